Context: an optimization exercise on an open-source flow, tuned for small area, a short achievable clock period and few clock cycles. The choices shown serve that exercise and are no tape-out recipe. RTL that was checked went through simulation tests only; none was proved equivalent to the original. Order is by start time. A run may have started before the one above it ended, and the first run may already hold edits. Not every run is shown, and edits may drop behaviour that the tests do not exercise. The RTL of runs 1 to 4 and 23 was laid out without a check of its function. No driver is modelled on the clock port, so clocking that relies on it looks cheaper here than on a real chip. Power figures rest on the tool's default switching activity, not on a simulated workload.

==> flow/config.mk <==
export PLATFORM = sky130hd
export DESIGN_NAME = interpolation
export DESIGN_NICKNAME = interpolation
export VERILOG_FILES = /design/flow/design.v
export SDC_FILE = /design/flow/constraint.sdc
export NUM_CORES = 4
export LEC_CHECK = 0
export CAP_MARGIN = 20
export CORE_MARGIN = 2
export CORE_UTILIZATION = 25
export SLEW_MARGIN = 20
==> flow/constraint.sdc <==
create_clock -name core_clock -period 30.0 [get_ports {clk}]
set_input_delay 6.0000 -clock core_clock [delete_from_list [all_inputs] [get_ports {clk}]]
set_output_delay 6.0000 -clock core_clock [all_outputs]
set_load 0.01 [all_outputs]
==> flow/design.v <==
module interpolation (
    input           clk,
    input           RST,
    input           START,
    input   [5:0]   H0,
    input   [5:0]   V0,
    input   [3:0]   SW,
    input   [3:0]   SH,
    output          REN,
    input   [7:0]   R_DATA,
    output  [11:0]  ADDR,
    output  [7:0]   O_DATA,
    output          O_VALID
);
function [7:0] lerp;
    input [7:0] a;
    input [7:0] b;
    input [3:0] w;
    reg [11:0] s;
    begin
        s = {4'b0, a}
          + {4'b0, w[0] ? b : a}
          + {3'b0, w[1] ? b : a, 1'b0}
          + {2'b0, w[2] ? b : a, 2'b0}
          + {1'b0, w[3] ? b : a, 3'b0};
        lerp = s[11:4];
    end
endfunction
reg [5:0] h0r;
reg [3:0] swm1, shm1;
reg        r_act;            
reg        r_low;            
reg [3:0]  r_c;              
reg [4:0]  r_j;              
reg [3:0]  r_y;              
reg [11:0] addr_q;
reg        ren_q;
reg        v1, u1, v2, u2;
reg [3:0]  y1, y2;
reg [7:0]  rd, hold;
reg [7:0]  q0, q1, q2, q3;
reg [2:0]  cnt;              
reg [2:0]  alloc;            
reg [4:0]  c_i;
reg [3:0]  c_x;              
reg [7:0]  o_data;
reg        o_valid;
assign REN = ren_q;
assign ADDR = addr_q;
assign O_DATA = o_data;
assign O_VALID = o_valid;
wire       c_last_i = c_i[4];
wire       c_go = (cnt != 3'd0) && (c_x == 4'd0 || cnt[2:1] != 2'b00);
wire [4:0] cx_sum = {1'b0, c_x} + {1'b0, swm1};
wire       pop = c_go && (c_last_i || cx_sum[4]);
reg        n_low, n_more;
reg [3:0]  n_c;
reg [4:0]  n_j;
reg [3:0]  n_y;
reg [5:0]  n_col;
reg [5:0]  n_dr;             
reg [4:0]  ysum;
always @(*) begin
    n_c = r_c;
    n_j = r_j;
    n_y = r_y;
    n_col = addr_q[5:0];
    n_low = 1'b0;
    n_more = 1'b1;
    n_dr = 6'd0;
    ysum = {1'b0, r_y} + {1'b0, shm1};
    if (r_low) begin
        n_dr = 6'h3f;
    end else if (r_c != swm1) begin
        n_c = r_c + 4'd1;
        n_col = addr_q[5:0] + 6'd1;
        n_low = (r_y != 4'd0);
        n_dr = {5'd0, n_low};
    end else begin
        n_c = 4'd0;
        n_j = r_j + 5'd1;
        n_y = ysum[3:0];
        n_col = h0r;
        n_low = (ysum[3:0] != 4'd0);
        n_dr = {4'd0, ysum[4] & n_low, ysum[4] ^ n_low};
        n_more = !r_j[4];
    end
end
wire credit = (alloc != 3'd4) || pop;
wire issue = r_act && n_more && (n_low || credit);
wire       push = v2 && u2;
wire [7:0] kv = lerp(rd, hold, y2);
reg [7:0] s0, s1, s2, s3;
reg [2:0] wi;
always @(*) begin
    s0 = pop ? q1 : q0;
    s1 = pop ? q2 : q1;
    s2 = pop ? q3 : q2;
    s3 = q3;
    wi = cnt - {2'b0, pop};
    if (push) begin
        case (wi[1:0])
            2'd0: s0 = kv;
            2'd1: s1 = kv;
            2'd2: s2 = kv;
            2'd3: s3 = kv;
        endcase
    end
end
always @(posedge clk) begin
    rd <= R_DATA;
    if (v2 && !u2)
        hold <= rd;
    y1 <= r_y;
    u1 <= !r_low;
    y2 <= y1;
    u2 <= u1;
    q0 <= s0;
    q1 <= s1;
    q2 <= s2;
    q3 <= s3;
    o_data <= lerp(q0, q1, c_x);
    if (START) begin
        h0r <= H0;
        swm1 <= SW - 4'd1;
        shm1 <= SH - 4'd1;
        addr_q <= {V0, H0};
        r_low <= 1'b0;
        r_c <= 4'd0;
        r_j <= 5'd0;
        r_y <= 4'd0;
        c_i <= 5'd0;
        c_x <= 4'd0;
    end else begin
        if (issue) begin
            addr_q <= {addr_q[11:6] + n_dr, n_col};
            r_low <= n_low;
            r_c <= n_c;
            r_j <= n_j;
            r_y <= n_y;
        end
        if (c_go) begin
            if (c_last_i) begin
                c_i <= 5'd0;
                c_x <= 4'd0;
            end else begin
                c_i <= c_i + 5'd1;
                c_x <= cx_sum[3:0];
            end
        end
    end
end
always @(posedge clk or posedge RST) begin
    if (RST) begin
        ren_q <= 1'b1;
        r_act <= 1'b0;
        v1 <= 1'b0;
        v2 <= 1'b0;
        cnt <= 3'd0;
        alloc <= 3'd0;
        o_valid <= 1'b0;
    end else begin
        v1 <= !ren_q;
        v2 <= v1;
        o_valid <= c_go;
        if (START) begin
            ren_q <= 1'b0;
            r_act <= 1'b1;
            cnt <= 3'd0;
            alloc <= 3'd1;
        end else begin
            ren_q <= !issue;
            if (!n_more)
                r_act <= 1'b0;
            cnt <= cnt + {2'b0, push} - {2'b0, pop};
            alloc <= alloc + {2'b0, issue && !n_low} - {2'b0, pop};
        end
    end
end
endmodule
==> flow/run.sh <==
#!/bin/bash
# synth_recipe.tcl (not shown) runs the flow's synth.tcl, then flattens the netlist and writes it again
# the make line also repeats each setting of config.mk as NAME=value (left out here)
make -C /OpenROAD-flow-scripts/flow DESIGN_CONFIG=/design/flow/config.mk WORK_HOME=/design/flow/orfs CLKGATE_MAP_FILE= SYNTH_SCRIPT=/design/flow/synth_recipe.tcl finish
==> results of run 1 <==
cells in the mapped netlist (all sizes together) (14+ instances only):
master,number
xor2,19
inv,95
fa,47
clkbuf,15
mux2,14
and2,15
dfxtp,73
xnor2,22
nand2,47
a211oi,17
mux2i,56
edfxtp,42
nor2,26
a21oi,45
ha,50
o21ai,39
cells by family (layout without fill, tap and decap cells):
| family | Yosys count | in the layout | share of synthesized area (%) |
|---|---|---|---|
| adders and majority gates | 97 | 97 | 20.19 |
| buffers and inverters | 122 | 183 | 6.355 |
| AOI/OAI and AO/OA | 132 | 132 | 11.00 |
| DFF | 126 | 126 | 38.66 |
| xor gates and xnor gates | 41 | 41 | 4.629 |
| and+or+nand+nor | 151 | 151 | 9.903 |
| muxes | 70 | 70 | 9.258 |
stage by stage:
step,worst slack (ps),utilization (%)
2_1_floorplan,22970,-
3_3_place_gp,22680,28.32
3_5_place_dp,22670,28.32
4_1_cts,22440,30.22
5_1_grt,22430,30.24
6_report,22500,30.24
state kept, by name, indices dropped and copies added, names as in the netlist, 3 cells and up:
signal,cells
r_y,4
q2,8
shm1,4
cnt,3
swm1,4
q3,8
c_x,4
c_i,5
alloc,3
rd,8
q0,8
y2,4
h0r,6
o_data,8
addr_q,12
y1,4
r_c,4
q1,8
r_j,5
hold,8
cell type report:
class,count,area [um2]
flip-flops and latches,126,2999
repair buffers,56,545.5
multi-input cells,491,4270
inverters,95,356.6
clock inverters,11,101.3
well taps,396,495.5
clock buffers,21,481.7
fillers,3168,21340
layer usage:
layer / part of all wire [%] / track usage, %
met5: 0 / 0
met4: 0.88 / 2.613
met1: 50 / 12.03
met3: 3.6 / 2.749
met2: 45 / 15.08
path summary, 6_finish.rpt:
check / startpoint / slack [ps] / endpoint / depth (start not counted)
hold / removal: y1[1]$_DFF_P_ / 330 / y2[1]$_DFF_P_ / 0
max in group asynchronous: RST / 23740 / ren_q$_DFF_PP1_ / 2
hold reg to reg: y1[1]$_DFF_P_ / 330 / y2[1]$_DFF_P_ / 0
min in group asynchronous: RST / 5900 / o_valid$_DFF_PP0_ / 2
setup / recovery: ren_q$_DFF_PP1_ / 22500 / REN / 1
setup reg to reg: y2[0]$_DFF_P_ / 25410 / q3[5]$_DFFE_PP_ / 15
==> notes.md, run 1 <==
Non-Filler Instances=1196; CTS resizes=0; post-route cell area=0.009250 mm2; Area contributors post-synth=dfxtp_1 (19%), edfxtp_1 (16%), fa_1 (12%); Placer Congestion=0.7414; commonest non-fill, non-tap cells in the layout=inv_1 (94), dfxtp_1 (73), mux2i_1 (56); Tot GR Track Use=9.295%; Final nets=915; Worst path top cell family by delay=buffers and inverters; crit end category=output pin; largest net degree at the start of global routing=73; WL final=14200 um; number of I/O pins=53; Crit-path slowest cell=clkdlybuf4s50_1; gr ovfl total=0; die height=180.2 um; Die Area=0.03245 mm2; Placement Cell Area=0.008662 mm2; Syn Inst Count=739; final worst-path cycle share=25.01%; clock sink total=126; measured slew at the worst slew-check pin=952.6 ps; initial antenna violation count=0; cell area after synthesis=0.007757 mm2; Synth Flop Type=dfxtp_1; area of the core=0.03059 mm2; distinct cell type count after synthesis=60; n_diodes=0; ys async rst share=8.730%; WP data arrival=1500 ps; fraction of layout cells with a size suffix above 1=8.125%; Clk pin slew, worst setup/hold paths=60 ps; Max-cap violations=0; CTS max path bufs=2; DP HPWL=10250 um; Worst setup SP type=flop; htree depth=4; Routed wire per std cell=11.87 um; #FFs+latches synth=126; mean post-synth cell area=10.50 um2; remaining antenna violation count=0; critical path type=reg -> out; first-pass GRT wire length=24920 um; vias in the first global route=5274; die width=180.2 um; Starting DRT DRC Count=235; Max stage delay on crit path=560 ps; Initial Util=25.36%; Port Buffers=52; Worst Clk Skew=10.41 ps; Fin. Hold Viols=0; Critical Path Fanout Max=2; RSZ-0062 raised after global routing=no; TritonCTS clock tree=built; Post-synth EDFFs=42; Core Rows=64; placed cells=1164; setup bufs post-CTS=0; Synth area leader=dfxtp_1; worst min-delay path category=reg -> reg; Inserted Clock Buffers=17; post-DR vias/cell=4.324; Seq/Total Area, Yosys=38.66%; drt pass-1 iters=4; clock latency on the worst-skew pair=420 ps; worst relative slew slack=36.26%; CTS root buf=clkbuf_16; area grow syn2layout=19.24%; commonest non-fill, non-tap cell in the layout=inv_1; Syn. warnings=1; syn nets=867; Buffers & Inverters on Critical Path=1; Hold WS=325.0 ps; status=timing/DRC/antenna clean; Vias=5172; final setup TNS=0 ps; CTS Hold Bufs=0; DRC Markers=0; Setup violations, final=0; Peak Freq=0.1333 GHz; Max Slew Vio Count=0; required time of the worst setup path=24000 ps; Tmin final=7502 ps; worst path cell trace=clkdlybuf4s50_1; Synth top area share=18.84%
Power of run 1 is not shown: default switching activity piles up to over one toggle a cycle in this logic, so the estimate is an artifact.
==> inputs of run 2 (changes only) <==
--- a/flow/design.v
+++ b/flow/design.v
@@ -13,4 +13,17 @@
     output          O_VALID
 );
+function [11:0] add12;
+    input [11:0] x;
+    input [11:0] y;
+    reg c;
+    integer k;
+    begin
+        c = 1'b0;
+        for (k = 0; k < 12; k = k + 1) begin
+            add12[k] = x[k] ^ y[k] ^ c;
+            c = (x[k] & y[k]) | (x[k] & c) | (y[k] & c);
+        end
+    end
+endfunction
 function [7:0] lerp;
     input [7:0] a;
@@ -19,9 +32,8 @@
     reg [11:0] s;
     begin
-        s = {4'b0, a}
-          + {4'b0, w[0] ? b : a}
-          + {3'b0, w[1] ? b : a, 1'b0}
-          + {2'b0, w[2] ? b : a, 2'b0}
-          + {1'b0, w[3] ? b : a, 3'b0};
+        s = add12({4'b0, a}, {4'b0, w[0] ? b : a});
+        s = add12(s, {3'b0, w[1] ? b : a, 1'b0});
+        s = add12(s, {2'b0, w[2] ? b : a, 2'b0});
+        s = add12(s, {1'b0, w[3] ? b : a, 3'b0});
         lerp = s[11:4];
     end
--- a/flow/config.mk
+++ b/flow/config.mk
@@ -8,4 +8,5 @@
 export CAP_MARGIN = 20
 export CORE_MARGIN = 2
-export CORE_UTILIZATION = 25
+export CORE_UTILIZATION = 60
+export CTS_BUF_LIST = sky130_fd_sc_hd__clkbuf_4
 export SLEW_MARGIN = 20
==> run 2 against run 1 <==
Clock-buffer cell count fell by 2. Sequential share of layout area grew 3.6 points. First-iteration DRC count fell by 2.1%. Register-to-register slack lost 2200 ps. Critical path depth unchanged. Flip-flop and latch count unchanged. Critical endpoint unchanged. Worst hold slack better by 18 ps.
==> notes.md, run 2 <==
status=timing/DRC/antenna clean; Max Slew Vio Count=0 (unchanged); Max stage delay on crit path=590 ps (+30 ps); WL final=12380 um (-13%); fraction of layout cells with a size suffix above 1=11.34% (+3.2 points); RR Endpoint=q0[6]$_DFF_P_; distinct cell type count after synthesis=50 (-17%); TritonCTS clock tree=built; final setup TNS=0 ps (unchanged); Worst Hold Launch=u1$_DFF_P_; commonest non-fill, non-tap cells in the layout=dfxtp_1 (73), inv_1 (71), fa_1 (61); measured slew at the worst slew-check pin=1035 ps (+82.05 ps); count leader, synth=dfxtp_1; remaining antenna violation count=0 (unchanged); number of flip-flops in the largest register=12 (unchanged); syn nets=778 (-10%); Synth Flop Type=dfxtp_1; Synth top area share=19.88% (+1.0 points); first-pass GRT wire length=21420 um (-14%); Final nets=828 (-9.5%); area of the core=0.01196 mm2 (-61%); Tot GR Track Use=20.64% (+11 points); Worst path top cell family by delay=flip-flops; Hold WS=343.5 ps (+18.44 ps); Fin. Hold Viols=0 (unchanged); Buffers & Inverters on Critical Path=1 (unchanged); Biggest register=addr_q; cell area after synthesis=0.007350 mm2 (-5.3%); area grow syn2layout=13.26%; Area contributors post-synth=dfxtp_1 (20%), edfxtp_1 (17%), fa_1 (17%); busiest grt layer=met2; Core Rows=40 (-38%); Port Buffers=52 (unchanged); die height=114.7 um (-36%); largest net degree at the start of global routing=62 (-15%); Initial Util=61.44% (+36 points); Post-synth EDFFs=42 (unchanged); DP HPWL=9168 um (-11%); Routed wire per std cell=14.22 um (+20%); post-DR vias/cell=5.390 (+25%); Worst Clk Skew=15.57 ps (+5.157 ps); ys async rst share=8.730% (unchanged); CTS root buf=clkbuf_4; vias in the first global route=4514 (-14%); DRC Markers=0 (unchanged); setup bufs post-CTS=0 (unchanged); Crit-path slowest cell=dfstp_2; Vias=4689 (-9.3%); reg2reg start=y2[0]$_DFF_P_; worst relative slew slack=30.29% (-6.0 points); Seq/Total Area, Yosys=40.81% (+2.1 points); die width=114.7 um (-36%); worst path cell trace=clkdlybuf4s50_1; Max-cap violations=0 (unchanged); clock latency on the worst-skew pair=520 ps (+100 ps); Syn. warnings=1 (unchanged); M3 GR Usage=5.717% (+3.0 points); final worst-path cycle share=25.52% (+0.51 points); RSZ-0062 raised after global routing=no; Syn Inst Count=660 (-11%); Synth area leader=dfxtp_1; CTS Hold Bufs=0 (unchanged); mean post-synth cell area=11.14 um2 (+6.1%); WHS Endpoint=u2$_DFF_P_; Placer Congestion=0.8384 (+13%); critical path type=reg -> out; required time of the worst setup path=24000 ps (about the same); FF-to-FF path depth=21 (+6); Peak Freq=0.1306 GHz (-2.0%); commonest non-fill, non-tap cell in the layout=dfxtp_1; crit end category=output pin; Commonest cells post-synth=dfxtp_1 (73), inv_1 (71), fa_1 (61); WP data arrival=1660 ps (+160 ps); CTS max path bufs=2 (unchanged); htree depth=4 (unchanged); Die Area=0.01315 mm2 (-59%); Critical Path Fanout Max=2 (unchanged); initial antenna violation count=0 (unchanged); clock sink total=126 (unchanged); worst min-delay path category=reg -> reg; gr ovfl total=0 (unchanged); Starting DRT DRC Count=230 (-2.1%); register-to-register setup slack=23220 ps (-2190 ps); met2 Usage GRT=32.39% (+17 points); #FFs+latches synth=126 (unchanged); Inserted Clock Buffers=17 (unchanged); drt pass-1 iters=4 (unchanged); CTS resizes=0 (unchanged); Worst setup SP type=flop; Clk pin slew, worst setup/hold paths=110 ps (+50 ps); n_diodes=0 (unchanged); number of I/O pins=53 (unchanged); Setup violations, final=0 (unchanged); GR Layer Usage met1=28.57% (+17 points); WHS Path Cells=0 (unchanged); Tmin final=7655 ps (+153.6 ps)
[run 2: cells by family after synthesis]
logic type	count (synthesis)	synth area share, %
adders and majority gates	87	21.04
AOI/OAI and AO/OA	99	8.427
xor gates and xnor gates	27	3.218
buffers and inverters	95	5.277
and+or+nand+nor	138	8.682
DFF	126	40.81
muxes	88	12.55
[run 2: per-layer routing]
metal	part of all wire [%]	vias to the layer above
met5	0	-
met4	0.77	0
met3	4.2	10
met2	47	91
met1	48	2253
li1	-	2335
[run 2: final cells by class]
cell class	instances	area [um2]
multi-input combinational	439	3974
fill	913	3637
sequential	126	2999
timing repair buffer	55	538.0
inverter	71	266.5
clock inverter	13	220.2
tap	147	183.9
clock buffer	19	142.6
[run 2: worst max path at each step]
| stage | from | end | slack [ps] | depth (start not counted) |
|---|---|---|---|---|
| after floorplan | START | addr_q[10]$_DFFE_PN_ | 22900 | 3 |
| after global placement | START | addr_q[8]$_DFFE_PN_ | 22280 | 4 |
| after detailed placement | START | addr_q[8]$_DFFE_PN_ | 22230 | 4 |
| after CTS | ren_q$_DFF_PP1_ | REN | 22280 | 1 |
| after global routing | ren_q$_DFF_PP1_ | REN | 22250 | 1 |
| final | ren_q$_DFF_PP1_ | REN | 22340 | 1 |
[run 2: metrics by stage]
step | area [um2] | instances | setup slack [ps] | utilization, %
finish | 8324 | 870 | 22340 | 69.59
global route | 8324 | 870 | 22250 | 69.59
CTS | 8319 | 870 | 22280 | 69.55
detailed placement | 7956 | 838 | 22230 | 66.52
global placement | 7956 | 838 | 22280 | 66.52
floorplan | 7350 | 660 | 22900 | -
Power of run 2 is left out for the same reason.
==> inputs of run 3 (changes only) <==
--- a/flow/design.v
+++ b/flow/design.v
@@ -100,5 +100,5 @@
 end
 wire credit = (alloc != 3'd4) || pop;
-wire issue = r_act && n_more && (n_low || credit);
+wire issue = r_act && n_more && (r_low || credit);
 wire       push = v2 && u2;
 wire [7:0] kv = lerp(rd, hold, y2);
@@ -122,6 +122,5 @@
 always @(posedge clk) begin
     rd <= R_DATA;
-    if (v2 && !u2)
-        hold <= rd;
+    hold <= rd;
     y1 <= r_y;
     u1 <= !r_low;
@@ -133,4 +132,5 @@
     q3 <= s3;
     o_data <= lerp(q0, q1, c_x);
+    ren_q <= !(START || issue);
     if (START) begin
         h0r <= H0;
@@ -165,5 +165,4 @@
 always @(posedge clk or posedge RST) begin
     if (RST) begin
-        ren_q <= 1'b1;
         r_act <= 1'b0;
         v1 <= 1'b0;
@@ -177,14 +176,12 @@
         o_valid <= c_go;
         if (START) begin
-            ren_q <= 1'b0;
             r_act <= 1'b1;
             cnt <= 3'd0;
             alloc <= 3'd1;
         end else begin
-            ren_q <= !issue;
             if (!n_more)
                 r_act <= 1'b0;
             cnt <= cnt + {2'b0, push} - {2'b0, pop};
-            alloc <= alloc + {2'b0, issue && !n_low} - {2'b0, pop};
+            alloc <= alloc + {2'b0, issue && !r_low} - {2'b0, pop};
         end
     end
--- a/flow/config.mk
+++ b/flow/config.mk
@@ -9,4 +9,4 @@
 export CORE_MARGIN = 2
 export CORE_UTILIZATION = 60
-export CTS_BUF_LIST = sky130_fd_sc_hd__clkbuf_4
+export CTS_BUF_LIST = sky130_fd_sc_hd__clkbuf_8
 export SLEW_MARGIN = 20
==> run 3 against run 2 <==
Wire length down 0.27%. Register-to-register slack got worse by 30 ps. Via count is 2.7% lower. Non-clock buffer count is the same. Critical path type unchanged. Clock-buffer cell count decreased by 1. Maximum frequency increased by 3.0%. Critical endpoint is now ADDR[7]. Flip-flop and latch count unchanged. Synthesized cell count down 4.1%.
==> notes.md, run 3 <==
Synth Flop Type=dfxtp_1; reg2reg start=y2[0]$_DFF_P_; DRC Markers=0 (unchanged); Max Slew Vio Count=0 (unchanged); Max-cap violations=0 (unchanged); Area contributors post-synth=dfxtp_1 (23%), fa_1 (17%), edfxtp_1 (14%); Biggest register=addr_q; critical path type=reg -> out; Setup violations, final=0 (unchanged); die height=113.6 um (-0.94%); WHS Path Cells=0 (unchanged); first-pass GRT wire length=21600 um (+0.84%); Fin. Hold Viols=0 (unchanged); RSZ-0062 raised after global routing=no; WP data arrival=1430 ps (-230 ps); TritonCTS clock tree=built; Final nets=802 (-3.1%); Clk pin slew, worst setup/hold paths=70 ps (-40 ps); register-to-register setup slack=23190 ps (-30 ps); commonest non-fill, non-tap cell in the layout=mux2i_1; Tot GR Track Use=21.23% (+0.58 points); Routed wire per std cell=14.62 um (+2.8%); largest net degree at the start of global routing=67 (+8.1%); Synth top area share=22.78% (+2.9 points); fraction of layout cells with a size suffix above 1=9.182% (-2.2 points); drt pass-1 iters=4 (unchanged); count leader, synth=mux2i_1; setup bufs post-CTS=0 (unchanged); area grow syn2layout=13.66%; worst min-delay path category=reg -> reg; RR Endpoint=q2[6]$_DFF_P_; die width=113.6 um (-0.94%); CTS resizes=0 (unchanged); Starting DRT DRC Count=216 (-6.1%); CTS Hold Bufs=0 (unchanged); Tmin final=7433 ps (-222.7 ps); final setup TNS=0 ps (unchanged); n_diodes=0 (unchanged); DP HPWL=9337 um (+1.9%); gr ovfl total=0 (unchanged); syn nets=751 (-3.5%); Worst path top cell family by delay=buffers and inverters; worst path cell trace=clkdlybuf4s50_1; #FFs+latches synth=126 (unchanged); status=timing/DRC/antenna clean; Inserted Clock Buffers=17 (unchanged); Syn Inst Count=633 (-4.1%); post-DR vias/cell=5.408 (+0.33%); htree depth=4 (unchanged); CTS max path bufs=2 (unchanged); CTS root buf=clkbuf_8; remaining antenna violation count=0 (unchanged); commonest non-fill, non-tap cells in the layout=mux2i_1 (88), dfxtp_1 (82), inv_1 (69); Commonest cells post-synth=mux2i_1 (88), dfxtp_1 (82), inv_1 (67); Syn. warnings=1 (unchanged); initial antenna violation count=0 (unchanged); distinct cell type count after synthesis=55 (+10%); Worst Hold Launch=y1[2]$_DFF_P_; worst relative slew slack=33.39% (+3.1 points); number of flip-flops in the largest register=12 (unchanged); number of I/O pins=53 (unchanged); Placer Congestion=0.7646 (-8.8%); Seq/Total Area, Yosys=40.42% (-0.39 points); WL final=12340 um (-0.27%); ys async rst share=7.937% (-0.79 points); Buffers & Inverters on Critical Path=1 (unchanged); WHS Endpoint=y2[2]$_DFF_P_; clock sink total=126 (unchanged); measured slew at the worst slew-check pin=999.2 ps (-35.46 ps); vias in the first global route=4691 (+3.9%); Port Buffers=52 (unchanged); Core Rows=40 (unchanged); Peak Freq=0.1345 GHz (+3.0%); crit end category=output pin; Die Area=0.01290 mm2 (-1.9%); area of the core=0.01186 mm2 (-0.84%); required time of the worst setup path=24000 ps (about the same); filler cell count=953 (+4.4%); Synth area leader=dfxtp_1; cell area after synthesis=0.007207 mm2 (-1.9%); Critical Path Fanout Max=3 (+1); Worst setup SP type=flop; Worst Clk Skew=9.110 ps (-6.461 ps); Initial Util=60.76% (-0.68 points); FF-to-FF path depth=21 (unchanged); clock latency on the worst-skew pair=450 ps (-70 ps); Vias=4564 (-2.7%); Max stage delay on crit path=570 ps (-20 ps); final worst-path cycle share=24.78% (-0.74 points); mean post-synth cell area=11.39 um2 (+2.2%); Post-synth EDFFs=34 (-19%); Crit-path slowest cell=clkdlybuf4s50_1
run 3: cell types whose count changed in the layout (fill, tap and decap cells not counted), sizes merged, moves of 8 or more:
cell	delta
a21oi	-17
dfxtp	+9
edfxtp	-8
mux2	-18
mux2i	+33
nor2	-28
run 3: worst max-delay path by stage:
| stage | start | endpoint | slack (ps) | cells past startpoint |
|---|---|---|---|---|
| after floorplan | START | addr_q[10]$_DFFE_PN_ | 23050 | 3 |
| after CTS | addr_q[7]$_DFFE_PN_ | ADDR[7] | 22530 | 1 |
| after global placement | START | addr_q[10]$_DFFE_PN_ | 22240 | 4 |
| final | addr_q[7]$_DFFE_PN_ | ADDR[7] | 22570 | 1 |
| after global routing | START | addr_q[7]$_DFFE_PN_ | 22480 | 4 |
| after detailed placement | START | addr_q[10]$_DFFE_PN_ | 22170 | 4 |
run 3: cell families (layout without fill, tap and decap cells):
family | after synthesis | after routing | synth area share [%]
DFF | 126 | 126 | 40.42
and+or+nand+nor | 118 | 118 | 8.368
muxes | 103 | 103 | 14.62
buffers and inverters | 90 | 154 | 5.174
adders and majority gates | 87 | 87 | 21.46
AOI/OAI and AO/OA | 84 | 84 | 6.927
xor gates and xnor gates | 25 | 25 | 3.038
run 3: layout make-up:
cell class	count	area [um2]	area share [%]
inverter	67	251.5	3.070
clock buffer	18	247.7	3.024
multi-input combinational	417	3933	48.01
sequential	126	2913	35.56
tap	147	183.9	2.245
clock inverter	14	125.1	1.527
timing repair buffer	55	538.0	6.568
run 3: per-stage QoR:
stage / hold WS [ps] / cells / setup WS, ps / utilization [%] / cell area, um2
global route: 335.5 / 844 / 22480 / 69.06 / 8192
global placement: 314.4 / 812 / 22240 / 65.88 / 7814
floorplan: 309.6 / 633 / 23050 / - / 7207
CTS: 324.1 / 844 / 22530 / 69.02 / 8187
detailed placement: 314.3 / 812 / 22170 / 65.88 / 7814
finish: 320.2 / 844 / 22570 / 69.06 / 8192
run 3: routing by layer:
metal / wire length, um / vias to the layer above / global-route usage (%)
met5: 0 / - / 0
met3: 423 / 22 / 5.739
met1: 5879 / 2201 / 28.69
met2: 5815 / 72 / 32.81
li1: - / 2269 / -
met4: 223 / 0 / 8.537
Power of run 3 is left out for the same reason.
==> inputs of run 4 (changes only) <==
==> flow/flow/run.sh (new file) <==
#!/bin/bash
# The standard ORFS layout (standard.sh) with two changes:
#  - the port buffers are sky130_fd_sc_hd__buf_2 cells instead of the
#    cell buffer_ports picks by itself (a slow clkdlybuf4s50);
#  - clock tree synthesis adds no dummy loads.
# make's full output goes to standard.log; ORFS keeps each step's log under
# orfs/logs.
set -euo pipefail
export BUFFER_PORTS_ARGS="-buffer_cell sky130_fd_sc_hd__buf_2"
export CTS_ARGS="-sink_clustering_enable -repair_clock_nets -dont_use_dummy_load"
bash standard.sh finish > standard.log 2>&1
==> flow/standard.sh (new file) <==
#!/bin/bash
# synth_recipe.tcl (not shown) runs the flow's synth.tcl, then flattens the netlist and writes it again
# the make line also repeats each setting of config.mk as NAME=value (left out here)
make -C /OpenROAD-flow-scripts/flow DESIGN_CONFIG=/design/flow/config.mk WORK_HOME=/design/flow/orfs CLKGATE_MAP_FILE= SYNTH_SCRIPT=/design/flow/synth_recipe.tcl "${@:-finish}"
--- a/flow/config.mk
+++ b/flow/config.mk
@@ -9,4 +9,3 @@
 export CORE_MARGIN = 2
 export CORE_UTILIZATION = 60
-export CTS_BUF_LIST = sky130_fd_sc_hd__clkbuf_8
 export SLEW_MARGIN = 20
removed: flow/run.sh
==> run 4 against run 3 <==
Maximum frequency is essentially flat. Register-to-register slack gained 60 ps. Die area is the same. Clock skew grew 5.7 ps. Synthesized cell count is the same. Wire length shrank 2.8%. Critical path depth grew 3. Worst hold slack gained 5.4 ps. Cell count shrank 1.8%. Design area shrank 2.5%. Critical path type is now in -> reg. Highest routed layer unchanged.
==> notes.md, run 4 <==
Starting DRT DRC Count=239 (+11%); Inserted Clock Buffers=17 (unchanged); Seq/Total Area, Yosys=40.42% (unchanged); Port Buffers=52 (unchanged); Commonest cells post-synth=mux2i_1 (88), dfxtp_1 (82), inv_1 (67); DRC Markers=0 (unchanged); Worst setup SP type=primary input; remaining antenna violation count=0 (unchanged); commonest non-fill, non-tap cells in the layout=mux2i_1 (88), dfxtp_1 (82), inv_1 (67); initial antenna violation count=0 (unchanged); measured slew at the worst slew-check pin=1031 ps (+31.89 ps); critical path type=in -> reg; #FFs+latches synth=126 (unchanged); Synth Flop Type=dfxtp_1; TritonCTS clock tree=built; Max stage delay on crit path=540 ps (-30 ps); DP HPWL=8929 um (-4.4%); RR Endpoint=q2[6]$_DFF_P_; CTS Hold Bufs=0 (unchanged); setup bufs post-CTS=0 (unchanged); commonest non-fill, non-tap cell in the layout=mux2i_1; register-to-register setup slack=23250 ps (+60 ps); number of I/O pins=53 (unchanged); die width=113.6 um (unchanged); ys async rst share=7.937% (unchanged); multi-input combinational cell area=0.003933 mm2 (unchanged); htree depth=4 (unchanged); largest net degree at the start of global routing=67 (unchanged); Final nets=802 (unchanged); CTS resizes=0 (unchanged); area of the core=0.01186 mm2 (unchanged); Tmin final=7435 ps (+2.900 ps); RSZ-0062 raised after global routing=no; mean post-synth cell area=11.39 um2 (unchanged); Routed wire per std cell=14.47 um (-1.1%); count leader, synth=mux2i_1; fraction of layout cells with a size suffix above 1=14.96% (+5.8 points); FF/Latch Area=0.002913 mm2 (unchanged); WHS Endpoint=y2[3]$_DFF_P_; Area contributors post-synth=dfxtp_1 (23%), fa_1 (17%), edfxtp_1 (14%); syn nets=751 (unchanged); Buffers & Inverters on Critical Path=3 (+2); Die Area=0.01290 mm2 (unchanged); Core Rows=40 (unchanged); WL final=11990 um (-2.8%); drt pass-1 iters=4 (unchanged); n_diodes=0 (unchanged); crit end category=flop; Max Slew Vio Count=0 (unchanged); Synth top area share=22.78% (unchanged); required time of the worst setup path=30020 ps (+6020 ps); worst min-delay path category=reg -> reg; clock latency on the worst-skew pair=410 ps (-40 ps); Synth area leader=dfxtp_1; Worst Clk Skew=14.86 ps (+5.746 ps); distinct cell type count after synthesis=55 (unchanged); final setup TNS=0 ps (unchanged); clock sink total=126 (unchanged); area grow syn2layout=10.85%; Initial Util=60.76% (unchanged); FF-to-FF path depth=21 (unchanged); Crit-path slowest cell=buf_4; post-DR vias/cell=5.466 (+1.1%); Vias=4531 (-0.72%); worst path cell trace=buf_2, buf_4, inv_1, o21ai_0; Worst path depth=4 (+3); Peak Freq=0.1345 GHz (about the same); Tot GR Track Use=20.57% (-0.65 points); first-pass GRT wire length=21150 um (-2.1%); WP data arrival=7460 ps (+6030 ps); WHS Path Cells=0 (unchanged); Fin. Hold Viols=0 (unchanged); Worst path top cell family by delay=buffers and inverters; Worst Hold Launch=y1[3]$_DFF_P_; CTS max path bufs=2 (unchanged); Placer Congestion=0.7671 (+0.33%); Setup violations, final=0 (unchanged); number of flip-flops in the largest register=12 (unchanged); filler cell count=917 (-3.8%); Biggest register=addr_q; final worst-path cycle share=24.78% (about the same); cell area after synthesis=0.007207 mm2 (unchanged); CTS root buf=clkbuf_16; Max-cap violations=0 (unchanged); Post-synth EDFFs=34 (unchanged); Syn. warnings=1 (unchanged); gr ovfl total=0 (unchanged); status=timing/DRC/antenna clean; die height=113.6 um (unchanged); reg2reg start=y2[0]$_DFF_P_; Critical Path Fanout Max=66 (+63); vias in the first global route=4557 (-2.9%); Syn Inst Count=633 (unchanged); worst relative slew slack=31.26% (-2.1 points); Clk pin slew, worst setup/hold paths=50 ps (-20 ps)
run 4: cell counts after synthesis:
No cell type changed its count.
run 4: cell families after synthesis:
kind of cell	after synthesis	share of synthesized area [%]
multiplexers	103	14.62
adder cells (fa/ha/maj)	87	21.46
AO/OA/AOI/OAI	84	6.927
buffers and inverters	90	5.174
flip-flops	126	40.42
XOR/XNOR	25	3.038
AND/OR/NAND/NOR	118	8.368
run 4: how the worst max path moves through the flow:
stage | start | endpoint | slack, ps
finish | START | addr_q[10]$_DFFE_PN_ | 22560
global route | START | addr_q[6]$_DFFE_PN_ | 22400
CTS | START | addr_q[7]$_DFFE_PN_ | 22570
detailed placement | START | addr_q[8]$_DFFE_PN_ | 22150
global placement | START | addr_q[10]$_DFFE_PN_ | 22230
floorplan | START | addr_q[10]$_DFFE_PN_ | 23050
run 4: final cells by class:
type / instances / area share [%]
clock buffers: 17 / 5.325
repair buffers: 55 / 3.540
well taps: 147 / 2.302
multi-input cells: 417 / 49.22
flip-flops and latches: 126 / 36.46
inverters: 67 / 3.148
run 4: worst reg2reg max path: cells and delay by family, from the launching register on:
| kind | cells | cell delay [ps] |
|---|---|---|
| flops | 1 | 530 |
| buf+inv | 5 | 310 |
| mux | 1 | 300 |
| fa+ha+maj | 13 | 5300 |
| simple gates | 1 | 80 |
| compound gates | 1 | 80 |
run 4: stage by stage:
| step | cells | instance area [um2] | setup WS [ps] | hold WS (ps) | utilization (%) |
|---|---|---|---|---|---|
| after floorplan | 633 | 7207 | 23050 | 309.6 | - |
| final | 829 | 7989 | 22560 | 325.6 | 67.35 |
| after global placement | 812 | 7559 | 22230 | 314.8 | 63.72 |
| after CTS | 829 | 7984 | 22570 | 329.1 | 67.31 |
| after detailed placement | 812 | 7559 | 22150 | 313.5 | 63.72 |
| after global routing | 829 | 7989 | 22400 | 335.9 | 67.35 |
run 4: metal layers:
metal / up-vias / GRT usage, % / wire length [um]
met5: - / 0 / 0
met4: 0 / 8.537 / 213
met3: 20 / 4.782 / 319
met2: 62 / 31.50 / 5564
met1: 2200 / 28.51 / 5895
li1: 2249 / - / -
Power of run 4 is left out for the same reason.
==> inputs of run 5 (changes only) <==
--- a/flow/design.v
+++ b/flow/design.v
@@ -48,4 +48,5 @@
 reg [11:0] addr_q;
 reg        ren_q;
+reg        start_q;          
 reg        v1, u1, v2, u2;
 reg [3:0]  y1, y2;
@@ -100,5 +101,5 @@
 end
 wire credit = (alloc != 3'd4) || pop;
-wire issue = r_act && n_more && (r_low || credit);
+wire issue = r_act && !start_q && n_more && (r_low || credit);
 wire       push = v2 && u2;
 wire [7:0] kv = lerp(rd, hold, y2);
@@ -123,6 +124,6 @@
     rd <= R_DATA;
     hold <= rd;
-    y1 <= r_y;
-    u1 <= !r_low;
+    y1 <= start_q ? 4'd0 : r_y;
+    u1 <= start_q || !r_low;
     y2 <= y1;
     u2 <= u1;
@@ -137,5 +138,10 @@
         swm1 <= SW - 4'd1;
         shm1 <= SH - 4'd1;
+    end
+    if (START)
         addr_q <= {V0, H0};
+    else if (issue)
+        addr_q <= {addr_q[11:6] + n_dr, n_col};
+    if (start_q) begin
         r_low <= 1'b0;
         r_c <= 4'd0;
@@ -146,5 +152,4 @@
     end else begin
         if (issue) begin
-            addr_q <= {addr_q[11:6] + n_dr, n_col};
             r_low <= n_low;
             r_c <= n_c;
@@ -166,4 +171,5 @@
     if (RST) begin
         r_act <= 1'b0;
+        start_q <= 1'b0;
         v1 <= 1'b0;
         v2 <= 1'b0;
@@ -175,5 +181,6 @@
         v2 <= v1;
         o_valid <= c_go;
-        if (START) begin
+        start_q <= START;
+        if (start_q) begin
             r_act <= 1'b1;
             cnt <= 3'd0;
==> run 5 against run 4 <==
Global-route usage is 0.12 points higher. Register-to-register slack hardly changed. Highest routed layer unchanged. Setup slack better by 400 ps. Largest cell class unchanged.
==> notes.md, run 5 <==
RR Endpoint=q0[6]$_DFF_P_; Max-cap violations=0 (unchanged); DP HPWL=9091 um (+1.8%); Max Slew Vio Count=0 (unchanged); busiest grt layer=met2; critical path type=reg -> out; count leader, synth=mux2i_1; Core Rows=40 (unchanged); ys async rst share=8.661% (+0.72 points); WP data arrival=1040 ps (-6420 ps); Vias=4537 (+0.13%); clock latency on the worst-skew pair=420 ps (about the same); filler cell count=925 (+0.87%); Peak Freq=0.1421 GHz (+5.7%); status=timing/DRC/antenna clean; largest net degree at the start of global routing=42 (-37%); measured slew at the worst slew-check pin=1072 ps (+41.20 ps); crit end category=output pin; first-pass GRT wire length=21320 um (+0.82%); FF/Latch Area=0.002938 mm2 (+0.86%); CTS root buf=clkbuf_16; area of the core=0.01196 mm2 (+0.84%); vias in the first global route=4621 (+1.4%); Port Buffers=52 (unchanged); cell area after synthesis=0.007325 mm2 (+1.6%); CTS Hold Bufs=0 (unchanged); Clk pin slew, worst setup/hold paths=50 ps (about the same); Syn. warnings=1 (unchanged); initial antenna violation count=0 (unchanged); final core utilization=67.49% (+0.14 points); register-to-register setup slack=23250 ps (about the same); required time of the worst setup path=24000 ps (-6020 ps); reg2reg start=y2[0]$_DFF_P_; Initial Util=61.23% (+0.47 points); worst path cell trace=buf_2; met2 Usage GRT=32.54% (+1.0 points); Buffers & Inverters on Critical Path=1 (-2); drt pass-1 iters=5 (+1); Area contributors post-synth=dfxtp_1 (22%), fa_1 (17%), edfxtp_1 (14%); Synth top area share=22.41% (-0.37 points); distinct cell type count after synthesis=61 (+11%); Worst Clk Skew=14.25 ps (-0.6031 ps); remaining antenna violation count=0 (unchanged); worst min-delay path category=reg -> reg; Critical Path Fanout Max=3 (-95%); WHS Endpoint=y2[1]$_DFF_P_; syn nets=744 (-0.93%); die width=114.5 um (+0.78%); WHS Path Cells=0 (unchanged); CTS max path bufs=2 (unchanged); WL final=12100 um (+0.88%); Synth Flop Type=dfxtp_1; commonest non-fill, non-tap cells in the layout=mux2i_1 (85), dfxtp_1 (82), inv_1 (64); worst relative slew slack=27.96% (-3.3 points); Fin. Hold Viols=0 (unchanged); htree depth=4 (unchanged); number of flip-flops in the largest register=12 (unchanged); number of I/O pins=53 (unchanged); FF-to-FF path depth=21 (unchanged); Tot GR Track Use=20.69% (+0.12 points); Crit-path slowest cell=edfxtp_1; Seq/Total Area, Yosys=40.11% (-0.31 points); setup bufs post-CTS=0 (unchanged); Biggest register=addr_q; commonest non-fill, non-tap cell in the layout=mux2i_1; RSZ-0062 raised after global routing=no; Worst Hold Launch=y1[1]$_SDFF_PP0_; Syn Inst Count=626 (-1.1%); final worst-path cycle share=23.46% (-1.3 points); Starting DRT DRC Count=242 (+1.3%); gr ovfl total=0 (unchanged); Final nets=794 (-1.0%); DRC Markers=0 (unchanged); multi-input combinational cell area=0.004000 mm2 (+1.7%); CTS resizes=0 (unchanged); Synth area leader=dfxtp_1; Worst setup SP type=flop; Max stage delay on crit path=450 ps (-90 ps); Setup violations, final=0 (unchanged); mean post-synth cell area=11.70 um2 (+2.8%); Tmin final=7037 ps (-398.4 ps); final setup TNS=0 ps (unchanged); Commonest cells post-synth=mux2i_1 (85), dfxtp_1 (82), inv_1 (64); fraction of layout cells with a size suffix above 1=16.32% (+1.4 points); Placer Congestion=0.7556 (-1.5%); Routed wire per std cell=14.74 um (+1.9%); clock sink total=127 (+0.79%); Worst path top cell family by delay=flip-flops; Die Area=0.01311 mm2 (+1.6%); Inserted Clock Buffers=17 (unchanged); die height=114.5 um (+0.78%); TritonCTS clock tree=built; area grow syn2layout=10.22%; #FFs+latches synth=127 (+0.79%); post-DR vias/cell=5.526 (+1.1%); M3 GR Usage=5.717% (+0.94 points); n_diodes=0 (unchanged); GR Layer Usage met1=27.77% (-0.74 points); Post-synth EDFFs=34 (unchanged)
-- run 5: changes by cell type in the layout (fill, tap and decap cells not counted), sizes merged, moves of 4 or more --
cell,previous run,this run
a21oi,24,20
o21ai,35,27
nor2b,7,16
nand2,36,30
mux2,15,21
-- run 5: how the worst max path moves through the flow --
stage                        start                   end  slack, ps  cells past startpoint
2_1_floorplan                START  addr_q[10]$_DFFE_PN_      22970                      3
3_3_place_gp                 START   addr_q[0]$_DFFE_PP_      22760                      2
3_5_place_dp                 START   addr_q[0]$_DFFE_PP_      22710                      2
4_1_cts        addr_q[7]$_DFFE_PN_               ADDR[7]      22940                      1
5_1_grt        addr_q[3]$_DFFE_PP_               ADDR[3]      22920                      1
6_report       addr_q[7]$_DFFE_PN_               ADDR[7]      22960                      1
-- run 5: layout make-up --
type	instances	area share [%]
clock buffers	17	5.270
inverters	66	3.100
multi-input cells	410	49.55
flip-flops and latches	127	36.39
well taps	147	2.278
repair buffers	54	3.410
-- run 5: through the flow --
stage          setup WS (ps)  cells  instance area, um2  hold slack [ps]
2_1_floorplan          22970    626                7325            309.6
3_3_place_gp           22760    804                7647            313.4
3_5_place_dp           22710    804                7647            313.6
4_1_cts                22940    821                8073            328.5
5_1_grt                22920    821                8073            332.5
6_report               22960    821                8073            325.9
-- run 5: cell families after synthesis --
family          Yosys count  synth area share, %
flops                   127                40.11
simple gates            115                8.473
mux                     106                14.84
buf+inv                  89                5.398
fa+ha+maj                87                21.11
compound gates           77                7.072
xor+xnor                 25                2.989
-- run 5: layer usage --
| layer | wire, um | share of wire, % |
|---|---|---|
| met2 | 5775 | 48 |
| met5 | 0 | 0 |
| met4 | 147 | 1.2 |
| met1 | 5778 | 48 |
| met3 | 396 | 3.3 |
Testbench counts for the RTL of run 5, summed over its fixed seeds: cycles 21,452.
Power of run 5 is left out for the same reason.
==> inputs of run 6 (changes only) <==
--- a/flow/flow/run.sh
+++ b/flow/flow/run.sh
@@ -8,4 +8,4 @@
 set -euo pipefail
 export BUFFER_PORTS_ARGS="-buffer_cell sky130_fd_sc_hd__buf_2"
-export CTS_ARGS="-sink_clustering_enable -repair_clock_nets -dont_use_dummy_load"
+export CTS_ARGS="-sink_clustering_enable -repair_clock_nets -dont_use_dummy_load -sink_clustering_size 30 -sink_clustering_max_diameter 100"
 bash standard.sh finish > standard.log 2>&1
==> run 6 against run 5 <==
Still clean. Design area unchanged. Non-clock buffer count unchanged. Synthesized area unchanged. Sequential share of layout area unchanged. Flip-flop and latch count is the same. Wire length stayed put. Cell count unchanged. Setup slack unchanged. First-iteration DRC count unchanged. Clock skew did not move. Die area unchanged. Global-route usage stayed put.
==> notes.md, run 6 <==
status=timing/DRC/antenna clean; Fin. Hold Viols=0 (unchanged); Initial Util=61.23% (unchanged); Tmin final=7037 ps (unchanged); worst relative slew slack=27.96% (unchanged); final worst-path cycle share=23.46% (unchanged); FF/Latch Area=0.002938 mm2 (unchanged); Core Rows=40 (unchanged); Syn Inst Count=626 (unchanged); Vias=4537 (unchanged); mean post-synth cell area=11.70 um2 (unchanged); number of flip-flops in the largest register=12 (unchanged); Tot GR Track Use=20.69% (unchanged); cell area after synthesis=0.007325 mm2 (unchanged); Setup violations, final=0 (unchanged); required time of the worst setup path=24000 ps (about the same); Buffers & Inverters on Critical Path=1 (unchanged); crit end category=output pin; Seq/Total Area, Yosys=40.11% (unchanged); Starting DRT DRC Count=242 (unchanged); Synth area leader=dfxtp_1; commonest non-fill, non-tap cell in the layout=mux2i_1; Max stage delay on crit path=450 ps (about the same); die height=114.5 um (unchanged); CTS max path bufs=2 (unchanged); gr ovfl total=0 (unchanged); clock latency on the worst-skew pair=420 ps (about the same); Routed wire per std cell=14.74 um (unchanged); CTS resizes=0 (unchanged); #FFs+latches synth=127 (unchanged); drt pass-1 iters=5 (unchanged); Commonest cells post-synth=mux2i_1 (85), dfxtp_1 (82), inv_1 (64); ys async rst share=8.661% (unchanged); number of I/O pins=53 (unchanged); Post-synth EDFFs=34 (unchanged); fraction of layout cells with a size suffix above 1=16.32% (unchanged); multi-input combinational cell area=0.004000 mm2 (unchanged); vias in the first global route=4621 (unchanged); die width=114.5 um (unchanged); setup bufs post-CTS=0 (unchanged); Inserted Clock Buffers=17 (unchanged); htree depth=4 (unchanged); filler cell count=925 (unchanged); worst path cell trace=buf_2; Synth top area share=22.41% (unchanged); DRC Markers=0 (unchanged); Clk pin slew, worst setup/hold paths=50 ps (about the same); Critical Path Fanout Max=3 (unchanged); Area contributors post-synth=dfxtp_1 (22%), fa_1 (17%), edfxtp_1 (14%); syn nets=744 (unchanged); Port Buffers=52 (unchanged); WP data arrival=1040 ps (about the same); post-DR vias/cell=5.526 (unchanged); area of the core=0.01196 mm2 (unchanged); Biggest register=addr_q; Worst path top cell family by delay=flip-flops; Max Slew Vio Count=0 (unchanged); Final nets=794 (unchanged); area grow syn2layout=10.22% (unchanged); final setup TNS=0 ps (unchanged); CTS root buf=clkbuf_16; Worst setup SP type=flop; final core utilization=67.49% (unchanged); worst min-delay path category=reg -> reg; Max-cap violations=0 (unchanged); WL final=12100 um (unchanged); Peak Freq=0.1421 GHz (unchanged); Worst Clk Skew=14.25 ps (unchanged); DP HPWL=9091 um (unchanged); initial antenna violation count=0 (unchanged); Die Area=0.01311 mm2 (unchanged); Placer Congestion=0.7556 (unchanged); n_diodes=0 (unchanged); critical path type=reg -> out; commonest non-fill, non-tap cells in the layout=mux2i_1 (85), dfxtp_1 (82), inv_1 (64); CTS Hold Bufs=0 (unchanged); distinct cell type count after synthesis=61 (unchanged); count leader, synth=mux2i_1; first-pass GRT wire length=21320 um (unchanged); Crit-path slowest cell=edfxtp_1; clock sink total=127 (unchanged); TritonCTS clock tree=built; measured slew at the worst slew-check pin=1072 ps (unchanged); RSZ-0062 raised after global routing=no; largest net degree at the start of global routing=42 (unchanged); Synth Flop Type=dfxtp_1; remaining antenna violation count=0 (unchanged); Syn. warnings=1 (unchanged); Hold WS=325.9 ps (unchanged)
## run 6: cell counts after synthesis
Identical to the previous run, type by type.
## run 6: kinds of logic after synthesis
| kind of cell | share of synthesized area, % |
|---|---|
| DFF | 40.11 |
| and+or+nand+nor | 8.473 |
| muxes | 14.84 |
| buffers and inverters | 5.398 |
| adders and majority gates | 21.11 |
| AOI/OAI and AO/OA | 7.072 |
| xor gates and xnor gates | 2.989 |
## run 6: final timing paths
| kind | from | end | slack, ps | cells past startpoint |
|---|---|---|---|---|
| worst max-delay path | addr_q[7]$_DFFE_PN_ | ADDR[7] | 22960 | 1 |
| min in group asynchronous | RST | alloc[2]$_DFF_PP0_ | 5600 | 2 |
| worst min register to register | y1[1]$_SDFF_PP0_ | y2[1]$_DFF_P_ | 330 | 0 |
| max in group asynchronous | RST | o_valid$_DFF_PP0_ | 24050 | 2 |
| worst min-delay path | y1[1]$_SDFF_PP0_ | y2[1]$_DFF_P_ | 330 | 0 |
| worst max register to register | y2[0]$_DFF_P_ | q0[6]$_DFF_P_ | 23250 | 21 |
## run 6: metal layers
metal / up-vias / part of all wire [%] / global-route usage [%] / routed length [um]
met5: - / 0 / 0 / 0
met2: 77 / 48 / 32.54 / 5775
met4: 0 / 1.2 / 7.154 / 147
li1: 2229 / - / - / -
met1: 2221 / 48 / 27.77 / 5778
met3: 10 / 3.3 / 5.717 / 396
## run 6: cell type report
type	count	share of cell area, %
flip-flops and latches	127	36.39
inverters	66	3.100
multi-input cells	410	49.55
clock buffers	17	5.270
well taps	147	2.278
repair buffers	54	3.410
## run 6: metrics by stage
step | std cells | setup slack (ps) | cell area [um2]
2_1_floorplan | 626 | 22970 | 7325
3_3_place_gp | 804 | 22760 | 7647
3_5_place_dp | 804 | 22710 | 7647
4_1_cts | 821 | 22940 | 8073
5_1_grt | 821 | 22920 | 8073
6_report | 821 | 22960 | 8073
Power of run 6 is left out for the same reason.
==> inputs of run 7 (changes only) <==
--- a/flow/flow/run.sh
+++ b/flow/flow/run.sh
@@ -8,4 +8,4 @@
 set -euo pipefail
 export BUFFER_PORTS_ARGS="-buffer_cell sky130_fd_sc_hd__buf_2"
-export CTS_ARGS="-sink_clustering_enable -repair_clock_nets -dont_use_dummy_load -sink_clustering_size 30 -sink_clustering_max_diameter 100"
+export CTS_ARGS="-sink_clustering_enable -repair_clock_nets -dont_use_dummy_load -sink_clustering_size 30 -sink_clustering_max_diameter 100 -buf_list sky130_fd_sc_hd__clkbuf_8"
 bash standard.sh finish > standard.log 2>&1
==> run 7 against run 6 <==
Still clean. Non-clock buffer count did not move. Wire length fell by 1.3%. Synthesized area did not move. Synthesized cell count did not move. Critical path type unchanged.
==> notes.md, run 7 <==
post-DR vias/cell=5.503 (-0.42%); commonest non-fill, non-tap cell in the layout=mux2i_1; setup bufs post-CTS=0 (unchanged); Placement Cell Area=0.007647 mm2 (unchanged); Worst path top cell family by delay=flip-flops; Synth top area share=22.41% (unchanged); htree depth=4 (unchanged); mean post-synth cell area=11.70 um2 (unchanged); Syn. warnings=1 (unchanged); Post-synth EDFFs=34 (unchanged); worst min-delay path category=reg -> reg; largest net degree at the start of global routing=42 (unchanged); final worst-path cycle share=23.56% (+0.098 points); CTS Hold Bufs=0 (unchanged); reg2reg start=y2[0]$_DFF_P_; n_diodes=0 (unchanged); Starting DRT DRC Count=169 (-30%); Worst Clk Skew=19.43 ps (+5.179 ps); WHS Endpoint=y2[3]$_DFF_P_; Commonest cells post-synth=mux2i_1 (85), dfxtp_1 (82), inv_1 (64); WHS Path Cells=0 (unchanged); post-route cell area=0.007881 mm2 (-2.4%); GR Layer Usage met1=27.14% (-0.63 points); Placer Congestion=0.7556 (unchanged); ys async rst share=8.661% (unchanged); number of flip-flops in the largest register=12 (unchanged); CTS root buf=clkbuf_8; Crit-path slowest cell=edfxtp_1; first-pass GRT wire length=21180 um (-0.68%); drt pass-1 iters=4 (-1); count leader, synth=mux2i_1; RR Endpoint=q0[6]$_DFF_P_; Syn Inst Count=626 (unchanged); Tmin final=7067 ps (+29.50 ps); Inserted Clock Buffers=17 (unchanged); area grow syn2layout=7.602%; Die Area=0.01311 mm2 (unchanged); crit end category=output pin; area of the core=0.01196 mm2 (unchanged); Fin. Hold Viols=0 (unchanged); distinct cell type count after synthesis=61 (unchanged); clock latency on the worst-skew pair=430 ps (about the same); Max-cap violations=0 (unchanged); Worst Hold Launch=y1[3]$_SDFF_PP0_; gr ovfl total=0 (unchanged); vias in the first global route=4647 (+0.56%); Area contributors post-synth=dfxtp_1 (22%), fa_1 (17%), edfxtp_1 (14%); RSZ-0062 raised after global routing=no; worst path cell trace=buf_2; Seq/Total Area, Yosys=40.11% (unchanged); met2 Usage GRT=32.50% (-0.039 points); die height=114.5 um (unchanged); Port Buffers=52 (unchanged); Routed wire per std cell=14.55 um (-1.3%); Critical Path Fanout Max=3 (unchanged); #FFs+latches synth=127 (unchanged); CTS max path bufs=2 (unchanged); number of I/O pins=53 (unchanged); M3 GR Usage=5.876% (+0.16 points); Tot GR Track Use=20.46% (-0.23 points); worst relative slew slack=26.63% (-1.3 points); Core Rows=40 (unchanged); required time of the worst setup path=24000 ps (about the same); die width=114.5 um (unchanged); Buffers & Inverters on Critical Path=1 (unchanged); syn nets=744 (unchanged); fraction of layout cells with a size suffix above 1=16.32% (unchanged); cell area after synthesis=0.007325 mm2 (unchanged); Peak Freq=0.1415 GHz (-0.42%); clock sink total=127 (unchanged); DRC Markers=0 (unchanged); Setup violations, final=0 (unchanged); Final nets=794 (unchanged); WP data arrival=1070 ps (+30 ps); register-to-register setup slack=23250 ps (about the same); TritonCTS clock tree=built; Biggest register=addr_q; Synth Flop Type=dfxtp_1; critical path type=reg -> out; Vias=4518 (-0.42%); CTS resizes=0 (unchanged); Initial Util=61.23% (unchanged); status=timing/DRC/antenna clean; FF-to-FF path depth=21 (unchanged); DP HPWL=9091 um (unchanged); measured slew at the worst slew-check pin=1092 ps (+19.83 ps); Synth area leader=dfxtp_1; Worst setup SP type=flop; Max stage delay on crit path=450 ps (about the same); busiest grt layer=met2; WL final=11940 um (-1.3%); remaining antenna violation count=0 (unchanged); commonest non-fill, non-tap cells in the layout=mux2i_1 (85), dfxtp_1 (82), inv_1 (64); initial antenna violation count=0 (unchanged); Max Slew Vio Count=0 (unchanged); final setup TNS=0 ps (unchanged); Clk pin slew, worst setup/hold paths=70 ps (+20 ps)
==> run 7: cell families after synthesis <==
logic type                 synth area share [%]
xor gates and xnor gates                  2.989
AOI/OAI and AO/OA                         7.072
muxes                                     14.84
buffers and inverters                     5.398
adders and majority gates                 21.11
and+or+nand+nor                           8.473
DFF                                       40.11
==> run 7: worst max path at each step <==
stage	from	to	slack, ps	cells after the start
floorplan	START	addr_q[10]$_DFFE_PN_	22970	3
global placement	START	addr_q[0]$_DFFE_PP_	22760	2
detailed placement	START	addr_q[0]$_DFFE_PP_	22710	2
CTS	addr_q[7]$_DFFE_PN_	ADDR[7]	22900	1
global route	addr_q[3]$_DFFE_PP_	ADDR[3]	22880	1
finish	addr_q[7]$_DFFE_PN_	ADDR[7]	22930	1
==> run 7: layout make-up <==
class,instances,area [um2]
inverters,66,250.2
repair buffers,54,275.3
multi-input cells,410,4000
fillers,950,4080
flip-flops and latches,127,2938
well taps,147,183.9
clock buffers,17,234.0
==> run 7: metrics by stage <==
stage          util (%)  std cells  hold WS, ps  setup slack, ps
2_1_floorplan         -        626        309.6            22970
3_3_place_gp      63.93        804        313.4            22760
3_5_place_dp      63.93        804        313.6            22710
4_1_cts           65.89        821        331.4            22900
5_1_grt           65.89        821        336.9            22880
6_report          65.89        821        326.6            22930
==> run 7: metal layers <==
layer	up-vias	part of all wire, %
li1	2230	-
met1	2191	47
met2	85	48
met3	12	3.8
met4	0	1.2
met5	-	0
Power of run 7 is left out for the same reason.
==> inputs of run 8 (changes only) <==
--- a/flow/flow/run.sh
+++ b/flow/flow/run.sh
@@ -8,4 +8,4 @@
 set -euo pipefail
 export BUFFER_PORTS_ARGS="-buffer_cell sky130_fd_sc_hd__buf_2"
-export CTS_ARGS="-sink_clustering_enable -repair_clock_nets -dont_use_dummy_load -sink_clustering_size 30 -sink_clustering_max_diameter 100 -buf_list sky130_fd_sc_hd__clkbuf_8"
+export CTS_ARGS="-sink_clustering_enable -repair_clock_nets -dont_use_dummy_load -root_buf sky130_fd_sc_hd__clkbuf_16 -buf_list sky130_fd_sc_hd__clkbuf_8"
 bash standard.sh finish > standard.log 2>&1
==> run 8 against run 7 <==
Setup slack better by 79 ps. Register-to-register slack about the same. Sequential share of layout area down 0.053 points. Flip-flop and latch count unchanged. Wire length about the same. Synthesized cell count unchanged. Die area unchanged. First-iteration DRC count up 38%. Maximum frequency up 1.1%. Design area up 0.14%. Critical path type unchanged.
==> notes.md, run 8 <==
ys async rst share=8.661% (unchanged); vias in the first global route=4646 (-0.022%); gr ovfl total=0 (unchanged); FF/Latch Area=0.002938 mm2 (unchanged); Max stage delay on crit path=450 ps (about the same); filler cell count=949 (-0.11%); Clk pin slew, worst setup/hold paths=70 ps (about the same); Syn Inst Count=626 (unchanged); DP HPWL=9091 um (unchanged); CTS root buf=clkbuf_16; Synth Area in Simple Gates=8.473% (unchanged); Buffers & Inverters on Critical Path=1 (unchanged); Port Buffers=52 (unchanged); Syn. warnings=1 (unchanged); mean post-synth cell area=11.70 um2 (unchanged); Post-synth EDFFs=34 (unchanged); register-to-register setup slack=23250 ps (about the same); status=timing/DRC/antenna clean; htree depth=4 (unchanged); CTS Hold Bufs=0 (unchanged); required time of the worst setup path=24000 ps (about the same); worst min-delay path category=reg -> reg; critical path type=reg -> out; Synth Area in Compound Gates=7.072% (unchanged); FF-to-FF path depth=21 (unchanged); reg2reg start=y2[0]$_DFF_P_; Tmin final=6987 ps (-79.20 ps); Die Area=0.01311 mm2 (unchanged); first-pass GRT wire length=21180 um (unchanged); xor-xnor portion of the synthesized cell area=2.989% (unchanged); die height=114.5 um (unchanged); Synth top area share=22.41% (unchanged); Placer Congestion=0.7556 (unchanged); largest family of logic cells by synthesized area=adder cells; initial antenna violation count=0 (unchanged); Vias=4524 (+0.13%); remaining antenna violation count=0 (unchanged); Area contributors post-synth=dfxtp_1 (22%), fa_1 (17%), edfxtp_1 (14%); post-DR vias/cell=5.510 (+0.13%); WL final=11950 um (about the same); Core Rows=40 (unchanged); Synth area leader=dfxtp_1; multi-input combinational cell area=0.004000 mm2 (unchanged); CTS resizes=0 (unchanged); drt pass-1 iters=5 (+1); area grow syn2layout=7.755%; commonest non-fill, non-tap cells in the layout=mux2i_1 (85), dfxtp_1 (82), inv_1 (64); Inserted Clock Buffers=17 (unchanged); crit path from=addr_q[7]$_DFFE_PN_; clock latency on the worst-skew pair=350 ps (-80 ps); Tot GR Track Use=20.50% (+0.034 points); n_diodes=0 (unchanged); Crit-path slowest cell=edfxtp_1; final setup TNS=0 ps (unchanged); setup bufs post-CTS=0 (unchanged); DRC Markers=0 (unchanged); fraction of layout cells with a size suffix above 1=16.32% (unchanged); Worst path depth=1 (unchanged); RR Endpoint=q0[6]$_DFF_P_; commonest non-fill, non-tap cell in the layout=mux2i_1; Routed wire per std cell=14.55 um (about the same); Synth Area in Adders=21.11% (unchanged); Seq/Total Area, Yosys=40.11% (unchanged); Biggest register=addr_q; area of the core=0.01196 mm2 (unchanged); TritonCTS clock tree=built; Worst Clk Skew=19.01 ps (-0.4186 ps); cell area after synthesis=0.007325 mm2 (unchanged); final worst-path cycle share=23.29% (-0.26 points); Setup violations, final=0 (unchanged); WP data arrival=990 ps (-80 ps); #FFs+latches synth=127 (unchanged); clock sink total=127 (unchanged); Initial Util=61.23% (unchanged); crit end category=output pin; RSZ-0062 raised after global routing=no; worst relative slew slack=26.57% (-0.068 points); Starting DRT DRC Count=233 (+38%); measured slew at the worst slew-check pin=1093 ps (+1.006 ps); worst path cell trace=buf_2; count leader, synth=mux2i_1; Synth Flop Type=dfxtp_1; Max Slew Vio Count=0 (unchanged); Final nets=794 (unchanged); Max-cap violations=0 (unchanged); syn nets=744 (unchanged); Peak Freq=0.1431 GHz (+1.1%); Critical Path Fanout Max=3 (unchanged); die width=114.5 um (unchanged); distinct cell type count after synthesis=61 (unchanged); portion of netlist area occupied by mux cells=14.84% (unchanged); Worst path top cell family by delay=flip-flops; Critical Path End=ADDR[7]; number of flip-flops in the largest register=12 (unchanged); number of I/O pins=53 (unchanged); Worst setup SP type=flop; largest net degree at the start of global routing=42 (unchanged); Commonest cells post-synth=mux2i_1 (85), dfxtp_1 (82), inv_1 (64); CTS max path bufs=2 (unchanged); Fin. Hold Viols=0 (unchanged)
==> run 8: cell counts after synthesis <==
No cell type changed its count.
==> run 8: worst min-delay path by stage <==
stage                startpoint             to  slack (ps)  cells past startpoint
6_report       y1[3]$_SDFF_PP0_  y2[3]$_DFF_P_         330                      0
5_1_grt        y1[1]$_SDFF_PP0_  y2[1]$_DFF_P_         340                      0
4_1_cts        y1[3]$_SDFF_PP0_  y2[3]$_DFF_P_         330                      0
3_5_place_dp   y1[3]$_SDFF_PP0_  y2[3]$_DFF_P_         310                      0
3_3_place_gp   y1[3]$_SDFF_PP0_  y2[3]$_DFF_P_         310                      0
2_1_floorplan        u1$_DFF_P_     u2$_DFF_P_         310                      0
==> run 8: cell families after synthesis <==
group,count (synthesis)
compound gates,77
simple gates,115
buf+inv,89
xor+xnor,25
flops,127
fa+ha+maj,87
mux,106
==> run 8: cell type report <==
cell class,instances,share of cell area (%)
Clock buffer,17,3.107
Timing Repair Buffer,54,3.488
Tap cell,147,2.330
Multi-Input combinational cell,410,50.68
Sequential cell,127,37.22
Inverter,66,3.171
==> run 8: layer usage <==
metal / track usage [%] / part of all wire, %
met5: 0 / 0
met4: 6.260 / 1.1
met3: 6.511 / 4.0
met2: 32.43 / 48
met1: 27.14 / 47
==> run 8: per-stage QoR <==
stage	worst slack, ps	instances	util [%]	hold WS [ps]	instance area, um2
2_1_floorplan	22970	626	-	309.6	7325
3_3_place_gp	22760	804	63.93	313.4	7647
3_5_place_dp	22710	804	63.93	313.6	7647
4_1_cts	22990	821	65.98	331.1	7893
5_1_grt	22930	821	65.98	336.6	7893
6_report	23010	821	65.98	326.1	7893
Power of run 8 is left out for the same reason.
==> inputs of run 9 (changes only) <==
--- a/flow/flow/run.sh
+++ b/flow/flow/run.sh
@@ -8,4 +8,4 @@
 set -euo pipefail
 export BUFFER_PORTS_ARGS="-buffer_cell sky130_fd_sc_hd__buf_2"
-export CTS_ARGS="-sink_clustering_enable -repair_clock_nets -dont_use_dummy_load -root_buf sky130_fd_sc_hd__clkbuf_16 -buf_list sky130_fd_sc_hd__clkbuf_8"
+export CTS_ARGS="-sink_clustering_enable -repair_clock_nets -dont_use_dummy_load -root_buf sky130_fd_sc_hd__clkbuf_16 -buf_list sky130_fd_sc_hd__clkbuf_4"
 bash standard.sh finish > standard.log 2>&1
--- a/flow/config.mk
+++ b/flow/config.mk
@@ -9,3 +9,3 @@
 export CORE_MARGIN = 2
 export CORE_UTILIZATION = 60
-export SLEW_MARGIN = 20
+export SLEW_MARGIN = 70
==> run 9 against run 8 <==
Clock skew grew 9.6 ps. Sequential share of layout area increased by 0.11 points. Non-clock buffer count is 6 higher. Wire length increased by 0.24%. Flip-flop and latch count did not move. Die area unchanged. First-iteration DRC count shrank 4.3%. Design area hardly changed.
==> notes.md, run 9 <==
Tot GR Track Use=20.47% (-0.028 points); Starting DRT DRC Count=223 (-4.3%); critical path type=reg -> out; FF/Latch Area=0.002948 mm2 (+0.34%); CTS resizes=0 (unchanged); Port Buffers=52 (unchanged); clock sink total=127 (unchanged); Peak Freq=0.1428 GHz (-0.22%); TritonCTS clock tree=built; number of I/O pins=53 (unchanged); remaining antenna violation count=0 (unchanged); area grow syn2layout=7.807% (about the same); status=timing/DRC/antenna clean; Crit-path slowest cell=edfxtp_1; mean post-synth cell area=11.70 um2 (unchanged); Max-cap violations=0 (unchanged); CTS Hold Bufs=0 (unchanged); xor-xnor portion of the synthesized cell area=2.989% (unchanged); RSZ-0062 raised after global routing=no; Syn Inst Count=626 (unchanged); fraction of layout cells with a size suffix above 1=18.97% (+2.7 points); DRC Markers=0 (unchanged); commonest non-fill, non-tap cells in the layout=mux2i_1 (85), dfxtp_1 (74), inv_1 (63); Clk pin slew, worst setup/hold paths=100 ps (+30 ps); crit path from=addr_q[7]$_DFFE_PN_; ys async rst share=8.661% (unchanged); final setup TNS=0 ps (unchanged); Placement Cell Area=0.007710 mm2 (+0.82%); WL final=11980 um (+0.24%); largest net degree at the start of global routing=42 (unchanged); worst relative slew slack=74.06% (+47 points); gr ovfl total=0 (unchanged); Setup violations, final=0 (unchanged); CTS root buf=clkbuf_16; Synth top area share=22.41% (unchanged); #FFs+latches synth=127 (unchanged); distinct cell type count after synthesis=61 (unchanged); Buffers & Inverters on Critical Path=1 (unchanged); Synth Area in Adders=21.11% (unchanged); Worst Clk Skew=28.63 ps (+9.615 ps); area of the core=0.01196 mm2 (unchanged); post-route cell area=0.007896 mm2 (about the same); cell area after synthesis=0.007325 mm2 (unchanged); DP HPWL=9186 um (+1.0%); Post-synth EDFFs=34 (unchanged); clock latency on the worst-skew pair=350 ps (about the same); Vias=4534 (+0.22%); crit end category=output pin; die height=114.5 um (unchanged); commonest non-fill, non-tap cell in the layout=mux2i_1; Core Rows=40 (unchanged); die width=114.5 um (unchanged); Seq/Total Area, Yosys=40.11% (unchanged); Area contributors post-synth=dfxtp_1 (22%), fa_1 (17%), edfxtp_1 (14%); post-DR vias/cell=5.482 (-0.51%); WP data arrival=1000 ps (about the same); measured slew at the worst slew-check pin=388.5 ps (-704.6 ps); syn nets=744 (unchanged); Biggest register=addr_q; count leader, synth=mux2i_1; drt pass-1 iters=4 (-1); Max Slew Vio Count=0 (unchanged); Syn. warnings=1 (unchanged); Initial Util=61.23% (unchanged); Worst path top cell family by delay=flip-flops; first-pass GRT wire length=21100 um (-0.36%); htree depth=4 (unchanged); Placer Congestion=0.7556 (unchanged); final worst-path cycle share=23.34% (+0.052 points); number of flip-flops in the largest register=12 (unchanged); Critical Path Fanout Max=3 (unchanged); Synth area leader=dfxtp_1; Commonest cells post-synth=mux2i_1 (85), dfxtp_1 (82), inv_1 (64); vias in the first global route=4618 (-0.60%); Worst Hold Launch=y1[3]$_SDFF_PP0_; required time of the worst setup path=24000 ps (about the same); Routed wire per std cell=14.48 um (-0.48%); Max stage delay on crit path=470 ps (+20 ps); Fin. Hold Viols=0 (unchanged); portion of netlist area occupied by mux cells=14.84% (unchanged); worst min-delay path category=reg -> reg; Die Area=0.01311 mm2 (unchanged); Inserted Clock Buffers=17 (unchanged); multi-input combinational cell area=0.004036 mm2 (+0.91%); largest family of logic cells by synthesized area=adder cells; CTS max path bufs=2 (unchanged); Synth Area in Compound Gates=7.072% (unchanged); Worst setup SP type=flop; worst path cell trace=buf_2; Final nets=800 (+0.76%); n_diodes=0 (unchanged); initial antenna violation count=0 (unchanged); reg2reg start=y2[0]$_DFF_P_; setup bufs post-CTS=0 (unchanged); Tmin final=7003 ps (+15.70 ps); Synth Area in Simple Gates=8.473% (unchanged); filler cell count=967 (+1.9%); Synth Flop Type=dfxtp_1
[run 9: path summary, 6_finish.rpt]
kind,to,slack (ps),depth (start not counted)
worst max-delay path,ADDR[7],23000,1
worst max register to register,q0[6]$_DFF_P_,23250,21
worst min-delay path,y2[3]$_DFF_P_,330,0
max in group asynchronous,cnt[1]$_DFF_PP0_,24200,2
min in group asynchronous,alloc[2]$_DFF_PP0_,5560,2
worst min register to register,y2[3]$_DFF_P_,330,0
[run 9: routing by layer]
| metal | vias up | GRT usage (%) | wire length [um] |
|---|---|---|---|
| met5 | - | 0 | 0 |
| met4 | 0 | 6.504 | 167 |
| met3 | 13 | 5.876 | 379 |
| met2 | 60 | 32.31 | 5746 |
| met1 | 2216 | 27.46 | 5683 |
| li1 | 2245 | - | - |
[run 9: layout make-up]
cell class	count	share of cell area (%)
tap	147	2.329
inverter	66	3.169
multi-input combinational	410	51.12
timing repair buffer	60	4.215
sequential	127	37.33
clock buffer	17	1.838
[run 9: per-stage QoR]
stage	hold WS, ps	util (%)	std cells	worst slack [ps]
final	325.5	66.01	827	23000
after global routing	337.5	66.01	827	22940
after CTS	335.8	65.67	826	22980
after detailed placement	313.6	64.46	809	22890
after global placement	313.4	63.93	804	22760
after floorplan	309.6	-	626	22970
[run 9: kinds of logic (layout without fill, tap and decap cells)]
| kind of cell | after synthesis | count (layout) |
|---|---|---|
| and+or+nand+nor | 115 | 115 |
| muxes | 106 | 106 |
| buffers and inverters | 89 | 143 |
| DFF | 127 | 127 |
| AOI/OAI and AO/OA | 77 | 77 |
| xor gates and xnor gates | 25 | 25 |
| adders and majority gates | 87 | 87 |
Power of run 9 is left out for the same reason.
==> inputs of run 10 (changes only) <==
--- a/flow/config.mk
+++ b/flow/config.mk
@@ -9,3 +9,3 @@
 export CORE_MARGIN = 2
 export CORE_UTILIZATION = 60
-export SLEW_MARGIN = 70
+export SLEW_MARGIN = 20
==> run 10 against run 9 <==
Maximum frequency hardly changed. Clock-buffer cell count unchanged. Non-clock buffer count is 6 lower. Design area shrank 1.3%. Core utilization fell by 0.87 points. Still clean. Die area stayed put. Flip-flop and latch count stayed put. Cell count is 0.73% lower.
==> notes.md, run 10 <==
vias in the first global route=4637 (+0.41%); cell area after synthesis=0.007325 mm2 (unchanged); FF-to-FF path depth=21 (unchanged); mean post-synth cell area=11.70 um2 (unchanged); Inserted Clock Buffers=17 (unchanged); worst min-delay path category=reg -> reg; gr ovfl total=0 (unchanged); Max-cap violations=0 (unchanged); Vias=4523 (-0.24%); Placer Congestion=0.7556 (unchanged); Fin. Hold Viols=0 (unchanged); Peak Freq=0.1429 GHz (about the same); ys async rst share=8.661% (unchanged); Worst setup SP type=flop; Routed wire per std cell=14.45 um (-0.25%); Syn. warnings=1 (unchanged); number of I/O pins=53 (unchanged); htree depth=4 (unchanged); Initial Util=61.23% (unchanged); WHS Path Cells=0 (unchanged); setup bufs post-CTS=0 (unchanged); Setup violations, final=0 (unchanged); Tot GR Track Use=20.29% (-0.18 points); status=timing/DRC/antenna clean; Starting DRT DRC Count=234 (+4.9%); commonest non-fill, non-tap cell in the layout=mux2i_1; die width=114.5 um (unchanged); Clk pin slew, worst setup/hold paths=100 ps (about the same); Crit-path slowest cell=edfxtp_1; Worst Hold Launch=y1[3]$_SDFF_PP0_; CTS root buf=clkbuf_16; worst relative slew slack=28.93% (-45 points); clock latency on the worst-skew pair=350 ps (about the same); largest net degree at the start of global routing=42 (unchanged); number of flip-flops in the largest register=12 (unchanged); Area contributors post-synth=dfxtp_1 (22%), fa_1 (17%), edfxtp_1 (14%); CTS resizes=0 (unchanged); worst path cell trace=buf_2; Synth top area share=22.41% (unchanged); final worst-path cycle share=23.33% (about the same); n_diodes=0 (unchanged); Critical Path Fanout Max=3 (unchanged); crit end category=output pin; clock sink total=127 (unchanged); DRC Markers=0 (unchanged); Seq/Total Area, Yosys=40.11% (unchanged); Port Buffers=52 (unchanged); final setup TNS=0 ps (unchanged); remaining antenna violation count=0 (unchanged); Max Slew Vio Count=0 (unchanged); Core Rows=40 (unchanged); Synth area leader=dfxtp_1; Max stage delay on crit path=470 ps (about the same); fraction of layout cells with a size suffix above 1=16.32% (-2.7 points); Final nets=794 (-0.75%); Tmin final=7000 ps (-2.800 ps); register-to-register setup slack=23240 ps (about the same); WP data arrival=1000 ps (about the same); Worst Clk Skew=25.70 ps (-2.922 ps); drt pass-1 iters=4 (unchanged); CTS max path bufs=2 (unchanged); distinct cell type count after synthesis=61 (unchanged); RR Endpoint=q0[6]$_DFF_P_; TritonCTS clock tree=built; Commonest cells post-synth=mux2i_1 (85), dfxtp_1 (82), inv_1 (64); reg2reg start=y2[0]$_DFF_P_; #FFs+latches synth=127 (unchanged); die height=114.5 um (unchanged); syn nets=744 (unchanged); area grow syn2layout=6.389%; required time of the worst setup path=24000 ps (about the same); Biggest register=addr_q; RSZ-0062 raised after global routing=no; WL final=11860 um (-0.98%); critical path type=reg -> out; Worst path top cell family by delay=flip-flops; first-pass GRT wire length=21120 um (about the same); initial antenna violation count=0 (unchanged); area of the core=0.01196 mm2 (unchanged); count leader, synth=mux2i_1; CTS Hold Bufs=0 (unchanged); Post-synth EDFFs=34 (unchanged); Synth Flop Type=dfxtp_1; measured slew at the worst slew-check pin=1058 ps (+669.4 ps); DP HPWL=9091 um (-1.0%); commonest non-fill, non-tap cells in the layout=mux2i_1 (85), dfxtp_1 (82), inv_1 (64); Die Area=0.01311 mm2 (unchanged); Buffers & Inverters on Critical Path=1 (unchanged); Syn Inst Count=626 (unchanged); WHS Endpoint=y2[3]$_DFF_P_; post-DR vias/cell=5.509 (+0.49%)
run 10: cell counts after synthesis:
No cell type changed its count.
run 10: cells by family after synthesis:
logic type	count (synthesis)	synth area share (%)
fa+ha+maj	87	21.11
buf+inv	89	5.398
flops	127	40.11
simple gates	115	8.473
compound gates	77	7.072
xor+xnor	25	2.989
mux	106	14.84
run 10: metal layers:
layer	share of wire (%)	global-route usage (%)
met2	48	32.23
met3	3.9	5.611
met5	0	0
met4	1.4	6.585
met1	47	27.15
run 10: worst max path at each step:
stage | startpoint | to | slack (ps) | cells past startpoint
2_1_floorplan | START | addr_q[10]$_DFFE_PN_ | 22970 | 3
3_3_place_gp | START | addr_q[0]$_DFFE_PP_ | 22760 | 2
3_5_place_dp | START | addr_q[0]$_DFFE_PP_ | 22710 | 2
4_1_cts | addr_q[7]$_DFFE_PN_ | ADDR[7] | 22980 | 1
5_1_grt | y2[0]$_DFF_P_ | q2[6]$_DFF_P_ | 22930 | 20
6_report | addr_q[7]$_DFFE_PN_ | ADDR[7] | 23000 | 1
run 10: through the flow:
step / hold WS [ps] / area (um2) / instances / setup slack, ps / utilization (%)
after floorplan: 309.6 / 7325 / 626 / 22970 / -
after global placement: 313.4 / 7647 / 804 / 22760 / 63.93
after detailed placement: 313.6 / 7647 / 804 / 22710 / 63.93
after CTS: 338.8 / 7792 / 821 / 22980 / 65.15
after global routing: 346.2 / 7792 / 821 / 22930 / 65.15
final: 335.2 / 7792 / 821 / 23000 / 65.15
run 10: cell type report:
cell class,count,area [um2]
Tap cell,147,183.9
Inverter,66,250.2
Sequential cell,127,2938
Clock buffer,17,145.1
Fill cell,959,4169
Timing Repair Buffer,54,275.3
Multi-Input combinational cell,410,4000
Power of run 10 is left out for the same reason.
==> inputs of run 11 (changes only) <==
--- a/flow/config.mk
+++ b/flow/config.mk
@@ -8,4 +8,5 @@
 export CAP_MARGIN = 20
 export CORE_MARGIN = 2
-export CORE_UTILIZATION = 60
+export CORE_UTILIZATION = 75
+export PLACE_DENSITY = 0.8
 export SLEW_MARGIN = 20
==> run 11 against run 10 <==
Flip-flop and latch count is the same. Maximum frequency fell by 0.20%. Critical endpoint unchanged. Non-clock buffer count fell by 1. Synthesized area unchanged. Critical path depth did not move. Clock-buffer cell count unchanged. Still clean. Global-route usage up 5.7 points. Synthesized cell count unchanged. Critical path type unchanged.
==> notes.md, run 11 <==
post-DR vias/cell=5.706 (+3.6%); Buffers & Inverters on Critical Path=1 (unchanged); Tmin final=7014 ps (+13.80 ps); Final Worst Setup Slack=22990 ps (-13.80 ps); first-pass GRT wire length=20850 um (-1.3%); worst path cell trace=buf_2; Biggest register=addr_q; Synth area leader=dfxtp_1; WL final=12510 um (+5.4%); Commonest cells post-synth=mux2i_1 (85), dfxtp_1 (82), inv_1 (64); htree depth=4 (unchanged); Placer Congestion=0.8068 (+6.8%); FF/Latch Area=0.002938 mm2 (unchanged); largest net degree at the start of global routing=42 (unchanged); clock sink total=127 (unchanged); Syn. warnings=1 (unchanged); Tot GR Track Use=25.95% (+5.7 points); Max-cap violations=0 (unchanged); #FFs+latches synth=127 (unchanged); fraction of layout cells with a size suffix above 1=16.34% (+0.024 points); required time of the worst setup path=24000 ps (about the same); Peak Freq=0.1426 GHz (-0.20%); final setup TNS=0 ps (unchanged); Final nets=793 (-0.13%); Clk pin slew, worst setup/hold paths=100 ps (about the same); Crit-path slowest cell=edfxtp_1; filler cell count=634 (-34%); Max stage delay on crit path=470 ps (about the same); worst relative slew slack=32.04% (+3.1 points); CTS max path bufs=2 (unchanged); ys async rst share=8.661% (unchanged); syn nets=744 (unchanged); n_diodes=0 (unchanged); worst min-delay path category=reg -> reg; Starting DRT DRC Count=185 (-21%); CTS Hold Bufs=0 (unchanged); mean post-synth cell area=11.70 um2 (unchanged); commonest non-fill, non-tap cell in the layout=mux2i_1; WP data arrival=1010 ps (about the same); Routed wire per std cell=15.52 um (+7.4%); CTS root buf=clkbuf_16; Core Rows=36 (-10%); pre-CTS setup slack=22730 ps (+15.90 ps); measured slew at the worst slew-check pin=1019 ps (-38.55 ps); drt pass-1 iters=4 (unchanged); Worst setup SP type=flop; clock latency on the worst-skew pair=380 ps (+30 ps); Critical Path Fanout Max=3 (unchanged); Post-synth EDFFs=34 (unchanged); setup bufs post-CTS=0 (unchanged); multi-input combinational cell area=0.004005 mm2 (+0.12%); die height=102.8 um (-10%); count leader, synth=mux2i_1; die width=102.8 um (-10%); Synth top area share=22.41% (unchanged); Worst path top cell family by delay=flip-flops; Syn Inst Count=626 (unchanged); Vias=4599 (+1.7%); Worst Clk Skew=33.40 ps (+7.692 ps); Synth Flop Type=dfxtp_1; final worst-path cycle share=23.38% (+0.046 points); RSZ-0062 raised after global routing=no; crit end category=output pin; vias in the first global route=4671 (+0.73%); area of the core=0.009639 mm2 (-19%); distinct cell type count after synthesis=61 (unchanged); cell area after synthesis=0.007325 mm2 (unchanged); Seq/Total Area, Yosys=40.11% (unchanged); Fin. Hold Viols=0 (unchanged); remaining antenna violation count=0 (unchanged); DRC Markers=0 (unchanged); number of flip-flops in the largest register=12 (unchanged); status=timing/DRC/antenna clean; Non-Filler Instances=806 (-1.8%); Initial Util=75.99% (+15 points); final core utilization=80.63% (+15 points); Setup violations, final=0 (unchanged); Port Buffers=52 (unchanged); CTS resizes=0 (unchanged); critical path type=reg -> out; number of I/O pins=53 (unchanged); placed cells=789 (-1.9%); gr ovfl total=0 (unchanged); DP HPWL=9625 um (+5.9%); commonest non-fill, non-tap cells in the layout=mux2i_1 (85), dfxtp_1 (82), inv_1 (64); TritonCTS clock tree=built; Die Area=0.01057 mm2 (-19%); initial antenna violation count=0 (unchanged); area grow syn2layout=6.115%; Inserted Clock Buffers=17 (unchanged); Max Slew Vio Count=0 (unchanged); Area contributors post-synth=dfxtp_1 (22%), fa_1 (17%), edfxtp_1 (14%)
[run 11: cell counts after synthesis]
No cell type changed its count.
[run 11: final cells by class]
type	count	share of cell area (%)
timing repair buffer	53	3.445
inverter	66	3.220
multi-input combinational	410	51.53
tap	133	2.141
clock buffer	17	1.867
sequential	127	37.80
[run 11: layer usage]
| layer | GRT usage (%) | wire length [um] |
|---|---|---|
| met3 | 7.254 | 484 |
| met4 | 10.22 | 194 |
| met1 | 33.17 | 5520 |
| met2 | 42.43 | 6308 |
| met5 | 0 | 0 |
[run 11: kinds of logic after synthesis]
group | Yosys count | synth area share [%]
multiplexers | 106 | 14.84
AND/OR/NAND/NOR | 115 | 8.473
AO/OA/AOI/OAI | 77 | 7.072
XOR/XNOR | 25 | 2.989
flip-flops | 127 | 40.11
buffers and inverters | 89 | 5.398
adder cells (fa/ha/maj) | 87 | 21.11
[run 11: worst paths after layout]
path	start	endpoint	slack [ps]	depth (start not counted)
max reg2reg	y2[0]$_DFF_P_	q2[6]$_DFF_P_	23190	21
min reg2reg	y1[3]$_SDFF_PP0_	y2[3]$_DFF_P_	320	0
min	y1[3]$_SDFF_PP0_	y2[3]$_DFF_P_	320	0
max in group asynchronous	RST	alloc[0]$_DFF_PP0_	24030	2
max	addr_q[7]$_DFFE_PN_	ADDR[7]	22990	1
min in group asynchronous	RST	v1$_DFF_PP0_	5610	2
[run 11: stage by stage]
stage               cell area (um2)  hold slack, ps
finish                         7772           319.8
global route                   7772           335.8
CTS                            7767           325.6
detailed placement             7622           316.0
global placement               7622           312.7
floorplan                      7325           309.6
Power of run 11 is left out for the same reason.
==> inputs of run 12 (changes only) <==
--- a/flow/design.v
+++ b/flow/design.v
@@ -39,4 +39,5 @@
     end
 endfunction
+localparam [4:0] LFSR16 = 5'd24;
 reg [5:0] h0r;
 reg [3:0] swm1, shm1;
@@ -55,5 +56,5 @@
 reg [2:0]  cnt;              
 reg [2:0]  alloc;            
-reg [4:0]  c_i;
+reg [4:0]  c_i;              
 reg [3:0]  c_x;              
 reg [7:0]  o_data;
@@ -63,5 +64,5 @@
 assign O_DATA = o_data;
 assign O_VALID = o_valid;
-wire       c_last_i = c_i[4];
+wire       c_last_i = (c_i == LFSR16);
 wire       c_go = (cnt != 3'd0) && (c_x == 4'd0 || cnt[2:1] != 2'b00);
 wire [4:0] cx_sum = {1'b0, c_x} + {1'b0, swm1};
@@ -92,10 +93,10 @@
     end else begin
         n_c = 4'd0;
-        n_j = r_j + 5'd1;
+        n_j = {r_j[3:0], r_j[4] ^ r_j[2]};
         n_y = ysum[3:0];
         n_col = h0r;
         n_low = (ysum[3:0] != 4'd0);
         n_dr = {4'd0, ysum[4] & n_low, ysum[4] ^ n_low};
-        n_more = !r_j[4];
+        n_more = (r_j != LFSR16);
     end
 end
@@ -146,7 +147,7 @@
         r_low <= 1'b0;
         r_c <= 4'd0;
-        r_j <= 5'd0;
+        r_j <= 5'd1;
         r_y <= 4'd0;
-        c_i <= 5'd0;
+        c_i <= 5'd1;
         c_x <= 4'd0;
     end else begin
@@ -159,8 +160,8 @@
         if (c_go) begin
             if (c_last_i) begin
-                c_i <= 5'd0;
+                c_i <= 5'd1;
                 c_x <= 4'd0;
             end else begin
-                c_i <= c_i + 5'd1;
+                c_i <= {c_i[3:0], c_i[4] ^ c_i[2]};
                 c_x <= cx_sum[3:0];
             end
==> flow/flow/run.sh (replaced) <==
#!/bin/bash
# The standard ORFS layout (standard.sh) with these changes:
#  - the port buffers are sky130_fd_sc_hd__buf_2 cells instead of the
#    cell buffer_ports picks by itself (a slow clkdlybuf4s50);
#  - before repair_design, an input port buffer that drives more than 16
#    pins becomes a sky130_fd_sc_hd__buf_8 (pre_resize.tcl);
#  - clock tree synthesis adds no dummy loads and uses a clkbuf_16 root
#    with clkbuf_4 buffers below it.
# make's full output goes to standard.log; ORFS keeps each step's log under
# orfs/logs.
set -euo pipefail
here="$(cd "$(dirname "${BASH_SOURCE[0]}")" && pwd)"
export BUFFER_PORTS_ARGS="-buffer_cell sky130_fd_sc_hd__buf_2"
export PRE_RESIZE_TCL="$here/pre_resize.tcl"
export CTS_ARGS="-sink_clustering_enable -repair_clock_nets -dont_use_dummy_load -root_buf sky130_fd_sc_hd__clkbuf_16 -buf_list sky130_fd_sc_hd__clkbuf_4"
bash standard.sh finish > standard.log 2>&1
==> flow/flow/pre_resize.tcl (new file) <==
# Input ports whose buffer drives many pins get a stronger buffer
# (START fans out to every register loaded at the start of a job).
foreach port [all_inputs] {
  set pname [get_full_name $port]
  if {$pname == "clk"} { continue }
  foreach pin [get_pins -quiet -of_objects [get_nets $pname]] {
    set inst [get_cells -of_objects $pin]
    if {![string match "*__buf_*" [get_property $inst ref_name]]} { continue }
    set out [get_pins -of_objects $inst -filter "direction == output"]
    set fanout [llength [get_pins -of_objects [get_nets -of_objects $out] -filter "direction == input"]]
    if {$fanout > 16} {
      puts "port $pname: buffer [get_full_name $inst] drives $fanout pins, now sky130_fd_sc_hd__buf_8"
      replace_cell $inst sky130_fd_sc_hd__buf_8
    }
  }
}
--- a/flow/config.mk
+++ b/flow/config.mk
@@ -8,5 +8,4 @@
 export CAP_MARGIN = 20
 export CORE_MARGIN = 2
-export CORE_UTILIZATION = 75
-export PLACE_DENSITY = 0.8
+export CORE_UTILIZATION = 60
 export SLEW_MARGIN = 20
==> run 12 against run 11 <==
Worst hold slack worse by 6.1 ps. Critical path type unchanged. Still clean on timing, DRC and antenna. Setup slack improved by 37 ps. First-iteration DRC count shrank 0.54%. Design area fell by 0.82%. Clock skew hardly changed. Register-to-register slack hardly changed. Cell count grew 2.7%. Synthesized area decreased by 1.5%. Core utilization shrank 16 points. Clock-buffer cell count unchanged. Global-route usage down 6.5 points.
==> notes.md, run 12 <==
fraction of layout cells with a size suffix above 1=13.95% (-2.4 points); CTS Hold Bufs=0 (unchanged); Crit-path slowest cell=edfxtp_1; Placer Congestion=0.7808 (-3.2%); cell area after synthesis=0.007217 mm2 (-1.5%); Initial Util=60.84% (-15 points); Worst Clk Skew=33.65 ps (+0.2500 ps); post-DR vias/cell=5.350 (-6.2%); #FFs+latches synth=127 (unchanged); mean post-synth cell area=11.37 um2 (-2.9%); Final nets=799 (+0.76%); worst min-delay path category=reg -> reg; Seq/Total Area, Yosys=40.71% (+0.60 points); placed cells=811 (+2.8%); Inserted Clock Buffers=17 (unchanged); TritonCTS clock tree=built; initial antenna violation count=0 (unchanged); status=timing/DRC/antenna clean; critical path type=reg -> out; first-pass GRT wire length=20000 um (-4.1%); required time of the worst setup path=24000 ps (about the same); Max-cap violations=0 (unchanged); CTS resizes=0 (unchanged); area of the core=0.01186 mm2 (+23%); Setup violations, final=0 (unchanged); area grow syn2layout=6.813%; WL final=11420 um (-8.7%); Synth top area share=22.75% (+0.33 points); Routed wire per std cell=13.79 um (-11%); htree depth=4 (unchanged); setup bufs post-CTS=0 (unchanged); Die Area=0.01292 mm2 (+22%); commonest non-fill, non-tap cell in the layout=mux2i_1; die width=113.7 um (+11%); number of I/O pins=53 (unchanged); Commonest cells post-synth=mux2i_1 (95), dfxtp_1 (82), inv_1 (70); largest net degree at the start of global routing=42 (unchanged); Synth area leader=dfxtp_1; Max Slew Vio Count=0 (unchanged); Port Buffers=52 (unchanged); DP HPWL=8774 um (-8.8%); Hold WS=313.7 ps (-6.106 ps); Fin. Hold Viols=0 (unchanged); CTS max path bufs=2 (unchanged); commonest non-fill, non-tap cells in the layout=mux2i_1 (95), dfxtp_1 (82), inv_1 (70); Worst setup SP type=flop; Tot GR Track Use=19.42% (-6.5 points); Buffers & Inverters on Critical Path=1 (unchanged); worst path cell trace=buf_2; n_diodes=0 (unchanged); crit end category=output pin; worst relative slew slack=35.71% (+3.7 points); clock latency on the worst-skew pair=360 ps (-20 ps); Max stage delay on crit path=450 ps (-20 ps); Synth Flop Type=dfxtp_1; Vias=4430 (-3.7%); Worst path top cell family by delay=flip-flops; Post-synth EDFFs=34 (unchanged); count leader, synth=mux2i_1; RSZ-0062 raised after global routing=no; Starting DRT DRC Count=184 (-0.54%); syn nets=751 (+0.94%); Area contributors post-synth=dfxtp_1 (23%), fa_1 (17%), edfxtp_1 (14%); Clk pin slew, worst setup/hold paths=100 ps (about the same); drt pass-1 iters=4 (unchanged); ys async rst share=8.661% (unchanged); Biggest register=addr_q; Syn. warnings=1 (unchanged); DRC Markers=0 (unchanged); Syn Inst Count=635 (+1.4%); WP data arrival=980 ps (-30 ps); Critical Path Fanout Max=4 (+1); Core Rows=40 (+11%); Peak Freq=0.1433 GHz (+0.54%); number of flip-flops in the largest register=12 (unchanged); clock sink total=127 (unchanged); measured slew at the worst slew-check pin=958.6 ps (-60.72 ps); Non-Filler Instances=828 (+2.7%); gr ovfl total=0 (unchanged); final worst-path cycle share=23.26% (-0.12 points); Tmin final=6977 ps (-37.30 ps); remaining antenna violation count=0 (unchanged); distinct cell type count after synthesis=46 (-25%); die height=113.7 um (+11%); vias in the first global route=4440 (-4.9%); CTS root buf=clkbuf_16; final setup TNS=0 ps (unchanged)
[run 12: layer usage]
layer  part of all wire (%)  global-route usage (%)  up-vias
li1                       -                       -     2228
met1                     49                   25.71     2125
met2                     47                   31.10       63
met3                    2.4                   4.835       14
met4                    1.5                   7.561        0
met5                      0                       0        -
[run 12: cell type report]
class / instances / area (um2)
fillers: 987 / 4153
multi-input cells: 414 / 3905
flip-flops and latches: 127 / 2938
repair buffers: 52 / 270.3
inverters: 71 / 266.5
well taps: 147 / 183.9
clock buffers: 17 / 145.1
[run 12: logic make-up (layout without fill, tap and decap cells)]
group           after synthesis  in the layout  synth area share (%)
flops                       127            127                 40.71
simple gates                123            123                 8.131
mux                         113            113                 15.98
buf+inv                      94            140                 5.253
fa+ha+maj                    85             85                 21.08
compound gates               67             67                 5.687
xor+xnor                     26             26                 3.155
[run 12: through the flow]
stage / worst slack (ps) / cell area, um2 / util (%)
after detailed placement: 23010 / 7559 / 63.72
after global placement: 22770 / 7548 / 63.64
final: 23020 / 7709 / 64.99
after CTS: 22990 / 7704 / 64.95
after floorplan: 22970 / 7217 / -
after global routing: 22890 / 7709 / 64.99
[run 12: path summary, 6_finish.rpt]
path                                      from            endpoint  slack (ps)  depth (start not counted)
max                        addr_q[0]$_DFFE_PP_             ADDR[0]       23020                          1
min                           y1[0]$_SDFF_PP0_       y2[0]$_DFF_P_         310                          0
max reg2reg                      y2[0]$_DFF_P_       q2[6]$_DFF_P_       23200                         21
min reg2reg                   y1[0]$_SDFF_PP0_       y2[0]$_DFF_P_         310                          0
max in group asynchronous                  RST   o_valid$_DFF_PP0_       24030                          2
min in group asynchronous                  RST  alloc[1]$_DFF_PP0_        5630                          2
Testbench counts for the RTL of run 12, summed over its fixed seeds: cycles 21,452.
Power of run 12 is left out for the same reason.
==> inputs of run 13 (changes only) <==
==> flow/flow/pre_resize.tcl (replaced) <==
foreach port [all_inputs] {
  set pname [get_full_name $port]
  if {$pname == "clk"} { continue }
  foreach pin [get_pins -quiet -of_objects [get_nets $pname]] {
    set inst [get_cells -of_objects $pin]
    if {![string match "*__buf_*" [get_property $inst ref_name]]} { continue }
    set out [get_pins -of_objects $inst -filter "direction == output"]
    set fanout [llength [get_pins -of_objects [get_nets -of_objects $out] -filter "direction == input"]]
    if {$fanout > 16} {
      set cell sky130_fd_sc_hd__buf_8
    } elseif {$fanout <= 4} {
      set cell sky130_fd_sc_hd__buf_1
    } else {
      continue
    }
    puts "port $pname: buffer [get_full_name $inst] drives $fanout pins, now $cell"
    replace_cell $inst $cell
  }
}
==> run 13 against run 12 <==
Register-to-register slack worse by 40 ps. Maximum frequency down 0.36%. Non-clock buffer count unchanged. Design area fell by 0.47%. Synthesized area did not move. First-iteration DRC count rose by 1.6%. Worst hold slack gained 12 ps. Setup slack got worse by 25 ps. Clock-buffer cell count stayed put. Global-route usage increased by 0.17 points. Critical endpoint is now ADDR[7].
==> notes.md, run 13 <==
status=timing/DRC/antenna clean; final setup TNS=0 ps (unchanged); Area contributors post-synth=dfxtp_1 (23%), fa_1 (17%), edfxtp_1 (14%); n_diodes=0 (unchanged); area of the core=0.01186 mm2 (unchanged); commonest non-fill, non-tap cells in the layout=mux2i_1 (95), dfxtp_1 (82), inv_1 (70); Final nets=799 (unchanged); xor-xnor portion of the synthesized cell area=3.155% (unchanged); setup bufs post-CTS=0 (unchanged); Seq/Total Area, Yosys=40.71% (unchanged); remaining antenna violation count=0 (unchanged); number of I/O pins=53 (unchanged); #FFs+latches synth=127 (unchanged); syn nets=751 (unchanged); Max stage delay on crit path=460 ps (about the same); mean post-synth cell area=11.37 um2 (unchanged); commonest non-fill, non-tap cell in the layout=mux2i_1; worst relative slew slack=36.96% (+1.2 points); Syn. warnings=1 (unchanged); Synth Area in Simple Gates=8.131% (unchanged); DRC Markers=0 (unchanged); busiest grt layer=met2; CTS root buf=clkbuf_16; Port Buffers=52 (unchanged); initial antenna violation count=0 (unchanged); Peak Freq=0.1428 GHz (-0.36%); post-DR vias/cell=5.384 (+0.63%); met2 Usage GRT=31.50% (+0.40 points); gr ovfl total=0 (unchanged); Worst Clk Skew=30.53 ps (-3.119 ps); area grow syn2layout=6.311%; clock sink total=127 (unchanged); Max-cap violations=0 (unchanged); portion of netlist area occupied by mux cells=15.98% (unchanged); measured slew at the worst slew-check pin=940.0 ps (-18.63 ps); Core Rows=40 (unchanged); Biggest register=addr_q; crit end category=output pin; Commonest cells post-synth=mux2i_1 (95), dfxtp_1 (82), inv_1 (70); die width=113.7 um (unchanged); Syn Inst Count=635 (unchanged); Vias=4458 (+0.63%); largest family of logic cells by synthesized area=adder cells; Fin. Hold Viols=0 (unchanged); largest net degree at the start of global routing=42 (unchanged); Post-synth EDFFs=34 (unchanged); critical path type=reg -> out; RSZ-0062 raised after global routing=no; clock latency on the worst-skew pair=370 ps (about the same); Synth Area in Adders=21.08% (unchanged); ys async rst share=8.661% (unchanged); Synth top area share=22.75% (unchanged); CTS max path bufs=2 (unchanged); drt pass-1 iters=4 (unchanged); Setup violations, final=0 (unchanged); DP HPWL=8839 um (+0.73%); cell area after synthesis=0.007217 mm2 (unchanged); Starting DRT DRC Count=187 (+1.6%); distinct cell type count after synthesis=46 (unchanged); Placement Cell Area=0.007522 mm2 (-0.48%); Die Area=0.01292 mm2 (unchanged); fraction of layout cells with a size suffix above 1=9.692% (-4.3 points); number of flip-flops in the largest register=12 (unchanged); Initial Util=60.84% (unchanged); Synth Flop Type=dfxtp_1; TritonCTS clock tree=built; required time of the worst setup path=24000 ps (about the same); M3 GR Usage=5.792% (+0.96 points); Buffers & Inverters on Critical Path=1 (unchanged); WP data arrival=1000 ps (+20 ps); Critical Path Fanout Max=3 (-1); first-pass GRT wire length=20090 um (+0.45%); post-route cell area=0.007672 mm2 (-0.47%); die height=113.7 um (unchanged); Worst setup SP type=flop; GR Layer Usage met1=25.63% (-0.079 points); vias in the first global route=4439 (-0.023%); CTS Hold Bufs=0 (unchanged); Worst path top cell family by delay=flip-flops; Tmin final=7002 ps (+25.30 ps); Synth Area in Compound Gates=5.687% (unchanged); Tot GR Track Use=19.59% (+0.17 points); final worst-path cycle share=23.34% (+0.084 points); worst path cell trace=buf_2; worst min-delay path category=reg -> reg; CTS resizes=0 (unchanged); Crit-path slowest cell=edfxtp_1; htree depth=4 (unchanged); Inserted Clock Buffers=17 (unchanged); Synth area leader=dfxtp_1; Placer Congestion=0.7808 (unchanged); WL final=11540 um (+1.0%); Max Slew Vio Count=0 (unchanged); count leader, synth=mux2i_1; Routed wire per std cell=13.93 um (+1.0%); Clk pin slew, worst setup/hold paths=100 ps (about the same)
==> run 13: cell counts after synthesis <==
Identical to the previous run, type by type.
==> run 13: cell type report <==
| cell class | count | area, um2 |
|---|---|---|
| multi-input cells | 414 | 3905 |
| clock buffers | 17 | 145.1 |
| fillers | 989 | 4189 |
| flip-flops and latches | 127 | 2938 |
| repair buffers | 52 | 234.0 |
| inverters | 71 | 266.5 |
| well taps | 147 | 183.9 |
==> run 13: path summary, 6_finish.rpt <==
kind                                      from  slack (ps)           endpoint  cells after the start
max in group asynchronous                  RST       24070  start_q$_DFF_PP0_                      2
hold / removal                      u1$_DFF_P_         330         u2$_DFF_P_                      0
setup / recovery           addr_q[7]$_DFFE_PN_       23000            ADDR[7]                      1
min in group asynchronous                  RST        5590       v1$_DFF_PP0_                      2
setup reg to reg                 y2[0]$_DFF_P_       23160      q2[6]$_DFF_P_                     21
hold reg to reg                     u1$_DFF_P_         330         u2$_DFF_P_                      0
==> run 13: per-stage QoR <==
step           hold slack (ps)  utilization [%]  instances  setup slack, ps
2_1_floorplan            309.6                -        635            22970
3_3_place_gp             312.8            63.64        811            22770
3_5_place_dp             314.6            63.42        811            23000
4_1_cts                  331.2            64.64        828            22970
5_1_grt                  341.3            64.68        828            22790
6_report                 326.1            64.68        828            23000
==> run 13: cells by family (layout without fill, tap and decap cells) <==
| logic type | Yosys count | after routing |
|---|---|---|
| mux | 113 | 113 |
| compound gates | 67 | 67 |
| flops | 127 | 127 |
| buf+inv | 94 | 140 |
| simple gates | 123 | 123 |
| xor+xnor | 26 | 26 |
| fa+ha+maj | 85 | 85 |
==> run 13: per-layer routing <==
| layer | share of wire (%) | wire length, um |
|---|---|---|
| met2 | 47 | 5467 |
| met4 | 1.4 | 164 |
| met5 | 0 | 0 |
| met3 | 3.2 | 364 |
| met1 | 48 | 5538 |
Power of run 13 is left out for the same reason.
==> inputs of run 14 (changes only) <==
--- a/flow/config.mk
+++ b/flow/config.mk
@@ -9,3 +9,4 @@
 export CORE_MARGIN = 2
 export CORE_UTILIZATION = 60
+export GPL_TIMING_DRIVEN = 0
 export SLEW_MARGIN = 20
==> run 14 against run 13 <==
Clock-buffer cell count unchanged. Synthesized cell count unchanged. First-iteration DRC count increased by 1.6%. Synthesized area unchanged. Core utilization increased by 0.86 points. Still clean on timing, DRC and antenna. Setup slack got worse by 430 ps. Cell count increased by 2.8%. Largest cell class unchanged.
==> notes.md, run 14 <==
Synth top area share=22.75% (unchanged); Port Buffers=52 (unchanged); first-pass GRT wire length=21410 um (+6.6%); worst min-delay path category=reg -> reg; Synth area leader=dfxtp_1; number of flip-flops in the largest register=12 (unchanged); CTS resizes=0 (unchanged); Final nets=822 (+2.9%); Routed wire per std cell=14.44 um (+3.7%); #FFs+latches synth=127 (unchanged); multi-input combinational cell area=0.003905 mm2 (unchanged); required time of the worst setup path=30020 ps (+6020 ps); measured slew at the worst slew-check pin=823.7 ps (-116.3 ps); Syn Inst Count=635 (unchanged); die width=113.7 um (unchanged); Commonest cells post-synth=mux2i_1 (95), dfxtp_1 (82), inv_1 (70); Die Area=0.01292 mm2 (unchanged); Tmin final=7427 ps (+425.0 ps); worst relative slew slack=44.88% (+7.9 points); remaining antenna violation count=0 (unchanged); CTS root buf=clkbuf_16; htree depth=4 (unchanged); final setup TNS=0 ps (unchanged); Peak Freq=0.1346 GHz (-5.7%); ys async rst share=8.661% (unchanged); initial antenna violation count=0 (unchanged); clock sink total=127 (unchanged); Inserted Clock Buffers=17 (unchanged); commonest non-fill, non-tap cells in the layout=mux2i_1 (95), dfxtp_1 (82), inv_1 (70); Placer Congestion=0.7811 (about the same); TritonCTS clock tree=built; DP HPWL=9564 um (+8.2%); n_diodes=0 (unchanged); post-DR vias/cell=5.392 (+0.16%); Tot GR Track Use=20.95% (+1.4 points); syn nets=751 (unchanged); largest net degree at the start of global routing=17 (-60%); setup bufs post-CTS=0 (unchanged); vias in the first global route=4680 (+5.4%); drt pass-1 iters=4 (unchanged); commonest non-fill, non-tap cell in the layout=mux2i_1; Setup violations, final=0 (unchanged); Max-cap violations=0 (unchanged); final worst-path cycle share=24.76% (+1.4 points); cell area after synthesis=0.007217 mm2 (unchanged); Synth Flop Type=dfxtp_1; CTS Hold Bufs=0 (unchanged); RSZ-0062 raised after global routing=no; DRC Markers=0 (unchanged); Seq/Total Area, Yosys=40.71% (unchanged); area of the core=0.01186 mm2 (unchanged); FF/Latch Area=0.002938 mm2 (unchanged); Syn. warnings=1 (unchanged); Area contributors post-synth=dfxtp_1 (23%), fa_1 (17%), edfxtp_1 (14%); Post-synth EDFFs=34 (unchanged); mean post-synth cell area=11.37 um2 (unchanged); Worst setup SP type=primary input; number of I/O pins=53 (unchanged); die height=113.7 um (unchanged); Critical Path Fanout Max=16 (+13); Vias=4589 (+2.9%); count leader, synth=mux2i_1; area grow syn2layout=7.732%; critical path type=in -> reg; Worst Clk Skew=31.54 ps (+1.010 ps); Fin. Hold Viols=0 (unchanged); Initial Util=60.84% (unchanged); distinct cell type count after synthesis=46 (unchanged); crit end category=flop; Core Rows=40 (unchanged); Clk pin slew, worst setup/hold paths=80 ps (-20 ps); Max Slew Vio Count=0 (unchanged); CTS max path bufs=2 (unchanged); Biggest register=addr_q; gr ovfl total=0 (unchanged); filler cell count=983 (-0.61%); fraction of layout cells with a size suffix above 1=10.09% (+0.39 points); Starting DRT DRC Count=190 (+1.6%); status=timing/DRC/antenna clean; clock latency on the worst-skew pair=360 ps (about the same); WP data arrival=7440 ps (+6440 ps); WL final=12290 um (+6.6%)
-- run 14: metrics by stage --
step                      setup slack (ps)  std cells  instance area (um2)  util [%]  hold slack (ps)
after floorplan                      22970        635                 7217         -            309.6
after global placement               22150        834                 7661     64.59            314.7
after detailed placement             22180        834                 7625     64.28            312.1
after CTS                            22550        851                 7770     65.51            319.1
after global routing                 22430        851                 7775     65.55            330.2
final                                22570        851                 7775     65.55            316.2
-- run 14: final timing paths --
| path | startpoint | end | slack, ps | cells after the start |
|---|---|---|---|---|
| min in group asynchronous | RST | alloc[1]$_DFF_PP0_ | 5600 | 2 |
| hold / removal | y1[1]$_SDFF_PP0_ | y2[1]$_DFF_P_ | 320 | 0 |
| setup reg to reg | y2[0]$_DFF_P_ | q0[6]$_DFF_P_ | 23090 | 22 |
| max in group asynchronous | RST | alloc[2]$_DFF_PP0_ | 24090 | 2 |
| hold reg to reg | y1[1]$_SDFF_PP0_ | y2[1]$_DFF_P_ | 320 | 0 |
| setup / recovery | START | addr_q[6]$_DFFE_PN_ | 22570 | 4 |
-- run 14: layout make-up --
type                    count  area share, %
well taps                 147          2.366
plain buffers              23          1.448
flip-flops and latches    127          37.79
clock buffers              17          1.867
inverters                  71          3.428
multi-input cells         414          50.23
repair buffers             52          2.881
-- run 14: logic make-up (layout without fill, tap and decap cells) --
kind of cell / after synthesis / after routing / share of synthesized area [%]
muxes: 113 / 113 / 15.98
and+or+nand+nor: 123 / 123 / 8.131
adders and majority gates: 85 / 85 / 21.08
DFF: 127 / 127 / 40.71
AOI/OAI and AO/OA: 67 / 67 / 5.687
xor gates and xnor gates: 26 / 26 / 3.155
buffers and inverters: 94 / 163 / 5.253
-- run 14: critical path, stage by stage --
cell	delay (ps)
buf_2	340
clkbuf_1	340
clkbuf_1	390
nand2b_1	360
-- run 14: per-layer routing --
| metal | part of all wire, % | vias to the layer above | global-route usage [%] |
|---|---|---|---|
| met3 | 3.0 | 16 | 4.623 |
| met5 | 0 | - | 0 |
| met2 | 48 | 67 | 34.33 |
| met4 | 1.7 | 0 | 8.211 |
| li1 | - | 2261 | - |
| met1 | 47 | 2245 | 27.44 |
Power of run 14 is left out for the same reason.
==> inputs of run 15 (changes only) <==
--- a/flow/config.mk
+++ b/flow/config.mk
@@ -8,5 +8,4 @@
 export CAP_MARGIN = 20
 export CORE_MARGIN = 2
-export CORE_UTILIZATION = 60
-export GPL_TIMING_DRIVEN = 0
+export CORE_UTILIZATION = 50
 export SLEW_MARGIN = 20
==> run 15 against run 14 <==
Still clean on timing, DRC and antenna. Design area is 0.79% lower. Via count is 4.6% lower. Global-route usage is 4.1 points lower. Core utilization is 10 points lower. Clock-buffer cell count stayed put. First-iteration DRC count is 2.1% lower. Synthesized cell count stayed put.
==> notes.md, run 15 <==
n_diodes=0 (unchanged); DP HPWL=9005 um (-5.8%); Clk pin slew, worst setup/hold paths=120 ps (+40 ps); vias in the first global route=4419 (-5.6%); Critical Path End=ADDR[2]; Setup violations, final=0 (unchanged); final core utilization=55.14% (-10 points); RR Endpoint=q0[6]$_DFF_P_; DRC Markers=0 (unchanged); #FFs+latches synth=127 (unchanged); Synth area leader=dfxtp_1; WP data arrival=1010 ps (-6430 ps); worst min-delay path category=reg -> reg; gr ovfl total=0 (unchanged); Die Area=0.01541 mm2 (+19%); ys async rst share=8.661% (unchanged); TritonCTS clock tree=built; first-pass GRT wire length=20410 um (-4.7%); Critical Path Fanout Max=4 (-12); die width=124.1 um (+9.2%); CTS Hold Bufs=0 (unchanged); Peak Freq=0.1427 GHz (+6.0%); mean post-synth cell area=11.37 um2 (unchanged); clock latency on the worst-skew pair=360 ps (about the same); Routed wire per std cell=13.47 um (-6.8%); Syn Inst Count=635 (unchanged); distinct cell type count after synthesis=46 (unchanged); Synth Flop Type=dfxtp_1; Worst Clk Skew=45.00 ps (+13.46 ps); status=timing/DRC/antenna clean; Inserted Clock Buffers=17 (unchanged); WL final=11600 um (-5.7%); Syn. warnings=1 (unchanged); setup bufs post-CTS=0 (unchanged); syn nets=751 (unchanged); CTS root buf=clkbuf_16; Area contributors post-synth=dfxtp_1 (23%), fa_1 (17%), edfxtp_1 (14%); Worst path depth=1 (-3); final setup TNS=0 ps (unchanged); post-DR vias/cell=5.087 (-5.7%); RSZ-0062 raised after global routing=no; Final nets=799 (-2.8%); Non-Filler Instances=861 (+1.2%); CTS resizes=0 (unchanged); htree depth=4 (unchanged); register-to-register setup slack=23250 ps (+160 ps); Starting DRT DRC Count=186 (-2.1%); worst path cell trace=buf_2; FF-to-FF path depth=22 (unchanged); worst relative slew slack=39.90% (-5.0 points); crit end category=output pin; WHS Path Cells=0 (unchanged); final worst-path cycle share=23.36% (-1.4 points); Post-synth EDFFs=34 (unchanged); commonest non-fill, non-tap cells in the layout=mux2i_1 (95), dfxtp_1 (82), inv_1 (70); placed cells=844 (+1.2%); crit path from=addr_q[2]$_DFFE_PP_; number of flip-flops in the largest register=12 (unchanged); largest net degree at the start of global routing=42 (+25); count leader, synth=mux2i_1; Max-cap violations=0 (unchanged); Initial Util=51.59% (-9.3 points); area grow syn2layout=6.883%; CTS max path bufs=2 (unchanged); Synth top area share=22.75% (unchanged); Crit-path slowest cell=edfxtp_1; area of the core=0.01399 mm2 (+18%); cell area after synthesis=0.007217 mm2 (unchanged); Core Rows=43 (+7.5%); Tmin final=7007 ps (-420.4 ps); drt pass-1 iters=4 (unchanged); fraction of layout cells with a size suffix above 1=9.692% (-0.39 points); Fin. Hold Viols=0 (unchanged); critical path type=reg -> out; measured slew at the worst slew-check pin=896.0 ps (+72.35 ps); Port Buffers=52 (unchanged); required time of the worst setup path=24000 ps (-6020 ps); Seq/Total Area, Yosys=40.71% (unchanged); Tot GR Track Use=16.89% (-4.1 points); Commonest cells post-synth=mux2i_1 (95), dfxtp_1 (82), inv_1 (70); Worst path top cell family by delay=flip-flops; Biggest register=addr_q; reg2reg start=y2[0]$_DFF_P_; initial antenna violation count=0 (unchanged); number of I/O pins=53 (unchanged); Buffers & Inverters on Critical Path=1 (-2); Max Slew Vio Count=0 (unchanged); commonest non-fill, non-tap cell in the layout=mux2i_1; die height=124.1 um (+9.2%); Max stage delay on crit path=460 ps (+70 ps); remaining antenna violation count=0 (unchanged); clock sink total=127 (unchanged); Placer Congestion=0.7590 (-2.8%); Worst setup SP type=flop; Vias=4380 (-4.6%)
[run 15: final cells by class]
cell class / count / area [um2]
fill: 1248 / 6275
inverter: 71 / 266.5
clock buffer: 17 / 145.1
tap: 180 / 225.2
sequential: 127 / 2938
timing repair buffer: 52 / 234.0
multi-input combinational: 414 / 3905
[run 15: worst min path at each step]
stage / startpoint / to / slack, ps
final: y1[2]$_SDFF_PP0_ / y2[2]$_DFF_P_ / 330
after global routing: y1[2]$_SDFF_PP0_ / y2[2]$_DFF_P_ / 350
after CTS: y1[2]$_SDFF_PP0_ / y2[2]$_DFF_P_ / 330
after detailed placement: y1[1]$_SDFF_PP0_ / y2[1]$_DFF_P_ / 310
after global placement: y1[2]$_SDFF_PP0_ / y2[2]$_DFF_P_ / 310
after floorplan: u1$_DFF_P_ / u2$_DFF_P_ / 310
[run 15: kinds of logic (layout without fill, tap and decap cells)]
kind of cell | count (synthesis) | count (layout) | synth area share, %
mux | 113 | 113 | 15.98
xor+xnor | 26 | 26 | 3.155
compound gates | 67 | 67 | 5.687
flops | 127 | 127 | 40.71
simple gates | 123 | 123 | 8.131
fa+ha+maj | 85 | 85 | 21.08
buf+inv | 94 | 140 | 5.253
[run 15: metrics by stage]
| step | area (um2) | hold WS, ps | setup WS (ps) |
|---|---|---|---|
| finish | 7714 | 333.0 | 22990 |
| global route | 7714 | 347.0 | 22930 |
| CTS | 7714 | 334.4 | 22960 |
| detailed placement | 7569 | 312.1 | 22980 |
| global placement | 7590 | 313.5 | 22740 |
| floorplan | 7217 | 309.6 | 22970 |
[run 15: routing by layer]
layer	global-route usage, %	wire (um)	up-vias
li1	-	-	2219
met1	22.40	5704	2089
met3	5.220	399	11
met5	0	0	-
met4	4.565	116	0
met2	26.91	5374	61
Power of run 15 is left out for the same reason.
==> inputs of run 16 (changes only) <==
--- a/flow/flow/run.sh
+++ b/flow/flow/run.sh
@@ -3,6 +3,4 @@
 #  - the port buffers are sky130_fd_sc_hd__buf_2 cells instead of the
 #    cell buffer_ports picks by itself (a slow clkdlybuf4s50);
-#  - before repair_design, an input port buffer that drives more than 16
-#    pins becomes a sky130_fd_sc_hd__buf_8 (pre_resize.tcl);
 #  - clock tree synthesis adds no dummy loads and uses a clkbuf_16 root
 #    with clkbuf_4 buffers below it.
--- a/flow/config.mk
+++ b/flow/config.mk
@@ -8,4 +8,4 @@
 export CAP_MARGIN = 20
 export CORE_MARGIN = 2
-export CORE_UTILIZATION = 50
+export CORE_UTILIZATION = 60
 export SLEW_MARGIN = 20
==> run 16 against run 15 <==
Design area is 0.54% lower. Via count is 1.8% higher. Clock-buffer cell count stayed put.
==> notes.md, run 16 <==
critical path type=reg -> out; commonest non-fill, non-tap cell in the layout=mux2i_1; Port Buffers=52 (unchanged); Max Slew Vio Count=0 (unchanged); Die Area=0.01292 mm2 (-16%); n_diodes=0 (unchanged); CTS resizes=0 (unchanged); TritonCTS clock tree=built; first-pass GRT wire length=20090 um (-1.6%); post-DR vias/cell=5.384 (+5.8%); remaining antenna violation count=0 (unchanged); Initial Util=60.84% (+9.3 points); WP data arrival=1000 ps (about the same); drt pass-1 iters=4 (unchanged); Seq/Total Area, Yosys=40.71% (unchanged); worst path cell trace=buf_2; Setup violations, final=0 (unchanged); CTS root buf=clkbuf_16; worst relative slew slack=36.96% (-2.9 points); area grow syn2layout=6.311%; count leader, synth=mux2i_1; Biggest register=addr_q; Max-cap violations=0 (unchanged); Critical Path Fanout Max=3 (-1); Synth top area share=22.75% (unchanged); mean post-synth cell area=11.37 um2 (unchanged); DP HPWL=8839 um (-1.8%); Tot GR Track Use=19.59% (+2.7 points); Synth Flop Type=dfxtp_1; fraction of layout cells with a size suffix above 1=9.692% (unchanged); vias in the first global route=4439 (+0.45%); syn nets=751 (unchanged); worst min-delay path category=reg -> reg; largest net degree at the start of global routing=42 (unchanged); RSZ-0062 raised after global routing=no; post-route cell area=0.007672 mm2 (-0.54%); clock latency on the worst-skew pair=370 ps (about the same); ys async rst share=8.661% (unchanged); distinct cell type count after synthesis=46 (unchanged); setup bufs post-CTS=0 (unchanged); htree depth=4 (unchanged); Routed wire per std cell=13.93 um (+3.4%); Commonest cells post-synth=mux2i_1 (95), dfxtp_1 (82), inv_1 (70); Buffers & Inverters on Critical Path=1 (unchanged); number of flip-flops in the largest register=12 (unchanged); Syn. warnings=1 (unchanged); status=timing/DRC/antenna clean; gr ovfl total=0 (unchanged); final worst-path cycle share=23.34% (about the same); Worst path top cell family by delay=flip-flops; Area contributors post-synth=dfxtp_1 (23%), fa_1 (17%), edfxtp_1 (14%); Peak Freq=0.1428 GHz (about the same); Max stage delay on crit path=460 ps (about the same); register-to-register setup slack=23160 ps (-90 ps); CTS Hold Bufs=0 (unchanged); Inserted Clock Buffers=17 (unchanged); commonest non-fill, non-tap cells in the layout=mux2i_1 (95), dfxtp_1 (82), inv_1 (70); Placement Cell Area=0.007522 mm2 (-0.61%); crit end category=output pin; Core Rows=40 (-7.0%); die width=113.7 um (-8.4%); initial antenna violation count=0 (unchanged); clock sink total=127 (unchanged); Vias=4458 (+1.8%); Crit-path slowest cell=edfxtp_1; Syn Inst Count=635 (unchanged); final setup TNS=0 ps (unchanged); Tmin final=7002 ps (-4.600 ps); Post-synth EDFFs=34 (unchanged); Worst Clk Skew=30.53 ps (-14.47 ps); area of the core=0.01186 mm2 (-15%); Starting DRT DRC Count=187 (+0.54%); DRC Markers=0 (unchanged); Fin. Hold Viols=0 (unchanged); CTS max path bufs=2 (unchanged); Worst setup SP type=flop; Clk pin slew, worst setup/hold paths=100 ps (-20 ps); required time of the worst setup path=24000 ps (about the same); filler cell count=989 (-21%); Synth area leader=dfxtp_1; #FFs+latches synth=127 (unchanged); Final nets=799 (unchanged); Non-Filler Instances=828 (-3.8%); number of I/O pins=53 (unchanged); measured slew at the worst slew-check pin=940.0 ps (+43.97 ps); placed cells=811 (-3.9%); die height=113.7 um (-8.4%); WL final=11540 um (-0.52%); Placer Congestion=0.7808 (+2.9%); cell area after synthesis=0.007217 mm2 (unchanged)
[run 16: worst paths after layout]
| kind | startpoint | to | depth (start not counted) |
|---|---|---|---|
| max in group asynchronous | RST | start_q$_DFF_PP0_ | 2 |
| min | u1$_DFF_P_ | u2$_DFF_P_ | 0 |
| min reg2reg | u1$_DFF_P_ | u2$_DFF_P_ | 0 |
| max | addr_q[7]$_DFFE_PN_ | ADDR[7] | 1 |
| min in group asynchronous | RST | v1$_DFF_PP0_ | 2 |
| max reg2reg | y2[0]$_DFF_P_ | q2[6]$_DFF_P_ | 21 |
[run 16: per-stage QoR]
stage	util (%)	setup slack (ps)	hold slack (ps)
floorplan	-	22970	309.6
global placement	63.64	22770	312.8
detailed placement	63.42	23000	314.6
CTS	64.64	22970	331.2
global route	64.68	22790	341.3
finish	64.68	23000	326.1
[run 16: cell families (layout without fill, tap and decap cells)]
group | after synthesis | after routing | share of synthesized area, %
DFF | 127 | 127 | 40.71
and+or+nand+nor | 123 | 123 | 8.131
muxes | 113 | 113 | 15.98
buffers and inverters | 94 | 140 | 5.253
adders and majority gates | 85 | 85 | 21.08
AOI/OAI and AO/OA | 67 | 67 | 5.687
xor gates and xnor gates | 26 | 26 | 3.155
[run 16: routing by layer]
metal | track usage [%] | share of wire, % | vias to the layer above
li1 | - | - | 2217
met1 | 25.63 | 48 | 2169
met2 | 31.50 | 47 | 55
met3 | 5.792 | 3.2 | 17
met4 | 6.667 | 1.4 | 0
met5 | 0 | 0 | -
[run 16: cell type report]
type                    instances  area, um2  share of cell area, %
inverters                      71      266.5                  3.474
repair buffers                 52      234.0                  3.050
flip-flops and latches        127       2938                  38.29
well taps                     147      183.9                  2.397
multi-input cells             414       3905                  50.90
clock buffers                  17      145.1                  1.892
Power of run 16 is left out for the same reason.
==> inputs of run 17 (changes only) <==
--- a/flow/design.v
+++ b/flow/design.v
@@ -179,5 +179,5 @@
         o_valid <= 1'b0;
     end else begin
-        v1 <= !ren_q;
+        v1 <= !ren_q && (r_act || start_q);
         v2 <= v1;
         o_valid <= c_go;
==> run 17 against run 16 <==
Global-route usage increased by 0.12 points. Flip-flop and latch count did not move. Worst hold slack gained 4.8 ps. Synthesized area up 0.12%. Core utilization rose by 0.32 points. Critical endpoint is now ADDR[3].
==> notes.md, run 17 <==
Synth area leader=dfxtp_1; largest net degree at the start of global routing=42 (unchanged); n_diodes=0 (unchanged); distinct cell type count after synthesis=44 (-4.3%); Clk pin slew, worst setup/hold paths=90 ps (about the same); Tot GR Track Use=19.70% (+0.12 points); commonest non-fill, non-tap cells in the layout=mux2i_1 (93), dfxtp_1 (82), inv_1 (73); register-to-register setup slack=23260 ps (+100 ps); post-DR vias/cell=5.402 (+0.33%); Core Rows=40 (unchanged); ys async rst share=8.661% (unchanged); Initial Util=60.92% (+0.074 points); Inserted Clock Buffers=17 (unchanged); clock latency on the worst-skew pair=370 ps (about the same); CTS Hold Bufs=0 (unchanged); drt pass-1 iters=5 (+1); Worst path top cell family by delay=flip-flops; DRC Markers=0 (unchanged); initial antenna violation count=0 (unchanged); Syn. warnings=1 (unchanged); Max stage delay on crit path=450 ps (about the same); Final nets=807 (+1.0%); worst relative slew slack=37.66% (+0.71 points); area of the core=0.01186 mm2 (unchanged); FF-to-FF path depth=21 (unchanged); Worst setup SP type=flop; crit path from=addr_q[3]$_DFFE_PP_; number of flip-flops in the largest register=12 (unchanged); Synth Area in Simple Gates=8.139% (about the same); Synth Area in Compound Gates=5.835% (+0.15 points); largest family of logic cells by synthesized area=adder cells; Die Area=0.01294 mm2 (+0.11%); remaining antenna violation count=0 (unchanged); Area contributors post-synth=dfxtp_1 (23%), fa_1 (17%), edfxtp_1 (14%); Max Slew Vio Count=0 (unchanged); Routed wire per std cell=13.87 um (-0.43%); first-pass GRT wire length=20370 um (+1.4%); xor-xnor portion of the synthesized cell area=3.152% (-0.0038 points); syn nets=755 (+0.53%); Port Buffers=52 (unchanged); status=timing/DRC/antenna clean; Seq/Total Area, Yosys=40.66% (-0.049 points); Setup violations, final=0 (unchanged); WL final=11600 um (+0.53%); portion of netlist area occupied by mux cells=15.84% (-0.14 points); Synth Flop Type=dfxtp_1; Tmin final=6970 ps (-32.30 ps); die width=113.7 um (about the same); CTS root buf=clkbuf_16; number of I/O pins=53 (unchanged); Peak Freq=0.1435 GHz (+0.46%); Critical Path Fanout Max=4 (+1); WP data arrival=970 ps (-30 ps); Worst Clk Skew=37.33 ps (+6.797 ps); Max-cap violations=0 (unchanged); Placer Congestion=0.7298 (-6.5%); Syn Inst Count=639 (+0.63%); critical path type=reg -> out; crit end category=output pin; mean post-synth cell area=11.31 um2 (-0.51%); Commonest cells post-synth=mux2i_1 (93), dfxtp_1 (82), inv_1 (73); CTS max path bufs=2 (unchanged); Post-synth EDFFs=34 (unchanged); gr ovfl total=0 (unchanged); DP HPWL=8779 um (-0.67%); htree depth=4 (unchanged); worst path cell trace=buf_2; commonest non-fill, non-tap cell in the layout=mux2i_1; #FFs+latches synth=127 (unchanged); clock sink total=127 (unchanged); vias in the first global route=4548 (+2.5%); RSZ-0062 raised after global routing=no; count leader, synth=mux2i_1; Biggest register=addr_q; fraction of layout cells with a size suffix above 1=10.89% (+1.2 points); worst min-delay path category=reg -> reg; reg2reg start=y2[0]$_DFF_P_; TritonCTS clock tree=built; setup bufs post-CTS=0 (unchanged); Starting DRT DRC Count=133 (-29%); Crit-path slowest cell=edfxtp_1; Worst path depth=1 (unchanged); RR Endpoint=q0[6]$_DFF_P_; Buffers & Inverters on Critical Path=1 (unchanged); CTS resizes=0 (unchanged); measured slew at the worst slew-check pin=929.5 ps (-10.55 ps); Fin. Hold Viols=0 (unchanged); Vias=4516 (+1.3%); cell area after synthesis=0.007226 mm2 (+0.12%); final worst-path cycle share=23.23% (-0.11 points); Synth Area in Adders=21.06% (-0.026 points); required time of the worst setup path=24000 ps (about the same); Critical Path End=ADDR[3]; Synth top area share=22.72% (-0.028 points); final setup TNS=0 ps (unchanged); die height=113.7 um (about the same); area grow syn2layout=6.701%
[run 17: changes by cell type in the layout (fill, tap and decap cells not counted), moves of 3 or more]
cell      change
inv_1         +3
buf_4         +3
mux2_2        +5
nand2_1       +3
o21ai_0       +3
a21oi_1       -4
mux2_1        -4
o211ai_1      -3
[run 17: worst min-delay path by stage]
stage | start | endpoint | slack, ps | cells after the start
final | y1[3]$_SDFF_PP0_ | y2[3]$_DFF_P_ | 330 | 0
after global routing | v1$_DFF_PP0_ | v2$_DFF_PP0_ | 340 | 0
after CTS | y1[3]$_SDFF_PP0_ | y2[3]$_DFF_P_ | 330 | 0
after detailed placement | y1[3]$_SDFF_PP0_ | y2[3]$_DFF_P_ | 310 | 0
after global placement | y1[2]$_SDFF_PP0_ | y2[2]$_DFF_P_ | 310 | 0
after floorplan | u1$_DFF_P_ | u2$_DFF_P_ | 310 | 0
[run 17: area by class of cell]
class | count | area (um2)
inverter | 74 | 277.8
multi-input combinational | 416 | 3909
sequential | 127 | 2938
tap | 147 | 183.9
clock buffer | 17 | 145.1
timing repair buffer | 55 | 256.5
fill | 991 | 4151
[run 17: cells by family after synthesis]
kind of cell / count (synthesis)
DFF: 127
and+or+nand+nor: 127
buffers and inverters: 96
AOI/OAI and AO/OA: 66
xor gates and xnor gates: 26
muxes: 112
adders and majority gates: 85
[run 17: layer usage]
layer  wire length, um  share of wire (%)  GRT usage [%]
met5                 0                  0              0
met4               164                1.4          7.480
met3               326                2.8          4.198
met2              5561                 48          32.18
met1              5544                 48          26.09
[run 17: through the flow]
| stage | worst slack, ps | area [um2] | util (%) | hold slack (ps) | cells |
|---|---|---|---|---|---|
| global placement | 22760 | 7586 | 63.96 | 313.3 | 819 |
| floorplan | 22970 | 7226 | - | 309.6 | 639 |
| CTS | 23000 | 7705 | 64.96 | 333.0 | 836 |
| finish | 23030 | 7710 | 65.00 | 330.9 | 836 |
| detailed placement | 23000 | 7560 | 63.73 | 314.3 | 819 |
| global route | 22910 | 7710 | 65.00 | 335.5 | 836 |
Testbench counts for the RTL of run 17, summed over its fixed seeds: cycles 21,452.
Power of run 17 is left out for the same reason.
==> inputs of run 18 (changes only) <==
--- a/flow/design.v
+++ b/flow/design.v
@@ -13,15 +13,23 @@
     output          O_VALID
 );
+function [11:0] addc;
+    input [11:0] x;
+    input [11:0] y;
+    input        ci;
+    reg c;
+    integer k;
+    begin
+        c = ci;
+        for (k = 0; k < 12; k = k + 1) begin
+            addc[k] = x[k] ^ y[k] ^ c;
+            c = (x[k] & y[k]) | (x[k] & c) | (y[k] & c);
+        end
+    end
+endfunction
 function [11:0] add12;
     input [11:0] x;
     input [11:0] y;
-    reg c;
-    integer k;
     begin
-        c = 1'b0;
-        for (k = 0; k < 12; k = k + 1) begin
-            add12[k] = x[k] ^ y[k] ^ c;
-            c = (x[k] & y[k]) | (x[k] & c) | (y[k] & c);
-        end
+        add12 = addc(x, y, 1'b0);
     end
 endfunction
@@ -40,5 +48,4 @@
 endfunction
 localparam [4:0] LFSR16 = 5'd24;
-reg [5:0] h0r;
 reg [3:0] swm1, shm1;
 reg        r_act;            
@@ -66,5 +73,5 @@
 wire       c_last_i = (c_i == LFSR16);
 wire       c_go = (cnt != 3'd0) && (c_x == 4'd0 || cnt[2:1] != 2'b00);
-wire [4:0] cx_sum = {1'b0, c_x} + {1'b0, swm1};
+wire [11:0] cx_sum = add12({8'd0, c_x}, {8'd0, swm1});
 wire       pop = c_go && (c_last_i || cx_sum[4]);
 reg        n_low, n_more;
@@ -72,21 +79,24 @@
 reg [4:0]  n_j;
 reg [3:0]  n_y;
-reg [5:0]  n_col;
+reg [5:0]  n_dc;             
+reg        n_ci;
 reg [5:0]  n_dr;             
-reg [4:0]  ysum;
+reg [11:0] ysum;
+reg [11:0] rc_inc;
 always @(*) begin
     n_c = r_c;
     n_j = r_j;
     n_y = r_y;
-    n_col = addr_q[5:0];
+    n_dc = 6'd0;
+    n_ci = !r_low;
     n_low = 1'b0;
     n_more = 1'b1;
     n_dr = 6'd0;
-    ysum = {1'b0, r_y} + {1'b0, shm1};
+    rc_inc = add12({8'd0, r_c}, 12'd1);
+    ysum = add12({8'd0, r_y}, {8'd0, shm1});
     if (r_low) begin
         n_dr = 6'h3f;
     end else if (r_c != swm1) begin
-        n_c = r_c + 4'd1;
-        n_col = addr_q[5:0] + 6'd1;
+        n_c = rc_inc[3:0];
         n_low = (r_y != 4'd0);
         n_dr = {5'd0, n_low};
@@ -95,5 +105,5 @@
         n_j = {r_j[3:0], r_j[4] ^ r_j[2]};
         n_y = ysum[3:0];
-        n_col = h0r;
+        n_dc = {2'b11, ~swm1};       
         n_low = (ysum[3:0] != 4'd0);
         n_dr = {4'd0, ysum[4] & n_low, ysum[4] ^ n_low};
@@ -101,4 +111,6 @@
     end
 end
+wire [11:0] row_sum = add12({6'd0, addr_q[11:6]}, {6'd0, n_dr});
+wire [11:0] col_sum = addc({6'd0, addr_q[5:0]}, {6'd0, n_dc}, n_ci);
 wire credit = (alloc != 3'd4) || pop;
 wire issue = r_act && !start_q && n_more && (r_low || credit);
@@ -122,4 +134,6 @@
     end
 end
+wire [11:0] sw_dec = add12({8'd0, SW}, 12'hfff);
+wire [11:0] sh_dec = add12({8'd0, SH}, 12'hfff);
 always @(posedge clk) begin
     rd <= R_DATA;
@@ -136,12 +150,11 @@
     ren_q <= !(START || issue);
     if (START) begin
-        h0r <= H0;
-        swm1 <= SW - 4'd1;
-        shm1 <= SH - 4'd1;
+        swm1 <= sw_dec[3:0];
+        shm1 <= sh_dec[3:0];
     end
     if (START)
         addr_q <= {V0, H0};
     else if (issue)
-        addr_q <= {addr_q[11:6] + n_dr, n_col};
+        addr_q <= {row_sum[5:0], col_sum[5:0]};
     if (start_q) begin
         r_low <= 1'b0;
==> run 18 against run 17 <==
Still clean on timing, DRC and antenna. Wire length is 9.3% lower. Non-clock buffer count is 2 lower. Maximum frequency hardly changed. Sequential share of layout area is 0.81 points lower. Core utilization is 0.32 points higher. First-iteration DRC count is 100% higher. Critical path depth stayed put. Synthesized cell count is 7.4% lower. Design area is 4.1% lower. Clock-buffer cell count stayed put. Flip-flop and latch count is 6 lower. Setup slack better by 3.7 ps. Critical endpoint is now ADDR[0].
==> notes.md, run 18 <==
Synth Area in Adders=23.72% (+2.7 points); measured slew at the worst slew-check pin=1004 ps (+74.76 ps); Final Worst Setup Slack=23030 ps (+3.700 ps); Max stage delay on crit path=440 ps (about the same); Synth top area share=23.72% (+1.0 points); area grow syn2layout=6.852%; Clk pin slew, worst setup/hold paths=100 ps (about the same); Peak Freq=0.1436 GHz (about the same); final setup TNS=0 ps (unchanged); Critical Path Fanout Max=3 (-1); Starting DRT DRC Count=266 (+100%); crit end category=output pin; number of flip-flops in the largest register=12 (unchanged); Tot GR Track Use=19.12% (-0.59 points); post-DR vias/cell=5.153 (-4.6%); CTS Hold Bufs=0 (unchanged); Non-Filler Instances=784 (-6.2%); Worst Clk Skew=29.43 ps (-7.898 ps); Seq/Total Area, Yosys=39.85% (-0.81 points); Commonest cells post-synth=mux2i_1 (90), dfxtp_1 (82), inv_1 (77); ys async rst share=9.091% (+0.43 points); Worst path top cell family by delay=flip-flops; Die Area=0.01241 mm2 (-4.1%); fraction of layout cells with a size suffix above 1=12.48% (+1.6 points); worst min-delay path category=reg -> reg; number of I/O pins=53 (unchanged); CTS root buf=clkbuf_16; required time of the worst setup path=24000 ps (about the same); portion of netlist area occupied by mux cells=17.41% (+1.6 points); worst path cell trace=buf_2; drt pass-1 iters=6 (+1); initial antenna violation count=0 (unchanged); WHS Path Cells=0 (unchanged); cell area after synthesis=0.006920 mm2 (-4.2%); xor-xnor portion of the synthesized cell area=2.405% (-0.75 points); first-pass GRT wire length=19130 um (-6.1%); critical path type=reg -> out; vias in the first global route=4300 (-5.5%); Synth Flop Type=dfxtp_1; remaining antenna violation count=0 (unchanged); placed cells=767 (-6.3%); syn nets=711 (-5.8%); Syn. warnings=1 (unchanged); Crit-path slowest cell=edfxtp_1; n_diodes=0 (unchanged); die width=111.4 um (-2.1%); gr ovfl total=0 (unchanged); Inserted Clock Buffers=17 (unchanged); pre-CTS setup slack=23080 ps (+82.80 ps); setup bufs post-CTS=0 (unchanged); Synth area leader=dfxtp_1; Tmin final=6966 ps (-3.700 ps); htree depth=4 (unchanged); mean post-synth cell area=11.69 um2 (+3.4%); die height=111.4 um (-2.1%); Vias=4040 (-11%); area of the core=0.01132 mm2 (-4.6%); Final nets=762 (-5.6%); Setup violations, final=0 (unchanged); Biggest register=addr_q; #FFs+latches synth=121 (-4.7%); CTS max path bufs=2 (unchanged); commonest non-fill, non-tap cells in the layout=mux2i_1 (90), dfxtp_1 (82), inv_1 (77); Core Rows=39 (-2.5%); Routed wire per std cell=13.41 um (-3.3%); clock sink total=121 (-4.7%); status=timing/DRC/antenna clean; Fin. Hold Viols=0 (unchanged); largest net degree at the start of global routing=34 (-19%); Placer Congestion=0.7661 (+5.0%); Area contributors post-synth=dfxtp_1 (24%), fa_1 (21%), mux2i_1 (13%); commonest non-fill, non-tap cell in the layout=mux2i_1; Initial Util=61.13% (+0.21 points); Worst setup SP type=flop; final worst-path cycle share=23.22% (about the same); TritonCTS clock tree=built; worst relative slew slack=33.05% (-4.6 points); largest family of logic cells by synthesized area=adder cells; Max Slew Vio Count=0 (unchanged); Synth Area in Compound Gates=3.309% (-2.5 points); DP HPWL=8222 um (-6.3%); DRC Markers=0 (unchanged); Post-synth EDFFs=28 (-18%); WL final=10510 um (-9.3%); Worst path depth=1 (unchanged); Buffers & Inverters on Critical Path=1 (unchanged); Syn Inst Count=592 (-7.4%); WP data arrival=970 ps (about the same); distinct cell type count after synthesis=41 (-6.8%); FF-to-FF path depth=18 (-14%); CTS resizes=0 (unchanged); count leader, synth=mux2i_1; clock latency on the worst-skew pair=360 ps (about the same); Max-cap violations=0 (unchanged); RSZ-0062 raised after global routing=no; Synth Area in Simple Gates=7.630% (-0.51 points); Port Buffers=52 (unchanged)
==> run 18: kinds of logic after synthesis <==
logic type / Yosys count
xor gates and xnor gates: 19
DFF: 121
muxes: 117
buffers and inverters: 100
adders and majority gates: 88
and+or+nand+nor: 107
AOI/OAI and AO/OA: 40
==> run 18: path summary, 6_finish.rpt <==
check	startpoint	endpoint	slack, ps
setup / recovery	addr_q[0]$_DFFE_PN_	ADDR[0]	23030
hold / removal	y1[2]$_SDFF_PP0_	y2[2]$_DFF_P_	330
setup reg to reg	c_x[0]$_SDFFE_PP0P_	o_data[6]$_DFF_P_	23160
hold reg to reg	y1[2]$_SDFF_PP0_	y2[2]$_DFF_P_	330
max in group asynchronous	RST	alloc[0]$_DFF_PP0_	24090
min in group asynchronous	RST	start_q$_DFF_PP0_	5590
==> run 18: per-layer routing <==
layer	share of wire, %	vias to the layer above	wire, um	track usage [%]
li1	-	2034	-	-
met3	4.4	12	467	6.641
met1	48	1921	5007	25.29
met5	0	-	0	0
met4	1.1	0	112	5.185
met2	47	73	4925	30.49
==> run 18: stage by stage <==
step	hold WS [ps]	utilization (%)	area, um2
floorplan	309.6	-	6920
global placement	311.5	64.22	7271
detailed placement	313.2	63.99	7244
CTS	333.0	65.27	7390
global route	342.8	65.32	7395
finish	330.0	65.32	7395
==> run 18: cell type report <==
type | count | area (um2)
multi-input combinational | 371 | 3775
timing repair buffer | 53 | 241.5
tap | 143 | 178.9
fill | 872 | 3926
clock buffer | 17 | 145.1
inverter | 79 | 296.5
sequential | 121 | 2758
Testbench counts for the RTL of run 18, summed over its fixed seeds: cycles 21,452.
Power of run 18 is left out for the same reason.
==> inputs of run 19 (changes only) <==
==> flow/flow/run.sh (replaced) <==
#!/bin/bash
# The standard ORFS layout (standard.sh) with these changes:
#  - the port buffers are sky130_fd_sc_hd__buf_2 cells instead of the
#    cell buffer_ports picks by itself (a slow clkdlybuf4s50);
#  - the clock tree is one level of four sky130_fd_sc_hd__clkbuf_16 cells,
#    one per quadrant of the placed flip-flops, built before the CTS step
#    (pre_cts.tcl), which then leaves the clock nets alone.
# make's full output goes to standard.log; ORFS keeps each step's log under
# orfs/logs.
set -euo pipefail
here="$(cd "$(dirname "${BASH_SOURCE[0]}")" && pwd)"
export BUFFER_PORTS_ARGS="-buffer_cell sky130_fd_sc_hd__buf_2"
export PRE_RESIZE_TCL="$here/pre_resize.tcl"
export PRE_CTS_TCL="$here/pre_cts.tcl"
export CTS_ARGS="-repair_clock_nets -dont_use_dummy_load"
bash standard.sh finish > standard.log 2>&1
==> flow/flow/pre_cts.tcl (new file) <==
# Clock tree of one level: the clock port drives four clkbuf_16 cells, one per
# quadrant of the placed flip-flops (split at the median x and median y), each
# placed at the centre of its flip-flops.
set block [ord::get_db_block]
set clknet [$block findNet clk]
set sinks [$clknet getITerms]
set xs {}
set ys {}
foreach it $sinks {
  set loc [[$it getInst] getLocation]
  lappend xs [lindex $loc 0]
  lappend ys [lindex $loc 1]
}
set xs [lsort -integer $xs]
set ys [lsort -integer $ys]
set mx [lindex $xs [expr {[llength $xs] / 2}]]
set my [lindex $ys [expr {[llength $ys] / 2}]]
set master [[ord::get_db] findMaster sky130_fd_sc_hd__clkbuf_16]
for {set q 0} {$q < 4} {incr q} {
  set buf($q) [odb::dbInst_create $block $master "clkbuf_q$q"]
  set net($q) [odb::dbNet_create $block "clknet_q$q"]
  $net($q) setSigType CLOCK
  [$buf($q) findITerm A] connect $clknet
  [$buf($q) findITerm X] connect $net($q)
  set sx($q) 0
  set sy($q) 0
  set n($q) 0
}
foreach it $sinks {
  set loc [[$it getInst] getLocation]
  set q [expr {([lindex $loc 0] >= $mx ? 1 : 0) + ([lindex $loc 1] >= $my ? 2 : 0)}]
  $it disconnect
  $it connect $net($q)
  set sx($q) [expr {$sx($q) + [lindex $loc 0]}]
  set sy($q) [expr {$sy($q) + [lindex $loc 1]}]
  incr n($q)
}
for {set q 0} {$q < 4} {incr q} {
  $buf($q) setLocation [expr {$sx($q) / $n($q)}] [expr {$sy($q) / $n($q)}]
  $buf($q) setPlacementStatus PLACED
  puts "clock quadrant $q: $n($q) flip-flops"
}

# clock_tree_synthesis then leaves these nets as they are
set_cts_config -skip_nets {clk clknet_q0 clknet_q1 clknet_q2 clknet_q3}
==> run 19 against run 18 <==
Critical path depth up 17. First-iteration DRC count is 45% lower. Maximum frequency increased by 1.8%. Cell count down 1.7%. Sequential share of layout area grew 0.23 points. Synthesized cell count unchanged. Synthesized area stayed put. Design area down 0.61%. Critical path type is now reg -> reg.
==> notes.md, run 19 <==
placed cells=767 (unchanged); area of the core=0.01132 mm2 (unchanged); crit end category=flop; ys async rst share=9.091% (unchanged); mean post-synth cell area=11.69 um2 (unchanged); Fin. Hold Viols=0 (unchanged); drt pass-1 iters=5 (-1); Max-cap violations=0 (unchanged); Post-synth EDFFs=28 (unchanged); DP HPWL=8222 um (unchanged); remaining antenna violation count=0 (unchanged); worst path cell trace=inv_1, o21ai_0, fa_1, inv_1, fa_1, inv_1, fa_1, fa_1, fa_1, fa_1, fa_1, fa_1, fa_1, fa_1, fa_1, fa_1, inv_1, fa_1; register-to-register setup slack=23160 ps (about the same); first-pass GRT wire length=18950 um (-0.90%); Routed wire per std cell=13.58 um (+1.3%); Max stage delay on crit path=640 ps (+200 ps); commonest non-fill, non-tap cell in the layout=mux2i_1; commonest non-fill, non-tap cells in the layout=mux2i_1 (90), dfxtp_1 (82), inv_1 (77); Worst Hold Launch=y1[3]$_SDFF_PP0_; Critical Path Fanout Max=11 (+8); die width=111.4 um (unchanged); fraction of layout cells with a size suffix above 1=10.67% (-1.8 points); CTS Hold Bufs=0 (unchanged); Area contributors post-synth=dfxtp_1 (24%), fa_1 (21%), mux2i_1 (13%); Crit-path slowest cell=dfxtp_1; Buffers & Inverters on Critical Path=4 (+3); Placement Cell Area=0.007244 mm2 (unchanged); WP data arrival=6910 ps (+5940 ps); Max Slew Vio Count=0 (unchanged); largest net degree at the start of global routing=35 (+2.9%); worst min-delay path category=reg -> reg; post-route cell area=0.007350 mm2 (-0.61%); FF-to-FF path depth=18 (unchanged); Initial Util=61.13% (unchanged); WHS Path Cells=0 (unchanged); distinct cell type count after synthesis=41 (unchanged); reg2reg start=c_x[0]$_SDFFE_PP0P_; worst relative slew slack=31.68% (-1.4 points); Commonest cells post-synth=mux2i_1 (90), dfxtp_1 (82), inv_1 (77); critical path type=reg -> reg; Tot GR Track Use=17.67% (-1.5 points); Syn Inst Count=592 (unchanged); number of flip-flops in the largest register=12 (unchanged); Most common cell on crit path=fa_1; n_diodes=0 (unchanged); Placer Congestion=0.7661 (unchanged); Setup violations, final=0 (unchanged); post-DR vias/cell=5.179 (+0.50%); Vias=3993 (-1.2%); required time of the worst setup path=30070 ps (+6070 ps); Synth top area share=23.72% (unchanged); number of I/O pins=53 (unchanged); count leader, synth=mux2i_1; Final nets=749 (-1.7%); Peak Freq=0.1462 GHz (+1.8%); CTS resizes=0 (unchanged); Starting DRT DRC Count=147 (-45%); WL final=10470 um (-0.41%); DRC Markers=0 (unchanged); #FFs+latches synth=121 (unchanged); initial antenna violation count=0 (unchanged); Worst setup SP type=flop; Syn. warnings=1 (unchanged); RR Endpoint=o_data[6]$_DFF_P_; Die Area=0.01241 mm2 (unchanged); setup bufs post-CTS=0 (unchanged); Worst Clk Skew=21.78 ps (-7.649 ps); RSZ-0062 raised after global routing=no; Core Rows=39 (unchanged); Synth Flop Type=dfxtp_1; final setup TNS=0 ps (unchanged); die height=111.4 um (unchanged); area grow syn2layout=6.201%; Seq/Total Area, Yosys=39.85% (unchanged); Tmin final=6840 ps (-126.0 ps); Worst path top cell family by delay=adder cells; final worst-path cycle share=22.80% (-0.42 points); Port Buffers=52 (unchanged); clock latency on the worst-skew pair=180 ps (-180 ps); Non-Filler Instances=771 (-1.7%); gr ovfl total=0 (unchanged); WHS Endpoint=y2[3]$_DFF_P_; syn nets=711 (unchanged); vias in the first global route=4227 (-1.7%); status=timing/DRC/antenna clean; Biggest register=addr_q; measured slew at the worst slew-check pin=1025 ps (+20.57 ps); Clk pin slew, worst setup/hold paths=120 ps (+20 ps); cell area after synthesis=0.006920 mm2 (unchanged); Synth area leader=dfxtp_1
-- run 19: logic make-up after synthesis --
kind of cell / synth area share, %
AO/OA/AOI/OAI: 3.309
XOR/XNOR: 2.405
adder cells (fa/ha/maj): 23.72
buffers and inverters: 5.677
flip-flops: 39.85
multiplexers: 17.41
AND/OR/NAND/NOR: 7.630
-- run 19: cell type report --
class	count	area, um2
Tap cell	143	178.9
Fill cell	873	3971
Timing Repair Buffer	53	241.5
Buffer	4	100.1
Multi-Input combinational cell	371	3775
Inverter	79	296.5
Sequential cell	121	2758
-- run 19: metrics by stage --
stage / utilization (%) / setup WS (ps) / hold slack, ps
3_5_place_dp: 63.99 / 23080 / 313.2
3_3_place_gp: 64.22 / 22860 / 311.5
4_1_cts: 64.88 / 23080 / 313.2
6_report: 64.92 / 23160 / 339.2
5_1_grt: 64.92 / 22810 / 350.2
2_1_floorplan: - / 22830 / 309.6
-- run 19: how the worst max path moves through the flow --
stage                                   start             endpoint  slack, ps  cells after the start
after floorplan                         START  addr_q[0]$_DFFE_PN_      22830                      3
after global placement                  START  addr_q[5]$_DFFE_PN_      22860                      2
after detailed placement                SW[0]    swm1[3]$_DFFE_PP_      23080                      5
after CTS                               SW[0]    swm1[3]$_DFFE_PP_      23080                      5
after global routing      c_x[0]$_SDFFE_PP0P_    o_data[6]$_DFF_P_      22810                     20
final                     c_x[0]$_SDFFE_PP0P_    o_data[6]$_DFF_P_      23160                     18
-- run 19: worst reg2reg max path, stage by stage (launching register included) --
cell     delay, ps
dfxtp_1        640
inv_1           80
o21ai_0        220
fa_1           200
inv_1           50
fa_1           470
inv_1           50
fa_1           440
fa_1           460
fa_1           460
fa_1           460
fa_1           460
fa_1           520
fa_1           440
fa_1           480
fa_1           450
fa_1           370
inv_1           80
fa_1           390
-- run 19: layer usage --
layer  track usage [%]  vias up  routed length (um)
met5                 0        -                   0
met4             1.811        0                 106
met3             1.415       10                 312
met2             31.26       52                5031
met1             25.10     1931                5018
li1                  -     2000                   -
Power of run 19 is not shown: the default activity estimate is doubtful for this run.
==> inputs of run 20 (changes only) <==
--- a/flow/design.v
+++ b/flow/design.v
@@ -38,10 +38,18 @@
     input [7:0] b;
     input [3:0] w;
-    reg [11:0] s;
+    reg [11:0] t0, t1, t2, t3, t4, s1, c1, s2, c2, s3, c3, s;
     begin
-        s = add12({4'b0, a}, {4'b0, w[0] ? b : a});
-        s = add12(s, {3'b0, w[1] ? b : a, 1'b0});
-        s = add12(s, {2'b0, w[2] ? b : a, 2'b0});
-        s = add12(s, {1'b0, w[3] ? b : a, 3'b0});
+        t0 = {4'b0, a};
+        t1 = {4'b0, w[0] ? b : a};
+        t2 = {3'b0, w[1] ? b : a, 1'b0};
+        t3 = {2'b0, w[2] ? b : a, 2'b0};
+        t4 = {1'b0, w[3] ? b : a, 3'b0};
+        s1 = t0 ^ t1 ^ t2;
+        c1 = {(t0 & t1) | (t0 & t2) | (t1 & t2), 1'b0};
+        s2 = s1 ^ c1 ^ t3;
+        c2 = {(s1 & c1) | (s1 & t3) | (c1 & t3), 1'b0};
+        s3 = s2 ^ c2 ^ t4;
+        c3 = {(s2 & c2) | (s2 & t4) | (c2 & t4), 1'b0};
+        s = add12(s3, c3);
         lerp = s[11:4];
     end
==> run 20 against run 19 <==
Maximum frequency up 0.94%. Die area up 0.16%. Flip-flop and latch count unchanged. Global-route usage up 0.22 points. Wire length up 4.1%. Clock skew down 1.6 ps. Core utilization down 0.12 points.
==> notes.md, run 20 <==
Synth Area in Simple Gates=7.744% (+0.11 points); Routed wire per std cell=13.97 um (+2.9%); Synth Flop Type=dfxtp_1; post-DR vias/cell=5.281 (+2.0%); largest family of logic cells by synthesized area=adder cells; Crit-path slowest cell=edfxtp_1; Synth Area in Adders=23.68% (-0.039 points); worst path cell trace=buf_2; Fin. Hold Viols=0 (unchanged); distinct cell type count after synthesis=41 (unchanged); Core Rows=39 (unchanged); Port Buffers=52 (unchanged); setup bufs post-CTS=0 (unchanged); CTS resizes=0 (unchanged); Worst path top cell family by delay=flip-flops; Starting DRT DRC Count=181 (+23%); initial antenna violation count=0 (unchanged); Setup violations, final=0 (unchanged); crit path from=addr_q[2]$_DFFE_PN_; WHS Endpoint=y2[0]$_DFF_P_; status=timing/DRC/antenna clean; Synth top area share=23.68% (-0.039 points); final worst-path cycle share=22.59% (-0.21 points); fraction of layout cells with a size suffix above 1=12.72% (+2.0 points); required time of the worst setup path=24000 ps (-6070 ps); die height=111.5 um (about the same); commonest non-fill, non-tap cells in the layout=inv_1 (84), dfxtp_1 (82), fa_1 (72); syn nets=718 (+0.98%); Syn. warnings=1 (unchanged); Tot GR Track Use=17.88% (+0.22 points); Die Area=0.01243 mm2 (+0.16%); largest net degree at the start of global routing=35 (unchanged); filler cell count=912 (+4.5%); Tmin final=6776 ps (-64.00 ps); Worst setup SP type=flop; mean post-synth cell area=11.57 um2 (-1.0%); gr ovfl total=0 (unchanged); WL final=10900 um (+4.1%); vias in the first global route=4318 (+2.2%); final core utilization=64.80% (-0.12 points); Critical Path Fanout Max=2 (-9); xor-xnor portion of the synthesized cell area=2.401% (-0.0039 points); reg2reg start=y2[0]$_DFF_P_; Final nets=758 (+1.2%); area of the core=0.01137 mm2 (+0.43%); number of flip-flops in the largest register=12 (unchanged); remaining antenna violation count=0 (unchanged); worst relative slew slack=28.74% (-2.9 points); DP HPWL=8555 um (+4.1%); die width=111.5 um (about the same); Vias=4119 (+3.2%); #FFs+latches synth=121 (unchanged); RR Endpoint=q0[6]$_DFF_P_; FF-to-FF path depth=15 (-3); final setup TNS=0 ps (unchanged); crit end category=output pin; portion of netlist area occupied by mux cells=15.65% (-1.8 points); Max-cap violations=0 (unchanged); drt pass-1 iters=4 (-1); CTS Hold Bufs=0 (unchanged); Area contributors post-synth=dfxtp_1 (24%), fa_1 (21%), edfxtp_1 (12%); Buffers & Inverters on Critical Path=1 (-3); clock latency on the worst-skew pair=180 ps (about the same); measured slew at the worst slew-check pin=1069 ps (+44.11 ps); number of I/O pins=53 (unchanged); area grow syn2layout=6.282% (about the same); Synth Area in Compound Gates=4.783% (+1.5 points); Max Slew Vio Count=0 (unchanged); Seq/Total Area, Yosys=39.78% (-0.065 points); Post-synth EDFFs=28 (unchanged); first-pass GRT wire length=19140 um (+0.98%); Worst Hold Launch=y1[0]$_SDFF_PP0_; Peak Freq=0.1476 GHz (+0.94%); Worst Clk Skew=20.23 ps (-1.551 ps); count leader, synth=inv_1; WHS Path Cells=0 (unchanged); Syn Inst Count=599 (+1.2%); n_diodes=0 (unchanged); Initial Util=60.97% (-0.16 points); register-to-register setup slack=24250 ps (+1090 ps); ys async rst share=9.091% (unchanged); DRC Markers=0 (unchanged); worst min-delay path category=reg -> reg; cell area after synthesis=0.006932 mm2 (+0.16%); critical path type=reg -> out; commonest non-fill, non-tap cell in the layout=inv_1; WP data arrival=780 ps (-6130 ps); Placer Congestion=0.7668 (about the same); Commonest cells post-synth=inv_1 (84), dfxtp_1 (82), fa_1 (72); Clk pin slew, worst setup/hold paths=110 ps (about the same); Synth area leader=dfxtp_1; Biggest register=addr_q; RSZ-0062 raised after global routing=no; Max stage delay on crit path=440 ps (-200 ps)
## run 20: cell types whose count changed after synthesis, sizes merged, moves of 3 or more
cell   before  now
o21ai      24   35
mux2       27   43
nor2b      14   11
inv        79   84
or2         6    1
mux2i      90   60
nand2      32   48
## run 20: layout make-up
cell class	instances	area [um2]	share of cell area [%]
Timing Repair Buffer	54	249.0	3.380
Buffer	4	100.1	1.359
Sequential cell	121	2758	37.43
Tap cell	143	178.9	2.429
Multi-Input combinational cell	374	3766	51.12
Inverter	84	315.3	4.280
## run 20: logic make-up (layout without fill, tap and decap cells)
family	Yosys count	count (layout)
buffers and inverters	104	142
multiplexers	103	103
AND/OR/NAND/NOR	110	110
XOR/XNOR	19	19
flip-flops	121	121
AO/OA/AOI/OAI	54	54
adder cells (fa/ha/maj)	88	88
## run 20: worst max path at each step
stage,cells past startpoint,end,slack (ps)
final,1,ADDR[2],23220
after global routing,1,ADDR[1],23180
after CTS,2,addr_q[2]$_DFFE_PN_,23070
after detailed placement,5,shm1[3]$_DFFE_PP_,23090
after global placement,2,addr_q[2]$_DFFE_PN_,22800
after floorplan,3,addr_q[0]$_DFFE_PN_,22830
## run 20: stage by stage
stage / instance area, um2 / instances / hold slack [ps] / setup WS (ps)
6_report: 7367 / 780 / 339.3 / 23220
5_1_grt: 7367 / 780 / 349.2 / 23180
4_1_cts: 7362 / 780 / 312.1 / 23070
3_5_place_dp: 7262 / 776 / 312.1 / 23090
3_3_place_gp: 7288 / 776 / 311.3 / 22800
2_1_floorplan: 6932 / 599 / 309.6 / 22830
## run 20: metal layers
metal | global-route usage [%] | share of wire [%] | up-vias
li1 | - | - | 2024
met3 | 0.8165 | 1.6 | 9
met4 | 1.893 | 1.3 | 0
met5 | 0 | 0 | -
met2 | 36.26 | 56 | 36
met1 | 21.56 | 42 | 2050
Testbench counts for the RTL of run 20, summed over its fixed seeds: cycles 21,452.
Power of run 20 is not shown: the default activity estimate is doubtful for this run.
==> inputs of run 21 (changes only) <==
--- a/flow/flow/run.sh
+++ b/flow/flow/run.sh
@@ -4,5 +4,5 @@
 #    cell buffer_ports picks by itself (a slow clkdlybuf4s50);
 #  - the clock tree is one level of four sky130_fd_sc_hd__clkbuf_16 cells,
-#    one per quadrant of the placed flip-flops, built before the CTS step
+#    one per quarter of the placed flip-flops (equal counts), built before the CTS step
 #    (pre_cts.tcl), which then leaves the clock nets alone.
 # make's full output goes to standard.log; ORFS keeps each step's log under
==> flow/flow/pre_cts.tcl (replaced) <==
# Clock tree of one level: the clock port drives four clkbuf_16 cells. The
# placed flip-flops are split into two halves at the median x, each half
# into two at its own median y, and each buffer is placed at the centre of
# its quarter. clock_tree_synthesis then leaves these nets as they are.
set block [ord::get_db_block]
set clknet [$block findNet clk]
set sinks {}
foreach it [$clknet getITerms] {
  set loc [[$it getInst] getLocation]
  lappend sinks [list [lindex $loc 0] [lindex $loc 1] $it]
}
set sinks [lsort -integer -index 0 $sinks]
set half [expr {[llength $sinks] / 2}]
set groups {}
foreach part [list [lrange $sinks 0 [expr {$half - 1}]] [lrange $sinks $half end]] {
  set part [lsort -integer -index 1 $part]
  set h [expr {[llength $part] / 2}]
  lappend groups [lrange $part 0 [expr {$h - 1}]] [lrange $part $h end]
}
set master [[ord::get_db] findMaster sky130_fd_sc_hd__clkbuf_16]
set q 0
foreach g $groups {
  set buf [odb::dbInst_create $block $master "clkbuf_q$q"]
  set net [odb::dbNet_create $block "clknet_q$q"]
  $net setSigType CLOCK
  [$buf findITerm A] connect $clknet
  [$buf findITerm X] connect $net
  set sx 0
  set sy 0
  foreach s $g {
    set it [lindex $s 2]
    $it disconnect
    $it connect $net
    incr sx [lindex $s 0]
    incr sy [lindex $s 1]
  }
  $buf setLocation [expr {$sx / [llength $g]}] [expr {$sy / [llength $g]}]
  $buf setPlacementStatus PLACED
  puts "clock buffer clkbuf_q$q: [llength $g] flip-flops"
  incr q
}
set_cts_config -skip_nets {clk clknet_q0 clknet_q1 clknet_q2 clknet_q3}
==> run 21 against run 20 <==
Still clean on timing, DRC and antenna. Wire length is 0.61% lower. Critical path depth stayed put. Register-to-register slack is essentially flat. Synthesized cell count stayed put. Die area is the same. Clock skew decreased by 5.1 ps. First-iteration DRC count is 8.3% higher. Design area unchanged. Sequential share of layout area unchanged. Core utilization did not move. Cell count is the same. Critical endpoint is now ADDR[0]. Largest cell class unchanged.
==> notes.md, run 21 <==
distinct cell type count after synthesis=41 (unchanged); mean post-synth cell area=11.57 um2 (unchanged); Commonest cells post-synth=inv_1 (84), dfxtp_1 (82), fa_1 (72); Worst Hold Launch=u1$_DFF_P_; Worst path top cell family by delay=flip-flops; Port Buffers=52 (unchanged); Max Slew Vio Count=0 (unchanged); Peak Freq=0.1474 GHz (-0.13%); drt pass-1 iters=4 (unchanged); Synth area leader=dfxtp_1; area of the core=0.01137 mm2 (unchanged); register-to-register setup slack=24260 ps (about the same); Crit-path slowest cell=edfxtp_1; cell area after synthesis=0.006932 mm2 (unchanged); commonest non-fill, non-tap cells in the layout=inv_1 (84), dfxtp_1 (82), fa_1 (72); DRC Markers=0 (unchanged); n_diodes=0 (unchanged); worst path cell trace=buf_2; Critical Path Fanout Max=3 (+1); clock latency on the worst-skew pair=180 ps (about the same); filler cell count=908 (-0.44%); WP data arrival=780 ps (about the same); Area contributors post-synth=dfxtp_1 (24%), fa_1 (21%), edfxtp_1 (12%); Vias=4119 (unchanged); setup bufs post-CTS=0 (unchanged); multi-input combinational cell area=0.003766 mm2 (unchanged); highest metal used=met4; Core Rows=39 (unchanged); final setup TNS=0 ps (unchanged); met2 WL post-DR=6020 um (-0.46%); reg2reg start=y2[0]$_DFF_P_; gr ovfl total=0 (unchanged); ys async rst share=9.091% (unchanged); post-DR vias/cell=5.281 (unchanged); CTS Hold Bufs=0 (unchanged); Seq/Total Area, Yosys=39.78% (unchanged); Non-Filler Instances=780 (unchanged); WL final=10830 um (-0.61%); placed cells=776 (unchanged); commonest non-fill, non-tap cell in the layout=inv_1; Worst Clk Skew=15.15 ps (-5.074 ps); Setup violations, final=0 (unchanged); Post-synth EDFFs=28 (unchanged); Worst setup SP type=flop; RR Endpoint=q0[6]$_DFF_P_; number of I/O pins=53 (unchanged); Starting DRT DRC Count=196 (+8.3%); CTS resizes=0 (unchanged); initial antenna violation count=0 (unchanged); Initial Util=60.97% (unchanged); worst relative slew slack=30.81% (+2.1 points); Tot GR Track Use=17.95% (+0.070 points); Buffers & Inverters on Critical Path=1 (unchanged); status=timing/DRC/antenna clean; remaining antenna violation count=0 (unchanged); fraction of layout cells with a size suffix above 1=12.72% (unchanged); routed metal-1 wire length=4444 um (-2.0%); vias in the first global route=4298 (-0.46%); WHS Endpoint=u2$_DFF_P_; syn nets=718 (unchanged); required time of the worst setup path=24000 ps (about the same); FF-to-FF path depth=15 (unchanged); crit end category=output pin; measured slew at the worst slew-check pin=1038 ps (-31.12 ps); Routed wire per std cell=13.88 um (-0.61%); worst min-delay path category=reg -> reg; Final nets=758 (unchanged); Synth Flop Type=dfxtp_1; WHS Path Cells=0 (unchanged); Max-cap violations=0 (unchanged); Biggest register=addr_q; Synth top area share=23.68% (unchanged); Fin. Hold Viols=0 (unchanged); metal3 WL=225 um (+30%); largest net degree at the start of global routing=35 (unchanged); Syn Inst Count=599 (unchanged); Tmin final=6785 ps (+8.900 ps); #FFs+latches synth=121 (unchanged); Clk pin slew, worst setup/hold paths=110 ps (about the same); die width=111.5 um (unchanged); number of flip-flops in the largest register=12 (unchanged); first-pass GRT wire length=19190 um (+0.25%); RSZ-0062 raised after global routing=no; DP HPWL=8555 um (unchanged); count leader, synth=inv_1; Placer Congestion=0.7668 (unchanged); Syn. warnings=1 (unchanged); critical path type=reg -> out; die height=111.5 um (unchanged); FF/Latch Area=0.002758 mm2 (unchanged); Die Area=0.01243 mm2 (unchanged); final worst-path cycle share=22.62% (+0.030 points); area grow syn2layout=6.282% (unchanged); Max stage delay on crit path=450 ps (about the same)
[run 21: cell counts in the layout (fill, tap and decap cells not counted)]
Identical to the previous run, type by type.
[run 21: cell families (layout without fill, tap and decap cells)]
group	count (synthesis)	in the layout	synth area share [%]
XOR/XNOR	19	19	2.401
buffers and inverters	104	142	5.957
multiplexers	103	103	15.65
flip-flops	121	121	39.78
AND/OR/NAND/NOR	110	110	7.744
AO/OA/AOI/OAI	54	54	4.784
adder cells (fa/ha/maj)	88	88	23.68
[run 21: worst max-delay path by stage]
| stage | from | to | slack (ps) | cells past startpoint |
|---|---|---|---|---|
| floorplan | START | addr_q[0]$_DFFE_PN_ | 22830 | 3 |
| global placement | START | addr_q[2]$_DFFE_PN_ | 22800 | 2 |
| detailed placement | SH[0] | shm1[3]$_DFFE_PP_ | 23090 | 5 |
| CTS | START | addr_q[2]$_DFFE_PN_ | 23070 | 2 |
| global route | addr_q[1]$_DFFE_PN_ | ADDR[1] | 23170 | 1 |
| finish | addr_q[0]$_DFFE_PN_ | ADDR[0] | 23220 | 1 |
[run 21: final cells by class]
| type | instances | share of cell area (%) |
|---|---|---|
| inverter | 84 | 4.280 |
| tap | 143 | 2.429 |
| buffer | 4 | 1.359 |
| multi-input combinational | 374 | 51.12 |
| timing repair buffer | 54 | 3.380 |
| sequential | 121 | 37.43 |
[run 21: routing by layer]
| metal | global-route usage (%) | vias to the layer above |
|---|---|---|
| li1 | - | 2023 |
| met1 | 21.82 | 2042 |
| met2 | 36.18 | 44 |
| met3 | 0.7621 | 10 |
| met4 | 2.058 | 0 |
| met5 | 0 | - |
[run 21: through the flow]
stage                     instance area, um2  hold slack [ps]  worst slack (ps)  util (%)
after floorplan                         6932            309.6             22830         -
after global placement                  7288            311.3             22800     64.10
after detailed placement                7262            312.1             23090     63.87
after CTS                               7362            312.1             23070     64.75
after global routing                    7367            343.2             23170     64.80
final                                   7367            328.6             23220     64.80
Power of run 21 is not shown: the default activity estimate is doubtful for this run.
==> inputs of run 22 (changes only) <==
--- a/flow/flow/run.sh
+++ b/flow/flow/run.sh
@@ -14,3 +14,4 @@
 export PRE_CTS_TCL="$here/pre_cts.tcl"
 export CTS_ARGS="-repair_clock_nets -dont_use_dummy_load"
+export SETUP_SLACK_MARGIN=23.35
 bash standard.sh finish > standard.log 2>&1
==> run 22 against run 21 <==
Critical path type unchanged. Via count rose by 1.0%. Register-to-register slack better by 40 ps. Core utilization rose by 2.7 points. Still clean. Maximum frequency hardly changed. Sequential share of layout area down 1.4 points. Die area is the same.
==> notes.md, run 22 <==
Worst Hold Launch=y1[3]$_SDFF_PP0_; Setup violations, final=0 (unchanged); Core Rows=39 (unchanged); distinct cell type count after synthesis=41 (unchanged); Max-cap violations=0 (unchanged); crit path from=addr_q[0]$_DFFE_PN_; Peak Freq=0.1474 GHz (about the same); DRC Markers=0 (unchanged); post-DR vias/cell=5.254 (-0.51%); Synth Flop Type=dfxtp_1; die height=111.5 um (unchanged); Critical Path Fanout Max=3 (unchanged); Max Slew Vio Count=0 (unchanged); critical path type=reg -> out; Vias=4161 (+1.0%); gr ovfl total=0 (unchanged); cell area after synthesis=0.006932 mm2 (unchanged); reg2reg start=y2[0]$_DFF_P_; vias in the first global route=4249 (-1.1%); Clk pin slew, worst setup/hold paths=110 ps (about the same); Syn Inst Count=599 (unchanged); measured slew at the worst slew-check pin=1011 ps (-26.42 ps); Routed wire per std cell=14.29 um (+2.9%); initial antenna violation count=0 (unchanged); crit end category=output pin; Placement Cell Area=0.007365 mm2 (+1.4%); DP HPWL=8553 um (about the same); RR Endpoint=q0[6]$_DFF_P_; Placer Congestion=0.7874 (+2.7%); worst min-delay path category=reg -> reg; Commonest cells post-synth=inv_1 (84), dfxtp_1 (82), fa_1 (72); WHS Endpoint=y2[3]$_DFF_P_; CTS Hold Bufs=0 (unchanged); Starting DRT DRC Count=149 (-24%); commonest non-fill, non-tap cell in the layout=dfxtp_1; Fin. Hold Viols=0 (unchanged); Area contributors post-synth=dfxtp_1 (24%), fa_1 (21%), edfxtp_1 (12%); remaining antenna violation count=0 (unchanged); worst relative slew slack=32.58% (+1.8 points); Biggest register=addr_q; syn nets=718 (unchanged); WP data arrival=790 ps (about the same); first-pass GRT wire length=19530 um (+1.8%); mean post-synth cell area=11.57 um2 (unchanged); WL final=11320 um (+4.5%); post-route cell area=0.007674 mm2 (+4.2%); worst path cell trace=buf_2; WHS Path Cells=0 (unchanged); register-to-register setup slack=24300 ps (+40 ps); area grow syn2layout=10.70%; Synth area leader=dfxtp_1; ys async rst share=9.091% (unchanged); die width=111.5 um (unchanged); Final nets=770 (+1.6%); drt pass-1 iters=4 (unchanged); placed cells=776 (unchanged); Tot GR Track Use=18.34% (+0.39 points); Synth top area share=23.68% (unchanged); n_diodes=0 (unchanged); FF-to-FF path depth=15 (unchanged); Non-Filler Instances=792 (+1.5%); status=timing/DRC/antenna clean; required time of the worst setup path=24000 ps (about the same); commonest non-fill, non-tap cells in the layout=dfxtp_1 (80), inv_1 (78), fa_1 (72); Max stage delay on crit path=450 ps (about the same); Port Buffers=52 (unchanged); RSZ-0062 raised after global routing=yes; Syn. warnings=1 (unchanged); filler cell count=873 (-3.9%); Die Area=0.01243 mm2 (unchanged); clock latency on the worst-skew pair=180 ps (about the same); final worst-path cycle share=22.62% (about the same); number of flip-flops in the largest register=12 (unchanged); Seq/Total Area, Yosys=39.78% (unchanged); Post-synth EDFFs=28 (unchanged); Initial Util=60.97% (unchanged); count leader, synth=inv_1; final setup TNS=0 ps (unchanged); area of the core=0.01137 mm2 (unchanged); Crit-path slowest cell=edfxtp_1; number of I/O pins=53 (unchanged); fraction of layout cells with a size suffix above 1=16.80% (+4.1 points); Buffers & Inverters on Critical Path=1 (unchanged); largest net degree at the start of global routing=35 (unchanged); Worst path top cell family by delay=flip-flops; Tmin final=6786 ps (+1.400 ps); Worst setup SP type=flop; #FFs+latches synth=121 (unchanged); Worst Clk Skew=15.31 ps (+0.1597 ps)
[run 22: what timing repair did]
| item | 4_1_cts | 5_1_grt |
|---|---|---|
| resized for setup | 22 | 5 |
| buffers inserted | 0 | 10 |
| endpoints found under the setup margin | 27 | 16 |
| pin swaps | 4 | 0 |
| gates cloned | 2 | 0 |
[run 22: worst max path at each step]
stage | to | slack, ps | cells after the start
final | ADDR[0] | 23210 | 1
after global routing | ADDR[0] | 23190 | 1
after CTS | shm1[3]$_DFFE_PP_ | 23200 | 5
after detailed placement | shm1[3]$_DFFE_PP_ | 23000 | 5
after global placement | addr_q[3]$_DFFE_PN_ | 22890 | 2
after floorplan | addr_q[6]$_DFFE_PN_ | 23170 | 3
[run 22: logic make-up after synthesis]
logic type | share of synthesized area, %
muxes | 15.65
AOI/OAI and AO/OA | 4.784
and+or+nand+nor | 7.744
xor gates and xnor gates | 2.401
adders and majority gates | 23.68
buffers and inverters | 5.957
DFF | 39.78
[run 22: area by class of cell]
class	instances	area [um2]	area share [%]
plain buffers	4	100.1	1.304
inverters	84	355.3	4.631
multi-input cells	375	3854	50.22
flip-flops and latches	121	2763	36.00
well taps	143	178.9	2.332
repair buffers	65	422.9	5.511
[run 22: layer usage]
| layer | share of wire [%] | vias to the layer above | track usage, % |
|---|---|---|---|
| li1 | - | 2054 | - |
| met1 | 41 | 2059 | 22.93 |
| met2 | 55 | 38 | 36.02 |
| met3 | 2.1 | 10 | 1.089 |
| met4 | 1.2 | 0 | 2.140 |
| met5 | 0 | - | 0 |
[run 22: metrics by stage]
step | hold WS (ps) | setup WS (ps) | util [%]
floorplan | 309.6 | 23170 | -
global placement | 311.3 | 22890 | 65.01
detailed placement | 312.1 | 23000 | 64.77
CTS | 312.1 | 23200 | 66.63
global route | 344.0 | 23190 | 67.49
finish | 337.8 | 23210 | 67.49
Power of run 22 is not shown: the default activity estimate is doubtful for this run.
==> inputs of run 23 (changes only) <==
--- a/flow/design.v
+++ b/flow/design.v
@@ -119,6 +119,6 @@
     end
 end
-wire [11:0] row_sum = add12({6'd0, addr_q[11:6]}, {6'd0, n_dr});
-wire [11:0] col_sum = addc({6'd0, addr_q[5:0]}, {6'd0, n_dc}, n_ci);
+wire [11:0] row_sum = add12({6'd0, addr_q[11:6]}, {6'd0, n_dr & {6{issue}}});
+wire [11:0] col_sum = addc({6'd0, addr_q[5:0]}, {6'd0, n_dc & {6{issue}}}, n_ci & issue);
 wire credit = (alloc != 3'd4) || pop;
 wire issue = r_act && !start_q && n_more && (r_low || credit);
@@ -161,8 +161,5 @@
         shm1 <= sh_dec[3:0];
     end
-    if (START)
-        addr_q <= {V0, H0};
-    else if (issue)
-        addr_q <= {row_sum[5:0], col_sum[5:0]};
+    addr_q <= START ? {V0, H0} : {row_sum[5:0], col_sum[5:0]};
     if (start_q) begin
         r_low <= 1'b0;
--- a/flow/flow/run.sh
+++ b/flow/flow/run.sh
@@ -14,4 +14,3 @@
 export PRE_CTS_TCL="$here/pre_cts.tcl"
 export CTS_ARGS="-repair_clock_nets -dont_use_dummy_load"
-export SETUP_SLACK_MARGIN=23.35
 bash standard.sh finish > standard.log 2>&1
==> run 23 against run 22 <==
Cell count down 1.8%. Still clean on timing, DRC and antenna. Design area decreased by 5.4%. Synthesized area fell by 1.4%. Highest routed layer unchanged. Critical path depth increased by 4. Sequential share of layout area rose by 0.34 points. Critical path type is now in -> reg.
==> notes.md, run 23 <==
gr ovfl total=0 (unchanged); Core Rows=38 (-2.6%); Synth Area in Compound Gates=5.658% (+0.87 points); Worst Clk Skew=13.81 ps (-1.499 ps); final core utilization=66.07% (-1.4 points); commonest non-fill, non-tap cell in the layout=dfxtp_1; largest family of logic cells by synthesized area=adder cells; ys async rst share=9.091% (unchanged); count leader, synth=dfxtp_1; remaining antenna violation count=0 (unchanged); Die Area=0.01226 mm2 (-1.4%); Placer Congestion=0.7727 (-1.9%); Biggest register=addr_q; vias in the first global route=4516 (+6.3%); Worst setup SP type=primary input; Syn Inst Count=601 (+0.33%); Synth Area in Adders=24.32% (+0.64 points); Worst VDD drop=0.1551 mV; worst min-delay path category=reg -> reg; Synth top area share=27.54% (+3.9 points); drt pass-1 iters=4 (unchanged); critical path type=in -> reg; CTS resizes=0 (-100%); post-DR vias/cell=5.380 (+2.4%); die width=110.7 um (-0.69%); Final nets=760 (-1.3%); Hold WS=335.5 ps (-2.233 ps); Non-Filler Instances=778 (-1.8%); Post-synth EDFFs=16 (-43%); xor-xnor portion of the synthesized cell area=2.051% (-0.35 points); Tmin final=6712 ps (-74.10 ps); placed cells=774 (-0.26%); die height=110.7 um (-0.69%); distinct cell type count after synthesis=47 (+15%); Synth Flop Type=dfxtp_1; area of the core=0.01098 mm2 (-3.4%); first-pass GRT wire length=19500 um (-0.14%); status=timing/DRC/antenna clean; setup bufs post-CTS=0 (unchanged); WL final=11020 um (-2.7%); crit end category=flop; required time of the worst setup path=29930 ps (+5930 ps); DRC Markers=0 (unchanged); measured slew at the worst slew-check pin=1035 ps (+23.87 ps); clock latency on the worst-skew pair=170 ps (about the same); Starting DRT DRC Count=152 (+2.0%); FF/Latch Area=0.002638 mm2 (-4.5%); RSZ-0062 raised after global routing=no; cell area after synthesis=0.006833 mm2 (-1.4%); DP HPWL=8858 um (+3.6%); number of I/O pins=53 (unchanged); largest net degree at the start of global routing=35 (unchanged); portion of netlist area occupied by mux cells=15.02% (-0.63 points); commonest non-fill, non-tap cells in the layout=dfxtp_1 (94), inv_1 (76), fa_1 (73); final worst-path cycle share=22.37% (-0.25 points); worst relative slew slack=30.99% (-1.6 points); initial antenna violation count=0 (unchanged); Fin. Hold Viols=0 (unchanged); Vias=4186 (+0.60%); Setup violations, final=0 (unchanged); Seq/Total Area, Yosys=38.60% (-1.2 points); Area contributors post-synth=dfxtp_1 (28%), fa_1 (21%), mux2i_1 (7.8%); Synth area leader=dfxtp_1; area grow syn2layout=6.208%; Clk pin slew, worst setup/hold paths=100 ps (about the same); mean post-synth cell area=11.37 um2 (-1.8%); fraction of layout cells with a size suffix above 1=13.01% (-3.8 points); n_diodes=0 (unchanged); number of flip-flops in the largest register=12 (unchanged); syn nets=721 (+0.42%); Synth Area in Simple Gates=8.533% (+0.79 points); Peak Freq=0.1490 GHz (+1.1%); Commonest cells post-synth=dfxtp_1 (94), inv_1 (76), fa_1 (73); Pwr Total=760.9 uW; Tot GR Track Use=18.23% (-0.11 points); Max Slew Vio Count=0 (unchanged); Initial Util=62.21% (+1.2 points); Pwr Density=104.9 mW/mm2; CTS Hold Bufs=0 (unchanged); final setup TNS=0 ps (unchanged); Port Buffers=52 (unchanged); Routed wire per std cell=14.16 um (-0.91%); filler cell count=882 (+1.0%); WP data arrival=6640 ps (+5850 ps); Max-cap violations=0 (unchanged); #FFs+latches synth=121 (unchanged); Static Leakage=2.958 nW; multi-input combinational cell area=0.003802 mm2 (-1.3%); Critical Path Fanout Max=2 (-1); Syn. warnings=1 (unchanged)
[run 23: cells by family after synthesis]
logic type,after synthesis
multiplexers,97
AND/OR/NAND/NOR,114
buffers and inverters,99
XOR/XNOR,16
adder cells (fa/ha/maj),89
flip-flops,121
AO/OA/AOI/OAI,65
[run 23: final cells by class]
| class | count | area share, % |
|---|---|---|
| multi-input cells | 381 | 52.40 |
| well taps | 140 | 2.414 |
| inverters | 78 | 4.034 |
| repair buffers | 54 | 3.431 |
| flip-flops and latches | 121 | 36.34 |
| plain buffers | 4 | 1.379 |
[run 23: path summary, 6_finish.rpt]
path / start / end / slack, ps / cells past startpoint
min in group asynchronous: RST / o_valid$_DFF_PP0_ / 5800 / 2
setup reg to reg: y2[0]$_DFF_P_ / q2[6]$_DFF_P_ / 24260 / 15
hold / removal: u1$_DFF_P_ / u2$_DFF_P_ / 340 / 0
max in group asynchronous: RST / cnt[0]$_DFF_PP0_ / 23880 / 2
setup / recovery: SH[0] / shm1[3]$_DFFE_PP_ / 23290 / 5
hold reg to reg: u1$_DFF_P_ / u2$_DFF_P_ / 340 / 0
[run 23: worst max-delay path, cell delays in order]
cell	delay, ps
buf_1	60
inv_1	50
ha_1	190
ha_1	180
xor2_1	150
[run 23: per-layer routing]
layer  wire, um  part of all wire (%)  track usage [%]
met5          0                     0                0
met4        106                  0.96            2.167
met3        199                   1.8           0.8201
met2       6229                    57            36.89
met1       4485                    41            21.84
[run 23: per-stage QoR]
step | area (um2) | worst slack [ps]
after CTS | 7252 | 23090
after detailed placement | 7152 | 23090
after global placement | 7178 | 23110
after floorplan | 6833 | 23210
after global routing | 7257 | 23240
final | 7257 | 23290
[run 23: report_power, final]
part           total (mW)  leakage [nW]  switching (mW)  internal [mW]
Clock              0.0647        0.0493          0.0399         0.0248
Combinational       0.436          1.84           0.232          0.204
Sequential          0.261          1.07          0.0411          0.219
==> inputs of run 24 (changes only) <==
--- a/flow/design.v
+++ b/flow/design.v
@@ -46,9 +46,9 @@
         t4 = {1'b0, w[3] ? b : a, 3'b0};
         s1 = t0 ^ t1 ^ t2;
-        c1 = {(t0 & t1) | (t0 & t2) | (t1 & t2), 1'b0};
+        c1 = {((t0 & t1) | (t0 & t2) | (t1 & t2)) << 1};
         s2 = s1 ^ c1 ^ t3;
-        c2 = {(s1 & c1) | (s1 & t3) | (c1 & t3), 1'b0};
+        c2 = {((s1 & c1) | (s1 & t3) | (c1 & t3)) << 1};
         s3 = s2 ^ c2 ^ t4;
-        c3 = {(s2 & c2) | (s2 & t4) | (c2 & t4), 1'b0};
+        c3 = {((s2 & c2) | (s2 & t4) | (c2 & t4)) << 1};
         s = add12(s3, c3);
         lerp = s[11:4];
==> run 24 against run 23 <==
Still clean. Synthesized area did not move. Via count barely moved. Global-route usage rose by 0.20 points. Sequential share of layout area did not move. Sequential power barely moved. Wire length rose by 1.1%. Cell count did not move. Clock power rose by 2%. Largest power group unchanged. Highest routed layer unchanged.
==> notes.md, run 24 <==
Final nets=760 (unchanged); crit end category=flop; required time of the worst setup path=29930 ps (about the same); Biggest register=addr_q; Tot GR Track Use=18.43% (+0.20 points); Synth top area share=27.54% (unchanged); number of flip-flops in the largest register=12 (unchanged); n_diodes=0 (unchanged); Post-synth EDFFs=16 (unchanged); Peak Freq=0.1490 GHz (about the same); status=timing/DRC/antenna clean; final setup TNS=0 ps (unchanged); clock latency on the worst-skew pair=180 ps (about the same); Final Worst Setup Slack=23290 ps (+0.6000 ps); largest net degree at the start of global routing=35 (unchanged); vias in the first global route=4512 (-0.089%); gr ovfl total=0 (unchanged); #FFs+latches synth=121 (unchanged); Port Buffers=52 (unchanged); number of I/O pins=53 (unchanged); Commonest cells post-synth=dfxtp_1 (94), inv_1 (76), fa_1 (73); drt pass-1 iters=4 (unchanged); first-pass GRT wire length=19780 um (+1.4%); Max Slew Vio Count=0 (unchanged); commonest non-fill, non-tap cells in the layout=dfxtp_1 (94), inv_1 (76), fa_1 (73); CTS Hold Bufs=0 (unchanged); Vias=4183 (-0.072%); Placement Cell Area=0.007152 mm2 (unchanged); die height=110.7 um (unchanged); net switching power=314.7 uW (+0.65%); setup bufs post-CTS=0 (unchanged); Die Area=0.01226 mm2 (unchanged); Critical Path End=shm1[3]$_DFFE_PP_; area grow syn2layout=6.208% (unchanged); internal power=449.0 uW (+0.16%); RSZ-0062 raised after global routing=no; post-DR vias/cell=5.377 (about the same); count leader, synth=dfxtp_1; commonest non-fill, non-tap cell in the layout=dfxtp_1; Worst setup SP type=primary input; initial antenna violation count=0 (unchanged); Synth Flop Type=dfxtp_1; fraction of layout cells with a size suffix above 1=13.01% (unchanged); Worst VDD drop=0.1754 mV (+13%); remaining antenna violation count=0 (unchanged); worst relative slew slack=30.37% (-0.62 points); critical path type=in -> reg; Setup violations, final=0 (unchanged); Worst Clk Skew=14.51 ps (+0.7009 ps); crit path from=SH[0]; Hold WS=336.2 ps (+0.6510 ps); Routed wire per std cell=14.32 um (+1.1%); register-to-register setup slack=24240 ps (-20 ps); distinct cell type count after synthesis=47 (unchanged); Syn. warnings=1 (unchanged); reg2reg start=y2[0]$_DFF_P_; pre-CTS setup slack=23090 ps (unchanged); Max-cap violations=0 (unchanged); Static Leakage=2.958 nW (unchanged); Flop pwr share=34.1% (about the same); WP data arrival=6640 ps (about the same); worst min-delay path category=reg -> reg; DP HPWL=8870 um (+0.14%); Placer Congestion=0.7728 (about the same); Core Rows=38 (unchanged); CTS resizes=0 (unchanged); Seq/Total Area, Yosys=38.60% (unchanged); die width=110.7 um (unchanged); switching power share of the total=41.21% (+0.12 points); Clk pwr share=8.6% (about the same); cell area after synthesis=0.006833 mm2 (unchanged); Tmin final=6712 ps (-0.6000 ps); final worst-path cycle share=22.37% (about the same); syn nets=721 (unchanged); Initial Util=62.21% (unchanged); RR Endpoint=q2[6]$_DFF_P_; Area contributors post-synth=dfxtp_1 (28%), fa_1 (21%), mux2i_1 (7.8%); Syn Inst Count=601 (unchanged); Critical Path Fanout Max=2 (unchanged); measured slew at the worst slew-check pin=1044 ps (+9.234 ps); WL final=11140 um (+1.1%); ys async rst share=9.091% (unchanged); Synth area leader=dfxtp_1; Worst Hold Launch=u1$_DFF_P_; DRC Markers=0 (unchanged); mean post-synth cell area=11.37 um2 (unchanged); Fin. Hold Viols=0 (unchanged); post-route cell area=0.007257 mm2 (unchanged); Starting DRT DRC Count=203 (+34%); Clk pin slew, worst setup/hold paths=100 ps (about the same); Gate power share=57.3% (about the same); area of the core=0.01098 mm2 (unchanged); FF-to-FF path depth=15 (unchanged); Pwr Density=105.2 mW/mm2 (+0.36%)
-- run 24: cell counts in the layout (fill, tap and decap cells not counted) --
Identical to the previous run, type by type.
-- run 24: how the worst min path moves through the flow --
stage | depth (start not counted) | slack, ps | end
3_3_place_gp | 0 | 310 | y2[3]$_DFF_P_
6_report | 0 | 340 | u2$_DFF_P_
3_5_place_dp | 0 | 310 | u2$_DFF_P_
5_1_grt | 0 | 350 | y2[3]$_DFF_P_
4_1_cts | 0 | 310 | u2$_DFF_P_
2_1_floorplan | 0 | 310 | u2$_DFF_P_
-- run 24: metrics by stage --
step / util (%) / cells / power, mW
final: 66.07 / 778 / 0.7637
after global routing: 66.07 / 778 / 0.8665
after CTS: 66.03 / 778 / 0.7725
after detailed placement: 65.12 / 774 / 0.7211
after global placement: 65.36 / 774 / 0.6840
after floorplan: - / 601 / 0.6049
-- run 24: cell families (layout without fill, tap and decap cells) --
kind of cell	count (synthesis)	count (layout)	synth area share (%)
and+or+nand+nor	114	114	8.534
muxes	97	97	15.02
AOI/OAI and AO/OA	65	65	5.659
xor gates and xnor gates	16	16	2.051
DFF	121	121	38.60
adders and majority gates	89	89	24.32
buffers and inverters	99	136	5.823
-- run 24: final cells by class --
type	count	area, um2
Multi-Input combinational cell	381	3802
Timing Repair Buffer	54	249.0
Buffer	4	100.1
Tap cell	140	175.2
Fill cell	900	3726
Sequential cell	121	2638
Inverter	78	292.8
-- run 24: worst max-delay path, stage by stage --
cell	delay, ps
buf_1	60
inv_1	50
ha_1	190
ha_1	180
xor2_1	150
-- run 24: metal layers --
layer,vias to the layer above,wire [um],track usage (%)
met5,-,0,0
met4,0,95,1.583
met3,9,210,0.7654
met2,48,6212,36.73
met1,2075,4619,22.89
li1,2051,-,-
-- run 24: power by group through the flow --
stage               registers [mW]  clock network, mW  logic (mW)
floorplan                    0.254                  0       0.350
global placement             0.263                  0       0.421
detailed placement           0.266                  0       0.456
CTS                          0.266             0.0486       0.458
global route                 0.267             0.0729       0.526
finish                       0.260             0.0657       0.437
Testbench counts for the RTL of run 24, summed over its fixed seeds: cycles 21,452.
==> inputs of run 25 (changes only) <==
--- a/flow/config.mk
+++ b/flow/config.mk
@@ -8,4 +8,4 @@
 export CAP_MARGIN = 20
 export CORE_MARGIN = 2
-export CORE_UTILIZATION = 60
+export CORE_UTILIZATION = 70
 export SLEW_MARGIN = 20
==> run 25 against run 24 <==
Cell count down 0.77%. Maximum frequency is essentially flat. Sequential power about the same. Largest power group unchanged.
==> notes.md, run 25 <==
Starting DRT DRC Count=134 (-34%); n_diodes=0 (unchanged); Core Rows=36 (-5.3%); number of I/O pins=53 (unchanged); Seq/Total Area, Yosys=38.60% (unchanged); Crit-path slowest cell=dfxtp_1; Synth top area share=27.54% (unchanged); Port Buffers=52 (unchanged); count leader, synth=dfxtp_1; placed cells=768 (-0.78%); RSZ-0062 raised after global routing=no; Buffers & Inverters on Critical Path=1 (-1); Peak Freq=0.1490 GHz (about the same); net switching power=306.4 uW (-2.6%); Max stage delay on crit path=390 ps (+200 ps); syn nets=721 (unchanged); Setup violations, final=0 (unchanged); CTS Hold Bufs=0 (unchanged); DP HPWL=8380 um (-5.5%); Clk pwr share=8.7% (about the same); Initial Util=70.89% (+8.7 points); WHS Endpoint=y2[1]$_DFF_P_; clock latency on the worst-skew pair=170 ps (about the same); crit end category=output pin; largest net degree at the start of global routing=34 (-2.9%); vias in the first global route=4307 (-4.5%); Pwr Total=749.5 uW (-1.9%); Clk pin slew, worst setup/hold paths=110 ps (about the same); status=timing/DRC/antenna clean; DRC Markers=0 (unchanged); WL final=10760 um (-3.4%); register-to-register setup slack=24300 ps (+60 ps); Tot GR Track Use=21.33% (+2.9 points); Worst Clk Skew=7.120 ps (-7.395 ps); commonest non-fill, non-tap cell in the layout=dfxtp_1; Static Leakage=2.962 nW (+0.15%); Syn. warnings=1 (unchanged); final setup TNS=0 ps (unchanged); Worst VDD drop=0.1071 mV (-39%); first-pass GRT wire length=18690 um (-5.5%); final worst-path cycle share=22.38% (about the same); Worst path top cell family by delay=flip-flops; distinct cell type count after synthesis=47 (unchanged); Gate power share=56.7% (-0.6 points); mean post-synth cell area=11.37 um2 (unchanged); Vias=4196 (+0.31%); Max-cap violations=0 (unchanged); post-route cell area=0.007251 mm2 (about the same); worst path cell trace=buf_2; Placer Congestion=0.8032 (+3.9%); CTS resizes=0 (unchanged); reg2reg start=y2[0]$_DFF_P_; post-DR vias/cell=5.435 (+1.1%); drt pass-1 iters=4 (unchanged); worst relative slew slack=30.73% (+0.36 points); Final nets=761 (+0.13%); internal power=443.0 uW (-1.3%); Worst setup SP type=flop; commonest non-fill, non-tap cells in the layout=dfxtp_1 (94), inv_1 (76), fa_1 (73); Flop pwr share=34.6% (+0.5 points); worst min-delay path category=reg -> reg; Fin. Hold Viols=0 (unchanged); setup bufs post-CTS=0 (unchanged); Syn Inst Count=601 (unchanged); Pwr Density=103.4 mW/mm2 (-1.8%); Worst Hold Launch=y1[1]$_SDFF_PP0_; Synth area leader=dfxtp_1; RR Endpoint=q0[6]$_DFF_P_; number of flip-flops in the largest register=12 (unchanged); Max Slew Vio Count=0 (unchanged); final core utilization=75.22% (+9.1 points); switching power share of the total=40.89% (-0.32 points); measured slew at the worst slew-check pin=1031 ps (-13.38 ps); Area contributors post-synth=dfxtp_1 (28%), fa_1 (21%), mux2i_1 (7.8%); initial antenna violation count=0 (unchanged); critical path type=reg -> out; WHS Path Cells=0 (unchanged); FF-to-FF path depth=15 (unchanged); Critical Path Fanout Max=2 (unchanged); remaining antenna violation count=0 (unchanged); Placement Cell Area=0.007151 mm2 (about the same); Post-synth EDFFs=16 (unchanged); Routed wire per std cell=13.94 um (-2.7%); ys async rst share=9.091% (unchanged); gr ovfl total=0 (unchanged); Non-Filler Instances=772 (-0.77%); WP data arrival=710 ps (-5930 ps); area of the core=0.009639 mm2 (-12%); #FFs+latches synth=121 (unchanged); die width=102.8 um (-7.1%); Synth Flop Type=dfxtp_1; fraction of layout cells with a size suffix above 1=12.99% (-0.020 points); Die Area=0.01057 mm2 (-14%); Biggest register=addr_q; area grow syn2layout=6.116% (about the same); required time of the worst setup path=24000 ps (-5930 ps); Commonest cells post-synth=dfxtp_1 (94), inv_1 (76), fa_1 (73); cell area after synthesis=0.006833 mm2 (unchanged); die height=102.8 um (-7.1%); Tmin final=6713 ps (+1.500 ps); Worst path depth=1 (-4)
[run 25: changes by cell type in the layout (fill, tap and decap cells not counted), sizes merged]
cell,before,now
buf,54,55
[run 25: area by class of cell]
class                      instances  area (um2)
multi-input combinational        381        3797
sequential                       121        2638
inverter                          78       292.8
tap                              133       166.4
fill                             721        2389
timing repair buffer              55       256.5
buffer                             4       100.1
[run 25: worst reg2reg max path, stage by stage (launching register included)]
cell and delay (ps):
dfxtp_1 580, mux2i_1 290, fa_1 470, fa_1 520
fa_1 540, nand4b_1 110, a21oi_1 50, fa_1 390
fa_1 380, fa_1 380, fa_1 380, fa_1 380
fa_1 380, fa_1 570, nand2_1 90, o21ai_1 120
[run 25: kinds of logic after synthesis]
| family | after synthesis | synth area share (%) |
|---|---|---|
| compound gates | 65 | 5.659 |
| flops | 121 | 38.60 |
| mux | 97 | 15.02 |
| xor+xnor | 16 | 2.051 |
| fa+ha+maj | 89 | 24.32 |
| simple gates | 114 | 8.534 |
| buf+inv | 99 | 5.823 |
[run 25: through the flow]
stage / hold slack (ps) / worst slack [ps]
finish: 334.7 / 23290
global route: 339.2 / 23230
CTS: 313.5 / 23080
detailed placement: 313.5 / 23080
global placement: 310.0 / 23120
floorplan: 309.6 / 23210
[run 25: layer usage]
| metal | routed length [um] | up-vias | GRT usage (%) |
|---|---|---|---|
| li1 | - | 2048 | - |
| met1 | 4488 | 2067 | 26.55 |
| met2 | 5808 | 66 | 41.23 |
| met3 | 275 | 15 | 1.153 |
| met4 | 187 | 0 | 4.251 |
| met5 | 0 | - | 0 |
[run 25: worst max-delay path by stage]
stage	endpoint	slack, ps	start
final	ADDR[7]	23290	addr_q[7]$_DFF_P_
after global routing	swm1[3]$_DFFE_PP_	23230	SW[0]
after CTS	swm1[3]$_DFFE_PP_	23080	SW[0]
after detailed placement	swm1[3]$_DFFE_PP_	23080	SW[0]
after global placement	swm1[3]$_DFFE_PP_	23120	SW[0]
after floorplan	shm1[3]$_DFFE_PP_	23210	SH[0]
[run 25: power groups by stage]
| stage | combinational [mW] | sequential [mW] | clock, mW |
|---|---|---|---|
| final | 0.425 | 0.260 | 0.0651 |
| after global routing | 0.520 | 0.266 | 0.0727 |
| after CTS | 0.444 | 0.264 | 0.0486 |
| after detailed placement | 0.442 | 0.264 | 0 |
| after global placement | 0.415 | 0.262 | 0 |
| after floorplan | 0.350 | 0.254 | 0 |
==> inputs of run 26 (changes only) <==
--- a/flow/design.v
+++ b/flow/design.v
@@ -119,8 +119,8 @@
     end
 end
+wire credit = (alloc != 3'd4) || pop;
+wire issue = r_act && !start_q && n_more && (r_low || credit);
 wire [11:0] row_sum = add12({6'd0, addr_q[11:6]}, {6'd0, n_dr & {6{issue}}});
 wire [11:0] col_sum = addc({6'd0, addr_q[5:0]}, {6'd0, n_dc & {6{issue}}}, n_ci & issue);
-wire credit = (alloc != 3'd4) || pop;
-wire issue = r_act && !start_q && n_more && (r_low || credit);
 wire       push = v2 && u2;
 wire [7:0] kv = lerp(rd, hold, y2);
--- a/flow/config.mk
+++ b/flow/config.mk
@@ -8,4 +8,4 @@
 export CAP_MARGIN = 20
 export CORE_MARGIN = 2
-export CORE_UTILIZATION = 70
+export CORE_UTILIZATION = 60
 export SLEW_MARGIN = 20
==> run 26 against run 25 <==
Cell count increased by 0.78%. Worst hold slack improved by 1.5 ps. Global-route usage decreased by 2.9 points. Flip-flop and latch count unchanged. Die area increased by 16%. Critical endpoint is now shm1[3]$_DFFE_PP_. Largest power group unchanged. Via count decreased by 0.31%. Still clean on timing, DRC and antenna. Design area about the same. Combinational power increased by 3%. Sequential power about the same. Synthesized cell count unchanged.
==> notes.md, run 26 <==
FF/Latch Area=0.002638 mm2 (unchanged); crit end category=flop; area of the core=0.01098 mm2 (+14%); WP data arrival=6640 ps (+5930 ps); worst min-delay path category=reg -> reg; WHS Endpoint=u2$_DFF_P_; syn nets=721 (unchanged); pre-CTS setup slack=23090 ps (+3.100 ps); cell area after synthesis=0.006833 mm2 (unchanged); fraction of layout cells with a size suffix above 1=13.01% (+0.020 points); drt pass-1 iters=4 (unchanged); Final nets=760 (-0.13%); commonest non-fill, non-tap cells in the layout=dfxtp_1 (94), inv_1 (76), fa_1 (73); ys async rst share=9.091% (unchanged); Commonest cells post-synth=dfxtp_1 (94), inv_1 (76), fa_1 (73); Fin. Hold Viols=0 (unchanged); Peak Freq=0.1490 GHz (about the same); count leader, synth=dfxtp_1; Syn Inst Count=601 (unchanged); largest net degree at the start of global routing=35 (+2.9%); RSZ-0062 raised after global routing=no; Final Worst Setup Slack=23290 ps (+1.500 ps); DP HPWL=8870 um (+5.8%); filler cell count=900 (+25%); Crit-path slowest cell=ha_1; commonest non-fill, non-tap cell in the layout=dfxtp_1; DRC Markers=0 (unchanged); Die Area=0.01226 mm2 (+16%); remaining antenna violation count=0 (unchanged); Placement Cell Area=0.007152 mm2 (about the same); Critical Path Fanout Max=2 (unchanged); Area contributors post-synth=dfxtp_1 (28%), fa_1 (21%), mux2i_1 (7.8%); Initial Util=62.21% (-8.7 points); Worst VDD drop=0.1754 mV (+64%); n_diodes=0 (unchanged); worst relative slew slack=30.37% (-0.36 points); area grow syn2layout=6.208% (about the same); Worst Clk Skew=14.51 ps (+7.395 ps); Synth top area share=27.54% (unchanged); post-DR vias/cell=5.377 (-1.1%); Core Rows=38 (+5.6%); Pwr Total=763.7 uW (+1.9%); worst path cell trace=buf_1, inv_1, ha_1, ha_1, xor2_1; number of I/O pins=53 (unchanged); xor-xnor portion of the synthesized cell area=2.051% (unchanged); portion of netlist area occupied by mux cells=15.02% (unchanged); Worst Hold Launch=u1$_DFF_P_; Max Slew Vio Count=0 (unchanged); number of flip-flops in the largest register=12 (unchanged); die width=110.7 um (+7.7%); reg2reg start=y2[0]$_DFF_P_; Synth Area in Simple Gates=8.533% (unchanged); Synth Area in Adders=24.32% (unchanged); register-to-register setup slack=24240 ps (-60 ps); Static Leakage=2.958 nW (-0.15%); Pwr Density=105.2 mW/mm2 (+1.8%); Max-cap violations=0 (unchanged); Synth area leader=dfxtp_1; Max stage delay on crit path=190 ps (-200 ps); die height=110.7 um (+7.7%); Syn. warnings=1 (unchanged); CTS Hold Bufs=0 (unchanged); initial antenna violation count=0 (unchanged); Routed wire per std cell=14.32 um (+2.7%); clock latency on the worst-skew pair=180 ps (about the same); Tot GR Track Use=18.43% (-2.9 points); WHS Path Cells=0 (unchanged); final worst-path cycle share=22.37% (about the same); mean post-synth cell area=11.37 um2 (unchanged); multi-input combinational cell area=0.003802 mm2 (+0.13%); Port Buffers=52 (unchanged); Clk pin slew, worst setup/hold paths=100 ps (about the same); distinct cell type count after synthesis=47 (unchanged); Tmin final=6712 ps (-1.500 ps); first-pass GRT wire length=19780 um (+5.8%); critical path type=in -> reg; vias in the first global route=4512 (+4.8%); Placer Congestion=0.7728 (-3.8%); Worst setup SP type=primary input; final setup TNS=0 ps (unchanged); measured slew at the worst slew-check pin=1044 ps (+13.38 ps); FF-to-FF path depth=15 (unchanged); Synth Area in Compound Gates=5.658% (unchanged); required time of the worst setup path=29930 ps (+5930 ps); status=timing/DRC/antenna clean; Most common cell on crit path=ha_1; Setup violations, final=0 (unchanged); Biggest register=addr_q; Vias=4183 (-0.31%); setup bufs post-CTS=0 (unchanged); gr ovfl total=0 (unchanged); #FFs+latches synth=121 (unchanged); largest family of logic cells by synthesized area=adder cells; RR Endpoint=q2[6]$_DFF_P_; WL final=11140 um (+3.5%); Post-synth EDFFs=16 (unchanged); Seq/Total Area, Yosys=38.60% (unchanged); Starting DRT DRC Count=203 (+51%); Synth Flop Type=dfxtp_1; CTS resizes=0 (unchanged); post-route cell area=0.007257 mm2 (about the same)
[run 26: through the flow]
stage	std cells	util (%)	hold slack, ps
CTS	778	66.03	314.3
detailed placement	774	65.12	314.3
finish	778	66.07	336.2
global route	778	66.07	348.3
global placement	774	65.36	309.8
floorplan	601	-	309.6
[run 26: worst max-delay path by stage]
| stage | start | to | slack, ps | depth (start not counted) |
|---|---|---|---|---|
| 5_1_grt | SW[0] | swm1[3]$_DFFE_PP_ | 23250 | 5 |
| 2_1_floorplan | SH[0] | shm1[3]$_DFFE_PP_ | 23210 | 4 |
| 3_3_place_gp | START | addr_q[1]$_DFF_P_ | 23110 | 2 |
| 6_report | SH[0] | shm1[3]$_DFFE_PP_ | 23290 | 5 |
| 4_1_cts | SW[0] | swm1[3]$_DFFE_PP_ | 23090 | 5 |
| 3_5_place_dp | SW[0] | swm1[3]$_DFFE_PP_ | 23090 | 5 |
[run 26: cells by family after synthesis]
logic type / after synthesis
AND/OR/NAND/NOR: 114
AO/OA/AOI/OAI: 65
adder cells (fa/ha/maj): 89
XOR/XNOR: 16
buffers and inverters: 99
multiplexers: 97
flip-flops: 121
[run 26: critical path: cells and delay by family]
family / cells / cell delay, ps
buffers and inverters: 2 / 110
xor gates and xnor gates: 1 / 150
adders and majority gates: 2 / 370
[run 26: power by group]
part / leakage [nW] / internal, mW / total [mW] / switching [mW]
registers: 1.07 / 0.219 / 0.260 / 0.0410
logic: 1.84 / 0.205 / 0.437 / 0.233
clock network: 0.0493 / 0.0249 / 0.0657 / 0.0409
total: 2.96 / 0.449 / 0.764 / 0.315
[run 26: area by class of cell]
cell class / instances / share of cell area [%]
Buffer: 4 / 1.379
Inverter: 78 / 4.034
Multi-Input combinational cell: 381 / 52.40
Sequential cell: 121 / 36.34
Tap cell: 140 / 2.414
Timing Repair Buffer: 54 / 3.431
[run 26: layer usage]
layer	wire [um]	track usage, %
met5	0	0
met4	95	1.583
met3	210	0.7654
met2	6212	36.73
met1	4619	22.89
Testbench counts for the RTL of run 26, summed over its fixed seeds: cycles 21,452.

-- port drivers added, routing unchanged --
How much do the figures lean on ideal ports? The routed layouts below were timed once more, with nothing changed but the port constraints.
Step 1 sets driving cells, clkbuf_16 on the clock port and buf_2 on the other inputs (assumed; they add their load-dependent delay and slew).
Step 2 adds t to the input delays and takes it off the output delays; t is the mean of the earliest and latest rising clock arrival at the registers after step 1. Input paths then give back, and output paths get back, about the clock's delay inside the block.
Three values: no drivers, after step 1, after step 2; two values: the first two.
| run | t (ns) | setup WS [ns] | worst data-port slew with drivers (ns) |
|---|---|---|---|
| run 1 | 0.459 | 22.498 / 22.457 / 22.670 | 0.04 |
| run 2 | 0.544 | 22.345 / 22.313 / 22.240 | 0.03 |
| run 3 | 0.478 | 22.567 / 22.530 / 22.182 | 0.04 |
| run 4 | 0.445 | 22.565 / 22.582 / 22.137 | 0.03 |
| run 5 | 0.449 | 22.963 / 22.921 / 22.717 | 0.03 |
| run 6 | 0.449 | 22.963 / 22.921 / 22.717 | 0.03 |
| run 7 | 0.464 | 22.934 / 22.895 / 22.727 | 0.03 |
| run 8 | 0.392 | 23.013 / 22.970 / 22.721 | 0.03 |
| run 9 | 0.383 | 22.997 / 22.956 / 22.989 | 0.04 |
| run 10 | 0.383 | 23.000 / 22.958 / 22.736 | 0.03 |
| run 11 | 0.400 | 22.986 / 22.947 / 22.730 | 0.03 |
| run 12 | 0.386 | 23.023 / 22.982 / 22.996 | 0.05 |
| run 13 | 0.398 | 22.998 / 22.958 / 23.007 | 0.05 |
| run 14 | 0.390 | 22.573 / 22.595 / 22.205 | 0.03 |
| run 15 | 0.383 | 22.993 / 22.952 / 23.003 | 0.05 |
| run 16 | 0.398 | 22.998 / 22.958 / 23.007 | 0.05 |
| run 17 | 0.388 | 23.030 / 22.991 / 22.982 | 0.05 |
| run 18 | 0.379 | 23.034 / 22.996 / 23.079 | 0.05 |
| run 19 | 0.251 | 23.160 / 23.133 / 23.082 | 0.05 |
| run 20 | 0.252 | 23.224 / 23.142 / 23.071 | 0.05 |
| run 21 | 0.251 | 23.215 / 23.133 / 23.081 | 0.05 |
| run 22 | 0.251 | 23.214 / 23.132 / 23.177 | 0.12 |
| run 23 | 0.246 | 23.288 / 23.218 / 23.094 | 0.05 |
| run 24 | 0.248 | 23.288 / 23.211 / 23.091 | 0.05 |
| run 25 | 0.248 | 23.287 / 23.207 / 23.095 | 0.05 |
| run 26 | 0.248 | 23.288 / 23.211 / 23.091 | 0.05 |
After both steps setup and hold are still met in every run listed. The setup slack of run 4, which loses most, moves by +0.017 ns with the drivers and by -0.428 ns with both steps.
